From an optimization exercise on the open Yosys and OpenROAD flow, aimed at small area, a short achievable clock period and few clock cycles per item; shortcuts taken in it are not production practice.
RTL that was checked went through simulation tests only; none was proved equivalent to the original.
Runs are listed by start time; runs that overlapped did not see each other's results, and the first one shown may already differ from the original design.
The series may have gaps, and a smaller design here may also do less where the tests do not look.
For runs 6, 17, 18, 20 and 21, only the layout was checked, not whether the RTL still works.
Power is estimated from default activity; no workload was simulated.

## flow/run.sh

```bash
#!/bin/bash
# synth_recipe.tcl (not shown) runs the flow's synth.tcl, then flattens the netlist and writes it again
# the make line also repeats each setting of config.mk as NAME=value (left out here)
make -C /OpenROAD-flow-scripts/flow DESIGN_CONFIG=/design/flow/config.mk WORK_HOME=/design/flow/orfs CLKGATE_MAP_FILE= SYNTH_SCRIPT=/design/flow/synth_recipe.tcl finish
```

## flow/config.mk

```make
export PLATFORM = sky130hd
export DESIGN_NAME = bitty_core
export DESIGN_NICKNAME = bitty_core
export VERILOG_FILES = /design/flow/design.v
export SDC_FILE = /design/flow/constraint.sdc
export NUM_CORES = 4
export LEC_CHECK = 0
export CAP_MARGIN = 20
export CORE_MARGIN = 2
export CORE_UTILIZATION = 40
export SLEW_MARGIN = 20
```

## flow/constraint.sdc

```tcl
create_clock -name core_clock -period 40.0 [get_ports {clk}]
set_input_delay 8.0000 -clock core_clock [delete_from_list [all_inputs] [get_ports {clk}]]
set_output_delay 8.0000 -clock core_clock [all_outputs]
set_load 0.01 [all_outputs]
```

## flow/design.v

```verilog
module register (
    input clk, reset, enable,
    input [15:0] data_in,
    output reg [15:0] data_out
);
    always @(posedge clk or posedge reset) begin
        if (reset)
            data_out <= 16'h0000;
        else if (enable)
            data_out <= data_in;
    end
endmodule
module alu (
    input [15:0] A, B,           
    input [3:0] ALU_Sel,         
    input mode,                  
    output reg [15:0] ALU_Result,  
    output reg Zero              
);
    always @(*) begin
        if (mode == 0) begin
            case (ALU_Sel)
                4'b0000: ALU_Result = A + B;             
                4'b0001: ALU_Result = A - B;             
                4'b0010: ALU_Result = A * B;             
                4'b0011: ALU_Result = (B != 0) ? A / B : 16'hFFFF;  
                4'b0100: ALU_Result = (B != 0) ? A % B : A;  
                4'b0101: ALU_Result = A + 1;             
                4'b0110: ALU_Result = A - 1;             
                4'b0111: ALU_Result = (A > B) ? 16'h1 : 16'h0;  
                4'b1000: ALU_Result = (A == B) ? 16'h1 : 16'h0;  
                4'b1001: ALU_Result = (A < B) ? 16'h1 : 16'h0;  
                4'b1010: ALU_Result = (A >= B) ? 16'h1 : 16'h0;  
                4'b1011: ALU_Result = (A <= B) ? 16'h1 : 16'h0;  
                4'b1100: ALU_Result = -(A);             
                4'b1101: ALU_Result = A + B + 1;        
                4'b1110: ALU_Result = B - A;            
                4'b1111: ALU_Result = 16'h0;            
                default: ALU_Result = 16'h0000;         
            endcase
        end else begin
            case (ALU_Sel)
                4'b0000: ALU_Result = A & B;             
                4'b0001: ALU_Result = A | B;             
                4'b0010: ALU_Result = A ^ B;             
                4'b0011: ALU_Result = ~A;                
                4'b0100: ALU_Result = A << 1;            
                4'b0101: ALU_Result = A >> 1;            
                4'b0110: ALU_Result = A << B;            
                4'b0111: ALU_Result = A >> B;            
                4'b1000: ALU_Result = ~(A & B);          
                4'b1001: ALU_Result = ~(A | B);          
                4'b1010: ALU_Result = ~(A ^ B);          
                4'b1011: ALU_Result = {A[7:0], A[15:8]};  
                4'b1100: ALU_Result = (A == B) ? 16'hFFFF : 16'h0000;  
                4'b1101: ALU_Result = A & ~B;            
                4'b1110: ALU_Result = A | ~B;            
                4'b1111: ALU_Result = 16'hFFFF;          
                default: ALU_Result = 16'h0000;          
            endcase
        end
        Zero = (ALU_Result == 16'h0000) ? 1'b1 : 1'b0;
    end
endmodule
module control_unit (
    input clk, reset, run,                 
    input [15:0] instruction,              
    output reg [2:0] mux_sel,              
    output reg en_S, en_C, en_5,           
    output reg [3:0] alu_sel,              
    output reg alu_mode,                   
    output reg done,                       
    output reg [1:0] state                 
);
    typedef enum reg [1:0] {
        STATE_0 = 2'b00,   
        STATE_1 = 2'b01,   
        STATE_2 = 2'b10    
    } state_t;
    reg [1:0] next_state;           
    always @(posedge clk or posedge reset) begin
        if (reset)
            state <= STATE_0;
        else if (run)   
            state <= next_state;
    end
    always @(*) begin
        next_state = state;
        mux_sel = 3'b000;
        en_S = 0;
        en_C = 0;
        en_5 = 0;
        alu_sel = 4'b0000;
        alu_mode = 0;
        done = 0;
        case (state)
            STATE_0: begin
                mux_sel = instruction[15:13];  
                en_S = 1;                      
                next_state = STATE_1;          
            end
            STATE_1: begin
                mux_sel = instruction[12:10];  
                en_C = 1;                      
                alu_sel = instruction[6:3];    
                alu_mode = instruction[2];     
                next_state = STATE_2;          
            end
            STATE_2: begin
                en_5 = 1;                      
                done = 1;                      
                next_state = STATE_0;          
            end
            default: next_state = STATE_0;     
        endcase
    end
endmodule
module bitty_core (
    input clk, reset, run,                   
    input [15:0] instruction,                
    output done,                             
    output [15:0] reg_s,                     
    output [15:0] alu_result                 
);
    wire [15:0] reg_data[7:0];               
    wire [2:0] mux_sel;                      
    wire [3:0] alu_sel;                      
    wire alu_mode;                           
    wire en_S, en_C, en_5;                   
    wire [15:0] alu_out;                     
    generate
        genvar i;
        for (i = 0; i < 8; i = i + 1) begin : gen_registers
            register reg_inst (
                .clk(clk),
                .reset(reset),
                .enable(en_5 && (instruction[15:13] == i)),  
                .data_in(alu_result),                         
                .data_out(reg_data[i])
            );
        end
    endgenerate
    register reg_s_inst (
        .clk(clk),
        .reset(reset),
        .enable(en_S),
        .data_in(reg_data[mux_sel]),  
        .data_out(reg_s)
    );
    register reg_c_inst (
        .clk(clk),
        .reset(reset),
        .enable(en_C),
        .data_in(alu_out),
        .data_out(alu_result)
    );
    alu alu_inst (
        .A(reg_s),               
        .B(reg_data[mux_sel]),   
        .ALU_Sel(alu_sel),       
        .mode(alu_mode),         
        .ALU_Result(alu_out),    
        .Zero()                  
        /*verilator lint_off PINCONNECTEMPTY*/
        /*verilator lint_on PINCONNECTEMPTY*/
    );
    control_unit cu (
        .clk(clk),
        .reset(reset),
        .run(run),
        .instruction(instruction),
        .mux_sel(mux_sel),
        .en_S(en_S),
        .en_C(en_C),
        .en_5(en_5),
        .alu_sel(alu_sel),
        .alu_mode(alu_mode),
        .done(done),
        .state()                 
        /*verilator lint_off PINCONNECTEMPTY*/
        /*verilator lint_on PINCONNECTEMPTY*/
    );
endmodule
```

==> reports/results.ini, run 1 <==
[cells_and_area]
fillers = 6470
post_route_cells_drive_above_1_share_pct = 21.8
area_added_between_synthesis_and_finish_pct = 20.5
sequential_cell_area_mm2 = 0.00405
finish.net_count = 4091
multi_input_comb_area_mm2 = 0.0211

[cts]
cts_root_buf = sky130_fd_sc_hd__clkbuf_16
clock_sink_count = 162
cts.hold.buffers_added = 0
tritoncts = done
insertion_delay_ns = 0.44
cts_buffer_depth = 2
cts_made_buffers = 17
worst_setup_hold_path_clk_slew_ns = 0.07
htree_num_levels = 4

[floorplanning]
fp.dieArea_mm2 = 0.0680
die_w_um = 261
floorplan.rows = 94
ioPinCount = 52
initial_utilization_pct = 40.3
die_y_um = 261
core_box_area_mm2 = 0.0655

[timing]
slew_headroom_pct = 15.6
max_freq_ghz = 0.0261
final_max_tran_viols = 0
final.setup.worst_slack_ns = 1.66
max_slew.worst_pin.slew_ns = 1.26
clock_skew_ns = 0.0160
final_min_period_over_clock_period_pct = 95.9
period_needed_ns = 38.34
setup-violations-final = 0
timing_hold_violations_final = 0

[global_routing]
wire_length_of_the_first_global_routing_pass_um = 178000
met1_usage_pct = 47.3
grtUsageMet3_pct = 8.35
first_global_vias = 27316
track_usage_pct = 35.1
overflow = 0
grt_max_degree = 104
gr-usage-met2_pct = 53.3
grt-busiest-layer = met2
initial_antenna_violation_count = 7

[drt]
vias = 28707
wirelength_um = 121000
routed_wire_length_per_instance_um = 26.5
drtPass1Iterations = 10
drt_first_iter_violations = 3712
drcViolationCount = 0
final_antenna_net_count = 0
vias_per_cell = 6.28

[synth]
synth-edff-count = 0
syn-cell-area_mm2 = 0.0264
postSynthCellCount = 3332
async_flop_share_pct = 100
synth_flop_cell = sky130_fd_sc_hd__dfrtp_1
ys_types = 107
postSynthAreaPerCell_um2 = 7.92
synthesis.yosys.warnings = 4
yosys_register_bits = 162
part_of_the_yosys_area_used_for_sequential_elements_pct = 15.4

[setup_path]
ff2ff_setup_slack_ns = 8.84
cells_on_worst_reg2reg_path = 148
cpMaxStageDelayCell = sky130_fd_sc_hd__a2111o_1
arrival_ns = 38.71
critPathMaxStageDelay_ns = 0.48
timing.critical_path.required_ns = 40.36
r2r-end = reg_c_inst.data_out[14]
worstSetupStartpointType = input pin
critPathCaptureType = flip-flop
worst_path_most_repeated_cell = sky130_fd_sc_hd__ha_1
critical-path-top-delay-family = compound AO/OA/AOI/OAI gates
cp_num_buf_inv = 19
cp.depth = 148
timing.rr.start = cu.state[1]
critical_path.max_fanout = 11
critical_path_class = in2reg

[place]
detailedPlace.worstSlack_ns = -0.296
detailedPlacementHpwl_um = 90800
gpl.final_weighted_congestion = 1.08
io_buffers = 46

[worst_hold_path]
whs_endpoint = gen_registers[4].reg_inst.data_out[5]
hp-start = gen_registers[4].reg_inst.data_out[5]
worst_hold_path.num_cells = 1
hp-class = reg2reg

[run]
max_cap_viol_count = 0

[outcome]
run_status = finished clean

==> metrics by stage <==
step	TNS (ns)	utilization, %	instances	instance area (um2)	hold slack [ns]
CTS	0	48.0	4560	31500	0.504
detailed placement	-2.42	47.1	4528	30800	0.488
floorplan	0	-	3332	26400	0.471
finish	0	48.5	4571	31800	0.500
global placement	-0.142	47.1	4528	30800	0.480
global route	-0.00744	48.5	4568	31800	0.511
==> repair_timing <==
item                                    in CTS  in global routing
endpoints found under the setup margin       0                 16
resized for setup                            0                 63
hold endpoints to repair                     0                  0
setup buffers                                0                  7
==> worst max-delay path by stage <==
stage                                    endpoint            start
after floorplan            reg_c_inst.data_out[8]  instruction[14]
after global placement     reg_c_inst.data_out[6]  instruction[15]
after detailed placement   reg_c_inst.data_out[6]  instruction[15]
after CTS                  reg_c_inst.data_out[6]  instruction[15]
after global routing      reg_c_inst.data_out[13]  instruction[12]
final                     reg_c_inst.data_out[14]  instruction[12]
==> synth_stat cells, types with 10 or more instances <==
cell type,count,area share (%)
sky130_fd_sc_hd__a2111oi_0,20,0.66
sky130_fd_sc_hd__a211oi_1,34,0.97
sky130_fd_sc_hd__a21o_1,63,1.8
sky130_fd_sc_hd__a21oi_1,220,4.2
sky130_fd_sc_hd__a221oi_1,25,0.83
sky130_fd_sc_hd__a222oi_1,17,0.65
sky130_fd_sc_hd__a22oi_1,15,0.43
sky130_fd_sc_hd__a31oi_1,28,0.66
sky130_fd_sc_hd__and3_1,16,0.38
sky130_fd_sc_hd__buf_1,25,0.36
sky130_fd_sc_hd__buf_2,25,0.47
sky130_fd_sc_hd__clkbuf_1,142,2.0
sky130_fd_sc_hd__dfrtp_1,162,15
sky130_fd_sc_hd__fa_1,85,6.5
sky130_fd_sc_hd__ha_1,296,14
sky130_fd_sc_hd__inv_1,179,2.5
sky130_fd_sc_hd__mux2_2,153,6.5
sky130_fd_sc_hd__mux2i_1,28,1.1
sky130_fd_sc_hd__nand2_1,273,3.9
sky130_fd_sc_hd__nand2b_1,27,0.64
sky130_fd_sc_hd__nand3_1,58,1.1
sky130_fd_sc_hd__nand4_1,26,0.62
sky130_fd_sc_hd__nor2_1,356,5.1
sky130_fd_sc_hd__nor2b_1,25,0.59
sky130_fd_sc_hd__nor3_1,110,2.1
sky130_fd_sc_hd__nor4_1,15,0.36
sky130_fd_sc_hd__o2111ai_1,19,0.63
sky130_fd_sc_hd__o211ai_1,25,0.71
sky130_fd_sc_hd__o21a_1,58,1.7
sky130_fd_sc_hd__o21ai_0,208,3.9
sky130_fd_sc_hd__o21ai_1,11,0.21
sky130_fd_sc_hd__o21bai_1,19,0.54
sky130_fd_sc_hd__o221ai_1,23,0.76
sky130_fd_sc_hd__o22ai_1,45,1.1
sky130_fd_sc_hd__o31ai_1,18,0.51
sky130_fd_sc_hd__or2_1,10,0.24
sky130_fd_sc_hd__or2_2,17,0.40
sky130_fd_sc_hd__or3_1,35,0.83
sky130_fd_sc_hd__xnor2_1,139,4.6
sky130_fd_sc_hd__xor2_1,43,1.4
==> registers in the layout, indices dropped and copies added, names as in the netlist <==
name	flops
reg_c_inst.data_out	16
cu.state	2
gen_registers.reg_inst.data_out	128
reg_s_inst.data_out	16
==> cell usage in the layout, fill, tap and decap left out, types with 45 or more instances in the layout <==
cell	synthesis	final
sky130_fd_sc_hd__nor3_1	110	109
sky130_fd_sc_hd__o21ai_0	208	200
sky130_fd_sc_hd__a21o_1	63	63
sky130_fd_sc_hd__fa_1	85	85
sky130_fd_sc_hd__inv_1	179	177
sky130_fd_sc_hd__o22ai_1	45	45
sky130_fd_sc_hd__dfrtp_1	162	162
sky130_fd_sc_hd__a21oi_1	220	216
sky130_fd_sc_hd__mux2_2	153	153
sky130_fd_sc_hd__nand2_1	273	271
sky130_fd_sc_hd__buf_4	3	489
sky130_fd_sc_hd__nand3_1	58	58
sky130_fd_sc_hd__xnor2_1	139	139
sky130_fd_sc_hd__nor2_1	356	350
sky130_fd_sc_hd__ha_1	296	296
sky130_fd_sc_hd__o21a_1	58	57
==> kinds of logic (layout without fill, tap and decap cells) <==
family | after synthesis | after routing | synth area share (%)
AOI/OAI and AO/OA | 982 | 982 | 25.3
xor gates and xnor gates | 186 | 186 | 6.39
adders and majority gates | 381 | 381 | 20.5
buffers and inverters | 396 | 767 | 5.94
DFF | 162 | 162 | 15.4
muxes | 185 | 185 | 7.85
other | 0 | 3 | 0
and+or+nand+nor | 1040 | 1041 | 18.6
==> area by class of cell <==
| cell class | instances | area share [%] |
|---|---|---|
| multi-input cells | 2775 | 66.3 |
| inverters | 196 | 2.33 |
| repair buffers | 539 | 13.2 |
| clock inverters | 15 | 0.661 |
| well taps | 864 | 3.40 |
| clock buffers | 17 | 1.34 |
| diodes | 3 | 0.0236 |
| flip-flops and latches | 162 | 12.8 |
==> per-layer routing <==
layer	part of all wire, %	vias up
met3	12	368
met5	0.040	-
met4	5.2	8
met1	41	13773
met2	42	1652
li1	-	12906
Testbench counts, summed over its fixed seeds: cycles 36,000, instrs 12,000.
Power of run 1 is left out: the tool's default activity adds up to more than one toggle a clock period on the data nets, which glitch-free logic cannot reach.
==> run 2, diff against run 1 <==
==> flow/design.v (replaced) <==
module register (
    input clk, reset, enable,
    input [15:0] data_in,
    output reg [15:0] data_out
);
    always @(posedge clk or posedge reset) begin
        if (reset)
            data_out <= 16'h0000;
        else if (enable)
            data_out <= data_in;
    end
endmodule
module alu (
    input  [15:0] A, B,
    input  [3:0]  ALU_Sel,
    input         mode,
    output reg [15:0] ALU_Result
);
    wire s0 = (ALU_Sel == 4'd0), s1 = (ALU_Sel == 4'd1), s5 = (ALU_Sel == 4'd5),
         s6 = (ALU_Sel == 4'd6), s7 = (ALU_Sel == 4'd7), s9 = (ALU_Sel == 4'd9),
         s10 = (ALU_Sel == 4'd10), s11 = (ALU_Sel == 4'd11), s12 = (ALU_Sel == 4'd12),
         s13 = (ALU_Sel == 4'd13), s14 = (ALU_Sel == 4'd14);
    wire        inv_a  = s7 | s11 | s12 | s14;           
    wire        y_b    = s0 | s7 | s11 | s13 | s14;      
    wire        y_nb   = s1 | s9 | s10;                  
    wire        y_ones = s6;                             
    wire        cin    = ~(s0 | s6);
    wire [15:0] X = inv_a ? ~A : A;
    wire [15:0] Y = ({16{y_b}} & B) | ({16{y_nb}} & ~B) | {16{y_ones}};
    wire [16:0] S = {1'b0, X} + {1'b0, Y} + {16'd0, cin};
    wire        cout = S[16];
    wire        eq = (A == B);
    wire        big = |B[15:4];
    wire [15:0] shl = big ? 16'd0 : (A << B[3:0]);
    wire [15:0] shr = big ? 16'd0 : (A >> B[3:0]);
    always @(*) begin
        if (!mode) begin
            case (ALU_Sel)
                4'd7, 4'd9:   ALU_Result = {15'd0, ~cout};
                4'd10, 4'd11: ALU_Result = {15'd0, cout};
                4'd8:         ALU_Result = {15'd0, eq};
                4'd2, 4'd3, 4'd4, 4'd15: ALU_Result = 16'h0000;
                default:      ALU_Result = S[15:0];
            endcase
        end else begin
            case (ALU_Sel)
                4'd0:  ALU_Result = A & B;
                4'd1:  ALU_Result = A | B;
                4'd2:  ALU_Result = A ^ B;
                4'd3:  ALU_Result = ~A;
                4'd4:  ALU_Result = {A[14:0], 1'b0};
                4'd5:  ALU_Result = {1'b0, A[15:1]};
                4'd6:  ALU_Result = shl;
                4'd7:  ALU_Result = shr;
                4'd8:  ALU_Result = ~(A & B);
                4'd9:  ALU_Result = ~(A | B);
                4'd10: ALU_Result = ~(A ^ B);
                4'd11: ALU_Result = {A[7:0], A[15:8]};
                4'd12: ALU_Result = {16{eq}};
                4'd13: ALU_Result = A & ~B;
                4'd14: ALU_Result = A | ~B;
                default: ALU_Result = 16'hFFFF;
            endcase
        end
    end
endmodule
module muldiv #(parameter K = 1) (
    input             clk,
    input             first,      
    input             is_mul,
    input      [15:0] A, B,
    output reg [15:0] R,
    output reg [15:0] Q
);
    reg [15:0] r, q;
    reg [16:0] rs, d;
    integer k;
    always @(*) begin
        r = first ? 16'd0 : R;
        q = first ? A : Q;
        for (k = 0; k < K; k = k + 1) begin
            rs = {r, q[15]};
            d  = rs - {1'b0, B};
            r  = d[16] ? rs[15:0] : d[15:0];
            q  = {q[14:0], ~d[16]};
        end
    end
    always @(posedge clk) begin
        R <= is_mul ? A * B : r;
        Q <= q;
    end
endmodule
module control_unit #(parameter K = 1) (
    input        clk, reset, run,
    input  [15:0] instruction,
    output       first,
    output       is_mul,
    output       multi,
    output       done
);
    localparam integer NDIV = 16 / K;
    wire [3:0] sel  = instruction[6:3];
    wire       mode = instruction[2];
    assign is_mul = ~mode & (sel == 4'd2);
    wire   is_div = ~mode & ((sel == 4'd3) | (sel == 4'd4));
    assign multi  = is_mul | is_div;
    reg [4:0] cnt;
    assign first = (cnt == 5'd0);
    wire last = is_mul ? (cnt == 5'd1) : (cnt == NDIV);
    assign done = run & (~multi | last);
    always @(posedge clk or posedge reset) begin
        if (reset)
            cnt <= 5'd0;
        else if (run & multi & ~last)
            cnt <= cnt + 5'd1;
        else
            cnt <= 5'd0;
    end
endmodule
module bitty_core (
    input clk, reset, run,                   
    input [15:0] instruction,                
    output done,                             
    output [15:0] reg_s,                     
    output [15:0] alu_result                 
);
    localparam integer K = 1;                
    wire [15:0] reg_data [7:0];
    wire [2:0]  rx = instruction[15:13];
    wire [2:0]  ry = instruction[12:10];
    wire [15:0] A = reg_data[rx];
    wire [15:0] B = reg_data[ry];
    wire        first, is_mul, multi;
    wire [15:0] fast_out, R, Q;
    generate
        genvar i;
        for (i = 0; i < 8; i = i + 1) begin : gen_registers
            register reg_inst (
                .clk(clk),
                .reset(reset),
                .enable(done && (rx == i)),
                .data_in(alu_result),
                .data_out(reg_data[i])
            );
        end
    endgenerate
    assign reg_s = A;
    alu alu_inst (
        .A(A), .B(B),
        .ALU_Sel(instruction[6:3]),
        .mode(instruction[2]),
        .ALU_Result(fast_out)
    );
    muldiv #(.K(K)) md (
        .clk(clk), .first(first), .is_mul(is_mul),
        .A(A), .B(B), .R(R), .Q(Q)
    );
    assign alu_result = multi ? ((instruction[6:3] == 4'd3) ? Q : R) : fast_out;
    control_unit #(.K(K)) cu (
        .clk(clk), .reset(reset), .run(run),
        .instruction(instruction),
        .first(first), .is_mul(is_mul), .multi(multi), .done(done)
    );
endmodule
==> run 2 against run 1 <==
Still clean on timing, DRC and antenna; worst setup slack improved by 16 ns; sequential share of layout area up 5.9 points; core utilization down 4.8 points; register-to-register slack better by 24 ns; die area down 25%; final area is 33% lower; area after synthesis decreased by 26%; sequential cell count is 3 higher.
==> reports/results.ini, run 2 <==
[setup_path]
critPathCaptureType = output pin
r2r-end = md.R[15]
arrival_ns = 14.83
timing.rr.start = gen_registers[5].reg_inst.data_out[2]
ff2ff_setup_slack_ns = 32.40
worstSetupStartpointType = input pin
timing.critical_path.required_ns = 32.00
cells_on_worst_reg2reg_path = 26
critical_path.max_fanout = 46
critical_path_class = in2out

[cells_and_area]
sequential_cell_area_mm2 = 0.00397
multi_input_comb_area_mm2 = 0.0142
mostFrequentLayoutCells = sky130_fd_sc_hd__nand2_1, sky130_fd_sc_hd__nor2_1, sky130_fd_sc_hd__inv_1
area_added_between_synthesis_and_finish_pct = 8.40
reg_top3 = gen_registers.reg_inst.data_out (128), md.Q (16), md.R (16)
post_route_cells_drive_above_1_share_pct = 9.29
max_reg_flops = 128
finish.net_count = 2652
insertedDiodeCount = 0
top_register = gen_registers.reg_inst.data_out
layout.core_utilization_pct = 43.7
post_route_non_filler_standard_cell_count = 3043
fillers = 4904
mostFrequentLayoutCell = sky130_fd_sc_hd__nand2_1

[timing]
finalSetupTns_ns = 0
unrepaired_setup_endpoints_after_global_routing = false
max_freq_ghz = 0.0438
setup-violations-final = 0
max_slew.worst_pin.slew_ns = 1.11
final_min_period_over_clock_period_pct = 57.1
slew_headroom_pct = 23.9
clock_skew_ns = 0.00714
period_needed_ns = 22.83
final_max_tran_viols = 0
timing_hold_violations_final = 0

[floorplanning]
ioPinCount = 52
fp.dieArea_mm2 = 0.0508
die_y_um = 225
initial_utilization_pct = 40.3
core_box_area_mm2 = 0.0486
floorplan.rows = 81
die_w_um = 225

[synth]
part_of_the_yosys_area_used_for_sequential_elements_pct = 20.2
netlist_top_cells_count = sky130_fd_sc_hd__nand2_1, sky130_fd_sc_hd__nor2_1, sky130_fd_sc_hd__inv_1, sky130_fd_sc_hd__ha_1, sky130_fd_sc_hd__o21ai_0
synthesis.yosys.warnings = 5
yosys_register_bits = 165
postSynthAreaPerCell_um2 = 8.03
async_flop_share_pct = 80.6
syn-cell-area_mm2 = 0.0196
synth_largest_area_cell = sky130_fd_sc_hd__dfrtp_1
postSynthCellCount = 2442
synth_flop_cell = sky130_fd_sc_hd__dfrtp_1
synth.top_cells.by_area = sky130_fd_sc_hd__dfrtp_1, sky130_fd_sc_hd__ha_1, sky130_fd_sc_hd__fa_1
ys_types = 105
synth-edff-count = 0
synth_top_area_share_pct = 17.0
synth.most_common_cell = sky130_fd_sc_hd__nand2_1

[drt]
routed_wire_length_per_instance_um = 25.3
drcViolationCount = 0
drtPass1Iterations = 5
wirelength_um = 76900
vias = 19045
final_antenna_net_count = 0
vias_per_cell = 6.26
drt_first_iter_violations = 1946

[cts]
cts.hold.buffers_added = 0
cts_buffer_depth = 2
cts_resized = 0
cts_root_buf = sky130_fd_sc_hd__clkbuf_16
cts_made_buffers = 17
clock_sink_count = 165
total_setup_buffers_inserted_after_cts = 0
htree_num_levels = 4
tritoncts = done
insertion_delay_ns = 0.46
worst_setup_hold_path_clk_slew_ns = 0.07

[place]
gpl.final_weighted_congestion = 1.00
detailedPlacementHpwl_um = 53700
io_buffers = 46
placed_cells = 3011

[worst_hold_path]
hp-class = reg2reg
whs_endpoint = md.Q[12]
worst_hold_path.num_cells = 2
hp-start = md.Q[11]

[global_routing]
grt-busiest-layer = met2
met1_usage_pct = 39.4
grtUsageMet3_pct = 5.33
gr-usage-met2_pct = 47.7
grt_max_degree = 76
overflow = 0
initial_antenna_violation_count = 0
first_global_vias = 18497
wire_length_of_the_first_global_routing_pass_um = 116000
track_usage_pct = 30.5

[power_and_ir_drop]
vdd_drop_max_v = 0.0000337
static_leakage_nw = 9.17
power_density_mw_per_mm2 = 68.5

[outcome]
run_status = finished clean

[run]
max_cap_viol_count = 0

==> run 2: cell count changes in the layout (fill, tap and decap cells not counted), sizes merged, moves of 62 or more <==
| cell | previous run | this run |
|---|---|---|
| xnor2 | 139 | 74 |
| mux2 | 155 | 47 |
| o21ai | 219 | 157 |
| a21oi | 221 | 135 |
| nor2 | 359 | 230 |
| buf | 493 | 79 |
| mux2i | 29 | 97 |
| nor3 | 113 | 47 |
| ha | 296 | 143 |
==> run 2: logic make-up after synthesis <==
kind of cell	Yosys count	share of synthesized area (%)
compound gates	656	22.6
xor+xnor	103	4.88
fa+ha+maj	237	18.1
buf+inv	367	7.69
flops	165	20.2
mux	148	8.11
simple gates	766	18.4
==> run 2: area by class of cell <==
type | count | area share (%)
flip-flops and latches | 165 | 18.7
repair buffers | 117 | 4.50
multi-input cells | 1910 | 66.9
well taps | 622 | 3.66
inverters | 197 | 3.50
clock buffers | 18 | 2.02
clock inverters | 14 | 0.771
==> run 2: metrics by stage <==
| stage | hold slack, ns | cell area (um2) | setup WS [ns] | power (mW) |
|---|---|---|---|---|
| global route | 0.480 | 21300 | 16.88 | 1.57 |
| global placement | 0.431 | 20600 | 17.17 | 1.24 |
| CTS | 0.457 | 21300 | 17.28 | 1.44 |
| finish | 0.455 | 21300 | 17.17 | 1.46 |
| floorplan | 0.424 | 19600 | 19.03 | 0.953 |
| detailed placement | 0.441 | 20700 | 17.29 | 1.26 |
==> run 2: worst max-delay path by stage <==
stage,from,to,slack (ns),cells past startpoint
6_report,instruction[12],alu_result[0],17.17,24
2_1_floorplan,instruction[10],alu_result[15],19.03,28
3_3_place_gp,instruction[12],alu_result[14],17.17,24
3_5_place_dp,instruction[12],alu_result[0],17.29,24
5_1_grt,instruction[12],alu_result[0],16.88,24
4_1_cts,instruction[12],alu_result[0],17.28,24
==> run 2: per-layer routing <==
| layer | vias up | share of wire, % |
|---|---|---|
| li1 | 8553 | - |
| met1 | 9252 | 41 |
| met2 | 984 | 44 |
| met3 | 256 | 8.3 |
| met4 | 0 | 6.7 |
| met5 | - | 0 |
==> run 2: where the power goes <==
part | internal (mW) | leakage (nW) | switching, mW
clock network | 0.0938 | 0.287 | 0.0778
registers | 0.215 | 1.95 | 0.0386
logic | 0.409 | 6.94 | 0.622
==> run 2: critical path: stages <==
cell and delay (ns):
sky130_fd_sc_hd__clkdlybuf4s50_1 0.46, sky130_fd_sc_hd__buf_4 0.45, sky130_fd_sc_hd__nand2_1 0.43, sky130_fd_sc_hd__o2bb2ai_1 0.26, sky130_fd_sc_hd__o32a_1 0.43, sky130_fd_sc_hd__inv_2 0.04
sky130_fd_sc_hd__buf_4 0.31, sky130_fd_sc_hd__nor2_1 0.19, sky130_fd_sc_hd__a21oi_1 0.09, sky130_fd_sc_hd__o32ai_1 0.14, sky130_fd_sc_hd__o21ai_0 0.15, sky130_fd_sc_hd__fa_1 0.48
sky130_fd_sc_hd__fa_1 0.48, sky130_fd_sc_hd__nor2b_1 0.14, sky130_fd_sc_hd__o21ai_0 0.12, sky130_fd_sc_hd__a21o_1 0.26, sky130_fd_sc_hd__a21oi_1 0.25, sky130_fd_sc_hd__a41oi_1 0.20
sky130_fd_sc_hd__a31oi_1 0.32, sky130_fd_sc_hd__mux2i_1 0.22, sky130_fd_sc_hd__o21ai_0 0.14, sky130_fd_sc_hd__a31oi_2 0.62, sky130_fd_sc_hd__inv_1 0.08, sky130_fd_sc_hd__clkdlybuf4s50_1 0.50
Testbench counts for the RTL of run 2, summed over its fixed seeds: cycles 16,557, instrs 12,000.
==> run 3, diff against run 2 <==
==> flow/design.v (replaced) <==
module register (
    input clk, enable,
    input [15:0] data_in,
    output reg [15:0] data_out
);
    always @(posedge clk)
        if (enable)
            data_out <= data_in;
endmodule
module regfile (
    input         clk, reset,
    input  [2:0]  rx, ry,
    input         we,
    input  [15:0] wdata,
    output reg [15:0] A, B
);
    wire [15:0] rd [7:0];
    reg  [7:0]  valid;
    integer j;
    always @(posedge clk or posedge reset)
        if (reset)
            valid <= 8'd0;
        else if (we)
            valid[rx] <= 1'b1;
    genvar i;
    generate
        for (i = 0; i < 8; i = i + 1) begin : gen_registers
            register reg_inst (
                .clk(clk),
                .enable(we && (rx == i)),
                .data_in(wdata),
                .data_out(rd[i])
            );
        end
    endgenerate
    always @(*) begin
        A = 16'd0;
        B = 16'd0;
        for (j = 0; j < 8; j = j + 1) begin
            A = A | ({16{valid[j] & (rx == j)}} & rd[j]);
            B = B | ({16{valid[j] & (ry == j)}} & rd[j]);
        end
    end
endmodule
module alu (
    input  [15:0] A, B,
    input  [3:0]  ALU_Sel,
    input         mode,
    output reg [15:0] ALU_Result
);
    wire s0 = (ALU_Sel == 4'd0), s1 = (ALU_Sel == 4'd1), s5 = (ALU_Sel == 4'd5),
         s6 = (ALU_Sel == 4'd6), s7 = (ALU_Sel == 4'd7), s9 = (ALU_Sel == 4'd9),
         s10 = (ALU_Sel == 4'd10), s11 = (ALU_Sel == 4'd11), s12 = (ALU_Sel == 4'd12),
         s13 = (ALU_Sel == 4'd13), s14 = (ALU_Sel == 4'd14);
    wire        inv_a  = s7 | s11 | s12 | s14;           
    wire        y_b    = s0 | s7 | s11 | s13 | s14;      
    wire        y_nb   = s1 | s9 | s10;                  
    wire        y_ones = s6;                             
    wire        cin    = ~(s0 | s6);
    wire [15:0] X = inv_a ? ~A : A;
    wire [15:0] Y = ({16{y_b}} & B) | ({16{y_nb}} & ~B) | {16{y_ones}};
    wire [16:0] S = {1'b0, X} + {1'b0, Y} + {16'd0, cin};
    wire        cout = S[16];
    reg [3:0] t;
    always @(*) begin
        case ({mode, ALU_Sel})
            5'h10: t = 4'b1000;   
            5'h11: t = 4'b1110;   
            5'h13: t = 4'b0011;   
            5'h18: t = 4'b0111;   
            5'h19: t = 4'b0001;   
            5'h1A: t = 4'b1001;   
            5'h1D: t = 4'b0100;   
            5'h1E: t = 4'b1101;   
            5'h1F: t = 4'b1111;   
            default: t = 4'b0110;  
        endcase
    end
    wire [15:0] L;
    genvar i;
    generate
        for (i = 0; i < 16; i = i + 1) begin : gen_lut
            assign L[i] = t[{A[i], B[i]}];
        end
    endgenerate
    wire eq = ~|L;
    always @(*) begin
        if (!mode) begin
            case (ALU_Sel)
                4'd7, 4'd9:   ALU_Result = {15'd0, ~cout};
                4'd10, 4'd11: ALU_Result = {15'd0, cout};
                4'd8:         ALU_Result = {15'd0, eq};
                4'd2, 4'd3, 4'd4, 4'd15: ALU_Result = 16'h0000;
                default:      ALU_Result = S[15:0];
            endcase
        end else begin
            case (ALU_Sel)
                4'd4:  ALU_Result = {A[14:0], 1'b0};
                4'd5:  ALU_Result = {1'b0, A[15:1]};
                4'd6, 4'd7: ALU_Result = 16'h0000;
                4'd11: ALU_Result = {A[7:0], A[15:8]};
                4'd12: ALU_Result = {16{eq}};
                default: ALU_Result = L;
            endcase
        end
    end
endmodule
module fa (input x, y, z, output s, c);
    assign s = x ^ y ^ z;
    assign c = (x & y) | (x & z) | (y & z);
endmodule
module muldiv (
    input             clk,
    input             first,      
    input             is_mul,     
    input             is_shift,   
    input             is_shr,     
    input      [15:0] A, B,
    output reg [15:0] R,
    output reg [15:0] Q
);
    function [15:0] rev(input [15:0] v);
        integer n;
        for (n = 0; n < 16; n = n + 1) rev[n] = v[15 - n];
    endfunction
    wire [15:0] pow2 = (|B[15:4]) ? 16'd0 : (16'd1 << B[3:0]);
    wire [15:0] ma = is_shr ? rev(A) : A;
    wire [15:0] mb = is_shift ? pow2 : B;
    wire [15:0] prod;
    mul16lo mul (.a(ma), .b(mb), .p(prod));
    wire [15:0] r  = first ? 16'd0 : R;
    wire [15:0] q  = first ? A : Q;
    wire [15:0] rs = {r[14:0], q[15]};
    wire [15:0] nb = ~B;
    wire [16:0] cy;
    wire [15:0] d;
    assign cy[0] = 1'b1;
    genvar i;
    generate
        for (i = 0; i < 16; i = i + 1) begin : gen_sub
            fa f (.x(rs[i]), .y(nb[i]), .z(cy[i]), .s(d[i]), .c(cy[i + 1]));
        end
    endgenerate
    wire ge = cy[16] | r[15];    
    always @(posedge clk) begin
        R <= is_mul ? (is_shr ? rev(prod) : prod) : (ge ? d : rs);
        Q <= {q[14:0], ge};
    end
endmodule
module mul16lo (input [15:0] a, b, output [15:0] p);
    wire n0_0, n0_1, n0_2, n0_3, n0_4, n0_5, n0_6, n0_7, n0_8, n0_9, n0_10, n0_11, n0_12, n0_13, n0_14, n0_15, n1_0, n1_1, n1_2, n1_3, n1_4, n1_5, n1_6, n1_7, n1_8, n1_9, n1_10, n1_11, n1_12, n1_13, n1_14, n2_0, n2_1, n2_2, n2_3, n2_4, n2_5, n2_6, n2_7, n2_8, n2_9, n2_10, n2_11, n2_12, n2_13, n3_0, n3_1, n3_2, n3_3, n3_4, n3_5, n3_6, n3_7, n3_8, n3_9, n3_10, n3_11, n3_12, n4_0, n4_1, n4_2, n4_3, n4_4, n4_5, n4_6, n4_7, n4_8, n4_9, n4_10, n4_11, n5_0, n5_1, n5_2, n5_3, n5_4, n5_5, n5_6, n5_7, n5_8, n5_9, n5_10, n6_0, n6_1, n6_2, n6_3, n6_4, n6_5, n6_6, n6_7, n6_8, n6_9, n7_0, n7_1, n7_2, n7_3, n7_4, n7_5, n7_6, n7_7, n7_8, n8_0, n8_1, n8_2, n8_3, n8_4, n8_5, n8_6, n8_7, n9_0, n9_1, n9_2, n9_3, n9_4, n9_5, n9_6, n10_0, n10_1, n10_2, n10_3, n10_4, n10_5, n11_0, n11_1, n11_2, n11_3, n11_4, n12_0, n12_1, n12_2, n12_3, n13_0, n13_1, n13_2, n14_0, n14_1, n15_0, s0, k0, s1, k1, s2, k2, s3, k3, s4, k4, s5, k5, s6, k6, s7, k7, s8, k8, s9, k9, s10, k10, s11, k11, s12, k12, s13, k13, s14, k14, s15, k15, s16, k16, s17, k17, s18, k18, s19, k19, s20, k20, s21, k21, s22, k22, s23, k23, s24, k24, s25, k25, s26, k26, s27, k27, s28, k28, s29, k29, s30, k30, s31, k31, s32, k32, s33, k33, s34, k34, s35, k35, s36, k36, s37, k37, s38, k38, s39, k39, s40, k40, s41, k41, s42, k42, s43, k43, s44, k44, s45, k45, s46, k46, s47, k47, s48, k48, s49, k49, s50, k50, s51, k51, s52, k52, s53, k53, s54, k54, s55, k55, s56, k56, s57, k57, s58, k58, s59, k59, s60, k60, s61, k61, s62, k62, s63, k63, s64, k64, s65, k65, s66, k66, s67, k67, s68, k68, s69, k69, s70, k70, s71, k71, s72, k72, s73, k73, s74, k74, s75, k75, s76, k76, s77, k77, s78, k78, s79, k79, s80, k80, s81, k81, s82, k82, s83, k83, s84, k84, s85, k85, s86, k86, s87, k87, s88, k88, s89, k89, s90, k90, s91, k91, s92, k92, s93, k93, s94, k94, s95, k95, s96, k96, s97, k97, s98, k98, s99, k99, s100, k100, s101, k101, s102, k102, s103, k103, s104, k104;
    assign n0_0 = ~(a[0] & b[0]);
    assign n0_1 = ~(a[0] & b[1]);
    assign n0_2 = ~(a[0] & b[2]);
    assign n0_3 = ~(a[0] & b[3]);
    assign n0_4 = ~(a[0] & b[4]);
    assign n0_5 = ~(a[0] & b[5]);
    assign n0_6 = ~(a[0] & b[6]);
    assign n0_7 = ~(a[0] & b[7]);
    assign n0_8 = ~(a[0] & b[8]);
    assign n0_9 = ~(a[0] & b[9]);
    assign n0_10 = ~(a[0] & b[10]);
    assign n0_11 = ~(a[0] & b[11]);
    assign n0_12 = ~(a[0] & b[12]);
    assign n0_13 = ~(a[0] & b[13]);
    assign n0_14 = ~(a[0] & b[14]);
    assign n0_15 = ~(a[0] & b[15]);
    assign n1_0 = ~(a[1] & b[0]);
    assign n1_1 = ~(a[1] & b[1]);
    assign n1_2 = ~(a[1] & b[2]);
    assign n1_3 = ~(a[1] & b[3]);
    assign n1_4 = ~(a[1] & b[4]);
    assign n1_5 = ~(a[1] & b[5]);
    assign n1_6 = ~(a[1] & b[6]);
    assign n1_7 = ~(a[1] & b[7]);
    assign n1_8 = ~(a[1] & b[8]);
    assign n1_9 = ~(a[1] & b[9]);
    assign n1_10 = ~(a[1] & b[10]);
    assign n1_11 = ~(a[1] & b[11]);
    assign n1_12 = ~(a[1] & b[12]);
    assign n1_13 = ~(a[1] & b[13]);
    assign n1_14 = ~(a[1] & b[14]);
    assign n2_0 = ~(a[2] & b[0]);
    assign n2_1 = ~(a[2] & b[1]);
    assign n2_2 = ~(a[2] & b[2]);
    assign n2_3 = ~(a[2] & b[3]);
    assign n2_4 = ~(a[2] & b[4]);
    assign n2_5 = ~(a[2] & b[5]);
    assign n2_6 = ~(a[2] & b[6]);
    assign n2_7 = ~(a[2] & b[7]);
    assign n2_8 = ~(a[2] & b[8]);
    assign n2_9 = ~(a[2] & b[9]);
    assign n2_10 = ~(a[2] & b[10]);
    assign n2_11 = ~(a[2] & b[11]);
    assign n2_12 = ~(a[2] & b[12]);
    assign n2_13 = ~(a[2] & b[13]);
    assign n3_0 = ~(a[3] & b[0]);
    assign n3_1 = ~(a[3] & b[1]);
    assign n3_2 = ~(a[3] & b[2]);
    assign n3_3 = ~(a[3] & b[3]);
    assign n3_4 = ~(a[3] & b[4]);
    assign n3_5 = ~(a[3] & b[5]);
    assign n3_6 = ~(a[3] & b[6]);
    assign n3_7 = ~(a[3] & b[7]);
    assign n3_8 = ~(a[3] & b[8]);
    assign n3_9 = ~(a[3] & b[9]);
    assign n3_10 = ~(a[3] & b[10]);
    assign n3_11 = ~(a[3] & b[11]);
    assign n3_12 = ~(a[3] & b[12]);
    assign n4_0 = ~(a[4] & b[0]);
    assign n4_1 = ~(a[4] & b[1]);
    assign n4_2 = ~(a[4] & b[2]);
    assign n4_3 = ~(a[4] & b[3]);
    assign n4_4 = ~(a[4] & b[4]);
    assign n4_5 = ~(a[4] & b[5]);
    assign n4_6 = ~(a[4] & b[6]);
    assign n4_7 = ~(a[4] & b[7]);
    assign n4_8 = ~(a[4] & b[8]);
    assign n4_9 = ~(a[4] & b[9]);
    assign n4_10 = ~(a[4] & b[10]);
    assign n4_11 = ~(a[4] & b[11]);
    assign n5_0 = ~(a[5] & b[0]);
    assign n5_1 = ~(a[5] & b[1]);
    assign n5_2 = ~(a[5] & b[2]);
    assign n5_3 = ~(a[5] & b[3]);
    assign n5_4 = ~(a[5] & b[4]);
    assign n5_5 = ~(a[5] & b[5]);
    assign n5_6 = ~(a[5] & b[6]);
    assign n5_7 = ~(a[5] & b[7]);
    assign n5_8 = ~(a[5] & b[8]);
    assign n5_9 = ~(a[5] & b[9]);
    assign n5_10 = ~(a[5] & b[10]);
    assign n6_0 = ~(a[6] & b[0]);
    assign n6_1 = ~(a[6] & b[1]);
    assign n6_2 = ~(a[6] & b[2]);
    assign n6_3 = ~(a[6] & b[3]);
    assign n6_4 = ~(a[6] & b[4]);
    assign n6_5 = ~(a[6] & b[5]);
    assign n6_6 = ~(a[6] & b[6]);
    assign n6_7 = ~(a[6] & b[7]);
    assign n6_8 = ~(a[6] & b[8]);
    assign n6_9 = ~(a[6] & b[9]);
    assign n7_0 = ~(a[7] & b[0]);
    assign n7_1 = ~(a[7] & b[1]);
    assign n7_2 = ~(a[7] & b[2]);
    assign n7_3 = ~(a[7] & b[3]);
    assign n7_4 = ~(a[7] & b[4]);
    assign n7_5 = ~(a[7] & b[5]);
    assign n7_6 = ~(a[7] & b[6]);
    assign n7_7 = ~(a[7] & b[7]);
    assign n7_8 = ~(a[7] & b[8]);
    assign n8_0 = ~(a[8] & b[0]);
    assign n8_1 = ~(a[8] & b[1]);
    assign n8_2 = ~(a[8] & b[2]);
    assign n8_3 = ~(a[8] & b[3]);
    assign n8_4 = ~(a[8] & b[4]);
    assign n8_5 = ~(a[8] & b[5]);
    assign n8_6 = ~(a[8] & b[6]);
    assign n8_7 = ~(a[8] & b[7]);
    assign n9_0 = ~(a[9] & b[0]);
    assign n9_1 = ~(a[9] & b[1]);
    assign n9_2 = ~(a[9] & b[2]);
    assign n9_3 = ~(a[9] & b[3]);
    assign n9_4 = ~(a[9] & b[4]);
    assign n9_5 = ~(a[9] & b[5]);
    assign n9_6 = ~(a[9] & b[6]);
    assign n10_0 = ~(a[10] & b[0]);
    assign n10_1 = ~(a[10] & b[1]);
    assign n10_2 = ~(a[10] & b[2]);
    assign n10_3 = ~(a[10] & b[3]);
    assign n10_4 = ~(a[10] & b[4]);
    assign n10_5 = ~(a[10] & b[5]);
    assign n11_0 = ~(a[11] & b[0]);
    assign n11_1 = ~(a[11] & b[1]);
    assign n11_2 = ~(a[11] & b[2]);
    assign n11_3 = ~(a[11] & b[3]);
    assign n11_4 = ~(a[11] & b[4]);
    assign n12_0 = ~(a[12] & b[0]);
    assign n12_1 = ~(a[12] & b[1]);
    assign n12_2 = ~(a[12] & b[2]);
    assign n12_3 = ~(a[12] & b[3]);
    assign n13_0 = ~(a[13] & b[0]);
    assign n13_1 = ~(a[13] & b[1]);
    assign n13_2 = ~(a[13] & b[2]);
    assign n14_0 = ~(a[14] & b[0]);
    assign n14_1 = ~(a[14] & b[1]);
    assign n15_0 = ~(a[15] & b[0]);
    fa u0 (.x(n0_2), .y(n1_1), .z(n2_0), .s(s0), .c(k0));
    fa u1 (.x(n0_3), .y(n1_2), .z(n2_1), .s(s1), .c(k1));
    fa u2 (.x(n3_0), .y(k0), .z(s1), .s(s2), .c(k2));
    fa u3 (.x(n0_4), .y(n1_3), .z(n2_2), .s(s3), .c(k3));
    fa u4 (.x(n3_1), .y(n4_0), .z(k1), .s(s4), .c(k4));
    fa u5 (.x(s3), .y(k2), .z(s4), .s(s5), .c(k5));
    fa u6 (.x(n0_5), .y(n1_4), .z(n2_3), .s(s6), .c(k6));
    fa u7 (.x(n3_2), .y(n4_1), .z(n5_0), .s(s7), .c(k7));
    fa u8 (.x(k3), .y(s6), .z(s7), .s(s8), .c(k8));
    fa u9 (.x(k4), .y(s8), .z(k5), .s(s9), .c(k9));
    fa u10 (.x(n0_6), .y(n1_5), .z(n2_4), .s(s10), .c(k10));
    fa u11 (.x(n3_3), .y(n4_2), .z(n5_1), .s(s11), .c(k11));
    fa u12 (.x(n6_0), .y(k6), .z(k7), .s(s12), .c(k12));
    fa u13 (.x(s10), .y(s11), .z(k8), .s(s13), .c(k13));
    fa u14 (.x(s12), .y(s13), .z(k9), .s(s14), .c(k14));
    fa u15 (.x(n0_7), .y(n1_6), .z(n2_5), .s(s15), .c(k15));
    fa u16 (.x(n3_4), .y(n4_3), .z(n5_2), .s(s16), .c(k16));
    fa u17 (.x(n6_1), .y(n7_0), .z(k10), .s(s17), .c(k17));
    fa u18 (.x(k11), .y(s15), .z(s16), .s(s18), .c(k18));
    fa u19 (.x(k12), .y(s17), .z(s18), .s(s19), .c(k19));
    fa u20 (.x(k13), .y(s19), .z(k14), .s(s20), .c(k20));
    fa u21 (.x(n0_8), .y(n1_7), .z(n2_6), .s(s21), .c(k21));
    fa u22 (.x(n3_5), .y(n4_4), .z(n5_3), .s(s22), .c(k22));
    fa u23 (.x(n6_2), .y(n7_1), .z(n8_0), .s(s23), .c(k23));
    fa u24 (.x(k15), .y(k16), .z(s21), .s(s24), .c(k24));
    fa u25 (.x(s22), .y(s23), .z(k17), .s(s25), .c(k25));
    fa u26 (.x(k18), .y(s24), .z(k19), .s(s26), .c(k26));
    fa u27 (.x(s25), .y(s26), .z(k20), .s(s27), .c(k27));
    fa u28 (.x(n0_9), .y(n1_8), .z(n2_7), .s(s28), .c(k28));
    fa u29 (.x(n3_6), .y(n4_5), .z(n5_4), .s(s29), .c(k29));
    fa u30 (.x(n6_3), .y(n7_2), .z(n8_1), .s(s30), .c(k30));
    fa u31 (.x(n9_0), .y(k21), .z(k22), .s(s31), .c(k31));
    fa u32 (.x(k23), .y(s28), .z(s29), .s(s32), .c(k32));
    fa u33 (.x(s30), .y(k24), .z(s31), .s(s33), .c(k33));
    fa u34 (.x(s32), .y(k25), .z(s33), .s(s34), .c(k34));
    fa u35 (.x(k26), .y(s34), .z(k27), .s(s35), .c(k35));
    fa u36 (.x(n0_10), .y(n1_9), .z(n2_8), .s(s36), .c(k36));
    fa u37 (.x(n3_7), .y(n4_6), .z(n5_5), .s(s37), .c(k37));
    fa u38 (.x(n6_4), .y(n7_3), .z(n8_2), .s(s38), .c(k38));
    fa u39 (.x(n9_1), .y(n10_0), .z(k28), .s(s39), .c(k39));
    fa u40 (.x(k29), .y(k30), .z(s36), .s(s40), .c(k40));
    fa u41 (.x(s37), .y(s38), .z(k31), .s(s41), .c(k41));
    fa u42 (.x(k32), .y(s39), .z(s40), .s(s42), .c(k42));
    fa u43 (.x(k33), .y(s41), .z(s42), .s(s43), .c(k43));
    fa u44 (.x(k34), .y(s43), .z(k35), .s(s44), .c(k44));
    fa u45 (.x(n0_11), .y(n1_10), .z(n2_9), .s(s45), .c(k45));
    fa u46 (.x(n3_8), .y(n4_7), .z(n5_6), .s(s46), .c(k46));
    fa u47 (.x(n6_5), .y(n7_4), .z(n8_3), .s(s47), .c(k47));
    fa u48 (.x(n9_2), .y(n10_1), .z(n11_0), .s(s48), .c(k48));
    fa u49 (.x(k36), .y(k37), .z(k38), .s(s49), .c(k49));
    fa u50 (.x(s45), .y(s46), .z(s47), .s(s50), .c(k50));
    fa u51 (.x(s48), .y(k39), .z(k40), .s(s51), .c(k51));
    fa u52 (.x(s49), .y(s50), .z(k41), .s(s52), .c(k52));
    fa u53 (.x(k42), .y(s51), .z(k43), .s(s53), .c(k53));
    fa u54 (.x(s52), .y(s53), .z(k44), .s(s54), .c(k54));
    fa u55 (.x(n0_12), .y(n1_11), .z(n2_10), .s(s55), .c(k55));
    fa u56 (.x(n3_9), .y(n4_8), .z(n5_7), .s(s56), .c(k56));
    fa u57 (.x(n6_6), .y(n7_5), .z(n8_4), .s(s57), .c(k57));
    fa u58 (.x(n9_3), .y(n10_2), .z(n11_1), .s(s58), .c(k58));
    fa u59 (.x(n12_0), .y(k45), .z(k46), .s(s59), .c(k59));
    fa u60 (.x(k47), .y(k48), .z(s55), .s(s60), .c(k60));
    fa u61 (.x(s56), .y(s57), .z(s58), .s(s61), .c(k61));
    fa u62 (.x(k49), .y(k50), .z(s59), .s(s62), .c(k62));
    fa u63 (.x(s60), .y(s61), .z(k51), .s(s63), .c(k63));
    fa u64 (.x(s62), .y(k52), .z(s63), .s(s64), .c(k64));
    fa u65 (.x(k53), .y(s64), .z(k54), .s(s65), .c(k65));
    fa u66 (.x(n0_13), .y(n1_12), .z(n2_11), .s(s66), .c(k66));
    fa u67 (.x(n3_10), .y(n4_9), .z(n5_8), .s(s67), .c(k67));
    fa u68 (.x(n6_7), .y(n7_6), .z(n8_5), .s(s68), .c(k68));
    fa u69 (.x(n9_4), .y(n10_3), .z(n11_2), .s(s69), .c(k69));
    fa u70 (.x(n12_1), .y(n13_0), .z(k55), .s(s70), .c(k70));
    fa u71 (.x(k56), .y(k57), .z(k58), .s(s71), .c(k71));
    fa u72 (.x(s66), .y(s67), .z(s68), .s(s72), .c(k72));
    fa u73 (.x(s69), .y(k59), .z(k60), .s(s73), .c(k73));
    fa u74 (.x(k61), .y(s70), .z(s71), .s(s74), .c(k74));
    fa u75 (.x(s72), .y(k62), .z(s73), .s(s75), .c(k75));
    fa u76 (.x(s74), .y(k63), .z(s75), .s(s76), .c(k76));
    fa u77 (.x(k64), .y(s76), .z(k65), .s(s77), .c(k77));
    fa u78 (.x(n0_14), .y(n1_13), .z(n2_12), .s(s78), .c(k78));
    fa u79 (.x(n3_11), .y(n4_10), .z(n5_9), .s(s79), .c(k79));
    fa u80 (.x(n6_8), .y(n7_7), .z(n8_6), .s(s80), .c(k80));
    fa u81 (.x(n9_5), .y(n10_4), .z(n11_3), .s(s81), .c(k81));
    fa u82 (.x(n12_2), .y(n13_1), .z(n14_0), .s(s82), .c(k82));
    fa u83 (.x(k66), .y(k67), .z(k68), .s(s83), .c(k83));
    fa u84 (.x(k69), .y(s78), .z(s79), .s(s84), .c(k84));
    fa u85 (.x(s80), .y(s81), .z(s82), .s(s85), .c(k85));
    fa u86 (.x(k70), .y(k71), .z(k72), .s(s86), .c(k86));
    fa u87 (.x(s83), .y(s84), .z(s85), .s(s87), .c(k87));
    fa u88 (.x(k73), .y(k74), .z(s86), .s(s88), .c(k88));
    fa u89 (.x(s87), .y(k75), .z(s88), .s(s89), .c(k89));
    fa u90 (.x(k76), .y(s89), .z(k77), .s(s90), .c(k90));
    fa u91 (.x(n0_15), .y(n1_14), .z(n2_13), .s(s91), .c(k91));
    fa u92 (.x(n3_12), .y(n4_11), .z(n5_10), .s(s92), .c(k92));
    fa u93 (.x(n6_9), .y(n7_8), .z(n8_7), .s(s93), .c(k93));
    fa u94 (.x(n9_6), .y(n10_5), .z(n11_4), .s(s94), .c(k94));
    fa u95 (.x(n12_3), .y(n13_2), .z(n14_1), .s(s95), .c(k95));
    fa u96 (.x(n15_0), .y(k78), .z(k79), .s(s96), .c(k96));
    fa u97 (.x(k80), .y(k81), .z(k82), .s(s97), .c(k97));
    fa u98 (.x(s91), .y(s92), .z(s93), .s(s98), .c(k98));
    fa u99 (.x(s94), .y(s95), .z(k83), .s(s99), .c(k99));
    fa u100 (.x(k84), .y(k85), .z(s96), .s(s100), .c(k100));
    fa u101 (.x(s97), .y(s98), .z(k86), .s(s101), .c(k101));
    fa u102 (.x(k87), .y(s99), .z(s100), .s(s102), .c(k102));
    fa u103 (.x(k88), .y(s101), .z(s102), .s(s103), .c(k103));
    fa u104 (.x(k89), .y(s103), .z(k90), .s(s104), .c(k104));
    wire [15:0] ns = {s104, s90, s77, s65, s54, s44, s35, s27, s20, s14, s9, s5, s2, s0, n0_1, n0_0};
    wire [15:0] nc = {1'b1, 1'b1, 1'b1, 1'b1, 1'b1, 1'b1, 1'b1, 1'b1, 1'b1, 1'b1, 1'b1, 1'b1, 1'b1, 1'b1, n1_0, 1'b1};
    assign p = ~(ns + nc + 16'd1);
endmodule
module control_unit #(parameter K = 1) (
    input        clk, reset, run,
    input  [15:0] instruction,
    output       first,
    output       is_mul,
    output       is_shift,
    output       is_shr,
    output       multi,
    output       done
);
    localparam integer NDIV = 16 / K;
    wire [3:0] sel  = instruction[6:3];
    wire       mode = instruction[2];
    assign is_shift = mode & ((sel == 4'd6) | (sel == 4'd7));
    assign is_shr   = mode & (sel == 4'd7);
    assign is_mul   = (~mode & (sel == 4'd2)) | is_shift;
    wire   is_div   = ~mode & ((sel == 4'd3) | (sel == 4'd4));
    assign multi    = is_mul | is_div;
    reg [4:0] cnt;
    assign first = (cnt == 5'd0);
    wire last = is_mul ? (cnt == 5'd1) : (cnt == NDIV);
    assign done = run & (~multi | last);
    always @(posedge clk or posedge reset) begin
        if (reset)
            cnt <= 5'd0;
        else if (run & multi & ~last)
            cnt <= cnt + 5'd1;
        else
            cnt <= 5'd0;
    end
endmodule
module bitty_core (
    input clk, reset, run,                   
    input [15:0] instruction,                
    output done,                             
    output [15:0] reg_s,                     
    output [15:0] alu_result                 
);
    localparam integer K = 1;                
    wire [15:0] A, B;
    wire        first, is_mul, is_shift, is_shr, multi;
    wire [15:0] fast_out, R, Q;
    regfile rf (
        .clk(clk), .reset(reset),
        .rx(instruction[15:13]), .ry(instruction[12:10]),
        .we(done), .wdata(alu_result),
        .A(A), .B(B)
    );
    assign reg_s = A;
    alu alu_inst (
        .A(A), .B(B),
        .ALU_Sel(instruction[6:3]),
        .mode(instruction[2]),
        .ALU_Result(fast_out)
    );
    muldiv md (
        .clk(clk), .first(first), .is_mul(is_mul),
        .is_shift(is_shift), .is_shr(is_shr),
        .A(A), .B(B), .R(R), .Q(Q)
    );
    assign alu_result = multi ? ((~instruction[2] & (instruction[6:3] == 4'd3)) ? Q : R)
                              : fast_out;
    control_unit #(.K(K)) cu (
        .clk(clk), .reset(reset), .run(run),
        .instruction(instruction),
        .first(first), .is_mul(is_mul), .is_shift(is_shift), .is_shr(is_shr),
        .multi(multi), .done(done)
    );
endmodule
--- a/flow/config.mk
+++ b/flow/config.mk
@@ -7,2 +7,3 @@
 export LEC_CHECK = 0
+export ABC_AREA = 1
 export CAP_MARGIN = 20
@@ -11 +12,3 @@
 export SLEW_MARGIN = 20
+export SYNTH_HIERARCHICAL = 1
+export SYNTH_MINIMUM_KEEP_SIZE = 0
==> run 3 against run 2 <==
Still clean; hold slack better by 0.012 ns; count of clock-buffer cells in the layout is 1 lower; clock skew is 0.012 ns higher; largest power group unchanged; critical path type unchanged; global-route usage is 4.0 points lower.
==> reports/results.ini, run 3 <==
[timing]
period_needed_ns = 22.11
setup-violations-final = 0
final_max_tran_viols = 0
timing_hold_violations_final = 0
max_freq_ghz = 0.0452
final_min_period_over_clock_period_pct = 55.3
finalSetupTns_ns = 0
slew_headroom_pct = 29.4
clock_skew_ns = 0.0196
unrepaired_setup_endpoints_after_global_routing = false
max_slew.worst_pin.slew_ns = 1.05
final.setup.worst_slack_ns = 17.89

[cells_and_area]
top_register = rf.gen_registers.reg_inst.data_out
finish.net_count = 2396
multi_input_comb_area_mm2 = 0.00990
mostFrequentLayoutCells = sky130_fd_sc_hd__nand2_1, sky130_fd_sc_hd__nand3_1, sky130_fd_sc_hd__inv_1
insertedDiodeCount = 0
sequential_cell_area_mm2 = 0.00481
mostFrequentLayoutCell = sky130_fd_sc_hd__nand2_1
fillers = 4091
area_added_between_synthesis_and_finish_pct = 8.96
post_route_non_filler_standard_cell_count = 2770
post_route_cells_drive_above_1_share_pct = 6.48
layout.core_utilization_pct = 44.1
max_reg_flops = 128
reg_top3 = rf.gen_registers.reg_inst.data_out (128), md.Q (16), md.R (16)

[global_routing]
track_usage_pct = 26.5
grt_max_degree = 65
overflow = 0
wire_length_of_the_first_global_routing_pass_um = 85000
initial_antenna_violation_count = 0
first_global_vias = 14913

[floorplanning]
fp.dieArea_mm2 = 0.0427
die_y_um = 207
initial_utilization_pct = 40.4
core_box_area_mm2 = 0.0406
ioPinCount = 52
die_w_um = 207
floorplan.rows = 74

[cts]
cts_root_buf = sky130_fd_sc_hd__clkbuf_16
insertion_delay_ns = 0.46
cts_made_buffers = 17
clock_sink_count = 173
cts_resized = 0
htree_num_levels = 4
cts.hold.buffers_added = 0
total_setup_buffers_inserted_after_cts = 0
worst_setup_hold_path_clk_slew_ns = 0.08
tritoncts = done
cts_buffer_depth = 2

[synth]
postSynthCellCount = 2236
netlist_top_cells_count = sky130_fd_sc_hd__nand2_1, sky130_fd_sc_hd__nand3_1, sky130_fd_sc_hd__inv_1, sky130_fd_sc_hd__nor2_1, sky130_fd_sc_hd__edfxtp_1
async_flop_share_pct = 7.51
synthesis.yosys.warnings = 11
postSynthAreaPerCell_um2 = 7.35
synth_flop_cell = sky130_fd_sc_hd__edfxtp_1
part_of_the_yosys_area_used_for_sequential_elements_pct = 29.3
yosys_register_bits = 173
syn-cell-area_mm2 = 0.0164
synth.most_common_cell = sky130_fd_sc_hd__nand2_1
synth.top_cells.by_area = sky130_fd_sc_hd__edfxtp_1, sky130_fd_sc_hd__nand2_1, sky130_fd_sc_hd__fa_1
synth_largest_area_cell = sky130_fd_sc_hd__edfxtp_1
synth-edff-count = 128
ys_types = 52
synth_top_area_share_pct = 23.4

[drt]
vias = 15453
routed_wire_length_per_instance_um = 20.2
vias_per_cell = 5.58
drtPass1Iterations = 6
final_antenna_net_count = 0
drcViolationCount = 0
wirelength_um = 56000
drt_first_iter_violations = 1835

[setup_path]
critPathCaptureType = output pin
critical_path.max_fanout = 19
critical_path_class = in2out
arrival_ns = 14.11
worstSetupStartpointType = input pin
timing.critical_path.required_ns = 32.00

[power_and_ir_drop]
static_leakage_nw = 7.74
vdd_drop_max_v = 0.0000404
power_density_mw_per_mm2 = 49.2
p_sw_share_pct = 46.8
p_int_mw = 0.469
power_frac_comb_pct = 53.9
p_seq_share_pct = 25.2
power_frac_clock_pct = 20.9
net-switching-power_mw = 0.412

[place]
placed_cells = 2735
detailedPlace.worstSlack_ns = 17.95
gpl.final_weighted_congestion = 0.939
detailedPlacementHpwl_um = 40300
io_buffers = 46

[worst_hold_path]
hp-class = reg2reg

[outcome]
run_status = finished clean

[run]
max_cap_viol_count = 0

## run 3: cell types whose count changed after synthesis, sizes merged, moves of 49 or more
cell,before,now
dfrtp,133,13
nand3,51,328
clkbuf,100,36
inv,194,293
nand2,256,678
ha,143,29
nand4,5,62
a21oi,135,38
o22ai,70,16
o21ai,157,108
mux2i,97,0
edfxtp,0,128
xnor2,74,6
## run 3: power by group through the flow
stage               combinational [mW]  sequential, mW  clock (mW)
floorplan                        0.327           0.222           0
CTS                              0.477           0.221       0.185
detailed placement               0.475           0.225           0
global placement                 0.467           0.225           0
finish                           0.475           0.222       0.184
global route                     0.531           0.223       0.193
## run 3: critical path: stages
cell                              delay (ns)
sky130_fd_sc_hd__clkdlybuf4s50_1        0.55
sky130_fd_sc_hd__ha_1                   0.17
sky130_fd_sc_hd__buf_4                  0.29
sky130_fd_sc_hd__nand3_1                0.56
sky130_fd_sc_hd__nor2_1                 0.26
sky130_fd_sc_hd__nor2_1                 0.07
sky130_fd_sc_hd__nand2_1                0.29
sky130_fd_sc_hd__inv_1                  0.22
sky130_fd_sc_hd__xor2_1                 0.22
sky130_fd_sc_hd__fa_1                   0.49
sky130_fd_sc_hd__fa_1                   0.37
sky130_fd_sc_hd__inv_1                  0.10
sky130_fd_sc_hd__nand3_1                0.07
sky130_fd_sc_hd__nand2_1                0.13
sky130_fd_sc_hd__a21oi_1                0.10
sky130_fd_sc_hd__o21ai_0                0.34
sky130_fd_sc_hd__nand3_1                0.22
sky130_fd_sc_hd__nand2_1                0.12
sky130_fd_sc_hd__nand2_1                0.05
sky130_fd_sc_hd__nand2_1                0.05
sky130_fd_sc_hd__inv_1                  0.05
sky130_fd_sc_hd__nand3_1                0.10
sky130_fd_sc_hd__nand2_1                0.07
sky130_fd_sc_hd__nand2_1                0.12
sky130_fd_sc_hd__nand2_1                0.09
sky130_fd_sc_hd__nand2_1                0.37
sky130_fd_sc_hd__clkdlybuf4s50_1        0.62
## run 3: per-stage QoR
stage / instance area [um2] / hold slack, ns / power [mW]
2_1_floorplan: 16400 / 0.428 / 0.549
3_3_place_gp: 17200 / 0.440 / 0.692
3_5_place_dp: 17200 / 0.450 / 0.700
4_1_cts: 17900 / 0.469 / 0.883
5_1_grt: 17900 / 0.485 / 0.947
6_report: 17900 / 0.467 / 0.880
## run 3: path summary, 6_finish.rpt
check                                      from            end  slack [ns]  cells past startpoint
worst max-delay path            instruction[13]  alu_result[0]       17.89                     27
worst min register to register          md.Q[6]        md.Q[7]        0.47                      2
min in group asynchronous                 reset      cu.cnt[1]        8.02                      2
max in group asynchronous                 reset    rf.valid[5]       31.69                      2
worst min-delay path                    md.Q[6]        md.Q[7]        0.47                      2
worst max register to register      rf.valid[3]       md.R[15]       29.75                     33
## run 3: cells by family after synthesis
| logic type | count (synthesis) | share of synthesized area [%] |
|---|---|---|
| and+or+nand+nor | 1267 | 34.1 |
| buffers and inverters | 408 | 10.7 |
| AOI/OAI and AO/OA | 205 | 7.11 |
| DFF | 173 | 29.3 |
| adders and majority gates | 152 | 17.2 |
| xor gates and xnor gates | 30 | 1.60 |
| other | 1 | 0.0228 |
## run 3: area by class of cell
cell class	count	share of cell area [%]
Timing Repair Buffer	84	4.32
Clock buffer	17	2.38
Tap cell	532	3.72
Clock inverter	15	1.27
Inverter	294	6.16
Multi-Input combinational cell	1655	55.3
Sequential cell	173	26.9
## run 3: per-module statistics from Yosys, one instance, submodules excluded, excerpt
module	cell area, um2	cells inside
bitty_core	582	123
fa	20.0	1
mul16lo	1000	239
register	480	16
regfile	3030	625
alu	2820	539
muldiv	2270	403
## run 3: metal layers
metal / track usage [%] / wire (um) / part of all wire [%] / vias to the layer above
met5: 0 / 0 / 0 / -
met3: 3.59 / 4680 / 8.4 / 126
met1: 35.4 / 23100 / 41 / 7381
met4: 11.5 / 2230 / 4.0 / 0
li1: - / - / - / 7178
met2: 43.2 / 26000 / 46 / 768
Testbench counts for the RTL of run 3, summed over its fixed seeds: cycles 16,742, instrs 12,000.
==> run 4, diff against run 3 <==
--- a/flow/design.v
+++ b/flow/design.v
@@ -9,2 +9,8 @@
 endmodule
+module ao8 (
+    input  [7:0] s, d,
+    output       y
+);
+    assign y = |(s & d);
+endmodule
 module regfile (
@@ -14,3 +20,3 @@
     input  [15:0] wdata,
-    output reg [15:0] A, B
+    output [15:0] A, B
 );
@@ -18,3 +24,3 @@
     reg  [7:0]  valid;
-    integer j;
+    wire [7:0]  asel, bsel;
     always @(posedge clk or posedge reset)
@@ -24,3 +30,3 @@
             valid[rx] <= 1'b1;
-    genvar i;
+    genvar i, j;
     generate
@@ -33,12 +39,12 @@
             );
+            assign asel[i] = valid[i] & (rx == i);
+            assign bsel[i] = valid[i] & (ry == i);
         end
-    endgenerate
-    always @(*) begin
-        A = 16'd0;
-        B = 16'd0;
-        for (j = 0; j < 8; j = j + 1) begin
-            A = A | ({16{valid[j] & (rx == j)}} & rd[j]);
-            B = B | ({16{valid[j] & (ry == j)}} & rd[j]);
+        for (j = 0; j < 16; j = j + 1) begin : gen_read
+            wire [7:0] col = {rd[7][j], rd[6][j], rd[5][j], rd[4][j],
+                              rd[3][j], rd[2][j], rd[1][j], rd[0][j]};
+            ao8 ra (.s(asel), .d(col), .y(A[j]));
+            ao8 rb (.s(bsel), .d(col), .y(B[j]));
         end
-    end
+    endgenerate
 endmodule
@@ -48,20 +54,26 @@
     input         mode,
-    output reg [15:0] ALU_Result
+    input         shift_multi,      
+    input  [15:0] R, Q,             
+    output [15:0] ALU_Result
 );
-    wire s0 = (ALU_Sel == 4'd0), s1 = (ALU_Sel == 4'd1), s5 = (ALU_Sel == 4'd5),
-         s6 = (ALU_Sel == 4'd6), s7 = (ALU_Sel == 4'd7), s9 = (ALU_Sel == 4'd9),
-         s10 = (ALU_Sel == 4'd10), s11 = (ALU_Sel == 4'd11), s12 = (ALU_Sel == 4'd12),
-         s13 = (ALU_Sel == 4'd13), s14 = (ALU_Sel == 4'd14);
-    wire        inv_a  = s7 | s11 | s12 | s14;           
-    wire        y_b    = s0 | s7 | s11 | s13 | s14;      
-    wire        y_nb   = s1 | s9 | s10;                  
-    wire        y_ones = s6;                             
-    wire        cin    = ~(s0 | s6);
-    wire [15:0] X = inv_a ? ~A : A;
-    wire [15:0] Y = ({16{y_b}} & B) | ({16{y_nb}} & ~B) | {16{y_ones}};
-    wire [16:0] S = {1'b0, X} + {1'b0, Y} + {16'd0, cin};
-    wire        cout = S[16];
+    wire [4:0] op = {mode, ALU_Sel};
+    wire o_add  = (op == 5'h00), o_sub  = (op == 5'h01), o_mul  = (op == 5'h02),
+         o_div  = (op == 5'h03), o_mod  = (op == 5'h04), o_inc  = (op == 5'h05),
+         o_dec  = (op == 5'h06), o_gt   = (op == 5'h07), o_eq   = (op == 5'h08),
+         o_lt   = (op == 5'h09), o_ge   = (op == 5'h0A), o_le   = (op == 5'h0B),
+         o_neg  = (op == 5'h0C), o_addc = (op == 5'h0D), o_rsub = (op == 5'h0E),
+         o_shl1 = (op == 5'h14), o_shr1 = (op == 5'h15), o_shl  = (op == 5'h16),
+         o_shr  = (op == 5'h17), o_swap = (op == 5'h1B), o_eqm  = (op == 5'h1C);
+    wire o_cmp = o_gt | o_lt | o_ge | o_le;
+    wire arith = o_add | o_sub | o_inc | o_dec | o_neg | o_addc | o_rsub | o_shl1;
+    wire inv_a  = o_gt | o_le | o_neg | o_rsub;
+    wire y_b    = o_add | o_addc | o_rsub | o_gt | o_le;
+    wire y_nb   = o_sub | o_lt | o_ge;
+    wire y_a    = o_shl1;                        
+    wire y_ones = o_dec;
+    wire cin    = o_sub | o_inc | o_neg | o_addc | o_rsub | o_cmp;
+    wire b_zero = ~|B;
     reg [3:0] t;
     always @(*) begin
-        case ({mode, ALU_Sel})
+        case (op)
             5'h10: t = 4'b1000;   
@@ -69,2 +81,3 @@
             5'h13: t = 4'b0011;   
+            5'h16, 5'h17: t = b_zero ? 4'b1100 : 4'b0000;
             5'h18: t = 4'b0111;   
@@ -75,33 +88,89 @@
             5'h1F: t = 4'b1111;   
-            default: t = 4'b0110;  
+            5'h12, 5'h08, 5'h1C: t = 4'b0110;   
+            default: t = 4'b0000;
         endcase
     end
-    wire [15:0] L;
+    wire en_L = ~(o_eq | o_eqm) & ~shift_multi;
+    wire en_R = o_mul | o_mod;
+    wire en_Q = o_div | (shift_multi & (o_shl | o_shr));
+    wire [15:0] p, g, h, L;
+    wire [15:0] a_up = {1'b0, A[15:1]};
+    wire [15:0] a_sw = {A[7:0], A[15:8]};
+    wire        eq = ~|L;
+    wire        e_all = o_eqm & eq;
+    wire        e_0 = (o_eqm | o_eq) & eq;
     genvar i;
     generate
-        for (i = 0; i < 16; i = i + 1) begin : gen_lut
-            assign L[i] = t[{A[i], B[i]}];
+        for (i = 0; i < 16; i = i + 1) begin : gen_slice
+            alu_slice s (
+                .a(A[i]), .b(B[i]), .a_up(a_up[i]), .a_sw(a_sw[i]),
+                .r(R[i]), .q(Q[i]), .e(i == 0 ? e_0 : e_all),
+                .inv_a(inv_a), .y_b(y_b), .y_nb(y_nb), .y_a(y_a), .y_ones(y_ones),
+                .t(t), .en_L(en_L), .en_shr1(o_shr1), .en_sw(o_swap),
+                .en_R(en_R), .en_Q(en_Q), .arith(arith),
+                .p(p[i]), .g(g[i]), .L(L[i]), .h(h[i])
+            );
         end
     endgenerate
-    wire eq = ~|L;
-    always @(*) begin
-        if (!mode) begin
-            case (ALU_Sel)
-                4'd7, 4'd9:   ALU_Result = {15'd0, ~cout};
-                4'd10, 4'd11: ALU_Result = {15'd0, cout};
-                4'd8:         ALU_Result = {15'd0, eq};
-                4'd2, 4'd3, 4'd4, 4'd15: ALU_Result = 16'h0000;
-                default:      ALU_Result = S[15:0];
-            endcase
-        end else begin
-            case (ALU_Sel)
-                4'd4:  ALU_Result = {A[14:0], 1'b0};
-                4'd5:  ALU_Result = {1'b0, A[15:1]};
-                4'd6, 4'd7: ALU_Result = 16'h0000;
-                4'd11: ALU_Result = {A[7:0], A[15:8]};
-                4'd12: ALU_Result = {16{eq}};
-                default: ALU_Result = L;
-            endcase
+    wire [15:0] c;
+    wire        cout;
+    prefix16 pf (.p(p), .g(g), .cin(cin), .c(c), .cout(cout));
+    wire [15:0] cm = c & {16{~o_cmp}};
+    assign ALU_Result = {h[15:1] ^ cm[15:1],
+                         o_cmp ? (cout ^ (o_gt | o_lt)) : (h[0] ^ cin)};
+endmodule
+module alu_slice (
+    input       a, b, a_up, a_sw, r, q, e,
+    input       inv_a, y_b, y_nb, y_a, y_ones,
+    input [3:0] t,
+    input       en_L, en_shr1, en_sw, en_R, en_Q, arith,
+    output      p, g, L, h
+);
+    wire x = a ^ inv_a;
+    wire y = (y_b & b) | (y_nb & ~b) | (y_a & a) | y_ones;
+    assign p = x ^ y;
+    assign g = x & y;
+    assign L = t[{a, b}];
+    wire other = (en_L & L) | (en_shr1 & a_up) | (en_sw & a_sw) | e |
+                 (en_R & r) | (en_Q & q);
+    assign h = arith ? p : other;
+endmodule
+module prefix16 (
+    input  [15:0] p, g,
+    input         cin,
+    output [15:0] c,
+    output        cout
+);
+    wire [15:0] G1, P1, G2, P2, G3, P3, G4;
+    wire [15:0] g0 = {g[15:1], g[0] | (p[0] & cin)};
+    genvar i;
+    generate
+        for (i = 0; i < 16; i = i + 1) begin : pf
+            if (i % 2 == 1) begin
+                assign G1[i] = g0[i] | (p[i] & g0[i-1]);
+                assign P1[i] = p[i] & p[i-1];
+            end else begin
+                assign G1[i] = g0[i]; assign P1[i] = p[i];
+            end
+            if (i % 4 >= 2) begin
+                assign G2[i] = G1[i] | (P1[i] & G1[(i/4)*4+1]);
+                assign P2[i] = P1[i] & P1[(i/4)*4+1];
+            end else begin
+                assign G2[i] = G1[i]; assign P2[i] = P1[i];
+            end
+            if (i % 8 >= 4) begin
+                assign G3[i] = G2[i] | (P2[i] & G2[(i/8)*8+3]);
+                assign P3[i] = P2[i] & P2[(i/8)*8+3];
+            end else begin
+                assign G3[i] = G2[i]; assign P3[i] = P2[i];
+            end
+            if (i >= 8) begin
+                assign G4[i] = G3[i] | (P3[i] & G3[7]);
+            end else begin
+                assign G4[i] = G3[i];
+            end
         end
-    end
+    endgenerate
+    assign c = {G4[14:0], cin};
+    assign cout = G4[15];
 endmodule
@@ -114,4 +183,4 @@
     input             first,      
-    input             is_mul,     
-    input             is_shift,   
+    input             is_mul,
+    input             is_div,     
     input             is_shr,     
@@ -121,11 +190,4 @@
 );
-    function [15:0] rev(input [15:0] v);
-        integer n;
-        for (n = 0; n < 16; n = n + 1) rev[n] = v[15 - n];
-    endfunction
-    wire [15:0] pow2 = (|B[15:4]) ? 16'd0 : (16'd1 << B[3:0]);
-    wire [15:0] ma = is_shr ? rev(A) : A;
-    wire [15:0] mb = is_shift ? pow2 : B;
     wire [15:0] prod;
-    mul16lo mul (.a(ma), .b(mb), .p(prod));
+    mul16lo mul (.a(A), .b(B), .p(prod));
     wire [15:0] r  = first ? 16'd0 : R;
@@ -145,4 +207,4 @@
     always @(posedge clk) begin
-        R <= is_mul ? (is_shr ? rev(prod) : prod) : (ge ? d : rs);
-        Q <= {q[14:0], ge};
+        R <= is_mul ? prod : (ge ? d : rs);
+        Q <= is_shr ? {1'b0, q[15:1]} : {q[14:0], ge & is_div};
     end
@@ -396,23 +458,25 @@
 endmodule
-module control_unit #(parameter K = 1) (
+module control_unit (
     input        clk, reset, run,
     input  [15:0] instruction,
+    input  [15:0] B,
     output       first,
     output       is_mul,
-    output       is_shift,
+    output       is_div,
     output       is_shr,
-    output       multi,
+    output       shift_multi,
     output       done
 );
-    localparam integer NDIV = 16 / K;
     wire [3:0] sel  = instruction[6:3];
     wire       mode = instruction[2];
-    assign is_shift = mode & ((sel == 4'd6) | (sel == 4'd7));
+    wire   is_shift = mode & ((sel == 4'd6) | (sel == 4'd7));
     assign is_shr   = mode & (sel == 4'd7);
-    assign is_mul   = (~mode & (sel == 4'd2)) | is_shift;
-    wire   is_div   = ~mode & ((sel == 4'd3) | (sel == 4'd4));
-    assign multi    = is_mul | is_div;
+    assign is_mul   = ~mode & (sel == 4'd2);
+    assign is_div   = ~mode & ((sel == 4'd3) | (sel == 4'd4));
+    assign shift_multi = is_shift & ~|B[15:4] & |B[3:0];
+    wire   multi    = is_mul | is_div | shift_multi;
     reg [4:0] cnt;
     assign first = (cnt == 5'd0);
-    wire last = is_mul ? (cnt == 5'd1) : (cnt == NDIV);
+    wire [4:0] target = is_div ? 5'd16 : is_mul ? 5'd1 : {1'b0, B[3:0]};
+    wire last = (cnt == target);
     assign done = run & (~multi | last);
@@ -434,6 +498,4 @@
 );
-    localparam integer K = 1;                
-    wire [15:0] A, B;
-    wire        first, is_mul, is_shift, is_shr, multi;
-    wire [15:0] fast_out, R, Q;
+    wire [15:0] A, B, R, Q;
+    wire        first, is_mul, is_div, is_shr, shift_multi;
     regfile rf (
@@ -449,16 +511,15 @@
         .mode(instruction[2]),
-        .ALU_Result(fast_out)
+        .shift_multi(shift_multi),
+        .R(R), .Q(Q),
+        .ALU_Result(alu_result)
     );
     muldiv md (
-        .clk(clk), .first(first), .is_mul(is_mul),
-        .is_shift(is_shift), .is_shr(is_shr),
-        .A(A), .B(B), .R(R), .Q(Q)
+        .clk(clk), .first(first), .is_mul(is_mul), .is_div(is_div),
+        .is_shr(is_shr), .A(A), .B(B), .R(R), .Q(Q)
     );
-    assign alu_result = multi ? ((~instruction[2] & (instruction[6:3] == 4'd3)) ? Q : R)
-                              : fast_out;
-    control_unit #(.K(K)) cu (
+    control_unit cu (
         .clk(clk), .reset(reset), .run(run),
-        .instruction(instruction),
-        .first(first), .is_mul(is_mul), .is_shift(is_shift), .is_shr(is_shr),
-        .multi(multi), .done(done)
+        .instruction(instruction), .B(B),
+        .first(first), .is_mul(is_mul), .is_div(is_div), .is_shr(is_shr),
+        .shift_multi(shift_multi), .done(done)
     );
==> run 4 against run 3 <==
Still clean; count of clock-buffer cells in the layout unchanged; synthesized cell count decreased by 5.0%; global-route usage decreased by 0.86 points; final area decreased by 2.1%; sequential power about the same; non-clock buffer count increased by 16; worst setup slack got worse by 0.20 ns; largest power group unchanged; highest routed layer unchanged.
==> reports/results.ini, run 4 <==
[drt]
final_antenna_net_count = 0
drt_first_iter_violations = 1360
vias = 14414
wirelength_um = 51100
vias_per_cell = 5.26
drtPass1Iterations = 5
routed_wire_length_per_instance_um = 18.6
drcViolationCount = 0

[cells_and_area]
area_added_between_synthesis_and_finish_pct = 13.4
top_register = rf.gen_registers.reg_inst.data_out
insertedDiodeCount = 0
finish.net_count = 2374
post_route_cells_drive_above_1_share_pct = 11.7
max_reg_flops = 128
layout.cell_area.non_filler_mm2 = 0.0175
mostFrequentLayoutCell = sky130_fd_sc_hd__nand2_1
post_route_non_filler_standard_cell_count = 2738
mostFrequentLayoutCells = sky130_fd_sc_hd__nand2_1, sky130_fd_sc_hd__nor2_1, sky130_fd_sc_hd__inv_1
reg_top3 = rf.gen_registers.reg_inst.data_out (128), md.Q (16), md.R (16)
layout.core_utilization_pct = 45.7

[global_routing]
wire_length_of_the_first_global_routing_pass_um = 79200
track_usage_pct = 25.7
initial_antenna_violation_count = 0
first_global_vias = 14403
overflow = 0
grt_max_degree = 34

[cts]
cts_made_buffers = 17
cts_resized = 0
htree_num_levels = 4
insertion_delay_ns = 0.45
tritoncts = done
cts_buffer_depth = 2
clock_sink_count = 173
cts.hold.buffers_added = 0
total_setup_buffers_inserted_after_cts = 0
worst_setup_hold_path_clk_slew_ns = 0.07
cts_root_buf = sky130_fd_sc_hd__clkbuf_16

[timing]
setup-violations-final = 0
final_max_tran_viols = 0
max_slew.worst_pin.slew_ns = 0.929
clock_skew_ns = 0.0132
period_needed_ns = 22.32
slew_headroom_pct = 37.8
timing_hold_violations_final = 0
smallest_hold_slack_ns = 0.514
final.setup.worst_slack_ns = 17.68
max_freq_ghz = 0.0448
finalSetupTns_ns = 0
final_min_period_over_clock_period_pct = 55.8
unrepaired_setup_endpoints_after_global_routing = false

[worst_hold_path]
hp-class = reg2reg
worst_hold_path.num_cells = 2

[place]
gpl.final_weighted_congestion = 0.891
detailedPlace.worstSlack_ns = 17.79
io_buffers = 46
placement.cell_area_mm2 = 0.0169
detailedPlacementHpwl_um = 33900
placed_cells = 2705

[floorplanning]
fp.dieArea_mm2 = 0.0402
die_w_um = 201
core_box_area_mm2 = 0.0384
die_y_um = 201
floorplan.rows = 72
ioPinCount = 52
initial_utilization_pct = 40.3

[power_and_ir_drop]
power_frac_clock_pct = 19.7
net-switching-power_mw = 0.390
p_int_mw = 0.479
vdd_drop_max_v = 0.0000559
total_power_mw = 0.870
static_leakage_nw = 7.98
p_sw_share_pct = 44.9
power_density_mw_per_mm2 = 49.6
p_seq_share_pct = 25.3
power_frac_comb_pct = 55.0

[run]
max_cap_viol_count = 0

[synth]
synthesis.yosys.warnings = 11
postSynthAreaPerCell_um2 = 7.28
syn-cell-area_mm2 = 0.0155
postSynthCellCount = 2125

[setup_path]
critical_path.max_fanout = 16
cpMaxStageDelayCell = sky130_fd_sc_hd__nor2_1
critPathCaptureType = output pin
critPathMaxStageDelay_ns = 0.75
worstSetupStartpointType = input pin
critical_path_class = in2out
ff2ff_setup_slack_ns = 30.27
timing.critical_path.required_ns = 32.00
cells_on_worst_reg2reg_path = 31
arrival_ns = 14.32
worst_path_most_repeated_cell = sky130_fd_sc_hd__nand2_1

[outcome]
run_status = finished clean

run 4: power groups by stage:
stage / Sequential, mW / Combinational, mW / Clock [mW]
floorplan: 0.222 / 0.342 / 0
global placement: 0.223 / 0.467 / 0
detailed placement: 0.224 / 0.478 / 0
CTS: 0.220 / 0.481 / 0.173
global route: 0.221 / 0.543 / 0.180
finish: 0.220 / 0.479 / 0.171
run 4: path summary, 6_finish.rpt:
kind / startpoint / end
max reg2reg: rf.valid[0] / md.R[10]
min in group asynchronous: reset / cu.cnt[4]
min: rf.valid[5] / rf.valid[5]
min reg2reg: rf.valid[5] / rf.valid[5]
max: instruction[12] / alu_result[5]
max in group asynchronous: reset / rf.valid[4]
run 4: layer usage:
layer	GRT usage (%)	wire [um]
met4	13.2	2510
met3	4.87	4270
met1	31.9	20600
met5	0	0
met2	42.6	23700
run 4: critical path, delay by kind of cell:
kind	cells	cell delay, ns
AO/OA/AOI/OAI	2	0.23
buffers and inverters	4	1.71
AND/OR/NAND/NOR	20	4.32
run 4: layout make-up:
class	count	area (um2)
clock buffer	17	425
sequential	173	4810
clock inverter	15	186
fill	3799	20800
timing repair buffer	100	873
multi-input combinational	1692	9750
tap	518	648
inverter	223	840
Testbench counts for the RTL of run 4, summed over its fixed seeds: cycles 16,588, instrs 12,000.
==> run 5, diff against run 4 <==
==> flow/flow/run.sh (new file) <==
#!/bin/bash
# Own layout flow: the standard ORFS flow (standard.sh) with two changes:
#  - synthesis maps the logic with an area-oriented abc script
#    (flow/abc_myarea.script) instead of ORFS's delay-oriented one; the
#    flip-flops, flattening and renaming are the standard flow's (synth_recipe.tcl);
#  - the port buffers that placement inserts are buf_2 cells.
# Each tool's output goes to the logs under orfs/logs and to flow_*.log here.
set -euo pipefail
HERE=$(pwd)
rm -rf scripts_mod
cp -r "$FLOW_HOME/scripts" scripts_mod
cp flow/abc_myarea.script scripts_mod/
python3 flow/patch_synth.py scripts_mod/synth.tcl
# standard.sh with our scripts folder and port buffer cell added to its make call
sed -e "s|make -C |make SCRIPTS_DIR=$HERE/scripts_mod 'BUFFER_PORTS_ARGS=-buffer_cell sky130_fd_sc_hd__buf_2' -C |" standard.sh > standard_mod.sh
grep -q "SCRIPTS_DIR=$HERE/scripts_mod" standard_mod.sh
bash standard_mod.sh synth > flow_synth.log 2>&1
bash standard_mod.sh > flow_layout.log 2>&1
test -f out/final.def
==> flow/flow/abc_myarea.script (new file) <==
strash
dch
map -a
topo
stime -c
==> flow/flow/patch_synth.py (new file) <==
#!/usr/bin/env python3
"""Patch a copy of ORFS's synth.tcl so that abc maps with abc_myarea.script
(area-oriented mapping) instead of ORFS's delay-oriented abc script. Only the
abc call changes: flip-flop mapping, flattening and renaming are untouched."""
import sys
f = sys.argv[1]
t = open(f).read()
old = '  log_cmd abc {*}$abc_args\n'
assert t.count(old) == 1, "abc call not found"
new = '  log_cmd abc {*}[lreplace $abc_args 1 1 $::env(SCRIPTS_DIR)/abc_myarea.script]\n'
open(f, 'w').write(t.replace(old, new))
==> flow/standard.sh (new file) <==
#!/bin/bash
# synth_recipe.tcl (not shown) runs the flow's synth.tcl, then flattens the netlist and writes it again
# the make line also repeats each setting of config.mk as NAME=value (left out here)
make -C /OpenROAD-flow-scripts/flow DESIGN_CONFIG=/design/flow/config.mk WORK_HOME=/design/flow/orfs CLKGATE_MAP_FILE= SYNTH_SCRIPT=/design/flow/synth_recipe.tcl "${@:-finish}"
removed: flow/run.sh
==> run 5 against run 4 <==
Hold slack worse by 0.017 ns; still clean; clock skew is 0.0043 ns higher; via count decreased by 18%; largest power group unchanged.
==> reports/results.ini, run 5 <==
[outcome]
run_status = finished clean

[synth]
postSynthAreaPerCell_um2 = 9.39
postSynthCellCount = 1407
syn-cell-area_mm2 = 0.0132
synthesis.yosys.warnings = 11

[global_routing]
overflow = 0
wire_length_of_the_first_global_routing_pass_um = 68600
first_global_vias = 11703
initial_antenna_violation_count = 1
grt_max_degree = 34
track_usage_pct = 26.5

[setup_path]
critPathCaptureType = output pin
critical_path.max_fanout = 16
critical_path_class = in2out
arrival_ns = 14.05
timing.critical_path.required_ns = 32.00
worstSetupStartpointType = input pin

[floorplanning]
die_w_um = 186
fp.dieArea_mm2 = 0.0345
die_y_um = 186
core_box_area_mm2 = 0.0325
floorplan.rows = 66
ioPinCount = 52
initial_utilization_pct = 40.6

[drt]
wirelength_um = 44300
final_antenna_net_count = 0
drtPass1Iterations = 6
drcViolationCount = 0
vias_per_cell = 5.94
vias = 11812
drt_first_iter_violations = 1444
routed_wire_length_per_instance_um = 22.3

[timing]
clock_skew_ns = 0.0175
max_freq_ghz = 0.0453
period_needed_ns = 22.05
final.setup.worst_slack_ns = 17.95
final_min_period_over_clock_period_pct = 55.1
slew_headroom_pct = 27.4
setup-violations-final = 0
timing_hold_violations_final = 0
final_max_tran_viols = 0
unrepaired_setup_endpoints_after_global_routing = false
finalSetupTns_ns = 0
smallest_hold_slack_ns = 0.497
max_slew.worst_pin.slew_ns = 1.08

[cts]
htree_num_levels = 4
cts.hold.buffers_added = 0
clock_sink_count = 173
tritoncts = done
insertion_delay_ns = 0.44
cts_root_buf = sky130_fd_sc_hd__clkbuf_16
worst_setup_hold_path_clk_slew_ns = 0.07
cts_buffer_depth = 2
cts_resized = 0
total_setup_buffers_inserted_after_cts = 0
cts_made_buffers = 17

[power_and_ir_drop]
total_power_mw = 0.796
static_leakage_nw = 5.17
vdd_drop_max_v = 0.0000466
power_density_mw_per_mm2 = 52.2

[place]
detailedPlace.worstSlack_ns = 17.93
detailedPlacementHpwl_um = 29000
gpl.final_weighted_congestion = 0.912
io_buffers = 46

[cells_and_area]
max_reg_flops = 128
reg_top3 = rf.gen_registers.reg_inst.data_out (128), md.Q (16), md.R (16)
top_register = rf.gen_registers.reg_inst.data_out
layout.core_utilization_pct = 46.9
mostFrequentLayoutCells = sky130_fd_sc_hd__nand2_1, sky130_fd_sc_hd__a22oi_1, sky130_fd_sc_hd__clkinv_1
finish.net_count = 1699
post_route_cells_drive_above_1_share_pct = 10.8
insertedDiodeCount = 0
mostFrequentLayoutCell = sky130_fd_sc_hd__nand2_1
area_added_between_synthesis_and_finish_pct = 15.4

[run]
max_cap_viol_count = 0

[worst_hold_path]
hp-class = reg2reg

run 5: routing by layer:
metal,global-route usage (%),vias to the layer above,share of wire (%)
met5,0,-,0
met1,37.0,5852,42
li1,-,5267,-
met4,7.50,0,2.1
met2,43.4,615,47
met3,3.15,78,8.7
run 5: layout make-up:
class | instances | area [um2]
Fill cell | 3140 | 17300
Timing Repair Buffer | 106 | 688
Inverter | 138 | 518
Clock buffer | 17 | 425
Multi-Input combinational cell | 1096 | 8040
Tap cell | 442 | 553
Clock inverter | 15 | 214
Sequential cell | 173 | 4810
run 5: worst max-delay path, cell delays in order:
cell and delay [ns]:
sky130_fd_sc_hd__buf_2 0.17, sky130_fd_sc_hd__clkinv_1 0.21, sky130_fd_sc_hd__nor3_2 0.44, sky130_fd_sc_hd__buf_4 0.32
sky130_fd_sc_hd__a22oi_1 0.12, sky130_fd_sc_hd__nand4_1 0.55, sky130_fd_sc_hd__nor4_1 0.19, sky130_fd_sc_hd__nand2_1 0.15
sky130_fd_sc_hd__nor2_1 0.05, sky130_fd_sc_hd__a31oi_1 0.20, sky130_fd_sc_hd__nand3_1 0.57, sky130_fd_sc_hd__nand2_1 0.24
sky130_fd_sc_hd__a32oi_1 0.15, sky130_fd_sc_hd__nor4_1 0.47, sky130_fd_sc_hd__nand4_1 0.32, sky130_fd_sc_hd__nor4_4 0.59
sky130_fd_sc_hd__nand3b_1 0.19, sky130_fd_sc_hd__a221oi_1 0.07, sky130_fd_sc_hd__o21ai_0 0.33, sky130_fd_sc_hd__xnor2_1 0.42
sky130_fd_sc_hd__buf_2 0.27
run 5: report_power, final:
group | internal [mW] | switching [mW] | total (mW)
Combinational | 0.156 | 0.243 | 0.399
Clock | 0.0912 | 0.0849 | 0.176
Sequential | 0.216 | 0.00472 | 0.221
Total | 0.464 | 0.333 | 0.796
run 5: final timing paths:
kind	slack, ns	endpoint	cells past startpoint	start
setup / recovery	17.95	alu_result[6]	21	instruction[12]
hold / removal	0.50	md.Q[1]	2	md.Q[0]
setup reg to reg	30.03	md.R[15]	28	rf.valid[0]
hold reg to reg	0.50	md.Q[1]	2	md.Q[0]
max in group asynchronous	32.31	rf.valid[7]	2	reset
min in group asynchronous	7.48	cu.cnt[2]	2	reset
run 5: through the flow:
| step | std cells | instance area (um2) |
|---|---|---|
| after floorplan | 1407 | 13200 |
| after global routing | 1987 | 15300 |
| after detailed placement | 1954 | 14600 |
| final | 1987 | 15300 |
| after CTS | 1986 | 15200 |
| after global placement | 1954 | 14600 |
==> run 6, diff against run 5 <==
--- a/flow/design.v
+++ b/flow/design.v
@@ -56,3 +56,6 @@
     input  [15:0] R, Q,             
-    output [15:0] ALU_Result
+    input         div_step,         
+    input  [15:0] rs,               
+    output [15:0] ALU_Result,
+    output        cout
 );
@@ -67,9 +70,9 @@
     wire o_cmp = o_gt | o_lt | o_ge | o_le;
-    wire arith = o_add | o_sub | o_inc | o_dec | o_neg | o_addc | o_rsub | o_shl1;
+    wire arith = o_add | o_sub | o_inc | o_dec | o_neg | o_addc | o_rsub | o_shl1 | div_step;
     wire inv_a  = o_gt | o_le | o_neg | o_rsub;
     wire y_b    = o_add | o_addc | o_rsub | o_gt | o_le;
-    wire y_nb   = o_sub | o_lt | o_ge;
+    wire y_nb   = o_sub | o_lt | o_ge | div_step;
     wire y_a    = o_shl1;                        
     wire y_ones = o_dec;
-    wire cin    = o_sub | o_inc | o_neg | o_addc | o_rsub | o_cmp;
+    wire cin    = o_sub | o_inc | o_neg | o_addc | o_rsub | o_cmp | div_step;
     wire b_zero = ~|B;
@@ -106,2 +109,3 @@
                 .a(A[i]), .b(B[i]), .a_up(a_up[i]), .a_sw(a_sw[i]),
+                .rs(rs[i]), .sel_rs(div_step),
                 .r(R[i]), .q(Q[i]), .e(i == 0 ? e_0 : e_all),
@@ -115,3 +119,2 @@
     wire [15:0] c;
-    wire        cout;
     prefix16 pf (.p(p), .g(g), .cin(cin), .c(c), .cout(cout));
@@ -122,3 +125,3 @@
 module alu_slice (
-    input       a, b, a_up, a_sw, r, q, e,
+    input       a, b, a_up, a_sw, r, q, e, rs, sel_rs,
     input       inv_a, y_b, y_nb, y_a, y_ones,
@@ -128,3 +131,3 @@
 );
-    wire x = a ^ inv_a;
+    wire x = (~sel_rs & ~inv_a & a) | (~sel_rs & inv_a & ~a) | (sel_rs & rs);
     wire y = (y_b & b) | (y_nb & ~b) | (y_a & a) | y_ones;
@@ -187,2 +190,5 @@
     input      [15:0] A, B,
+    output     [15:0] rs,         
+    input      [15:0] d1,         
+    input             c1,         
     output reg [15:0] R,
@@ -192,8 +198,11 @@
     mul16lo mul (.a(A), .b(B), .p(prod));
-    wire [15:0] r  = first ? 16'd0 : R;
-    wire [15:0] q  = first ? A : Q;
-    wire [15:0] rs = {r[14:0], q[15]};
-    wire [15:0] nb = ~B;
+    wire [15:0] r   = first ? 16'd0 : R;
+    wire [15:0] q   = first ? A : Q;
+    assign rs = {r[14:0], q[15]};
+    wire        ge1 = c1 | r[15];            
+    wire [15:0] r1  = ge1 ? d1 : rs;
+    wire [15:0] rs2 = {r1[14:0], q[14]};
+    wire [15:0] nb  = ~B;
     wire [16:0] cy;
-    wire [15:0] d;
+    wire [15:0] d2;
     assign cy[0] = 1'b1;
@@ -202,9 +211,9 @@
         for (i = 0; i < 16; i = i + 1) begin : gen_sub
-            fa f (.x(rs[i]), .y(nb[i]), .z(cy[i]), .s(d[i]), .c(cy[i + 1]));
+            fa f (.x(rs2[i]), .y(nb[i]), .z(cy[i]), .s(d2[i]), .c(cy[i + 1]));
         end
     endgenerate
-    wire ge = cy[16] | r[15];    
+    wire ge2 = cy[16] | r1[15];
     always @(posedge clk) begin
-        R <= is_mul ? prod : (ge ? d : rs);
-        Q <= is_shr ? {1'b0, q[15:1]} : {q[14:0], ge & is_div};
+        R <= is_mul ? prod : (ge2 ? d2 : rs2);
+        Q <= is_shr ? {1'b0, q[15:1]} : is_div ? {q[13:0], ge1, ge2} : {q[14:0], 1'b0};
     end
@@ -467,2 +476,3 @@
     output       shift_multi,
+    output       div_step,
     output       done
@@ -477,14 +487,14 @@
     wire   multi    = is_mul | is_div | shift_multi;
-    reg [4:0] cnt;
-    assign first = (cnt == 5'd0);
-    wire [4:0] target = is_div ? 5'd16 : is_mul ? 5'd1 : {1'b0, B[3:0]};
-    wire last = (cnt == target);
+    reg [3:0] cnt;
+    assign first = (cnt == 4'd0);
+    wire last = is_div ? cnt[3] : is_mul ? cnt[0] : (cnt == B[3:0]);
     assign done = run & (~multi | last);
+    assign div_step = is_div & ~cnt[3];
     always @(posedge clk or posedge reset) begin
         if (reset)
-            cnt <= 5'd0;
+            cnt <= 4'd0;
         else if (run & multi & ~last)
-            cnt <= cnt + 5'd1;
+            cnt <= cnt + 4'd1;
         else
-            cnt <= 5'd0;
+            cnt <= 4'd0;
     end
@@ -499,3 +509,4 @@
     wire [15:0] A, B, R, Q;
-    wire        first, is_mul, is_div, is_shr, shift_multi;
+    wire        first, is_mul, is_div, is_shr, shift_multi, div_step, c1;
+    wire [15:0] rs;
     regfile rf (
@@ -513,3 +524,4 @@
         .R(R), .Q(Q),
-        .ALU_Result(alu_result)
+        .div_step(div_step), .rs(rs),
+        .ALU_Result(alu_result), .cout(c1)
     );
@@ -517,3 +529,4 @@
         .clk(clk), .first(first), .is_mul(is_mul), .is_div(is_div),
-        .is_shr(is_shr), .A(A), .B(B), .R(R), .Q(Q)
+        .is_shr(is_shr), .A(A), .B(B),
+        .rs(rs), .d1(alu_result), .c1(c1), .R(R), .Q(Q)
     );
@@ -523,3 +536,3 @@
         .first(first), .is_mul(is_mul), .is_div(is_div), .is_shr(is_shr),
-        .shift_multi(shift_multi), .done(done)
+        .shift_multi(shift_multi), .div_step(div_step), .done(done)
     );
--- a/flow/config.mk
+++ b/flow/config.mk
@@ -10,3 +10,4 @@
 export CORE_MARGIN = 2
-export CORE_UTILIZATION = 40
+export CORE_UTILIZATION = 55
+export CTS_BUF_LIST = sky130_fd_sc_hd__clkbuf_8
 export SLEW_MARGIN = 20
==> run 6 against run 5 <==
Core utilization rose by 16 points; critical path depth increased by 6; sequential share of layout area fell by 0.35 points; total power increased by 4.2%; largest power group unchanged; die area shrank 25%; final area increased by 0.58%; area after synthesis up 3.0%; clock power shrank 28%.
==> reports/results.ini, run 6 <==
[global_routing]
grt_max_degree = 33
track_usage_pct = 36.5
wire_length_of_the_first_global_routing_pass_um = 71300
initial_antenna_violation_count = 0
first_global_vias = 12273
overflow = 0

[drt]
vias_per_cell = 6.46
drt_first_iter_violations = 1764
wirelength_um = 46300
routed_wire_length_per_instance_um = 23.7
drtPass1Iterations = 8
final_antenna_net_count = 0
drcViolationCount = 0
vias = 12624

[cells_and_area]
post_route_cells_drive_above_1_share_pct = 12.5
top_register = rf.gen_registers.reg_inst.data_out
fillers = 2130
insertedDiodeCount = 0
max_reg_flops = 128
mostFrequentLayoutCells = sky130_fd_sc_hd__nand2_1, sky130_fd_sc_hd__a22oi_1, sky130_fd_sc_hd__clkinv_1
area_added_between_synthesis_and_finish_pct = 12.8
reg_top3 = rf.gen_registers.reg_inst.data_out (128), md.Q (16), md.R (16)
finish.net_count = 1784
mostFrequentLayoutCell = sky130_fd_sc_hd__nand2_1

[cts]
tritoncts = done
total_setup_buffers_inserted_after_cts = 0
cts_root_buf = sky130_fd_sc_hd__clkbuf_8
cts_buffer_depth = 2
htree_num_levels = 4
cts.hold.buffers_added = 0
worst_setup_hold_path_clk_slew_ns = 0.09
cts_made_buffers = 17
cts_resized = 0
insertion_delay_ns = 0.48
clock_sink_count = 172

[power_and_ir_drop]
power_density_mw_per_mm2 = 54.1
static_leakage_nw = 5.29
vdd_drop_max_v = 0.0000619

[timing]
final.setup.worst_slack_ns = 17.65
slew_headroom_pct = 26.3
finalSetupTns_ns = 0
unrepaired_setup_endpoints_after_global_routing = false
final_min_period_over_clock_period_pct = 55.9
max_freq_ghz = 0.0447
clock_skew_ns = 0.0152
final_max_tran_viols = 0
timing_hold_violations_final = 0
period_needed_ns = 22.35
max_slew.worst_pin.slew_ns = 1.10
setup-violations-final = 0

[setup_path]
critical_path.max_fanout = 16
worst_path_most_repeated_cell = sky130_fd_sc_hd__clkinv_1
timing.critical_path.required_ns = 32.00
critical-path-top-delay-family = compound AO/OA/AOI/OAI gates
worstSetupStartpointType = input pin
critPathMaxStageDelay_ns = 0.67
critical_path_class = in2out
cpMaxStageDelayCell = sky130_fd_sc_hd__nand4_1
arrival_ns = 14.35
cp_num_buf_inv = 10
critPathCaptureType = output pin

[floorplanning]
die_w_um = 161
core_box_area_mm2 = 0.0243
fp.dieArea_mm2 = 0.0260
ioPinCount = 52
initial_utilization_pct = 55.9
floorplan.rows = 57
die_y_um = 161

[run]
max_cap_viol_count = 0

[synth]
postSynthCellCount = 1474
syn-cell-area_mm2 = 0.0136
synthesis.yosys.warnings = 11
postSynthAreaPerCell_um2 = 9.23

[place]
io_buffers = 46
detailedPlace.worstSlack_ns = 17.82
gpl.final_weighted_congestion = 0.991
detailedPlacementHpwl_um = 31200

[worst_hold_path]
hp-class = reg2reg

[outcome]
run_status = finished clean

## run 6: changes by cell type in the layout (fill, tap and decap cells not counted), moves of 6 or more
cell,previous run,this run
sky130_fd_sc_hd__nand2_1,335,378
sky130_fd_sc_hd__buf_4,59,78
sky130_fd_sc_hd__clkbuf_16,17,0
sky130_fd_sc_hd__clkbuf_8,0,17
sky130_fd_sc_hd__mux2_2,0,16
sky130_fd_sc_hd__o221ai_1,2,12
sky130_fd_sc_hd__clkinv_8,8,0
sky130_fd_sc_hd__mux2i_1,16,8
sky130_fd_sc_hd__o21ai_0,43,37
sky130_fd_sc_hd__or2_2,0,6
## run 6: area by class of cell
| type | count | area (um2) | share of cell area, % |
|---|---|---|---|
| Sequential cell | 172 | 4780 | 31.2 |
| Inverter | 136 | 510 | 3.33 |
| Tap cell | 324 | 405 | 2.64 |
| Timing Repair Buffer | 125 | 827 | 5.39 |
| Multi-Input combinational cell | 1165 | 8420 | 54.9 |
| Clock inverter | 15 | 161 | 1.05 |
| Clock buffer | 17 | 234 | 1.53 |
## run 6: layer usage
| layer | GRT usage [%] | part of all wire, % | vias up |
|---|---|---|---|
| met5 | 0 | 0 | - |
| met4 | 11.9 | 3.0 | 0 |
| met3 | 9.04 | 12 | 116 |
| met2 | 56.6 | 45 | 746 |
| met1 | 51.0 | 41 | 6178 |
| li1 | - | - | 5584 |
## run 6: metrics by stage
stage          cells  area (um2)  hold slack, ns  power, mW  utilization, %
2_1_floorplan   1474       13600           0.477      0.557               -
3_3_place_gp    1921       14900           0.526      0.694            61.4
3_5_place_dp    1921       14900           0.542      0.702            61.4
4_1_cts         1953       15300           0.555      0.828            63.0
5_1_grt         1954       15300           0.579      0.890            63.1
6_report        1954       15300           0.545      0.829            63.1
## run 6: where the power goes
part           total, mW  switching (mW)  internal, mW
clock network      0.126          0.0693        0.0567
registers          0.236          0.0113         0.224
logic              0.468           0.285         0.182
total              0.829           0.366         0.463
## run 6: path summary, 6_finish.rpt
check                                      from            end  slack (ns)  cells after the start
worst max register to register      rf.valid[2]       md.R[12]       26.29                     42
worst min register to register        cu.cnt[0]      cu.cnt[0]        0.55                      1
min in group asynchronous                 reset      cu.cnt[0]        7.38                      2
max in group asynchronous                 reset    rf.valid[5]       32.39                      2
worst max-delay path            instruction[15]  alu_result[0]       17.65                     27
worst min-delay path                  cu.cnt[0]      cu.cnt[0]        0.55                      1
==> run 7, diff against run 6 <==
--- a/flow/design.v
+++ b/flow/design.v
@@ -78,2 +78,3 @@
     wire b_zero = ~|B;
+    wire shift_n0 = (o_shl | o_shr) & ~b_zero;
     reg [3:0] t;
@@ -84,3 +85,3 @@
             5'h13: t = 4'b0011;   
-            5'h16, 5'h17: t = b_zero ? 4'b1100 : 4'b0000;
+            5'h16, 5'h17: t = 4'b1100;   
             5'h18: t = 4'b0111;   
@@ -95,3 +96,3 @@
     end
-    wire en_L = ~(o_eq | o_eqm) & ~shift_multi;
+    wire en_L = ~(o_eq | o_eqm) & ~shift_n0;
     wire en_R = o_mul | o_mod;
==> flow/flow/run.sh (replaced) <==
#!/bin/bash
# Own layout flow: the standard ORFS flow (standard.sh) with these changes:
#  - synthesis maps the logic with an area-oriented abc script
#    (flow/abc_myarea.script) instead of ORFS's delay-oriented one; the
#    flip-flops, flattening and renaming are the standard flow's (synth_recipe.tcl);
#  - the port buffers that placement inserts are buf_2 cells;
#  - the extra ORFS make variables in flow/make_args.txt, if any (one per
#    line), are passed to every make call.
# Each tool's output goes to the logs under orfs/logs and to flow_*.log here.
set -euo pipefail
HERE=$(pwd)
rm -rf scripts_mod
cp -r "$FLOW_HOME/scripts" scripts_mod
cp flow/abc_myarea.script scripts_mod/
python3 flow/patch_synth.py scripts_mod/synth.tcl
EXTRA=""
if [[ -f flow/make_args.txt ]]; then
  while read -r line; do
    [[ -n "$line" ]] && EXTRA="$EXTRA '$line'"
  done < flow/make_args.txt
fi
# standard.sh with our scripts folder, port buffer cell and extra variables
# added to its make call
sed -e "s|make -C |make SCRIPTS_DIR=$HERE/scripts_mod 'BUFFER_PORTS_ARGS=-buffer_cell sky130_fd_sc_hd__buf_2' $EXTRA -C |" standard.sh > standard_mod.sh
grep -q "SCRIPTS_DIR=$HERE/scripts_mod" standard_mod.sh
bash standard_mod.sh synth > flow_synth.log 2>&1
bash standard_mod.sh > flow_layout.log 2>&1
test -f out/final.def
--- a/flow/config.mk
+++ b/flow/config.mk
@@ -8,3 +8,3 @@
 export ABC_AREA = 1
-export CAP_MARGIN = 20
+export CAP_MARGIN = 5
 export CORE_MARGIN = 2
@@ -12,3 +12,3 @@
 export CTS_BUF_LIST = sky130_fd_sc_hd__clkbuf_8
-export SLEW_MARGIN = 20
+export SLEW_MARGIN = 5
 export SYNTH_HIERARCHICAL = 1
==> run 7 against run 6 <==
Combinational power up 1%; via count down 0.57%; routed wire length down 0.92%; maximum frequency up 0.20%; first-iteration DRC count down 1.8%; synthesized cell count up 0.54%; clock skew up 0.0031 ns; cell count up 0.15%; sequential power about the same; register-to-register slack worse by 0.08 ns; critical endpoint unchanged; largest cell class unchanged.
==> reports/results.ini, run 7 <==
[timing]
max_slew.worst_pin.slew_ns = 1.24
finalSetupTns_ns = 0
max_freq_ghz = 0.0448
final.setup.worst_slack_ns = 17.69
clock_skew_ns = 0.0183
final_max_tran_viols = 0
unrepaired_setup_endpoints_after_global_routing = false
smallest_hold_slack_ns = 0.529
final_min_period_over_clock_period_pct = 55.8
period_needed_ns = 22.31
setup-violations-final = 0
timing_hold_violations_final = 0
slew_headroom_pct = 17.1

[cells_and_area]
top_register = rf.gen_registers.reg_inst.data_out
finish.net_count = 1793
insertedDiodeCount = 0
post_route_cells_drive_above_1_share_pct = 11.9
area_added_between_synthesis_and_finish_pct = 12.4
layout.cell_area.non_filler_mm2 = 0.0154
mostFrequentLayoutCells = sky130_fd_sc_hd__nand2_1, sky130_fd_sc_hd__a22oi_1, sky130_fd_sc_hd__clkinv_1
reg_top3 = rf.gen_registers.reg_inst.data_out (128), md.Q (16), md.R (16)
mostFrequentLayoutCell = sky130_fd_sc_hd__nand2_1
max_reg_flops = 128

[floorplanning]
die_w_um = 162
ioPinCount = 52
core_box_area_mm2 = 0.0243
fp.dieArea_mm2 = 0.0261
floorplan.rows = 57
die_y_um = 162
initial_utilization_pct = 56.2

[global_routing]
first_global_vias = 11881
initial_antenna_violation_count = 0
grt_max_degree = 33
track_usage_pct = 36.0
wire_length_of_the_first_global_routing_pass_um = 70700
overflow = 0

[drt]
drtPass1Iterations = 6
vias_per_cell = 6.41
drcViolationCount = 0
final_antenna_net_count = 0
routed_wire_length_per_instance_um = 23.4
vias = 12552
drt_first_iter_violations = 1732
wirelength_um = 45900

[setup_path]
critical_path_class = in2out
worstSetupStartpointType = input pin
timing.rr.start = rf.valid[5]
r2r-end = md.R[12]
timing.critical_path.required_ns = 32.00
arrival_ns = 14.31
ff2ff_setup_slack_ns = 26.21
cells_on_worst_reg2reg_path = 46
critical_path.max_fanout = 16
critPathCaptureType = output pin

[power_and_ir_drop]
p_int_mw = 0.463
static_leakage_nw = 5.34
p_seq_share_pct = 28.2
vdd_drop_max_v = 0.0000591
power_frac_comb_pct = 56.4
total_power_mw = 0.839
power_density_mw_per_mm2 = 54.6
power_frac_clock_pct = 15.4
p_sw_share_pct = 44.8
net-switching-power_mw = 0.375

[synth]
postSynthAreaPerCell_um2 = 9.22
synthesis.yosys.warnings = 11
syn-cell-area_mm2 = 0.0137
postSynthCellCount = 1482

[cts]
cts.hold.buffers_added = 0
tritoncts = done
cts_made_buffers = 17
cts_root_buf = sky130_fd_sc_hd__clkbuf_8
cts_buffer_depth = 2
clock_sink_count = 172
cts_resized = 0
worst_setup_hold_path_clk_slew_ns = 0.09
insertion_delay_ns = 0.47
total_setup_buffers_inserted_after_cts = 0
htree_num_levels = 4

[place]
detailedPlacementHpwl_um = 31400
io_buffers = 46
detailedPlace.worstSlack_ns = 18.00
gpl.final_weighted_congestion = 0.948
placement.cell_area_mm2 = 0.0149

[run]
max_cap_viol_count = 0

[worst_hold_path]
whs_endpoint = cu.cnt[0]
hp-class = reg2reg
worst_hold_path.num_cells = 1
hp-start = cu.cnt[0]

[outcome]
run_status = finished clean

-- run 7: worst max-delay path, stage by stage --
cell                       delay [ns]
sky130_fd_sc_hd__buf_2           0.23
sky130_fd_sc_hd__clkinv_1        0.30
sky130_fd_sc_hd__ha_1            0.29
sky130_fd_sc_hd__clkinv_1        0.06
sky130_fd_sc_hd__nor2_1          0.04
sky130_fd_sc_hd__buf_4           0.21
sky130_fd_sc_hd__a22oi_1         0.21
sky130_fd_sc_hd__nand4_1         0.68
sky130_fd_sc_hd__nand2_1         0.31
sky130_fd_sc_hd__nand2_1         0.10
sky130_fd_sc_hd__mux2_2          0.27
sky130_fd_sc_hd__ha_1            0.30
sky130_fd_sc_hd__a21oi_1         0.16
sky130_fd_sc_hd__clkinv_1        0.14
sky130_fd_sc_hd__a21oi_1         0.16
sky130_fd_sc_hd__clkinv_1        0.12
sky130_fd_sc_hd__a31oi_1         0.30
sky130_fd_sc_hd__clkinv_1        0.18
sky130_fd_sc_hd__a31oi_1         0.70
sky130_fd_sc_hd__clkinv_1        0.49
sky130_fd_sc_hd__nand3_1         0.16
sky130_fd_sc_hd__o311ai_0        0.21
sky130_fd_sc_hd__nand2_1         0.12
sky130_fd_sc_hd__or2_2           0.11
sky130_fd_sc_hd__o221ai_1        0.09
sky130_fd_sc_hd__buf_4           0.22
sky130_fd_sc_hd__buf_2           0.15
-- run 7: power groups by stage --
| stage | sequential, mW | clock (mW) | combinational, mW |
|---|---|---|---|
| after CTS | 0.235 | 0.129 | 0.472 |
| after global routing | 0.237 | 0.137 | 0.520 |
| final | 0.236 | 0.129 | 0.473 |
| after global placement | 0.239 | 0 | 0.463 |
| after floorplan | 0.234 | 0 | 0.324 |
| after detailed placement | 0.239 | 0 | 0.469 |
-- run 7: routing by layer --
layer  track usage (%)  vias to the layer above  wire length (um)
met5                 0                        -                 0
li1                  -                     5570                 -
met2              54.9                      759             20400
met4              10.6                        0              1370
met1              53.0                     6123             19300
met3              6.29                      100              4860
-- run 7: worst max-delay path by stage --
stage          cells after the start       startpoint       endpoint  slack, ns
2_1_floorplan                     20  instruction[13]  alu_result[0]      19.23
3_3_place_gp                      27  instruction[15]  alu_result[0]      17.98
3_5_place_dp                      27  instruction[15]  alu_result[0]      18.00
4_1_cts                           27  instruction[15]  alu_result[0]      18.00
5_1_grt                           27  instruction[15]  alu_result[0]      17.47
6_report                          27  instruction[15]  alu_result[0]      17.69
-- run 7: layout make-up --
| cell class | count | area (um2) |
|---|---|---|
| clock inverters | 15 | 179 |
| flip-flops and latches | 172 | 4780 |
| inverters | 139 | 522 |
| repair buffers | 120 | 786 |
| well taps | 324 | 405 |
| multi-input cells | 1170 | 8440 |
| fillers | 2108 | 8960 |
| clock buffers | 17 | 234 |
-- run 7: metrics by stage --
step                cells  utilization, %
global route         1957            63.1
CTS                  1957            63.1
floorplan            1482               -
finish               1957            63.1
global placement     1925            61.4
detailed placement   1925            61.4
Testbench counts for the RTL of run 7, summed over its fixed seeds: cycles 14,932, instrs 12,000.
==> run 8, diff against run 7 <==
==> flow/flow/make_args.txt (new file) <==
SETUP_SLACK_MARGIN=21.5
--- a/flow/config.mk
+++ b/flow/config.mk
@@ -8,3 +8,3 @@
 export ABC_AREA = 1
-export CAP_MARGIN = 5
+export CAP_MARGIN = 20
 export CORE_MARGIN = 2
@@ -12,3 +12,3 @@
 export CTS_BUF_LIST = sky130_fd_sc_hd__clkbuf_8
-export SLEW_MARGIN = 5
+export SLEW_MARGIN = 20
 export SYNTH_HIERARCHICAL = 1
==> run 8 against run 7 <==
Count of clock-buffer cells in the layout stayed put; worst setup slack improved by 2.0 ns; total power up 17%; clock power decreased by 5%; largest power group unchanged.
==> reports/results.ini, run 8 <==
[setup_path]
critPathMaxStageDelay_ns = 0.40
arrival_ns = 20.65
timing.critical_path.required_ns = 40.35
worstSetupStartpointType = input pin
cpMaxStageDelayCell = sky130_fd_sc_hd__fa_2
timing.rr.start = rf.valid[2]
critical_path_class = in2reg
cp_num_buf_inv = 59
crit_start = instruction[13]
worst_path_most_repeated_cell = sky130_fd_sc_hd__buf_6
critPathCaptureType = flip-flop
critical-path-top-delay-family = adder cells
critical_path.max_fanout = 7

[drt]
wirelength_um = 58800
drtPass1Iterations = 8
routed_wire_length_per_instance_um = 26.9
vias = 14390
final_antenna_net_count = 0
vias_per_cell = 6.58
drt_first_iter_violations = 1848
drcViolationCount = 0

[synth]
synthesis.yosys.warnings = 11
syn-cell-area_mm2 = 0.0137
postSynthCellCount = 1482
postSynthAreaPerCell_um2 = 9.22

[cts]
cts_buffer_depth = 2
tritoncts = done
cts.hold.buffers_added = 0
htree_num_levels = 4
cts_root_buf = sky130_fd_sc_hd__clkbuf_8
cts_made_buffers = 17
clock_sink_count = 172
worst_setup_hold_path_clk_slew_ns = 0.11
insertion_delay_ns = 0.49

[timing]
timing_hold_violations_final = 0
setup-violations-final = 0
unrepaired_setup_endpoints_after_global_routing = true
final.setup.worst_slack_ns = 19.70
finalSetupTns_ns = 0
period_needed_ns = 20.30
smallest_hold_slack_ns = 0.532
final_min_period_over_clock_period_pct = 50.7
max_freq_ghz = 0.0493
slew_headroom_pct = 23.1
final_max_tran_viols = 0
clock_skew_ns = 0.0209
max_slew.worst_pin.slew_ns = 1.15

[place]
detailedPlacementHpwl_um = 32600
placed_cells = 1895
gpl.final_weighted_congestion = 0.949
detailedPlace.worstSlack_ns = 18.97
io_buffers = 46
placement.cell_area_mm2 = 0.0154

[cells_and_area]
max_reg_flops = 128
layout.cell_area.non_filler_mm2 = 0.0195
finish.net_count = 2024
multi_input_comb_area_mm2 = 0.00984
sequential_cell_area_mm2 = 0.00478
reg_top3 = rf.gen_registers.reg_inst.data_out (128), md.Q (16), md.R (16)
area_added_between_synthesis_and_finish_pct = 42.6
mostFrequentLayoutCell = sky130_fd_sc_hd__nand2_1
post_route_cells_drive_above_1_share_pct = 33.2
insertedDiodeCount = 0
top_register = rf.gen_registers.reg_inst.data_out
post_route_non_filler_standard_cell_count = 2188
fillers = 1514
mostFrequentLayoutCells = sky130_fd_sc_hd__nand2_1, sky130_fd_sc_hd__buf_4, sky130_fd_sc_hd__a22oi_1

[worst_hold_path]
hp-start = cu.cnt[0]
hp-class = reg2reg

[floorplanning]
die_w_um = 162
ioPinCount = 52
floorplan.rows = 57
fp.dieArea_mm2 = 0.0261
die_y_um = 162
initial_utilization_pct = 56.2
core_box_area_mm2 = 0.0243

[power_and_ir_drop]
power_density_mw_per_mm2 = 50.3
static_leakage_nw = 7.10
vdd_drop_max_v = 0.0000579

[run]
max_cap_viol_count = 0

[global_routing]
overflow = 0
grt_max_degree = 33
track_usage_pct = 43.8
wire_length_of_the_first_global_routing_pass_um = 84300
initial_antenna_violation_count = 1
first_global_vias = 13855

[outcome]
run_status = finished clean

==> run 8: cell types whose count changed in the layout (fill, tap and decap cells not counted), moves of 15 or more <==
| cell | before | now |
|---|---|---|
| sky130_fd_sc_hd__fa_1 | 121 | 106 |
| sky130_fd_sc_hd__xnor2_1 | 22 | 7 |
| sky130_fd_sc_hd__buf_6 | 0 | 97 |
| sky130_fd_sc_hd__nand2_1 | 383 | 358 |
| sky130_fd_sc_hd__buf_4 | 74 | 180 |
| sky130_fd_sc_hd__clkinv_1 | 140 | 115 |
| sky130_fd_sc_hd__buf_12 | 0 | 30 |
| sky130_fd_sc_hd__nor2_1 | 97 | 78 |
| sky130_fd_sc_hd__nand2_2 | 0 | 18 |
| sky130_fd_sc_hd__fa_2 | 0 | 15 |
| sky130_fd_sc_hd__o21ai_0 | 35 | 16 |
| sky130_fd_sc_hd__a21oi_1 | 78 | 55 |
==> run 8: timing repair <==
action	4_1_cts	5_1_grt
pin swaps	83	49
setup endpoints to repair	38	34
gates cloned	6	1
hold endpoints to repair	0	0
buffers inserted	216	38
gates resized for setup	235	98
==> run 8: metal layers <==
metal,GRT usage [%],up-vias,part of all wire [%]
li1,-,6052,-
met1,58.9,7035,36
met2,66.6,1075,44
met3,11.7,226,13
met4,21.0,2,5.9
met5,0,-,0.019
==> run 8: worst reg2reg max path, delay by kind of cell, from the launching register on <==
family | cells | cell delay (ns)
compound gates | 5 | 0.71
fa+ha+maj | 15 | 5.76
flops | 1 | 0.39
buf+inv | 57 | 5.26
simple gates | 4 | 0.69
==> run 8: worst paths after layout <==
kind	to	slack [ns]	depth (start not counted)
min in group asynchronous	cu.cnt[3]	7.36	2
min reg2reg	cu.cnt[0]	0.53	1
max reg2reg	md.R[13]	27.13	81
min	cu.cnt[0]	0.53	1
max in group asynchronous	rf.valid[3]	32.37	2
max	md.R[13]	19.70	85
==> run 8: stage by stage <==
step / util, % / total power, mW
floorplan: - / 0.577
global placement: 63.1 / 0.703
detailed placement: 63.2 / 0.712
CTS: 76.8 / 0.926
global route: 80.1 / 1.03
finish: 80.1 / 0.979
==> run 8: cell type report <==
class | count | share of cell area, %
Multi-Input combinational cell | 1173 | 50.5
Sequential cell | 172 | 24.6
Timing Repair Buffer | 347 | 17.3
Inverter | 139 | 3.50
Tap cell | 324 | 2.08
Clock buffer | 17 | 1.20
Clock inverter | 15 | 0.790
Timing Repair inverter | 1 | 0.0835
==> run 8: where the power goes <==
group	switching [mW]	internal, mW	total (mW)
sequential	0.0144	0.224	0.239
clock	0.0767	0.0466	0.123
combinational	0.350	0.267	0.617
==> run 9, diff against run 8 <==
==> flow/flow/make_args.txt (replaced) <==
SETUP_SLACK_MARGIN=18.5
==> run 9 against run 8 <==
Still clean on timing, DRC and antenna; count of clock-buffer cells in the layout unchanged; combinational power down 23%; total power down 14%; synthesized cell count unchanged; critical endpoint is now alu_result[0]; largest power group unchanged.
==> reports/results.ini, run 9 <==
[setup_path]
ff2ff_setup_slack_ns = 27.16
arrival_ns = 13.17
worstSetupStartpointType = input pin
crit_start = instruction[13]
critical_path_class = in2out
critPathCaptureType = output pin
timing.rr.start = cu.cnt[0]
critical_path.max_fanout = 21
timing.critical_path.required_ns = 32.00
endpoint_of_the_worst_setup_timing_path = alu_result[0]
r2r-end = md.R[12]
cells_on_worst_reg2reg_path = 46

[drt]
vias_per_cell = 6.43
drt_first_iter_violations = 1556
drtPass1Iterations = 6
vias = 12616
routed_wire_length_per_instance_um = 23.5
final_antenna_net_count = 0
wirelength_um = 46000
drcViolationCount = 0

[synth]
synthesis.yosys.warnings = 11
syn-cell-area_mm2 = 0.0137
postSynthAreaPerCell_um2 = 9.22
postSynthCellCount = 1482

[cts]
tritoncts = done
cts_root_buf = sky130_fd_sc_hd__clkbuf_8
insertion_delay_ns = 0.47
cts_buffer_depth = 2
htree_num_levels = 4
worst_setup_hold_path_clk_slew_ns = 0.09
clock_sink_count = 172
cts_made_buffers = 17

[floorplanning]
die_w_um = 162
die_y_um = 162
floorplan.rows = 57
fp.dieArea_mm2 = 0.0261
initial_utilization_pct = 56.2
core_box_area_mm2 = 0.0243
ioPinCount = 52

[timing]
max_slew.worst_pin.slew_ns = 1.08
max_freq_ghz = 0.0472
period_needed_ns = 21.17
clock_skew_ns = 0.0177
slew_headroom_pct = 27.3
smallest_hold_slack_ns = 0.529
final_min_period_over_clock_period_pct = 52.9
finalSetupTns_ns = 0
setup-violations-final = 0
timing_hold_violations_final = 0
final_max_tran_viols = 0
unrepaired_setup_endpoints_after_global_routing = false

[outcome]
run_status = finished clean

[cells_and_area]
area_added_between_synthesis_and_finish_pct = 13.0
mostFrequentLayoutCells = sky130_fd_sc_hd__nand2_1, sky130_fd_sc_hd__a22oi_1, sky130_fd_sc_hd__clkinv_1
post_route_cells_drive_above_1_share_pct = 12.6
fillers = 2094
finish.net_count = 1798
insertedDiodeCount = 0
post_route_non_filler_standard_cell_count = 1962
mostFrequentLayoutCell = sky130_fd_sc_hd__nand2_1
max_reg_flops = 128
reg_top3 = rf.gen_registers.reg_inst.data_out (128), md.Q (16), md.R (16)
layout.core_utilization_pct = 63.5
top_register = rf.gen_registers.reg_inst.data_out

[global_routing]
overflow = 0
grt_max_degree = 33
initial_antenna_violation_count = 0
wire_length_of_the_first_global_routing_pass_um = 70800
track_usage_pct = 36.0
first_global_vias = 11890

[power_and_ir_drop]
vdd_drop_max_v = 0.0000593
total_power_mw = 0.840
power_density_mw_per_mm2 = 54.4
static_leakage_nw = 5.37

[place]
io_buffers = 46
placed_cells = 1925
gpl.final_weighted_congestion = 0.948
detailedPlacementHpwl_um = 31400

[worst_hold_path]
hp-start = cu.cnt[0]
hp-class = reg2reg

[run]
max_cap_viol_count = 0

-- run 9: cell count changes in the layout (fill, tap and decap cells not counted), sizes merged --
cell,delta
clkbuf,-1
bufbuf,-1
inv,-3
buf,-220
nor2,-1
clkinv,-2
xnor2,-2
bufinv,+2
clkinvlp,+2
-- run 9: where the power goes --
| part | internal [mW] | switching (mW) |
|---|---|---|
| logic | 0.182 | 0.293 |
| registers | 0.224 | 0.0117 |
| clock network | 0.0579 | 0.0710 |
-- run 9: how the worst min path moves through the flow --
stage             endpoint  slack [ns]  cells past startpoint
2_1_floorplan  rf.valid[4]        0.48                      2
3_3_place_gp     cu.cnt[0]        0.53                      1
3_5_place_dp     cu.cnt[0]        0.53                      1
4_1_cts          cu.cnt[0]        0.54                      1
5_1_grt          cu.cnt[0]        0.58                      1
6_report         cu.cnt[0]        0.53                      1
-- run 9: layer usage --
layer	vias up	routed length, um	GRT usage (%)
met5	-	0	0
met3	91	4860	6.42
li1	5581	-	-
met4	0	1270	10.9
met2	709	20500	54.9
met1	6235	19400	52.9
-- run 9: stage by stage --
| stage | worst slack (ns) | instance area, um2 |
|---|---|---|
| CTS | 18.60 | 15400 |
| detailed placement | 18.00 | 14900 |
| finish | 18.83 | 15400 |
| global placement | 17.98 | 14900 |
| global route | 18.54 | 15400 |
| floorplan | 19.23 | 13700 |
-- run 9: layout make-up --
class	count	area [um2]	area share (%)
multi-input cells	1170	8480	54.9
clock inverters	15	179	1.16
inverters	139	529	3.43
clock buffers	17	234	1.52
flip-flops and latches	172	4780	31.0
repair buffers	125	827	5.36
well taps	324	405	2.63
-- run 9: repair_timing --
item | in CTS | in global routing
buffers inserted | 1 | 4
cloned | 0 | 0
hold buffers | 0 | 0
pin swaps | 1 | 1
resized for setup | 2 | 4
endpoints found under the setup margin | 6 | 5
-- run 9: worst max-delay path: stages --
cell	delay (ns)
sky130_fd_sc_hd__buf_2	0.12
sky130_fd_sc_hd__clkinv_1	0.14
sky130_fd_sc_hd__ha_1	0.26
sky130_fd_sc_hd__ha_1	0.18
sky130_fd_sc_hd__clkinv_1	0.05
sky130_fd_sc_hd__nor2_1	0.04
sky130_fd_sc_hd__buf_4	0.21
sky130_fd_sc_hd__a22oi_1	0.22
sky130_fd_sc_hd__nand4_1	0.28
sky130_fd_sc_hd__buf_6	0.30
sky130_fd_sc_hd__xor2_1	0.17
sky130_fd_sc_hd__mux2_2	0.27
sky130_fd_sc_hd__ha_1	0.30
sky130_fd_sc_hd__a21oi_1	0.16
sky130_fd_sc_hd__clkinv_1	0.14
sky130_fd_sc_hd__a21oi_1	0.16
sky130_fd_sc_hd__clkinv_1	0.13
sky130_fd_sc_hd__a31oi_2	0.23
sky130_fd_sc_hd__clkinv_1	0.20
sky130_fd_sc_hd__a31oi_4	0.34
sky130_fd_sc_hd__clkinvlp_4	0.24
sky130_fd_sc_hd__nand3_1	0.10
sky130_fd_sc_hd__o311ai_0	0.20
sky130_fd_sc_hd__nand2_1	0.12
sky130_fd_sc_hd__or2_2	0.11
sky130_fd_sc_hd__o221ai_1	0.09
sky130_fd_sc_hd__buf_4	0.22
sky130_fd_sc_hd__buf_2	0.15
==> run 10, diff against run 9 <==
==> flow/flow/make_args.txt (replaced) <==
SETUP_SLACK_MARGIN=20.2
==> run 10 against run 9 <==
Worst setup slack better by 1.3 ns; final area is 13% higher; clock power barely moved; total power increased by 6.0%; cell count rose by 6.1%; register-to-register slack better by 0.34 ns; critical endpoint is now alu_result[9]; largest power group unchanged.
==> reports/results.ini, run 10 <==
[worst_hold_path]
hp-start = cu.cnt[0]
hp-class = reg2reg
worst_hold_path.num_cells = 1
whs_endpoint = cu.cnt[0]

[cts]
insertion_delay_ns = 0.47
tritoncts = done
clock_sink_count = 172
cts_made_buffers = 17
worst_setup_hold_path_clk_slew_ns = 0.09
cts_buffer_depth = 2
cts_root_buf = sky130_fd_sc_hd__clkbuf_8
cts.hold.buffers_added = 0
htree_num_levels = 4

[cells_and_area]
finish.net_count = 1918
reg_top3 = rf.gen_registers.reg_inst.data_out (128), md.Q (16), md.R (16)
mostFrequentLayoutCells = sky130_fd_sc_hd__nand2_1, sky130_fd_sc_hd__buf_4, sky130_fd_sc_hd__a22oi_1
area_added_between_synthesis_and_finish_pct = 27.7
top_register = rf.gen_registers.reg_inst.data_out
post_route_cells_drive_above_1_share_pct = 23.2
mostFrequentLayoutCell = sky130_fd_sc_hd__nand2_1
max_reg_flops = 128
insertedDiodeCount = 0
post_route_non_filler_standard_cell_count = 2082

[drt]
final_antenna_net_count = 0
vias_per_cell = 6.44
drcViolationCount = 0
drt_first_iter_violations = 1741
vias = 13405
wirelength_um = 49600
routed_wire_length_per_instance_um = 23.8
drtPass1Iterations = 7

[floorplanning]
core_box_area_mm2 = 0.0243
fp.dieArea_mm2 = 0.0261
die_w_um = 162
floorplan.rows = 57
ioPinCount = 52
die_y_um = 162
initial_utilization_pct = 56.2

[power_and_ir_drop]
static_leakage_nw = 6.30
power_density_mw_per_mm2 = 51.0
vdd_drop_max_v = 0.0000475
total_power_mw = 0.891

[synth]
synthesis.yosys.warnings = 11
postSynthCellCount = 1482
syn-cell-area_mm2 = 0.0137
postSynthAreaPerCell_um2 = 9.22

[timing]
slew_headroom_pct = 23.6
clock_skew_ns = 0.0219
finalSetupTns_ns = 0
max_slew.worst_pin.slew_ns = 1.14
final_max_tran_viols = 0
final_min_period_over_clock_period_pct = 49.8
unrepaired_setup_endpoints_after_global_routing = true
smallest_hold_slack_ns = 0.549
max_freq_ghz = 0.0502
setup-violations-final = 0
timing_hold_violations_final = 0
period_needed_ns = 19.92

[setup_path]
critical_path.max_fanout = 4
crit_start = instruction[13]
timing.rr.start = cu.cnt[0]
cells_on_worst_reg2reg_path = 42
critical_path_class = in2out
arrival_ns = 11.92
r2r-end = md.R[8]
ff2ff_setup_slack_ns = 27.50
worstSetupStartpointType = input pin
critPathCaptureType = output pin
timing.critical_path.required_ns = 32.00

[run]
max_cap_viol_count = 0

[global_routing]
initial_antenna_violation_count = 0
grt_max_degree = 33
first_global_vias = 12499
overflow = 0
wire_length_of_the_first_global_routing_pass_um = 73100
track_usage_pct = 37.0

[place]
io_buffers = 46
gpl.final_weighted_congestion = 0.955
placed_cells = 1912
detailedPlacementHpwl_um = 31100

[outcome]
run_status = finished clean

-- run 10: power breakdown --
part | internal [mW] | switching, mW
combinational | 0.224 | 0.305
sequential | 0.224 | 0.0123
clock | 0.0611 | 0.0648
total | 0.509 | 0.382
-- run 10: worst max-delay path, cell delays in order --
cell and delay [ns]:
sky130_fd_sc_hd__buf_12 0.09, sky130_fd_sc_hd__inv_8 0.03, sky130_fd_sc_hd__ha_1 0.20, sky130_fd_sc_hd__clkinv_2 0.11, sky130_fd_sc_hd__nor3_4 0.07, sky130_fd_sc_hd__buf_4 0.16
sky130_fd_sc_hd__a22oi_1 0.24, sky130_fd_sc_hd__nand4_1 0.28, sky130_fd_sc_hd__nand2_1 0.19, sky130_fd_sc_hd__nand2_2 0.08, sky130_fd_sc_hd__mux2_4 0.28, sky130_fd_sc_hd__ha_4 0.25
sky130_fd_sc_hd__a21oi_4 0.14, sky130_fd_sc_hd__inv_4 0.06, sky130_fd_sc_hd__a21oi_2 0.14, sky130_fd_sc_hd__clkinv_2 0.09, sky130_fd_sc_hd__a31oi_4 0.21, sky130_fd_sc_hd__clkinv_2 0.11
sky130_fd_sc_hd__a31oi_4 0.34, sky130_fd_sc_hd__clkinv_4 0.13, sky130_fd_sc_hd__buf_6 0.15, sky130_fd_sc_hd__nand2_2 0.04, sky130_fd_sc_hd__nand2_1 0.04, sky130_fd_sc_hd__nand2_1 0.07
sky130_fd_sc_hd__xnor2_1 0.14, sky130_fd_sc_hd__buf_4 0.15, sky130_fd_sc_hd__buf_6 0.10
-- run 10: worst max-delay path by stage --
stage / endpoint / slack [ns] / cells after the start
after CTS: alu_result[14] / 20.13 / 26
after floorplan: alu_result[0] / 20.19 / 22
after detailed placement: md.R[14] / 18.63 / 43
after global placement: md.R[14] / 18.75 / 43
after global routing: alu_result[12] / 20.03 / 25
final: alu_result[9] / 20.08 / 27
-- run 10: per-stage QoR --
step | instance area, um2 | worst slack, ns | utilization (%)
after global placement | 15100 | 18.75 | 62.0
final | 17500 | 20.08 | 71.8
after global routing | 17500 | 20.03 | 71.8
after detailed placement | 15100 | 18.63 | 62.0
after floorplan | 14000 | 20.19 | -
after CTS | 16400 | 20.13 | 67.5
-- run 10: routing by layer --
layer / wire, um / GRT usage (%)
met1: 19600 / 52.7
met2: 22400 / 57.4
met3: 5430 / 6.88
met4: 2210 / 12.8
met5: 0 / 0
-- run 10: area by class of cell --
cell class	count	area (um2)
fillers	1860	6870
repair buffers	244	2190
clock buffers	17	234
clock inverters	15	161
flip-flops and latches	172	4780
well taps	324	405
multi-input cells	1171	9070
inverters	139	612
-- run 10: timing repair --
item | in CTS | in global routing
setup endpoints to repair | 33 | 33
buffers inserted | 69 | 60
resized for setup | 65 | 102
gates cloned | 3 | 5
pin swaps | 31 | 37
==> run 11, diff against run 10 <==
==> flow/flow/make_args.txt (replaced) <==
SETUP_SLACK_MARGIN=19.5
==> run 11 against run 10 <==
Largest power group unchanged; highest routed layer unchanged; routed wire length fell by 6.0%; via count fell by 6.0%; total power fell by 5.5%.
==> reports/results.ini, run 11 <==
[outcome]
run_status = finished clean

[timing]
final_min_period_over_clock_period_pct = 50.6
final_max_tran_viols = 0
slew_headroom_pct = 20.0
period_needed_ns = 20.22
unrepaired_setup_endpoints_after_global_routing = false
setup-violations-final = 0
max_freq_ghz = 0.0495
clock_skew_ns = 0.0156
max_slew.worst_pin.slew_ns = 1.20
smallest_hold_slack_ns = 0.538
final.setup.worst_slack_ns = 19.78
finalSetupTns_ns = 0
timing_hold_violations_final = 0

[cts]
cts_root_buf = sky130_fd_sc_hd__clkbuf_8
cts_made_buffers = 17
insertion_delay_ns = 0.48
clock_sink_count = 172
tritoncts = done
cts_buffer_depth = 2
worst_setup_hold_path_clk_slew_ns = 0.10
htree_num_levels = 4

[place]
gpl.final_weighted_congestion = 0.994
io_buffers = 46
detailedPlacementHpwl_um = 31200
placement.cell_area_mm2 = 0.0149
detailedPlace.worstSlack_ns = 18.27

[synth]
syn-cell-area_mm2 = 0.0137
postSynthAreaPerCell_um2 = 9.22
postSynthCellCount = 1482
synthesis.yosys.warnings = 11

[setup_path]
ff2ff_setup_slack_ns = 27.49
timing.critical_path.required_ns = 32.00
timing.rr.start = cu.cnt[0]
critical_path.max_fanout = 21
arrival_ns = 12.22
critical_path_class = in2out
crit_start = instruction[12]
worstSetupStartpointType = input pin
critPathCaptureType = output pin

[drt]
drt_first_iter_violations = 1711
vias = 12605
wirelength_um = 46600
drtPass1Iterations = 6
drcViolationCount = 0
routed_wire_length_per_instance_um = 23.7
vias_per_cell = 6.41
final_antenna_net_count = 0

[power_and_ir_drop]
static_leakage_nw = 5.44
power_density_mw_per_mm2 = 54.1
vdd_drop_max_v = 0.0000688

[floorplanning]
initial_utilization_pct = 56.2
die_w_um = 162
floorplan.rows = 57
fp.dieArea_mm2 = 0.0261
core_box_area_mm2 = 0.0243
die_y_um = 162
ioPinCount = 52

[global_routing]
first_global_vias = 12269
wire_length_of_the_first_global_routing_pass_um = 71500
overflow = 0
initial_antenna_violation_count = 0
grt_max_degree = 33
track_usage_pct = 36.5

[cells_and_area]
top_register = rf.gen_registers.reg_inst.data_out
max_reg_flops = 128
post_route_cells_drive_above_1_share_pct = 14.2
area_added_between_synthesis_and_finish_pct = 14.0
mostFrequentLayoutCells = sky130_fd_sc_hd__nand2_1, sky130_fd_sc_hd__a22oi_1, sky130_fd_sc_hd__clkinv_1
fillers = 2079
insertedDiodeCount = 0
mostFrequentLayoutCell = sky130_fd_sc_hd__nand2_1
layout.cell_area.non_filler_mm2 = 0.0156
finish.net_count = 1803
layout.core_utilization_pct = 64.0
reg_top3 = rf.gen_registers.reg_inst.data_out (128), md.Q (16), md.R (16)

[worst_hold_path]
hp-class = reg2reg
hp-start = cu.cnt[0]

[run]
max_cap_viol_count = 0

-- run 11: path summary, 6_finish.rpt --
check	end	depth (start not counted)
worst max-delay path	alu_result[0]	21
worst max register to register	md.R[15]	48
min in group asynchronous	cu.cnt[0]	2
worst min-delay path	cu.cnt[0]	1
worst min register to register	cu.cnt[0]	1
max in group asynchronous	rf.valid[5]	2
-- run 11: per-layer routing --
layer | up-vias | GRT usage [%] | wire length [um]
li1 | 5584 | - | -
met1 | 6177 | 50.7 | 18900
met2 | 733 | 57.1 | 21000
met3 | 111 | 7.60 | 4950
met4 | 0 | 13.3 | 1680
met5 | - | 0 | 0
-- run 11: critical path, cell delays in order --
cell	delay [ns]
sky130_fd_sc_hd__buf_2	0.17
sky130_fd_sc_hd__clkinv_1	0.19
sky130_fd_sc_hd__nor3_2	0.28
sky130_fd_sc_hd__buf_4	0.33
sky130_fd_sc_hd__a22oi_1	0.12
sky130_fd_sc_hd__nand4_1	0.11
sky130_fd_sc_hd__buf_4	0.38
sky130_fd_sc_hd__clkinv_1	0.23
sky130_fd_sc_hd__nand2_1	0.10
sky130_fd_sc_hd__nand3_1	0.08
sky130_fd_sc_hd__ha_1	0.35
sky130_fd_sc_hd__a21o_2	0.25
sky130_fd_sc_hd__a31oi_4	0.18
sky130_fd_sc_hd__clkinv_1	0.12
sky130_fd_sc_hd__a31oi_1	0.15
sky130_fd_sc_hd__buf_4	0.18
sky130_fd_sc_hd__clkinv_2	0.13
sky130_fd_sc_hd__nand3_1	0.11
sky130_fd_sc_hd__o311ai_2	0.15
sky130_fd_sc_hd__o221ai_2	0.35
sky130_fd_sc_hd__buf_2	0.20
-- run 11: power by group --
group | total [mW] | internal (mW) | switching, mW
sequential | 0.236 | 0.224 | 0.0113
clock | 0.124 | 0.0516 | 0.0720
combinational | 0.483 | 0.189 | 0.294
-- run 11: metrics by stage --
stage          std cells  power [mW]
2_1_floorplan       1482       0.559
3_3_place_gp        1919       0.698
3_5_place_dp        1919       0.706
4_1_cts             1959       0.834
5_1_grt             1967       0.904
6_report            1967       0.842
-- run 11: cell type report --
class                   instances  area, um2  share of cell area (%)
multi-input cells            1170       8570                    55.0
flip-flops and latches        172       4780                    30.7
repair buffers                130        893                    5.74
inverters                     139        529                    3.40
well taps                     324        405                    2.60
clock buffers                  17        234                    1.50
clock inverters                15        158                    1.01
-- run 11: repair_timing --
item	4_1_cts	5_1_grt
setup buffers	8	8
pin swaps	5	4
setup endpoints to repair	33	33
hold buffers	0	0
gates resized for setup	9	20
endpoints found under the hold margin	0	0
==> run 12, diff against run 11 <==
--- a/flow/config.mk
+++ b/flow/config.mk
@@ -12,2 +12,4 @@
 export CTS_BUF_LIST = sky130_fd_sc_hd__clkbuf_8
+export CTS_CLUSTER_DIAMETER = 100
+export CTS_CLUSTER_SIZE = 40
 export SLEW_MARGIN = 20
==> run 12 against run 11 <==
Still clean; synthesized cell count is the same; hold slack unchanged; global-route usage stayed put; total power did not move; combinational power about the same; largest cell class unchanged.
==> reports/results.ini, run 12 <==
[outcome]
run_status = finished clean

[cells_and_area]
reg_top3 = rf.gen_registers.reg_inst.data_out (128), md.Q (16), md.R (16)
max_reg_flops = 128
finish.net_count = 1803
area_added_between_synthesis_and_finish_pct = 14.0
multi_input_comb_area_mm2 = 0.00857
mostFrequentLayoutCells = sky130_fd_sc_hd__nand2_1, sky130_fd_sc_hd__a22oi_1, sky130_fd_sc_hd__clkinv_1
fillers = 2079
insertedDiodeCount = 0
post_route_cells_drive_above_1_share_pct = 14.2
post_route_non_filler_standard_cell_count = 1967
top_register = rf.gen_registers.reg_inst.data_out
sequential_cell_area_mm2 = 0.00478
mostFrequentLayoutCell = sky130_fd_sc_hd__nand2_1

[global_routing]
overflow = 0
wire_length_of_the_first_global_routing_pass_um = 71500
track_usage_pct = 36.5
initial_antenna_violation_count = 0
first_global_vias = 12269
grt_max_degree = 33

[floorplanning]
core_box_area_mm2 = 0.0243
ioPinCount = 52
floorplan.rows = 57
die_y_um = 162
initial_utilization_pct = 56.2
die_w_um = 162
fp.dieArea_mm2 = 0.0261

[cts]
cts_made_buffers = 17
htree_num_levels = 4
clock_sink_count = 172
cts.hold.buffers_added = 0
tritoncts = done
cts_buffer_depth = 2
cts_root_buf = sky130_fd_sc_hd__clkbuf_8
worst_setup_hold_path_clk_slew_ns = 0.10
insertion_delay_ns = 0.48

[timing]
clock_skew_ns = 0.0156
period_needed_ns = 20.22
setup-violations-final = 0
max_slew.worst_pin.slew_ns = 1.20
finalSetupTns_ns = 0
final_min_period_over_clock_period_pct = 50.6
slew_headroom_pct = 20.0
timing_hold_violations_final = 0
max_freq_ghz = 0.0495
unrepaired_setup_endpoints_after_global_routing = false
final_max_tran_viols = 0

[place]
io_buffers = 46
detailedPlacementHpwl_um = 31200
placed_cells = 1919
gpl.final_weighted_congestion = 0.994

[synth]
synthesis.yosys.warnings = 11
postSynthCellCount = 1482
postSynthAreaPerCell_um2 = 9.22
syn-cell-area_mm2 = 0.0137

[setup_path]
critical_path.max_fanout = 21
critical_path_class = in2out
arrival_ns = 12.22
timing.critical_path.required_ns = 32.00
crit_path_cell_trace = buf_2 > clkinv_1 > nor3_2 > buf_4 > a22oi_1 > nand4_1 > buf_4 > clkinv_1 > nand2_1 > nand3_1 > ha_1 > a21o_2 > a31oi_4 > clkinv_1 > a31oi_1 > buf_4 > clkinv_2 > nand3_1 > o311ai_2 > o221ai_2 > buf_2
cpMaxStageDelayCell = sky130_fd_sc_hd__buf_4
critPathMaxStageDelay_ns = 0.38
cells_on_worst_reg2reg_path = 48
critPathCaptureType = output pin
worstSetupStartpointType = input pin

[power_and_ir_drop]
p_seq_share_pct = 28.0
static_leakage_nw = 5.44
power_density_mw_per_mm2 = 54.1
total_power_mw = 0.842
power_frac_clock_pct = 14.7
p_sw_share_pct = 44.8
power_frac_comb_pct = 57.3
vdd_drop_max_v = 0.0000688
net-switching-power_mw = 0.377
p_int_mw = 0.465

[worst_hold_path]
worst_hold_path.num_cells = 1
hp-class = reg2reg

[drt]
vias_per_cell = 6.41
drt_first_iter_violations = 1711
drcViolationCount = 0
final_antenna_net_count = 0
vias = 12605
drtPass1Iterations = 6
routed_wire_length_per_instance_um = 23.7
wirelength_um = 46600

[run]
max_cap_viol_count = 0

==> run 12: cell counts in the layout (fill, tap and decap cells not counted) <==
Identical to the previous run, type by type.
==> run 12: layer usage <==
layer | up-vias | wire, um | GRT usage [%]
li1 | 5584 | - | -
met1 | 6177 | 18900 | 50.7
met2 | 733 | 21000 | 57.1
met3 | 111 | 4950 | 7.60
met4 | 0 | 1680 | 13.3
met5 | - | 0 | 0
==> run 12: final timing paths <==
| path | startpoint | endpoint | slack, ns |
|---|---|---|---|
| max | instruction[12] | alu_result[0] | 19.78 |
| min | cu.cnt[0] | cu.cnt[0] | 0.54 |
| max reg2reg | cu.cnt[0] | md.R[15] | 27.49 |
| min reg2reg | cu.cnt[0] | cu.cnt[0] | 0.54 |
| max in group asynchronous | reset | rf.valid[5] | 32.40 |
| min in group asynchronous | reset | cu.cnt[0] | 7.38 |
==> run 12: area by class of cell <==
type	count	area share (%)
sequential	172	30.7
timing repair buffer	130	5.74
clock buffer	17	1.50
clock inverter	15	1.01
tap	324	2.60
inverter	139	3.40
multi-input combinational	1170	55.0
==> run 12: through the flow <==
step / setup slack (ns) / instance area, um2 / util [%] / hold slack [ns]
finish: 19.78 / 15600 / 64.0 / 0.538
global route: 19.47 / 15600 / 64.0 / 0.572
CTS: 19.52 / 15400 / 63.3 / 0.544
detailed placement: 18.27 / 14900 / 61.3 / 0.530
global placement: 18.22 / 14900 / 61.3 / 0.524
floorplan: 19.56 / 13700 / - / 0.477
==> run 12: worst max-delay path: cells and delay by family <==
| kind | cells | cell delay [ns] |
|---|---|---|
| buffers and inverters | 9 | 1.93 |
| AO/OA/AOI/OAI | 6 | 1.20 |
| AND/OR/NAND/NOR | 5 | 0.68 |
| adder cells (fa/ha/maj) | 1 | 0.35 |
==> run 12: power by group through the flow <==
| stage | combinational [mW] | clock (mW) | sequential, mW |
|---|---|---|---|
| global placement | 0.459 | 0 | 0.239 |
| CTS | 0.474 | 0.125 | 0.235 |
| detailed placement | 0.467 | 0 | 0.239 |
| global route | 0.536 | 0.131 | 0.237 |
| finish | 0.483 | 0.124 | 0.236 |
| floorplan | 0.324 | 0 | 0.234 |
==> run 12: timing repair <==
item | 4_1_cts | 5_1_grt
setup buffers | 8 | 8
gates resized for setup | 9 | 20
pin swaps | 5 | 4
endpoints found under the setup margin | 33 | 33
==> run 13, diff against run 12 <==
--- a/flow/config.mk
+++ b/flow/config.mk
@@ -10,6 +10,4 @@
 export CORE_MARGIN = 2
-export CORE_UTILIZATION = 55
+export CORE_UTILIZATION = 68
 export CTS_BUF_LIST = sky130_fd_sc_hd__clkbuf_8
-export CTS_CLUSTER_DIAMETER = 100
-export CTS_CLUSTER_SIZE = 40
 export SLEW_MARGIN = 20
==> run 13 against run 12 <==
Register-to-register slack got worse by 0.05 ns; synthesized cell count is the same; sequential power hardly changed; hold slack about the same; combinational power rose by 0.8%; non-clock buffer count up 9; cell count is 2.5% lower; final area is 0.18% lower; sequential cell count unchanged; first-iteration DRC count up 18%; die area shrank 19%; critical path type unchanged; highest routed layer unchanged.
==> reports/results.ini, run 13 <==
[outcome]
run_status = finished clean

[cells_and_area]
area_added_between_synthesis_and_finish_pct = 13.8
insertedDiodeCount = 0
mostFrequentLayoutCells = sky130_fd_sc_hd__nand2_1, sky130_fd_sc_hd__a22oi_1, sky130_fd_sc_hd__clkinv_1
layout.core_utilization_pct = 79.4
post_route_cells_drive_above_1_share_pct = 14.2
finish.net_count = 1812
fillers = 1308
max_reg_flops = 128
top_register = rf.gen_registers.reg_inst.data_out
mostFrequentLayoutCell = sky130_fd_sc_hd__nand2_1
reg_top3 = rf.gen_registers.reg_inst.data_out (128), md.Q (16), md.R (16)

[drt]
routed_wire_length_per_instance_um = 24.1
drt_first_iter_violations = 2023
drtPass1Iterations = 8
final_antenna_net_count = 0
wirelength_um = 46200
vias_per_cell = 6.91
drcViolationCount = 0
vias = 13242

[place]
io_buffers = 46
detailedPlace.worstSlack_ns = 18.18
gpl.final_weighted_congestion = 1.02
detailedPlacementHpwl_um = 31200

[global_routing]
overflow = 0
initial_antenna_violation_count = 0
wire_length_of_the_first_global_routing_pass_um = 71100
track_usage_pct = 43.4
grt_max_degree = 33
first_global_vias = 13118

[floorplanning]
ioPinCount = 52
die_y_um = 146
fp.dieArea_mm2 = 0.0212
initial_utilization_pct = 69.7
die_w_um = 146
core_box_area_mm2 = 0.0196
floorplan.rows = 51

[timing]
final_max_tran_viols = 0
slew_headroom_pct = 25.8
max_freq_ghz = 0.0492
unrepaired_setup_endpoints_after_global_routing = false
timing_hold_violations_final = 0
finalSetupTns_ns = 0
final.setup.worst_slack_ns = 19.66
max_slew.worst_pin.slew_ns = 1.10
setup-violations-final = 0
clock_skew_ns = 0.0176
final_min_period_over_clock_period_pct = 50.9
period_needed_ns = 20.34

[setup_path]
critical-path-top-delay-family = buffers and inverters
critPathCaptureType = output pin
cells_on_worst_reg2reg_path = 47
critical_path_class = in2out
cp_num_buf_inv = 10
cp.depth = 25
critPathMaxStageDelay_ns = 0.38
cpMaxStageDelayCell = sky130_fd_sc_hd__xnor2_1
endpoint_of_the_worst_setup_timing_path = alu_result[10]
timing.rr.start = cu.cnt[0]
ff2ff_setup_slack_ns = 27.44
critical_path.max_fanout = 16
crit_start = instruction[14]
arrival_ns = 12.34
r2r-end = md.R[12]
worst_path_most_repeated_cell = sky130_fd_sc_hd__ha_1
worstSetupStartpointType = input pin
timing.critical_path.required_ns = 32.00

[power_and_ir_drop]
power_density_mw_per_mm2 = 54.5
vdd_drop_max_v = 0.0000521
static_leakage_nw = 5.50

[cts]
clock_sink_count = 172
insertion_delay_ns = 0.45
cts_root_buf = sky130_fd_sc_hd__clkbuf_8
cts_buffer_depth = 2
tritoncts = done
htree_num_levels = 4
worst_setup_hold_path_clk_slew_ns = 0.09
cts_made_buffers = 17

[synth]
syn-cell-area_mm2 = 0.0137
synthesis.yosys.warnings = 11
postSynthAreaPerCell_um2 = 9.22
postSynthCellCount = 1482

[worst_hold_path]
hp-class = reg2reg
worst_hold_path.num_cells = 1

[run]
max_cap_viol_count = 0

run 13: how the worst min path moves through the flow:
| stage | from | end | slack, ns |
|---|---|---|---|
| final | cu.cnt[0] | cu.cnt[0] | 0.54 |
| after global routing | cu.cnt[0] | cu.cnt[0] | 0.55 |
| after CTS | cu.cnt[0] | cu.cnt[0] | 0.54 |
| after detailed placement | cu.cnt[0] | cu.cnt[0] | 0.53 |
| after global placement | cu.cnt[0] | cu.cnt[0] | 0.52 |
| after floorplan | rf.valid[4] | rf.valid[4] | 0.48 |
run 13: per-layer routing:
metal	GRT usage [%]	routed length (um)
met5	0	0
met4	21.8	2450
met3	12.5	7060
met2	66.1	20700
met1	57.4	16000
run 13: cell type report:
| type | instances | area [um2] | share of cell area (%) |
|---|---|---|---|
| Clock buffer | 17 | 234 | 1.50 |
| Clock inverter | 15 | 159 | 1.02 |
| Inverter | 139 | 528 | 3.40 |
| Multi-Input combinational cell | 1170 | 8550 | 55.0 |
| Sequential cell | 172 | 4780 | 30.8 |
| Tap cell | 265 | 332 | 2.13 |
| Timing Repair Buffer | 139 | 962 | 6.19 |
run 13: what timing repair did:
item | CTS | global route
buffers inserted | 9 | 9
setup endpoints to repair | 33 | 32
hold endpoints to repair | 0 | 0
cloned | 0 | 1
pin swaps | 4 | 3
resized for setup | 14 | 14
hold buffers | 0 | 0
run 13: through the flow:
step	cell area, um2	hold slack, ns	total power, mW	cells
6_report	15500	0.538	0.848	1917
5_1_grt	15500	0.554	0.901	1917
2_1_floorplan	13700	0.477	0.559	1482
3_5_place_dp	14900	0.527	0.705	1866
4_1_cts	15400	0.538	0.834	1907
3_3_place_gp	14900	0.523	0.691	1865
run 13: power by group:
group	internal, mW	leakage (nW)	switching (mW)
sequential	0.224	1.57	0.0125
clock	0.0568	0.202	0.0677
combinational	0.190	3.73	0.297
total	0.471	5.50	0.377
==> run 14, diff against run 13 <==
--- a/flow/config.mk
+++ b/flow/config.mk
@@ -10,4 +10,5 @@
 export CORE_MARGIN = 2
-export CORE_UTILIZATION = 68
+export CORE_UTILIZATION = 55
 export CTS_BUF_LIST = sky130_fd_sc_hd__clkbuf_8
+export GPL_TIMING_DRIVEN = 0
 export SLEW_MARGIN = 20
==> run 14 against run 13 <==
Count of clock-buffer cells in the layout unchanged; largest cell class unchanged; total power up 2.7%; still clean; hold slack better by 0.014 ns; global-route usage down 5.1 points; core utilization down 11 points; critical path depth down 8; sequential power about the same; combinational power up 4.3%; routed wire length up 7.0%; register-to-register slack worse by 0.30 ns; final area up 6.3%; sequential share of layout area down 1.8 points; highest routed layer unchanged.
==> reports/results.ini, run 14 <==
[outcome]
run_status = finished clean

[floorplanning]
core_box_area_mm2 = 0.0243
fp.dieArea_mm2 = 0.0261
ioPinCount = 52
die_y_um = 162
floorplan.rows = 57
die_w_um = 162
initial_utilization_pct = 56.2

[cells_and_area]
area_added_between_synthesis_and_finish_pct = 21.0
post_route_cells_drive_above_1_share_pct = 18.7
finish.net_count = 1865
mostFrequentLayoutCells = sky130_fd_sc_hd__nand2_1, sky130_fd_sc_hd__a22oi_1, sky130_fd_sc_hd__clkinv_1
sequential_cell_area_mm2 = 0.00478
post_route_non_filler_standard_cell_count = 2030
max_reg_flops = 128
fillers = 1964
multi_input_comb_area_mm2 = 0.00883
mostFrequentLayoutCell = sky130_fd_sc_hd__nand2_1
top_register = rf.gen_registers.reg_inst.data_out
reg_top3 = rf.gen_registers.reg_inst.data_out (128), md.Q (16), md.R (16)

[cts]
cts.hold.buffers_added = 0
cts_made_buffers = 17
htree_num_levels = 4
tritoncts = done
worst_setup_hold_path_clk_slew_ns = 0.10
insertion_delay_ns = 0.48
clock_sink_count = 172
cts_root_buf = sky130_fd_sc_hd__clkbuf_8
cts_buffer_depth = 2

[global_routing]
first_global_vias = 12872
grt_max_degree = 33
overflow = 0
initial_antenna_violation_count = 0
track_usage_pct = 38.4
wire_length_of_the_first_global_routing_pass_um = 75000

[timing]
slew_headroom_pct = 26.0
clock_skew_ns = 0.0280
final_min_period_over_clock_period_pct = 51.0
max_freq_ghz = 0.0490
final_max_tran_viols = 0
setup-violations-final = 0
unrepaired_setup_endpoints_after_global_routing = false
final.setup.worst_slack_ns = 19.59
timing_hold_violations_final = 0
period_needed_ns = 20.41
finalSetupTns_ns = 0
max_slew.worst_pin.slew_ns = 1.11

[synth]
syn-cell-area_mm2 = 0.0137
postSynthCellCount = 1482
synthesis.yosys.warnings = 11
postSynthAreaPerCell_um2 = 9.22

[drt]
drtPass1Iterations = 8
final_antenna_net_count = 0
vias = 13154
routed_wire_length_per_instance_um = 24.3
wirelength_um = 49400
drt_first_iter_violations = 1675
vias_per_cell = 6.48
drcViolationCount = 0

[power_and_ir_drop]
static_leakage_nw = 5.94
power_frac_comb_pct = 58.3
power_density_mw_per_mm2 = 52.7
p_int_mw = 0.483
total_power_mw = 0.871
vdd_drop_max_v = 0.0000462
p_seq_share_pct = 27.0
p_sw_share_pct = 44.5
power_frac_clock_pct = 14.6
net-switching-power_mw = 0.388

[setup_path]
critical_path_class = in2out
worstSetupStartpointType = input pin
timing.critical_path.required_ns = 32.00
critical_path.max_fanout = 15
crit_start = instruction[12]
arrival_ns = 12.41
critPathCaptureType = output pin
timing.rr.start = rf.valid[2]

[place]
detailedPlacementHpwl_um = 35000
gpl.final_weighted_congestion = 0.944
io_buffers = 46
placed_cells = 1910
detailedPlace.worstSlack_ns = 17.28

[worst_hold_path]
hp-start = cu.cnt[0]
hp-class = reg2reg

[run]
max_cap_viol_count = 0

run 14: repair_timing:
| action | CTS | global route |
|---|---|---|
| setup endpoints to repair | 33 | 33 |
| setup buffers | 75 | 12 |
| pin swaps | 32 | 9 |
| gates resized for setup | 34 | 26 |
run 14: power by group through the flow:
stage / Sequential [mW] / Clock (mW) / Combinational (mW)
final: 0.235 / 0.128 / 0.508
after global routing: 0.237 / 0.134 / 0.558
after CTS: 0.234 / 0.127 / 0.494
after detailed placement: 0.238 / 0 / 0.468
after global placement: 0.238 / 0 / 0.449
after floorplan: 0.234 / 0 / 0.324
run 14: path summary, 6_finish.rpt:
kind	endpoint	slack, ns	cells after the start
max	alu_result[9]	19.59	17
min	cu.cnt[0]	0.55	1
max reg2reg	md.R[14]	27.14	48
min reg2reg	cu.cnt[0]	0.55	1
max in group asynchronous	rf.valid[7]	32.40	2
min in group asynchronous	cu.cnt[0]	7.38	2
run 14: layer usage:
metal  global-route usage (%)  vias to the layer above  wire length, um  part of all wire, %
li1                         -                     5717                -                    -
met3                     8.42                      129             5590                   11
met4                     16.7                        0             2040                  4.1
met2                     59.2                      814            22300                   45
met1                     52.5                     6494            19500                   39
met5                        0                        -                0                    0
run 14: worst max-delay path: stages:
cell                         delay, ns
sky130_fd_sc_hd__clkbuf_4         0.19
sky130_fd_sc_hd__clkinvlp_4       0.19
sky130_fd_sc_hd__nor3_4           0.50
sky130_fd_sc_hd__buf_4            0.32
sky130_fd_sc_hd__a22oi_1          0.10
sky130_fd_sc_hd__nand4_1          0.52
sky130_fd_sc_hd__clkinv_1         0.29
sky130_fd_sc_hd__nand2_1          0.12
sky130_fd_sc_hd__a32oi_1          0.11
sky130_fd_sc_hd__nor4_1           0.35
sky130_fd_sc_hd__nand4_1          0.24
sky130_fd_sc_hd__nor2_4           0.29
sky130_fd_sc_hd__nand3b_1         0.22
sky130_fd_sc_hd__a221oi_1         0.08
sky130_fd_sc_hd__o21ai_0          0.36
sky130_fd_sc_hd__xnor2_2          0.28
sky130_fd_sc_hd__buf_2            0.23
run 14: through the flow:
stage / hold WS (ns) / utilization, % / instance area, um2
global route: 0.580 / 68.0 / 16500
detailed placement: 0.537 / 62.1 / 15100
global placement: 0.526 / 58.9 / 14300
finish: 0.551 / 68.0 / 16500
floorplan: 0.477 / - / 13700
CTS: 0.551 / 66.9 / 16300
run 14: area by class of cell:
| type | count | share of cell area [%] |
|---|---|---|
| Multi-Input combinational cell | 1170 | 53.4 |
| Sequential cell | 172 | 28.9 |
| Timing Repair Buffer | 191 | 9.43 |
| Inverter | 139 | 3.29 |
| Tap cell | 324 | 2.45 |
| Clock buffer | 17 | 1.42 |
| Clock inverter | 15 | 0.999 |
| Buffer | 1 | 0.0454 |
| Antenna cell | 1 | 0.0151 |
==> run 15, diff against run 14 <==
==> flow/flow/abc_myarea.script (replaced) <==
strash
&get -n
&st
&dch
&nf -R 1000
&put
topo
stime -c
--- a/flow/config.mk
+++ b/flow/config.mk
@@ -12,3 +12,2 @@
 export CTS_BUF_LIST = sky130_fd_sc_hd__clkbuf_8
-export GPL_TIMING_DRIVEN = 0
 export SLEW_MARGIN = 20
==> run 15 against run 14 <==
Sequential cell count stayed put; clock power is 6% higher; clock skew is 0.0076 ns lower; first-iteration DRC count is 16% lower; maximum frequency is 0.23% higher; critical path depth is 4 lower; area after synthesis is 1.2% lower.
==> reports/results.ini, run 15 <==
[floorplanning]
initial_utilization_pct = 55.8
fp.dieArea_mm2 = 0.0258
die_y_um = 161
core_box_area_mm2 = 0.0242
floorplan.rows = 57
ioPinCount = 52
die_w_um = 161

[cts]
insertion_delay_ns = 0.49
cts.hold.buffers_added = 0
clock_sink_count = 172
cts_made_buffers = 17
tritoncts = done
cts_buffer_depth = 2
worst_setup_hold_path_clk_slew_ns = 0.11
cts_root_buf = sky130_fd_sc_hd__clkbuf_8
htree_num_levels = 4

[drt]
wl_met3_um = 3930
top_layer_used = met4
met2RoutedLength_um = 19200
drcViolationCount = 0
vias = 11284
routed_wire_length_per_instance_um = 25.2
wl_met1_um = 18200
drtPass1Iterations = 6
wirelength_um = 42700
final_antenna_net_count = 0
drt_first_iter_violations = 1414
vias_per_cell = 6.65

[timing]
timing_hold_violations_final = 0
final_min_period_over_clock_period_pct = 50.9
period_needed_ns = 20.36
unrepaired_setup_endpoints_after_global_routing = false
setup-violations-final = 0
final_max_tran_viols = 0
clock_skew_ns = 0.0204
max_slew.worst_pin.slew_ns = 1.05
max_freq_ghz = 0.0491
finalSetupTns_ns = 0
final.setup.worst_slack_ns = 19.64
slew_headroom_pct = 28.3

[setup_path]
cp.depth = 13
endpoint_of_the_worst_setup_timing_path = alu_result[6]
crit_path_cell_trace = buf_2 > and4_2 > a22o_1 > a221oi_1 > nand3_2 > mux4_2 > nor4_1 > nand4_1 > nor2_4 > a211oi_1 > a32oi_1 > xnor2_1 > buf_2
r2r-end = md.R[13]
cpMaxStageDelayCell = sky130_fd_sc_hd__mux4_2
worst_path_most_repeated_cell = sky130_fd_sc_hd__buf_2
cells_on_worst_reg2reg_path = 38
timing.rr.start = rf.valid[3]
worstSetupStartpointType = input pin
critPathMaxStageDelay_ns = 0.55
arrival_ns = 12.36
critical-path-top-delay-family = simple AND/OR/NAND/NOR gates
critical_path_class = in2out
critPathCaptureType = output pin
critical_path.max_fanout = 16
ff2ff_setup_slack_ns = 27.82
timing.critical_path.required_ns = 32.00
cp_num_buf_inv = 2
crit_start = instruction[12]

[power_and_ir_drop]
power_density_mw_per_mm2 = 50.5
total_power_mw = 0.783
vdd_drop_max_v = 0.0000333
static_leakage_nw = 5.38

[cells_and_area]
layout.cell_area.non_filler_mm2 = 0.0155
mostFrequentLayoutCells = sky130_fd_sc_hd__nand2_1, sky130_fd_sc_hd__edfxtp_1, sky130_fd_sc_hd__fa_1
layout.core_utilization_pct = 64.1
top_register = rf.gen_registers.reg_inst.data_out
max_reg_flops = 128
finish.net_count = 1534
fillers = 2013
mostFrequentLayoutCell = sky130_fd_sc_hd__nand2_1
area_added_between_synthesis_and_finish_pct = 14.8
insertedDiodeCount = 0
reg_top3 = rf.gen_registers.reg_inst.data_out (128), md.Q (16), md.R (16)
post_route_cells_drive_above_1_share_pct = 15.7

[synth]
postSynthAreaPerCell_um2 = 11.0
synthesis.yosys.warnings = 11
syn-cell-area_mm2 = 0.0135
postSynthCellCount = 1223

[place]
io_buffers = 46
detailedPlace.worstSlack_ns = 17.86
gpl.final_weighted_congestion = 0.951
detailedPlacementHpwl_um = 29000
placement.cell_area_mm2 = 0.0147

[worst_hold_path]
hp-class = reg2reg

[outcome]
run_status = finished clean

[global_routing]
grt_max_degree = 36
initial_antenna_violation_count = 0
first_global_vias = 11320
track_usage_pct = 34.0
overflow = 0
wire_length_of_the_first_global_routing_pass_um = 66100

[run]
max_cap_viol_count = 0

-- run 15: cell type report --
type                            count  area [um2]  area share, %
Clock inverter                     15         205           1.32
Timing Repair Buffer              119         788           5.08
Multi-Input combinational cell    999        8890           57.3
Inverter                           52         199           1.28
Clock buffer                       17         234           1.51
Tap cell                          324         405           2.61
Sequential cell                   172        4780           30.9
-- run 15: how the worst min path moves through the flow --
| stage | from | to | slack [ns] | depth (start not counted) |
|---|---|---|---|---|
| floorplan | rf.valid[7] | rf.valid[7] | 0.43 | 1 |
| global placement | rf.valid[7] | rf.valid[7] | 0.47 | 1 |
| detailed placement | rf.valid[6] | rf.valid[6] | 0.47 | 1 |
| CTS | rf.valid[6] | rf.valid[6] | 0.50 | 1 |
| global route | rf.valid[7] | rf.valid[7] | 0.54 | 1 |
| finish | rf.valid[6] | rf.valid[6] | 0.50 | 1 |
-- run 15: what timing repair did --
item                       CTS  global route
pin swaps                    8             8
resized for setup           35            16
buffers inserted             9             8
cloned                       1             0
setup endpoints to repair   33            14
-- run 15: worst reg2reg max path: cells and delay by family, from the launching register on --
kind            cells  cell delay (ns)
flops               1             0.42
buf+inv             3             0.63
fa+ha+maj          16             6.81
xor+xnor            1             0.35
compound gates     11             2.06
simple gates        3             0.48
mux                 4             1.28
-- run 15: layer usage --
metal	track usage [%]	up-vias
met1	48.7	5679
li1	-	4922
met5	0	-
met4	9.34	0
met3	8.14	104
met2	52.2	579
-- run 15: per-stage QoR --
step | hold WS [ns] | cells
finish | 0.497 | 1698
global route | 0.537 | 1698
CTS | 0.496 | 1690
detailed placement | 0.471 | 1648
global placement | 0.466 | 1647
floorplan | 0.434 | 1223
-- run 15: power breakdown --
part / internal, mW / switching (mW)
clock: 0.0593 / 0.0768
sequential: 0.224 / 0.0112
combinational: 0.168 / 0.244
==> run 16, diff against run 15 <==
==> flow/flow/abc_myarea.script (replaced) <==
strash
dch
amap
topo
stime -c
==> run 16 against run 15 <==
Still clean on timing, DRC and antenna; non-clock buffer count is 24 higher; maximum frequency up 0.21%; area after synthesis hardly changed; cell count grew 14%; critical path type unchanged; critical endpoint is now alu_result[3].
==> reports/results.ini, run 16 <==
[cells_and_area]
top_register = rf.gen_registers.reg_inst.data_out
mostFrequentLayoutCell = sky130_fd_sc_hd__nand2_1
finish.net_count = 1776
multi_input_comb_area_mm2 = 0.00855
reg_top3 = rf.gen_registers.reg_inst.data_out (128), md.Q (16), md.R (16)
area_added_between_synthesis_and_finish_pct = 15.5
mostFrequentLayoutCells = sky130_fd_sc_hd__nand2_1, sky130_fd_sc_hd__a22oi_1, sky130_fd_sc_hd__edfxtp_1
post_route_non_filler_standard_cell_count = 1940
post_route_cells_drive_above_1_share_pct = 13.6
max_reg_flops = 128
sequential_cell_area_mm2 = 0.00478
insertedDiodeCount = 0
fillers = 2073
layout.core_utilization_pct = 64.3

[drt]
vias_per_cell = 6.55
drtPass1Iterations = 6
wl_met1_um = 19000
wirelength_um = 46600
top_layer_used = met5
final_antenna_net_count = 0
wl_met3_um = 5560
met2RoutedLength_um = 20500
vias = 12710
routed_wire_length_per_instance_um = 24.0
drt_first_iter_violations = 1778
drcViolationCount = 0

[timing]
slew_headroom_pct = 23.9
finalSetupTns_ns = 0
max_slew.worst_pin.slew_ns = 1.14
smallest_hold_slack_ns = 0.532
unrepaired_setup_endpoints_after_global_routing = true
setup-violations-final = 0
max_freq_ghz = 0.0492
timing_hold_violations_final = 0
period_needed_ns = 20.32
final_max_tran_viols = 0
clock_skew_ns = 0.0174
final_min_period_over_clock_period_pct = 50.8

[floorplanning]
floorplan.rows = 57
ioPinCount = 52
die_w_um = 161
initial_utilization_pct = 55.7
die_y_um = 161
core_box_area_mm2 = 0.0242
fp.dieArea_mm2 = 0.0258

[cts]
tritoncts = done
insertion_delay_ns = 0.48
cts_made_buffers = 17
worst_setup_hold_path_clk_slew_ns = 0.10
cts_root_buf = sky130_fd_sc_hd__clkbuf_8
htree_num_levels = 4
cts_buffer_depth = 2
clock_sink_count = 172

[synth]
postSynthCellCount = 1442
postSynthAreaPerCell_um2 = 9.37
synthesis.yosys.warnings = 11
syn-cell-area_mm2 = 0.0135

[global_routing]
initial_antenna_violation_count = 1
track_usage_pct = 36.1
overflow = 0
grt_max_degree = 36
wire_length_of_the_first_global_routing_pass_um = 70200
first_global_vias = 11903

[run]
max_cap_viol_count = 0

[setup_path]
critical_path.max_fanout = 23
timing.critical_path.required_ns = 32.00
worstSetupStartpointType = input pin
critPathCaptureType = output pin
arrival_ns = 12.32
critical_path_class = in2out

[place]
placed_cells = 1889
gpl.final_weighted_congestion = 0.966
io_buffers = 46
detailedPlacementHpwl_um = 30800

[power_and_ir_drop]
total_power_mw = 0.826
power_density_mw_per_mm2 = 53.0
static_leakage_nw = 5.24
vdd_drop_max_v = 0.0000511

[outcome]
run_status = finished clean

[worst_hold_path]
hp-class = reg2reg

-- run 16: area by class of cell --
type	instances	area share [%]
multi-input cells	1157	54.8
flip-flops and latches	172	30.7
repair buffers	143	6.55
inverters	112	2.75
well taps	324	2.60
clock buffers	17	1.50
clock inverters	15	1.12
-- run 16: final timing paths --
path	startpoint	to	slack, ns	cells after the start
max	instruction[12]	alu_result[3]	19.68	20
min	cu.cnt[2]	cu.cnt[2]	0.53	1
max reg2reg	cu.cnt[0]	md.R[12]	27.07	44
min reg2reg	cu.cnt[2]	cu.cnt[2]	0.53	1
max in group asynchronous	reset	rf.valid[5]	32.39	2
min in group asynchronous	reset	cu.cnt[1]	7.37	2
-- run 16: worst max-delay path, cell delays in order --
cell                        delay, ns
sky130_fd_sc_hd__buf_2           0.16
sky130_fd_sc_hd__clkinv_1        0.18
sky130_fd_sc_hd__nor3_2          0.20
sky130_fd_sc_hd__buf_4           0.30
sky130_fd_sc_hd__a22oi_1         0.14
sky130_fd_sc_hd__nand4_1         0.23
sky130_fd_sc_hd__buf_4           0.44
sky130_fd_sc_hd__a22oi_1         0.11
sky130_fd_sc_hd__o21ai_0         0.31
sky130_fd_sc_hd__nor4_1          0.09
sky130_fd_sc_hd__nand4_1         0.16
sky130_fd_sc_hd__nor3_1          0.06
sky130_fd_sc_hd__buf_4           0.20
sky130_fd_sc_hd__a2111oi_1       0.61
sky130_fd_sc_hd__nand2_1         0.11
sky130_fd_sc_hd__a21oi_1         0.14
sky130_fd_sc_hd__o21ai_0         0.12
sky130_fd_sc_hd__o21ai_0         0.35
sky130_fd_sc_hd__buf_4           0.25
sky130_fd_sc_hd__buf_2           0.15
-- run 16: per-stage QoR --
step                worst slack [ns]  cell area, um2
global placement               18.33           14900
finish                         19.68           15600
CTS                            19.36           15400
floorplan                      19.60           13600
detailed placement             18.22           14900
global route                   19.44           15600
-- run 16: per-layer routing --
metal	GRT usage [%]	vias to the layer above
met4	12.3	2
met3	8.73	114
met2	54.8	840
met1	51.5	6092
met5	0	-
li1	-	5662
-- run 16: report_power, final --
group	internal, mW	total [mW]	switching (mW)
clock network	0.0528	0.128	0.0751
registers	0.220	0.230	0.00967
logic	0.180	0.469	0.289
-- run 16: what timing repair did --
item / CTS / global route
setup endpoints to repair: 32 / 32
resized for setup: 8 / 28
pin swaps: 4 / 3
hold buffers: 0 / 0
cloned: 0 / 1
setup buffers: 8 / 9
==> run 17, diff against run 16 <==
--- a/flow/design.v
+++ b/flow/design.v
@@ -206,12 +206,19 @@
     wire [15:0] nb  = ~B;
-    wire [16:0] cy;
+    wire [8:0]  cl, c0, c1h;
     wire [15:0] d2;
-    assign cy[0] = 1'b1;
+    wire [7:0]  dh0, dh1;
+    assign cl[0]  = 1'b1;
+    assign c0[0]  = 1'b0;
+    assign c1h[0] = 1'b1;
     genvar i;
     generate
-        for (i = 0; i < 16; i = i + 1) begin : gen_sub
-            fa f (.x(rs2[i]), .y(nb[i]), .z(cy[i]), .s(d2[i]), .c(cy[i + 1]));
+        for (i = 0; i < 8; i = i + 1) begin : gen_sub
+            fa fl (.x(rs2[i]), .y(nb[i]), .z(cl[i]), .s(d2[i]), .c(cl[i + 1]));
+            fa f0 (.x(rs2[i + 8]), .y(nb[i + 8]), .z(c0[i]), .s(dh0[i]), .c(c0[i + 1]));
+            fa f1 (.x(rs2[i + 8]), .y(nb[i + 8]), .z(c1h[i]), .s(dh1[i]), .c(c1h[i + 1]));
         end
     endgenerate
-    wire ge2 = cy[16] | r1[15];
+    assign d2[15:8] = cl[8] ? dh1 : dh0;
+    wire cout2 = cl[8] ? c1h[8] : c0[8];
+    wire ge2 = cout2 | r1[15];
     always @(posedge clk) begin
==> flow/flow/abc_myarea.script (replaced) <==
strash
dch
map -a
topo
stime -c
==> run 17 against run 16 <==
Worst setup slack better by 0.0079 ns; via count is 1.5% higher; routed wire length is 2.6% higher; clock power is 5% lower; die area is 3.1% higher; cell count is 3.8% higher.
==> reports/results.ini, run 17 <==
[place]
gpl.final_weighted_congestion = 0.907
detailedPlacementHpwl_um = 32300
io_buffers = 46
placement.cell_area_mm2 = 0.0152

[synth]
postSynthAreaPerCell_um2 = 9.19
synthesis.yosys.warnings = 11
postSynthCellCount = 1516
syn-cell-area_mm2 = 0.0139

[cells_and_area]
area_added_between_synthesis_and_finish_pct = 14.0
mostFrequentLayoutCells = sky130_fd_sc_hd__nand2_1, sky130_fd_sc_hd__a22oi_1, sky130_fd_sc_hd__clkinv_1
finish.net_count = 1851
post_route_cells_drive_above_1_share_pct = 13.7
mostFrequentLayoutCell = sky130_fd_sc_hd__nand2_1
layout.cell_area.non_filler_mm2 = 0.0159
reg_top3 = rf.gen_registers.reg_inst.data_out (128), md.Q (16), md.R (16)
max_reg_flops = 128
top_register = rf.gen_registers.reg_inst.data_out
insertedDiodeCount = 0

[drt]
vias_per_cell = 6.41
drt_first_iter_violations = 1715
final_antenna_net_count = 0
wirelength_um = 47800
vias = 12904
drcViolationCount = 0
drtPass1Iterations = 6
routed_wire_length_per_instance_um = 23.7

[cts]
cts_root_buf = sky130_fd_sc_hd__clkbuf_8
insertion_delay_ns = 0.47
cts.hold.buffers_added = 0
htree_num_levels = 4
cts_made_buffers = 17
worst_setup_hold_path_clk_slew_ns = 0.10
tritoncts = done
clock_sink_count = 172
cts_buffer_depth = 2

[timing]
setup-violations-final = 0
finalSetupTns_ns = 0
clock_skew_ns = 0.0253
final_max_tran_viols = 0
max_freq_ghz = 0.0492
unrepaired_setup_endpoints_after_global_routing = false
timing_hold_violations_final = 0
final_min_period_over_clock_period_pct = 50.8
max_slew.worst_pin.slew_ns = 1.10
period_needed_ns = 20.31
slew_headroom_pct = 26.8

[power_and_ir_drop]
net-switching-power_mw = 0.389
static_leakage_nw = 5.57
p_seq_share_pct = 27.9
p_sw_share_pct = 45.5
vdd_drop_max_v = 0.0000399
p_int_mw = 0.466
power_density_mw_per_mm2 = 53.9
power_frac_comb_pct = 58.0
power_frac_clock_pct = 14.2

[setup_path]
timing.critical_path.required_ns = 32.00
critical_path_class = in2out
arrival_ns = 12.31
critical_path.max_fanout = 15
worstSetupStartpointType = input pin
critPathCaptureType = output pin

[floorplanning]
fp.dieArea_mm2 = 0.0266
die_y_um = 163
ioPinCount = 52
initial_utilization_pct = 55.6
die_w_um = 163
floorplan.rows = 58
core_box_area_mm2 = 0.0250

[global_routing]
initial_antenna_violation_count = 0
first_global_vias = 12400
track_usage_pct = 36.5
grt_max_degree = 34
wire_length_of_the_first_global_routing_pass_um = 72500
overflow = 0

[worst_hold_path]
hp-class = reg2reg

[run]
max_cap_viol_count = 0

[outcome]
run_status = finished clean

[run 17: cell count changes in the layout (fill, tap and decap cells not counted), moves of 23 or more]
cell / previous run / this run
sky130_fd_sc_hd__nor2b_1: 23 / 0
sky130_fd_sc_hd__nand2_1: 291 / 401
sky130_fd_sc_hd__o21ai_0: 85 / 34
sky130_fd_sc_hd__o22ai_1: 31 / 6
sky130_fd_sc_hd__xor2_1: 0 / 26
sky130_fd_sc_hd__and2_0: 32 / 0
sky130_fd_sc_hd__clkinv_1: 109 / 145
[run 17: power groups by stage]
stage          clock (mW)  sequential [mW]  combinational, mW
5_1_grt             0.129            0.239              0.547
4_1_cts             0.122            0.238              0.491
2_1_floorplan           0            0.235              0.335
6_report            0.121            0.238              0.496
3_3_place_gp            0            0.242              0.470
3_5_place_dp            0            0.242              0.478
[run 17: through the flow]
| stage | setup WS, ns | instances | power (mW) | utilization, % | hold WS [ns] |
|---|---|---|---|---|---|
| after floorplan | 19.56 | 1517 | 0.570 | - | 0.477 |
| after global placement | 18.13 | 1964 | 0.712 | 60.8 | 0.513 |
| after detailed placement | 18.21 | 1964 | 0.720 | 60.8 | 0.507 |
| after CTS | 19.50 | 2005 | 0.851 | 62.9 | 0.521 |
| after global routing | 19.49 | 2013 | 0.915 | 63.4 | 0.554 |
| final | 19.69 | 2013 | 0.855 | 63.4 | 0.520 |
[run 17: final timing paths]
check | from | to | slack, ns | depth (start not counted)
hold / removal | cu.cnt[0] | cu.cnt[0] | 0.52 | 1
max in group asynchronous | reset | rf.valid[3] | 32.37 | 2
setup / recovery | instruction[12] | alu_result[13] | 19.69 | 17
min in group asynchronous | reset | cu.cnt[1] | 7.40 | 2
hold reg to reg | cu.cnt[0] | cu.cnt[0] | 0.52 | 1
setup reg to reg | cu.cnt[0] | md.R[13] | 29.90 | 41
[run 17: final cells by class]
class | instances | area (um2)
timing repair buffer | 135 | 943
fill | 2151 | 9150
clock buffer | 17 | 234
sequential | 172 | 4780
clock inverter | 15 | 141
multi-input combinational | 1195 | 8800
tap | 330 | 413
inverter | 149 | 564
[run 17: layer usage]
layer  wire length (um)  track usage (%)  up-vias
li1                   -                -     5710
met1              19500             52.8     6329
met2              21800             57.1      749
met3               4890             5.51      116
met4               1590             11.1        0
met5                  0                0        -
[run 17: timing repair]
| action | 4_1_cts | 5_1_grt |
|---|---|---|
| setup endpoints to repair | 16 | 16 |
| endpoints found under the hold margin | 0 | 0 |
| pin swaps | 5 | 4 |
| gates cloned | 0 | 1 |
| gates resized for setup | 17 | 14 |
| setup buffers | 9 | 7 |
[run 17: critical path: stages]
cell                       delay, ns
sky130_fd_sc_hd__buf_2          0.16
sky130_fd_sc_hd__clkinv_1       0.18
sky130_fd_sc_hd__nor3_2         0.26
sky130_fd_sc_hd__buf_4          0.30
sky130_fd_sc_hd__a22oi_1        0.14
sky130_fd_sc_hd__nand4_1        0.48
sky130_fd_sc_hd__clkinv_1       0.22
sky130_fd_sc_hd__nand2_1        0.10
sky130_fd_sc_hd__a32oi_1        0.11
sky130_fd_sc_hd__nor4_1         0.43
sky130_fd_sc_hd__nand4_1        0.26
sky130_fd_sc_hd__nor2_2         0.48
sky130_fd_sc_hd__nand3b_1       0.18
sky130_fd_sc_hd__a221oi_1       0.06
sky130_fd_sc_hd__o21ai_0        0.22
sky130_fd_sc_hd__xnor2_1        0.47
sky130_fd_sc_hd__buf_2          0.27
==> run 18, diff against run 17 <==
--- a/flow/design.v
+++ b/flow/design.v
@@ -73,3 +73,3 @@
     wire y_b    = o_add | o_addc | o_rsub | o_gt | o_le;
-    wire y_nb   = o_sub | o_lt | o_ge | div_step;
+    wire y_nb   = o_sub | o_lt | o_ge | o_eq | o_eqm | div_step;
     wire y_a    = o_shl1;                        
@@ -92,3 +92,3 @@
             5'h1F: t = 4'b1111;   
-            5'h12, 5'h08, 5'h1C: t = 4'b0110;   
+            5'h12: t = 4'b0110;   
             default: t = 4'b0000;
@@ -102,5 +102,2 @@
     wire [15:0] a_sw = {A[7:0], A[15:8]};
-    wire        eq = ~|L;
-    wire        e_all = o_eqm & eq;
-    wire        e_0 = (o_eqm | o_eq) & eq;
     genvar i;
@@ -111,3 +108,3 @@
                 .rs(rs[i]), .sel_rs(div_step),
-                .r(R[i]), .q(Q[i]), .e(i == 0 ? e_0 : e_all),
+                .r(R[i]), .q(Q[i]),
                 .inv_a(inv_a), .y_b(y_b), .y_nb(y_nb), .y_a(y_a), .y_ones(y_ones),
@@ -120,9 +117,11 @@
     wire [15:0] c;
-    prefix16 pf (.p(p), .g(g), .cin(cin), .c(c), .cout(cout));
-    wire [15:0] cm = c & {16{~o_cmp}};
+    wire        eq;
+    prefix16 pf (.p(p), .g(g), .cin(cin), .c(c), .cout(cout), .pall(eq));
+    wire        o_flag = o_cmp | o_eq | o_eqm;
+    wire [15:0] cm = (c & {16{~o_flag}}) | {16{o_eqm & eq}};
     assign ALU_Result = {h[15:1] ^ cm[15:1],
-                         o_cmp ? (cout ^ (o_gt | o_lt)) : (h[0] ^ cin)};
+                         o_cmp ? (cout ^ (o_gt | o_lt)) : (o_eq | o_eqm) ? eq : (h[0] ^ cin)};
 endmodule
 module alu_slice (
-    input       a, b, a_up, a_sw, r, q, e, rs, sel_rs,
+    input       a, b, a_up, a_sw, r, q, rs, sel_rs,
     input       inv_a, y_b, y_nb, y_a, y_ones,
@@ -137,3 +136,3 @@
     assign L = t[{a, b}];
-    wire other = (en_L & L) | (en_shr1 & a_up) | (en_sw & a_sw) | e |
+    wire other = (en_L & L) | (en_shr1 & a_up) | (en_sw & a_sw) |
                  (en_R & r) | (en_Q & q);
@@ -145,3 +144,4 @@
     output [15:0] c,
-    output        cout
+    output        cout,
+    output        pall           
 );
@@ -178,2 +178,3 @@
     assign c = {G4[14:0], cin};
+    assign pall = P3[15] & P3[7];
     assign cout = G4[15];
==> run 18 against run 17 <==
Cell count rose by 0.94%; highest routed layer is now met5; via count grew 2.0%; worst setup slack better by 0.039 ns; critical endpoint is now alu_result[15]; critical path type unchanged; synthesized cell count grew 0.46%; combinational power is 2% higher; still clean; area after synthesis hardly changed; routed wire length up 4.7%; sequential cell count did not move.
==> reports/results.ini, run 18 <==
[outcome]
run_status = finished clean

[place]
placement.cell_area_mm2 = 0.0153
gpl.final_weighted_congestion = 0.909
detailedPlacementHpwl_um = 32400
io_buffers = 46

[setup_path]
timing.rr.start = cu.cnt[0]
critPathMaxStageDelay_ns = 0.34
cpMaxStageDelayCell = sky130_fd_sc_hd__ha_1
critical_path_class = in2out
timing.critical_path.required_ns = 32.00
cells_on_worst_reg2reg_path = 38
cp_num_buf_inv = 9
crit_start = instruction[13]
arrival_ns = 12.27
critPathCaptureType = output pin
cp.depth = 25
critical_path.max_fanout = 22
worst_path_most_repeated_cell = sky130_fd_sc_hd__ha_1
critical-path-top-delay-family = compound AO/OA/AOI/OAI gates
worstSetupStartpointType = input pin

[drt]
vias = 13168
wl_met1_um = 20100
final_antenna_net_count = 0
wl_met3_um = 6650
met2RoutedLength_um = 21500
routed_wire_length_per_instance_um = 24.6
drt_first_iter_violations = 1956
top_layer_used = met5
wirelength_um = 50000
drcViolationCount = 0
vias_per_cell = 6.48
drtPass1Iterations = 7

[timing]
slew_headroom_pct = 22.4
timing_hold_violations_final = 0
finalSetupTns_ns = 0
max_freq_ghz = 0.0493
clock_skew_ns = 0.0320
final_max_tran_viols = 0
unrepaired_setup_endpoints_after_global_routing = false
setup-violations-final = 0
final_min_period_over_clock_period_pct = 50.7
max_slew.worst_pin.slew_ns = 1.16
period_needed_ns = 20.27

[cts]
cts_made_buffers = 17
cts_root_buf = sky130_fd_sc_hd__clkbuf_8
cts_buffer_depth = 2
worst_setup_hold_path_clk_slew_ns = 0.11
tritoncts = done
clock_sink_count = 172
insertion_delay_ns = 0.48
htree_num_levels = 4

[cells_and_area]
insertedDiodeCount = 0
finish.net_count = 1870
mostFrequentLayoutCell = sky130_fd_sc_hd__nand2_1
post_route_cells_drive_above_1_share_pct = 14.7
area_added_between_synthesis_and_finish_pct = 15.2
multi_input_comb_area_mm2 = 0.00887
layout.cell_area.non_filler_mm2 = 0.0160
mostFrequentLayoutCells = sky130_fd_sc_hd__nand2_1, sky130_fd_sc_hd__a22oi_1, sky130_fd_sc_hd__clkinv_1
max_reg_flops = 128
top_register = rf.gen_registers.reg_inst.data_out
fillers = 2174
sequential_cell_area_mm2 = 0.00478
reg_top3 = rf.gen_registers.reg_inst.data_out (128), md.Q (16), md.R (16)

[global_routing]
overflow = 0
grt_max_degree = 34
wire_length_of_the_first_global_routing_pass_um = 74700
first_global_vias = 12402
initial_antenna_violation_count = 0
track_usage_pct = 38.3

[floorplanning]
core_box_area_mm2 = 0.0250
ioPinCount = 52
initial_utilization_pct = 55.6
floorplan.rows = 58
die_y_um = 163
fp.dieArea_mm2 = 0.0266
die_w_um = 163

[power_and_ir_drop]
vdd_drop_max_v = 0.0000454
static_leakage_nw = 5.81
p_seq_share_pct = 27.7
power_density_mw_per_mm2 = 54.3
p_sw_share_pct = 45.8
net-switching-power_mw = 0.398
p_int_mw = 0.472
power_frac_clock_pct = 14.4
power_frac_comb_pct = 57.9

[synth]
synthesis.yosys.warnings = 11
postSynthAreaPerCell_um2 = 9.14
postSynthCellCount = 1523
syn-cell-area_mm2 = 0.0139

[worst_hold_path]
hp-class = reg2reg
hp-start = cu.cnt[0]
worst_hold_path.num_cells = 1

[run]
max_cap_viol_count = 0

[run 18: timing repair]
| item | 4_1_cts | 5_1_grt |
|---|---|---|
| buffers inserted | 9 | 15 |
| pin swaps | 4 | 1 |
| gates resized for setup | 16 | 23 |
| setup endpoints to repair | 16 | 16 |
| hold buffers | 0 | 0 |
[run 18: final timing paths]
path | slack [ns] | end
setup / recovery | 19.73 | alu_result[15]
hold / removal | 0.54 | cu.cnt[0]
setup reg to reg | 30.06 | md.R[15]
hold reg to reg | 0.54 | cu.cnt[0]
max in group asynchronous | 32.41 | rf.valid[5]
min in group asynchronous | 7.37 | cu.cnt[0]
[run 18: through the flow]
| step | worst slack [ns] | power (mW) | util (%) | hold WS, ns | std cells |
|---|---|---|---|---|---|
| floorplan | 19.61 | 0.574 | - | 0.477 | 1524 |
| global placement | 18.15 | 0.710 | 61.0 | 0.530 | 1976 |
| detailed placement | 18.14 | 0.722 | 61.0 | 0.534 | 1976 |
| CTS | 19.51 | 0.854 | 63.3 | 0.551 | 2017 |
| global route | 19.50 | 0.930 | 64.0 | 0.567 | 2032 |
| finish | 19.73 | 0.871 | 64.0 | 0.541 | 2032 |
[run 18: layer usage]
layer	up-vias	track usage, %
met5	-	3.98
met4	4	12.0
met3	119	12.0
met2	905	56.2
met1	6402	54.1
li1	5738	-
[run 18: power groups by stage]
stage               Sequential, mW  Clock [mW]  Combinational, mW
floorplan                    0.236           0              0.338
CTS                          0.240       0.126              0.488
detailed placement           0.244           0              0.478
global route                 0.242       0.133              0.555
finish                       0.242       0.125              0.504
global placement             0.244           0              0.466
[run 18: cell type report]
type                    count  area share [%]
multi-input cells        1206            55.3
flip-flops and latches    172            29.8
repair buffers            147            6.34
inverters                 145            3.45
well taps                 330            2.57
clock buffers              17            1.46
clock inverters            15            1.04
==> run 19, diff against run 18 <==
==> flow/design.v: back to that of run 7 <==
==> flow/flow/make_args.txt (replaced) <==
SETUP_SLACK_MARGIN=19.8
==> run 19 against run 18 <==
Clock power increased by 16%; routed wire length down 0.30%; sequential share of layout area down 0.60 points; combinational power up 0.8%; maximum frequency rose by 0.94%; global-route usage increased by 0.36 points; final area increased by 2.1%.
==> reports/results.ini, run 19 <==
[outcome]
run_status = finished clean

[setup_path]
critical_path_class = in2out
arrival_ns = 12.09
timing.rr.start = rf.valid[1]
r2r-end = md.R[13]
cpMaxStageDelayCell = sky130_fd_sc_hd__nor3_4
critical_path.max_fanout = 24
worst_path_most_repeated_cell = sky130_fd_sc_hd__nand2_1
ff2ff_setup_slack_ns = 27.61
cp_num_buf_inv = 10
critPathCaptureType = output pin
worstSetupStartpointType = input pin
timing.critical_path.required_ns = 32.00
cells_on_worst_reg2reg_path = 68
critPathMaxStageDelay_ns = 0.36
cp.depth = 26
critical-path-top-delay-family = buffers and inverters

[timing]
max_freq_ghz = 0.0498
max_slew.worst_pin.slew_ns = 1.07
final_max_tran_viols = 0
clock_skew_ns = 0.0314
setup-violations-final = 0
final_min_period_over_clock_period_pct = 50.2
unrepaired_setup_endpoints_after_global_routing = false
finalSetupTns_ns = 0
period_needed_ns = 20.09
slew_headroom_pct = 28.4
timing_hold_violations_final = 0

[place]
placement.cell_area_mm2 = 0.0149
detailedPlacementHpwl_um = 31600
io_buffers = 46
placed_cells = 1921
gpl.final_weighted_congestion = 0.970

[cells_and_area]
area_added_between_synthesis_and_finish_pct = 19.8
insertedDiodeCount = 0
layout.cell_area.non_filler_mm2 = 0.0164
post_route_cells_drive_above_1_share_pct = 18.7
mostFrequentLayoutCells = sky130_fd_sc_hd__nand2_1, sky130_fd_sc_hd__a22oi_1, sky130_fd_sc_hd__clkinv_1
finish.net_count = 1863
post_route_non_filler_standard_cell_count = 2027
top_register = rf.gen_registers.reg_inst.data_out
max_reg_flops = 128
mostFrequentLayoutCell = sky130_fd_sc_hd__nand2_1
reg_top3 = rf.gen_registers.reg_inst.data_out (128), md.Q (16), md.R (16)

[floorplanning]
floorplan.rows = 57
die_y_um = 162
ioPinCount = 52
core_box_area_mm2 = 0.0243
fp.dieArea_mm2 = 0.0261
initial_utilization_pct = 56.2
die_w_um = 162

[power_and_ir_drop]
total_power_mw = 0.889
vdd_drop_max_v = 0.0000743
static_leakage_nw = 5.82
power_density_mw_per_mm2 = 54.3

[drt]
final_antenna_net_count = 0
vias = 13070
vias_per_cell = 6.45
drt_first_iter_violations = 1855
wirelength_um = 49800
routed_wire_length_per_instance_um = 24.6
drtPass1Iterations = 6
drcViolationCount = 0

[cts]
worst_setup_hold_path_clk_slew_ns = 0.09
tritoncts = done
cts_made_buffers = 17
insertion_delay_ns = 0.47
htree_num_levels = 4
cts.hold.buffers_added = 0
cts_buffer_depth = 2
clock_sink_count = 172
cts_root_buf = sky130_fd_sc_hd__clkbuf_8

[global_routing]
overflow = 0
track_usage_pct = 38.6
first_global_vias = 12851
initial_antenna_violation_count = 0
wire_length_of_the_first_global_routing_pass_um = 75300
grt_max_degree = 33

[worst_hold_path]
hp-class = reg2reg
hp-start = cu.cnt[0]
worst_hold_path.num_cells = 1
whs_endpoint = cu.cnt[0]

[synth]
synthesis.yosys.warnings = 11
postSynthCellCount = 1482
postSynthAreaPerCell_um2 = 9.22
syn-cell-area_mm2 = 0.0137

[run]
max_cap_viol_count = 0

[run 19: how the worst max path moves through the flow]
stage / slack (ns) / startpoint / end
after floorplan: 19.82 / instruction[4] / alu_result[0]
after global placement: 18.35 / instruction[15] / alu_result[0]
after detailed placement: 18.25 / instruction[15] / alu_result[0]
after CTS: 19.75 / instruction[13] / alu_result[0]
after global routing: 19.73 / instruction[11] / alu_result[0]
final: 19.91 / instruction[11] / alu_result[0]
[run 19: stage by stage]
step / setup slack, ns / util (%) / hold slack [ns]
final: 19.91 / 67.3 / 0.533
after global routing: 19.73 / 67.3 / 0.562
after CTS: 19.75 / 65.9 / 0.546
after detailed placement: 18.25 / 61.5 / 0.532
after global placement: 18.35 / 61.5 / 0.527
after floorplan: 19.82 / - / 0.477
[run 19: layer usage]
metal,track usage (%),vias to the layer above,routed length (um)
li1,-,5719,-
met1,51.6,6301,18900
met3,10.1,159,6110
met2,60.1,891,22600
met5,0,-,0
met4,16.5,0,2230
[run 19: area by class of cell]
cell class	instances	area [um2]
well taps	324	405
fillers	1936	7950
repair buffers	190	1380
multi-input cells	1170	8780
inverters	139	551
clock inverters	15	231
clock buffers	17	234
flip-flops and latches	172	4780
[run 19: timing repair]
action / 4_1_cts / 5_1_grt
pin swaps: 12 / 6
cloned: 0 / 0
setup buffers: 64 / 10
gates resized for setup: 28 / 62
setup endpoints to repair: 33 / 33
[run 19: report_power, final]
group          switching [mW]  total (mW)  internal, mW
Clock                  0.0696       0.145        0.0757
Sequential             0.0118       0.236         0.224
Combinational           0.303       0.508         0.204
Testbench counts for the RTL of run 19, summed over its fixed seeds: cycles 14,932, instrs 12,000.
==> run 20, diff against run 19 <==
--- a/flow/design.v
+++ b/flow/design.v
@@ -15,2 +15,14 @@
 endmodule
+module rsel (
+    input  [7:0] valid,
+    input  [2:0] r,
+    output [7:0] sel
+);
+    genvar i;
+    generate
+        for (i = 0; i < 8; i = i + 1) begin : gen_sel
+            assign sel[i] = valid[i] & (r == i);
+        end
+    endgenerate
+endmodule
 module regfile (
@@ -24,3 +36,3 @@
     reg  [7:0]  valid;
-    wire [7:0]  asel, bsel;
+    wire [7:0]  asel_lo, asel_hi, bsel_lo, bsel_hi;
     always @(posedge clk or posedge reset)
@@ -39,5 +51,7 @@
             );
-            assign asel[i] = valid[i] & (rx == i);
-            assign bsel[i] = valid[i] & (ry == i);
         end
+        rsel sal (.valid(valid), .r(rx), .sel(asel_lo));
+        rsel sah (.valid(valid), .r(rx), .sel(asel_hi));
+        rsel sbl (.valid(valid), .r(ry), .sel(bsel_lo));
+        rsel sbh (.valid(valid), .r(ry), .sel(bsel_hi));
         for (j = 0; j < 16; j = j + 1) begin : gen_read
@@ -45,4 +59,4 @@
                               rd[3][j], rd[2][j], rd[1][j], rd[0][j]};
-            ao8 ra (.s(asel), .d(col), .y(A[j]));
-            ao8 rb (.s(bsel), .d(col), .y(B[j]));
+            ao8 ra (.s(j < 8 ? asel_lo : asel_hi), .d(col), .y(A[j]));
+            ao8 rb (.s(j < 8 ? bsel_lo : bsel_hi), .d(col), .y(B[j]));
         end
@@ -58,3 +72,4 @@
     input  [15:0] rs,               
-    output [15:0] ALU_Result,
+    output [15:0] ALU_Result,       
+    output [15:0] ALU_Int,          
     output        cout
@@ -122,4 +137,12 @@
     wire [15:0] cm = c & {16{~o_cmp}};
-    assign ALU_Result = {h[15:1] ^ cm[15:1],
-                         o_cmp ? (cout ^ (o_gt | o_lt)) : (h[0] ^ cin)};
+    wire        k = o_gt | o_lt;
+    alu_out out_port (.h(h), .cm(cm), .cmp(o_cmp), .cout(cout), .k(k), .cin(cin), .y(ALU_Result));
+    alu_out out_int  (.h(h), .cm(cm), .cmp(o_cmp), .cout(cout), .k(k), .cin(cin), .y(ALU_Int));
+endmodule
+module alu_out (
+    input  [15:0] h, cm,
+    input         cmp, cout, k, cin,
+    output [15:0] y
+);
+    assign y = {h[15:1] ^ cm[15:1], cmp ? (cout ^ k) : (h[0] ^ cin)};
 endmodule
@@ -511,3 +534,3 @@
     wire        first, is_mul, is_div, is_shr, shift_multi, div_step, c1;
-    wire [15:0] rs;
+    wire [15:0] rs, result;
     regfile rf (
@@ -515,3 +538,3 @@
         .rx(instruction[15:13]), .ry(instruction[12:10]),
-        .we(done), .wdata(alu_result),
+        .we(done), .wdata(result),
         .A(A), .B(B)
@@ -526,3 +549,3 @@
         .div_step(div_step), .rs(rs),
-        .ALU_Result(alu_result), .cout(c1)
+        .ALU_Result(alu_result), .ALU_Int(result), .cout(c1)
     );
@@ -531,3 +554,3 @@
         .is_shr(is_shr), .A(A), .B(B),
-        .rs(rs), .d1(alu_result), .c1(c1), .R(R), .Q(Q)
+        .rs(rs), .d1(result), .c1(c1), .R(R), .Q(Q)
     );
==> flow/flow/make_args.txt (replaced) <==
SETUP_SLACK_MARGIN=19.5
==> run 20 against run 19 <==
Critical path type unchanged; sequential power rose by 2%; critical endpoint is now alu_result[9]; total power down 13%; area after synthesis grew 3.3%; still clean; largest cell class unchanged.
==> reports/results.ini, run 20 <==
[timing]
finalSetupTns_ns = 0
period_needed_ns = 20.27
max_freq_ghz = 0.0493
final_max_tran_viols = 0
clock_skew_ns = 0.0196
slew_headroom_pct = 28.2
unrepaired_setup_endpoints_after_global_routing = false
max_slew.worst_pin.slew_ns = 1.07
final_min_period_over_clock_period_pct = 50.7
setup-violations-final = 0
timing_hold_violations_final = 0

[place]
gpl.final_weighted_congestion = 0.983
detailedPlacementHpwl_um = 33200
io_buffers = 46

[drt]
vias = 13007
drcViolationCount = 0
routed_wire_length_per_instance_um = 23.4
drt_first_iter_violations = 1501
final_antenna_net_count = 0
vias_per_cell = 6.32
wirelength_um = 48100
drtPass1Iterations = 8

[global_routing]
initial_antenna_violation_count = 0
wire_length_of_the_first_global_routing_pass_um = 71900
overflow = 0
track_usage_pct = 36.2
first_global_vias = 12263
grt_max_degree = 33

[floorplanning]
die_w_um = 164
die_y_um = 164
floorplan.rows = 58
ioPinCount = 52
fp.dieArea_mm2 = 0.0270
initial_utilization_pct = 56.0
core_box_area_mm2 = 0.0252

[setup_path]
crit_start = instruction[4]
critPathMaxStageDelay_ns = 0.55
timing.critical_path.required_ns = 32.00
endpoint_of_the_worst_setup_timing_path = alu_result[9]
cpMaxStageDelayCell = sky130_fd_sc_hd__nor4_1
timing.rr.start = cu.cnt[0]
r2r-end = md.R[8]
arrival_ns = 12.27
critical_path.max_fanout = 16
cp_num_buf_inv = 4
critical_path_class = in2out
worst_path_most_repeated_cell = sky130_fd_sc_hd__o21ai_0
cp.depth = 18
critPathCaptureType = output pin
critical-path-top-delay-family = simple AND/OR/NAND/NOR gates
crit_path_cell_trace = buf_2 > clkinv_1 > ha_1 > clkinv_1 > o21ai_0 > o21ai_0 > nand2_1 > nand2_1 > a21oi_1 > a32oi_1 > nor4_1 > nand4_1 > nor2_2 > nand3b_1 > a221oi_1 > o21ai_0 > xor2_1 > buf_2
ff2ff_setup_slack_ns = 27.28
worstSetupStartpointType = input pin
cells_on_worst_reg2reg_path = 45

[cts]
clock_sink_count = 172
insertion_delay_ns = 0.47
tritoncts = done
cts.hold.buffers_added = 0
htree_num_levels = 4
cts_root_buf = sky130_fd_sc_hd__clkbuf_8
worst_setup_hold_path_clk_slew_ns = 0.10
cts_buffer_depth = 2
cts_made_buffers = 17

[synth]
postSynthCellCount = 1578
synthesis.yosys.warnings = 11
syn-cell-area_mm2 = 0.0141
postSynthAreaPerCell_um2 = 8.94

[cells_and_area]
mostFrequentLayoutCell = sky130_fd_sc_hd__nand2_1
insertedDiodeCount = 0
reg_top3 = rf.gen_registers.reg_inst.data_out (128), md.Q (16), md.R (16)
finish.net_count = 1888
layout.core_utilization_pct = 63.1
max_reg_flops = 128
area_added_between_synthesis_and_finish_pct = 12.6
post_route_cells_drive_above_1_share_pct = 12.2
top_register = rf.gen_registers.reg_inst.data_out
mostFrequentLayoutCells = sky130_fd_sc_hd__nand2_1, sky130_fd_sc_hd__clkinv_1, sky130_fd_sc_hd__a22oi_1

[outcome]
run_status = finished clean

[run]
max_cap_viol_count = 0

[power_and_ir_drop]
total_power_mw = 0.777
vdd_drop_max_v = 0.0000253
static_leakage_nw = 5.59
power_density_mw_per_mm2 = 48.9

[worst_hold_path]
hp-start = cu.cnt[0]
hp-class = reg2reg

==> run 20: area by class of cell <==
| type | instances | area, um2 |
|---|---|---|
| sequential | 172 | 4780 |
| timing repair buffer | 119 | 796 |
| fill | 2163 | 9290 |
| inverter | 152 | 573 |
| tap | 330 | 413 |
| clock inverter | 15 | 184 |
| clock buffer | 17 | 234 |
| multi-input combinational | 1253 | 8910 |
==> run 20: report_power, final <==
| part | internal (mW) | leakage [nW] | switching [mW] | total (mW) |
|---|---|---|---|---|
| clock network | 0.0529 | 0.209 | 0.0739 | 0.127 |
| logic | 0.148 | 3.81 | 0.261 | 0.410 |
| registers | 0.227 | 1.57 | 0.0137 | 0.240 |
==> run 20: repair_timing <==
action / CTS / global route
gates resized for setup: 22 / 19
setup endpoints to repair: 33 / 33
buffers inserted: 5 / 6
gates cloned: 0 / 0
pin swaps: 3 / 2
==> run 20: how the worst min path moves through the flow <==
| stage | to | slack (ns) | cells past startpoint |
|---|---|---|---|
| after floorplan | cu.cnt[0] | 0.48 | 1 |
| after CTS | cu.cnt[0] | 0.55 | 1 |
| after global placement | cu.cnt[0] | 0.52 | 1 |
| final | cu.cnt[0] | 0.55 | 1 |
| after global routing | cu.cnt[0] | 0.57 | 1 |
| after detailed placement | cu.cnt[0] | 0.53 | 1 |
==> run 20: per-layer routing <==
layer / GRT usage [%] / share of wire, % / vias up
met1: 50.8 / 42 / 6326
li1: - / - / 5853
met2: 57.7 / 46 / 744
met3: 7.95 / 10 / 84
met4: 8.45 / 2.2 / 0
met5: 0 / 0 / -
==> run 20: worst register-to-register path, delay by kind of cell, from the launching register on <==
family	cells	cell delay (ns)
muxes	1	0.27
and+or+nand+nor	8	0.96
adders and majority gates	17	7.09
AOI/OAI and AO/OA	9	1.74
xor gates and xnor gates	1	0.22
DFF	1	0.45
buffers and inverters	9	1.91
==> run 20: metrics by stage <==
step | std cells | cell area [um2] | setup WS [ns] | hold slack, ns
2_1_floorplan | 1578 | 14100 | 19.62 | 0.478
3_3_place_gp | 2015 | 15300 | 17.89 | 0.520
3_5_place_dp | 2015 | 15300 | 17.80 | 0.533
4_1_cts | 2052 | 15800 | 19.53 | 0.548
5_1_grt | 2058 | 15900 | 19.54 | 0.575
6_report | 2058 | 15900 | 19.73 | 0.550
==> run 21, diff against run 20 <==
==> flow/flow/make_args.txt (replaced) <==
SETUP_SLACK_MARGIN=19.9
==> run 21 against run 20 <==
Die area is the same; count of clock-buffer cells in the layout did not move; area after synthesis did not move; final area up 4.1%; worst setup slack better by 0.29 ns; critical endpoint is now alu_result[0].
==> reports/results.ini, run 21 <==
[power_and_ir_drop]
power_density_mw_per_mm2 = 47.8
power_frac_clock_pct = 15.0
p_int_mw = 0.442
p_sw_share_pct = 44.2
total_power_mw = 0.791
power_frac_comb_pct = 54.7
p_seq_share_pct = 30.3
static_leakage_nw = 5.85
vdd_drop_max_v = 0.0000285
net-switching-power_mw = 0.349

[timing]
finalSetupTns_ns = 0
timing_hold_violations_final = 0
setup-violations-final = 0
unrepaired_setup_endpoints_after_global_routing = false
period_needed_ns = 19.98
max_freq_ghz = 0.0500
final_min_period_over_clock_period_pct = 50.0
slew_headroom_pct = 23.5
clock_skew_ns = 0.0144
max_slew.worst_pin.slew_ns = 1.14
final_max_tran_viols = 0

[cells_and_area]
max_reg_flops = 128
fillers = 2106
area_added_between_synthesis_and_finish_pct = 17.2
insertedDiodeCount = 0
layout.core_utilization_pct = 65.7
top_register = rf.gen_registers.reg_inst.data_out
finish.net_count = 1942
mostFrequentLayoutCells = sky130_fd_sc_hd__nand2_1, sky130_fd_sc_hd__a22oi_1, sky130_fd_sc_hd__clkinv_1
reg_top3 = rf.gen_registers.reg_inst.data_out (128), md.Q (16), md.R (16)
layout.cell_area.non_filler_mm2 = 0.0165
post_route_cells_drive_above_1_share_pct = 17.2
mostFrequentLayoutCell = sky130_fd_sc_hd__nand2_1

[setup_path]
critical_path_class = in2out
critical_path.max_fanout = 16
timing.critical_path.required_ns = 32.00
critPathCaptureType = output pin
worstSetupStartpointType = input pin
arrival_ns = 11.98

[synth]
postSynthCellCount = 1578
synthesis.yosys.warnings = 11
postSynthAreaPerCell_um2 = 8.94
syn-cell-area_mm2 = 0.0141

[drt]
routed_wire_length_per_instance_um = 23.5
drt_first_iter_violations = 1917
wirelength_um = 49500
final_antenna_net_count = 0
drtPass1Iterations = 6
vias_per_cell = 6.36
drcViolationCount = 0
vias = 13434

[global_routing]
initial_antenna_violation_count = 0
overflow = 0
grt_max_degree = 33
wire_length_of_the_first_global_routing_pass_um = 73700
first_global_vias = 12503
track_usage_pct = 37.0

[floorplanning]
ioPinCount = 52
die_y_um = 164
core_box_area_mm2 = 0.0252
die_w_um = 164
fp.dieArea_mm2 = 0.0270
floorplan.rows = 58
initial_utilization_pct = 56.0

[worst_hold_path]
hp-class = reg2reg

[cts]
cts_buffer_depth = 2
cts_made_buffers = 17
cts.hold.buffers_added = 0
insertion_delay_ns = 0.47
cts_root_buf = sky130_fd_sc_hd__clkbuf_8
htree_num_levels = 4
clock_sink_count = 172
tritoncts = done
worst_setup_hold_path_clk_slew_ns = 0.09

[place]
gpl.final_weighted_congestion = 0.951
detailedPlacementHpwl_um = 32700
placement.cell_area_mm2 = 0.0152
io_buffers = 46

[run]
max_cap_viol_count = 0

[outcome]
run_status = finished clean

run 21: per-layer routing:
layer	track usage, %	up-vias	wire [um]
met3	6.79	157	5790
met5	0	-	0
li1	-	5938	-
met2	55.0	833	21700
met4	13.2	0	1880
met1	54.3	6506	20100
run 21: stage by stage:
step	std cells	setup slack, ns	hold WS [ns]
after floorplan	1578	19.93	0.478
after global placement	2008	18.16	0.516
after detailed placement	2008	18.04	0.518
after CTS	2086	19.91	0.531
after global routing	2111	19.86	0.558
final	2111	20.02	0.539
run 21: power groups by stage:
stage / clock network (mW) / logic (mW) / registers, mW
after global routing: 0.128 / 0.475 / 0.241
after floorplan: 0 / 0.277 / 0.237
after detailed placement: 0 / 0.393 / 0.243
final: 0.118 / 0.433 / 0.240
after global placement: 0 / 0.386 / 0.243
after CTS: 0.119 / 0.410 / 0.239
run 21: path summary, 6_finish.rpt:
check | depth (start not counted) | from | to | slack (ns)
setup / recovery | 26 | instruction[15] | alu_result[0] | 20.02
hold / removal | 1 | cu.cnt[0] | cu.cnt[0] | 0.54
setup reg to reg | 69 | rf.valid[5] | md.R[10] | 27.35
hold reg to reg | 1 | cu.cnt[0] | cu.cnt[0] | 0.54
max in group asynchronous | 2 | reset | rf.valid[3] | 32.31
min in group asynchronous | 2 | reset | cu.cnt[1] | 7.45
run 21: area by class of cell:
type / count / area (um2) / share of cell area (%)
Timing Repair Buffer: 173 / 1270 / 7.67
Clock inverter: 14 / 134 / 0.809
Sequential cell: 172 / 4780 / 28.9
Inverter: 152 / 594 / 3.59
Clock buffer: 17 / 234 / 1.41
Tap cell: 330 / 413 / 2.50
Multi-Input combinational cell: 1253 / 9110 / 55.1
run 21: what timing repair did:
action / 4_1_cts / 5_1_grt
setup endpoints to repair: 33 / 33
pin swaps: 6 / 16
gates resized for setup: 69 / 52
setup buffers: 47 / 25
cloned: 0 / 0
run 21: critical path: stages:
cell and delay, ns:
sky130_fd_sc_hd__buf_8 0.14, sky130_fd_sc_hd__clkinvlp_4 0.13, sky130_fd_sc_hd__nand2_1 0.07, sky130_fd_sc_hd__nor2_1 0.04
sky130_fd_sc_hd__buf_4 0.17, sky130_fd_sc_hd__a22oi_1 0.17, sky130_fd_sc_hd__nand4_1 0.28, sky130_fd_sc_hd__nand2_1 0.20
sky130_fd_sc_hd__nand2_1 0.10, sky130_fd_sc_hd__mux2_2 0.31, sky130_fd_sc_hd__ha_4 0.26, sky130_fd_sc_hd__a21oi_2 0.20
sky130_fd_sc_hd__inv_2 0.07, sky130_fd_sc_hd__a21oi_2 0.15, sky130_fd_sc_hd__clkinv_2 0.11, sky130_fd_sc_hd__a31oi_4 0.26
sky130_fd_sc_hd__inv_4 0.07, sky130_fd_sc_hd__a31oi_4 0.28, sky130_fd_sc_hd__clkinv_2 0.11, sky130_fd_sc_hd__nand3_1 0.08
sky130_fd_sc_hd__o311ai_0 0.12, sky130_fd_sc_hd__buf_4 0.18, sky130_fd_sc_hd__xor2_1 0.14, sky130_fd_sc_hd__nand2_1 0.07
sky130_fd_sc_hd__o21ai_1 0.09, sky130_fd_sc_hd__buf_2 0.18
==> run 22, diff against run 21 <==
==> flow/design.v: back to that of run 7 <==
==> flow/flow/fast_modules.txt (new file) <==
alu_slice prefix16
==> flow/flow/make_args.txt (replaced) <==
SETUP_SLACK_MARGIN=20.2
==> flow/flow/patch_synth.py (replaced) <==
#!/usr/bin/env python3
"""Patch a copy of ORFS's synth.tcl so that abc maps with abc_myarea.script
(area-oriented mapping) instead of ORFS's delay-oriented abc script, except
for the modules listed in fast_modules.txt (next to this file), which are
mapped first with ORFS's own script (the area-oriented call then finds no
logic left in them). Only the abc call changes: flip-flop mapping, flattening
and renaming are untouched."""
import os
import sys
f = sys.argv[1]
here = os.path.dirname(os.path.abspath(__file__))
fast = []
p = os.path.join(here, "fast_modules.txt")
if os.path.exists(p):
    fast = open(p).read().split()
t = open(f).read()
old = '  log_cmd abc {*}$abc_args\n'
assert t.count(old) == 1, "abc call not found"
area = '[lreplace $abc_args 1 1 $::env(SCRIPTS_DIR)/abc_myarea.script]'
if fast:
    sel = " ".join(fast)
    new = (f'  log_cmd abc {{*}}$abc_args {sel}\n'
           f'  log_cmd abc {{*}}{area}\n')
else:
    new = f'  log_cmd abc {{*}}{area}\n'
open(f, 'w').write(t.replace(old, new))
==> run 22 against run 21 <==
First-iteration DRC count down 18%; cell count up 2.6%; combinational power up about 20%; highest routed layer unchanged.
==> reports/results.ini, run 22 <==
[timing]
slew_headroom_pct = 20.8
setup-violations-final = 0
clock_skew_ns = 0.0251
unrepaired_setup_endpoints_after_global_routing = true
max_freq_ghz = 0.0507
finalSetupTns_ns = 0
max_slew.worst_pin.slew_ns = 1.19
final_min_period_over_clock_period_pct = 49.3
timing_hold_violations_final = 0
period_needed_ns = 19.71
final_max_tran_viols = 0

[drt]
routed_wire_length_per_instance_um = 23.7
drtPass1Iterations = 5
final_antenna_net_count = 0
vias_per_cell = 6.19
wirelength_um = 51300
drcViolationCount = 0
drt_first_iter_violations = 1571
vias = 13408

[cells_and_area]
area_added_between_synthesis_and_finish_pct = 17.0
finish.net_count = 1991
layout.core_utilization_pct = 64.8
insertedDiodeCount = 0
reg_top3 = rf.gen_registers.reg_inst.data_out (128), md.Q (16), md.R (16)
mostFrequentLayoutCell = sky130_fd_sc_hd__nand2_1
mostFrequentLayoutCells = sky130_fd_sc_hd__nand2_1, sky130_fd_sc_hd__nor2_1, sky130_fd_sc_hd__a22oi_1, sky130_fd_sc_hd__edfxtp_1, sky130_fd_sc_hd__fa_1
post_route_cells_drive_above_1_share_pct = 18.6
top_register = rf.gen_registers.reg_inst.data_out
max_reg_flops = 128

[floorplanning]
die_w_um = 165
floorplan.rows = 59
die_y_um = 165
ioPinCount = 52
fp.dieArea_mm2 = 0.0273
initial_utilization_pct = 55.4
core_box_area_mm2 = 0.0258

[cts]
tritoncts = done
cts_root_buf = sky130_fd_sc_hd__clkbuf_8
cts_made_buffers = 17
cts.hold.buffers_added = 0
htree_num_levels = 4
worst_setup_hold_path_clk_slew_ns = 0.11
clock_sink_count = 172
cts_buffer_depth = 2
insertion_delay_ns = 0.49

[synth]
syn-cell-area_mm2 = 0.0143
postSynthAreaPerCell_um2 = 8.74
postSynthCellCount = 1638
synthesis.yosys.warnings = 11

[power_and_ir_drop]
static_leakage_nw = 6.31
vdd_drop_max_v = 0.0000541
power_density_mw_per_mm2 = 52.8

[global_routing]
first_global_vias = 12459
grt_max_degree = 33
track_usage_pct = 38.1
grt-busiest-layer = met2
grtUsageMet3_pct = 9.29
initial_antenna_violation_count = 0
gr-usage-met2_pct = 59.5
wire_length_of_the_first_global_routing_pass_um = 75500
met1_usage_pct = 52.2
overflow = 0

[setup_path]
critical_path_class = in2out
worstSetupStartpointType = input pin
arrival_ns = 11.71
critical_path.max_fanout = 21
critPathCaptureType = output pin
critPathMaxStageDelay_ns = 0.33
timing.critical_path.required_ns = 32.00
cpMaxStageDelayCell = sky130_fd_sc_hd__ha_1

[place]
detailedPlacementHpwl_um = 34400
gpl.final_weighted_congestion = 0.974
io_buffers = 46

[outcome]
run_status = finished clean

[run]
max_cap_viol_count = 0

[worst_hold_path]
hp-class = reg2reg

-- run 22: per-layer routing --
| layer | vias up | share of wire [%] |
|---|---|---|
| met2 | 794 | 45 |
| met5 | - | 0 |
| li1 | 5979 | - |
| met1 | 6511 | 40 |
| met4 | 0 | 3.8 |
| met3 | 124 | 11 |
-- run 22: stage by stage --
step | hold slack [ns] | instances | total power, mW | setup WS (ns) | instance area, um2
final | 0.534 | 2166 | 0.884 | 20.29 | 16700
after CTS | 0.539 | 2144 | 0.864 | 20.21 | 16500
after detailed placement | 0.523 | 2093 | 0.722 | 18.95 | 15700
after global placement | 0.519 | 2092 | 0.713 | 18.38 | 15600
after global routing | 0.558 | 2166 | 0.941 | 20.11 | 16700
after floorplan | 0.477 | 1638 | 0.577 | 20.21 | 14300
-- run 22: repair_timing --
| action | 4_1_cts | 5_1_grt |
|---|---|---|
| pin swaps | 11 | 15 |
| resized for setup | 31 | 28 |
| setup buffers | 19 | 21 |
| endpoints found under the setup margin | 33 | 32 |
-- run 22: path summary, 6_finish.rpt --
path / to / slack (ns) / start / depth (start not counted)
worst max-delay path: alu_result[0] / 20.29 / instruction[14] / 25
max in group asynchronous: rf.valid[5] / 32.38 / reset / 2
worst max register to register: md.R[6] / 28.00 / cu.cnt[0] / 46
worst min register to register: cu.cnt[0] / 0.53 / cu.cnt[0] / 1
min in group asynchronous: cu.cnt[2] / 7.41 / reset / 2
worst min-delay path: cu.cnt[0] / 0.53 / cu.cnt[0] / 1
-- run 22: power breakdown --
group / switching, mW / internal (mW) / leakage (nW)
Sequential: 0.0111 / 0.225 / 1.56
Clock: 0.0767 / 0.0528 / 0.212
Combinational: 0.309 / 0.209 / 4.54
Total: 0.397 / 0.487 / 6.31
-- run 22: critical path, delay by kind of cell --
kind / cells / cell delay [ns]
XOR/XNOR: 1 / 0.16
AND/OR/NAND/NOR: 11 / 1.23
buffers and inverters: 7 / 1.00
AO/OA/AOI/OAI: 2 / 0.28
adder cells (fa/ha/maj): 3 / 0.72
multiplexers: 1 / 0.28
-- run 22: layout make-up --
class,count,area [um2]
Inverter,169,647
Clock buffer,17,234
Timing Repair Buffer,162,1260
Clock inverter,15,169
Fill cell,2256,9090
Multi-Input combinational cell,1296,9240
Sequential cell,172,4780
Tap cell,335,419
Testbench counts for the RTL of run 22, summed over its fixed seeds: cycles 14,932, instrs 12,000.
==> run 23, diff against run 22 <==
==> flow/flow/make_args.txt (replaced) <==
SETUP_SLACK_MARGIN=19.5
==> run 23 against run 22 <==
Sequential power barely moved; routed wire length fell by 0.28%; sequential cell count did not move; still clean on timing, DRC and antenna; hold slack improved by 0.027 ns; final area fell by 3.6%; synthesized cell count did not move; critical path depth fell by 5; worst setup slack got worse by 0.61 ns; total power fell by 3.6%; highest routed layer unchanged; cell count fell by 1.6%; count of clock-buffer cells in the layout did not move.
==> reports/results.ini, run 23 <==
[outcome]
run_status = finished clean

[setup_path]
arrival_ns = 12.32
worstSetupStartpointType = input pin
critical_path.max_fanout = 16
critical_path_class = in2out
timing.critical_path.required_ns = 32.00
critPathCaptureType = output pin
cells_on_worst_reg2reg_path = 41

[synth]
syn-cell-area_mm2 = 0.0143
synthesis.yosys.warnings = 11
postSynthCellCount = 1638
postSynthAreaPerCell_um2 = 8.74

[floorplanning]
die_y_um = 165
fp.dieArea_mm2 = 0.0273
floorplan.rows = 59
ioPinCount = 52
initial_utilization_pct = 55.4
die_w_um = 165
core_box_area_mm2 = 0.0258

[cells_and_area]
reg_top3 = rf.gen_registers.reg_inst.data_out (128), md.Q (16), md.R (16)
area_added_between_synthesis_and_finish_pct = 12.8
max_reg_flops = 128
fillers = 2311
multi_input_comb_area_mm2 = 0.00909
post_route_cells_drive_above_1_share_pct = 16.1
insertedDiodeCount = 0
mostFrequentLayoutCell = sky130_fd_sc_hd__nand2_1
layout.core_utilization_pct = 62.5
layout.cell_area.non_filler_mm2 = 0.0161
top_register = rf.gen_registers.reg_inst.data_out
finish.net_count = 1956
sequential_cell_area_mm2 = 0.00478
mostFrequentLayoutCells = sky130_fd_sc_hd__nand2_1, sky130_fd_sc_hd__nor2_1, sky130_fd_sc_hd__a22oi_1

[drt]
drtPass1Iterations = 6
wirelength_um = 51200
vias_per_cell = 6.18
vias = 13178
drcViolationCount = 0
routed_wire_length_per_instance_um = 24.0
final_antenna_net_count = 0
drt_first_iter_violations = 1488

[global_routing]
first_global_vias = 12563
grt_max_degree = 33
track_usage_pct = 38.3
initial_antenna_violation_count = 0
overflow = 0
wire_length_of_the_first_global_routing_pass_um = 75800

[power_and_ir_drop]
p_sw_share_pct = 45.0
p_int_mw = 0.469
p_seq_share_pct = 27.7
vdd_drop_max_v = 0.0000514
power_frac_clock_pct = 14.2
power_density_mw_per_mm2 = 52.8
static_leakage_nw = 6.07
net-switching-power_mw = 0.383
power_frac_comb_pct = 58.1

[timing]
timing_hold_violations_final = 0
max_slew.worst_pin.slew_ns = 1.14
setup-violations-final = 0
unrepaired_setup_endpoints_after_global_routing = true
slew_headroom_pct = 23.9
clock_skew_ns = 0.0245
final_max_tran_viols = 0
period_needed_ns = 20.32
max_freq_ghz = 0.0492
finalSetupTns_ns = 0
final_min_period_over_clock_period_pct = 50.8

[cts]
worst_setup_hold_path_clk_slew_ns = 0.11
cts_root_buf = sky130_fd_sc_hd__clkbuf_8
cts_made_buffers = 17
cts.hold.buffers_added = 0
insertion_delay_ns = 0.47
cts_buffer_depth = 2
htree_num_levels = 4
clock_sink_count = 172
tritoncts = done

[place]
placement.cell_area_mm2 = 0.0156
io_buffers = 46
detailedPlacementHpwl_um = 33800
gpl.final_weighted_congestion = 0.934

[run]
max_cap_viol_count = 0

[worst_hold_path]
hp-class = reg2reg
worst_hold_path.num_cells = 1

run 23: path summary, 6_finish.rpt:
check / endpoint / start / slack [ns]
max reg2reg: md.R[9] / rf.valid[0] / 27.79
max in group asynchronous: rf.valid[4] / reset / 32.35
max: alu_result[0] / instruction[10] / 19.68
min in group asynchronous: cu.cnt[0] / reset / 7.42
min reg2reg: cu.cnt[0] / cu.cnt[0] / 0.56
min: cu.cnt[0] / cu.cnt[0] / 0.56
run 23: critical path, stage by stage:
cell	delay (ns)
sky130_fd_sc_hd__buf_2	0.10
sky130_fd_sc_hd__clkinv_1	0.09
sky130_fd_sc_hd__nand2_1	0.12
sky130_fd_sc_hd__nor3_2	0.04
sky130_fd_sc_hd__buf_4	0.22
sky130_fd_sc_hd__a22oi_1	0.23
sky130_fd_sc_hd__nand4_1	0.86
sky130_fd_sc_hd__nor3_1	0.41
sky130_fd_sc_hd__nand2_1	0.08
sky130_fd_sc_hd__nor4_1	0.35
sky130_fd_sc_hd__nand2_1	0.09
sky130_fd_sc_hd__o21ai_1	0.10
sky130_fd_sc_hd__buf_4	0.25
sky130_fd_sc_hd__nand2_1	0.10
sky130_fd_sc_hd__nand3_1	0.12
sky130_fd_sc_hd__nor2_1	0.06
sky130_fd_sc_hd__a21oi_2	0.18
sky130_fd_sc_hd__o21ai_0	0.13
sky130_fd_sc_hd__o221ai_2	0.52
sky130_fd_sc_hd__buf_2	0.24
run 23: what timing repair did:
item                       4_1_cts  5_1_grt
gates resized for setup          5        6
setup buffers                    0        6
gates cloned                     0        0
setup endpoints to repair        9        9
pin swaps                        0        2
run 23: routing by layer:
layer  vias to the layer above  routed length (um)  GRT usage, %
met5                         -                   0             0
met4                         0                2300          16.1
met3                       145                5260          7.97
met2                       790               23600          60.9
met1                      6321               20000          51.2
li1                       5922                   -             -
run 23: final cells by class:
cell class / instances / share of cell area, %
Multi-Input combinational cell: 1296 / 56.3
Sequential cell: 172 / 29.6
Timing Repair Buffer: 127 / 5.22
Inverter: 169 / 3.93
Tap cell: 335 / 2.60
Clock buffer: 17 / 1.45
Clock inverter: 15 / 0.899
run 23: power by group through the flow:
stage                     logic, mW  clock network (mW)  registers, mW
after floorplan               0.342                   0          0.235
after global placement        0.472                   0          0.239
after detailed placement      0.485                   0          0.239
after CTS                     0.489               0.121          0.236
after global routing          0.547               0.131          0.237
final                         0.495               0.121          0.236
run 23: per-stage QoR:
step	std cells	setup slack (ns)	power (mW)	hold WS [ns]
2_1_floorplan	1638	20.06	0.577	0.477
3_3_place_gp	2092	19.18	0.711	0.537
5_1_grt	2131	19.47	0.915	0.583
3_5_place_dp	2092	19.13	0.724	0.545
4_1_cts	2124	19.52	0.846	0.560
6_report	2131	19.68	0.852	0.561
==> run 24, diff against run 23 <==
==> flow/flow/patch_synth.py (replaced) <==
#!/usr/bin/env python3
"""Patch a copy of ORFS's synth.tcl so that abc maps with abc_myarea.script
(area-oriented mapping) instead of ORFS's delay-oriented abc script. Only the
abc call changes: flip-flop mapping, flattening and renaming are untouched."""
import sys
f = sys.argv[1]
t = open(f).read()
old = '  log_cmd abc {*}$abc_args\n'
assert t.count(old) == 1, "abc call not found"
new = '  log_cmd abc {*}[lreplace $abc_args 1 1 $::env(SCRIPTS_DIR)/abc_myarea.script]\n'
open(f, 'w').write(t.replace(old, new))
--- a/flow/config.mk
+++ b/flow/config.mk
@@ -12,2 +12,3 @@
 export CTS_BUF_LIST = sky130_fd_sc_hd__clkbuf_8
+export PLACE_DENSITY = 0.7
 export SLEW_MARGIN = 20
removed: flow/flow/fast_modules.txt
==> run 24 against run 23 <==
Routed wire length fell by 4.5%; combinational power is 0.8% higher; die area shrank 4.4%; critical endpoint is now alu_result[10].
==> reports/results.ini, run 24 <==
[drt]
drtPass1Iterations = 7
drt_first_iter_violations = 1913
drcViolationCount = 0
vias = 13190
vias_per_cell = 6.46
wirelength_um = 48800
routed_wire_length_per_instance_um = 23.9
final_antenna_net_count = 0

[cells_and_area]
top_register = rf.gen_registers.reg_inst.data_out
post_route_cells_drive_above_1_share_pct = 17.7
mostFrequentLayoutCells = sky130_fd_sc_hd__nand2_1, sky130_fd_sc_hd__buf_4, sky130_fd_sc_hd__a22oi_1
finish.net_count = 1877
layout.core_utilization_pct = 66.6
insertedDiodeCount = 0
fillers = 1949
post_route_non_filler_standard_cell_count = 2041
mostFrequentLayoutCell = sky130_fd_sc_hd__nand2_1
reg_top3 = rf.gen_registers.reg_inst.data_out (128), md.Q (16), md.R (16)
area_added_between_synthesis_and_finish_pct = 18.5
layout.cell_area.non_filler_mm2 = 0.0162
max_reg_flops = 128

[setup_path]
critPathMaxStageDelay_ns = 0.45
timing.critical_path.required_ns = 32.00
cp.depth = 26
critical-path-top-delay-family = buffers and inverters
cells_on_worst_reg2reg_path = 70
critPathCaptureType = output pin
critical_path.max_fanout = 16
cpMaxStageDelayCell = sky130_fd_sc_hd__xnor2_1
cp_num_buf_inv = 11
worstSetupStartpointType = input pin
worst_path_most_repeated_cell = sky130_fd_sc_hd__ha_1
arrival_ns = 12.42
critical_path_class = in2out

[cts]
cts_root_buf = sky130_fd_sc_hd__clkbuf_8
clock_sink_count = 172
htree_num_levels = 4
tritoncts = done
insertion_delay_ns = 0.48
cts_made_buffers = 17
worst_setup_hold_path_clk_slew_ns = 0.08
cts_buffer_depth = 2

[place]
gpl.final_weighted_congestion = 0.987
io_buffers = 46
placed_cells = 1921
placement.cell_area_mm2 = 0.0149
detailedPlace.worstSlack_ns = 18.11
detailedPlacementHpwl_um = 30900

[floorplanning]
floorplan.rows = 57
die_y_um = 162
core_box_area_mm2 = 0.0243
ioPinCount = 52
initial_utilization_pct = 56.2
die_w_um = 162
fp.dieArea_mm2 = 0.0261

[power_and_ir_drop]
power_density_mw_per_mm2 = 53.4
vdd_drop_max_v = 0.0000523
total_power_mw = 0.865
static_leakage_nw = 5.87

[global_routing]
wire_length_of_the_first_global_routing_pass_um = 73300
first_global_vias = 12819
initial_antenna_violation_count = 1
overflow = 0
track_usage_pct = 37.6
grt_max_degree = 33

[timing]
clock_skew_ns = 0.0214
slew_headroom_pct = 27.9
finalSetupTns_ns = 0
final_min_period_over_clock_period_pct = 51.0
max_slew.worst_pin.slew_ns = 1.08
unrepaired_setup_endpoints_after_global_routing = true
period_needed_ns = 20.42
smallest_hold_slack_ns = 0.537
setup-violations-final = 0
final.setup.worst_slack_ns = 19.58
max_freq_ghz = 0.0490
timing_hold_violations_final = 0
final_max_tran_viols = 0

[worst_hold_path]
worst_hold_path.num_cells = 1
hp-class = reg2reg

[outcome]
run_status = finished clean

[synth]
synthesis.yosys.warnings = 11
postSynthAreaPerCell_um2 = 9.22
postSynthCellCount = 1482
syn-cell-area_mm2 = 0.0137

[run]
max_cap_viol_count = 0

run 24: repair_timing:
item,in CTS,in global routing
endpoints found under the setup margin,33,17
hold buffers,0,0
buffers inserted,66,20
pin swaps,7,11
cloned,2,0
gates resized for setup,23,27
run 24: worst paths after layout:
kind	startpoint	end	slack (ns)
max	instruction[13]	alu_result[10]	19.58
min	cu.cnt[0]	cu.cnt[0]	0.54
min in group asynchronous	reset	cu.cnt[0]	7.39
min reg2reg	cu.cnt[0]	cu.cnt[0]	0.54
max in group asynchronous	reset	rf.valid[1]	32.41
max reg2reg	rf.valid[5]	md.R[15]	27.22
run 24: layout make-up:
type	count	area, um2	area share, %
sequential	172	4780	29.5
tap	324	405	2.50
clock buffer	18	248	1.53
clock inverter	14	151	0.935
multi-input combinational	1171	8580	53.0
timing repair buffer	203	1490	9.19
inverter	139	534	3.30
run 24: worst reg2reg max path: cells and delay by family, from the launching register on:
family	cells	cell delay (ns)
AO/OA/AOI/OAI	2	0.43
adder cells (fa/ha/maj)	11	4.49
flip-flops	1	0.37
XOR/XNOR	1	0.20
AND/OR/NAND/NOR	4	0.41
buffers and inverters	52	6.80
run 24: routing by layer:
metal / GRT usage [%] / vias to the layer above / part of all wire, %
met3: 10.6 / 195 / 13
met2: 56.9 / 941 / 44
met1: 50.5 / 6306 / 38
li1: - / 5746 / -
met4: 17.8 / 2 / 5.5
met5: 0 / - / 0.023
run 24: power by group:
part / leakage, nW / switching (mW) / total [mW] / internal [mW]
sequential: 1.57 / 0.0139 / 0.238 / 0.224
clock: 0.221 / 0.0652 / 0.128 / 0.0626
combinational: 4.08 / 0.293 / 0.499 / 0.206
==> run 25, diff against run 24 <==
--- a/flow/config.mk
+++ b/flow/config.mk
@@ -12,3 +12,3 @@
 export CTS_BUF_LIST = sky130_fd_sc_hd__clkbuf_8
-export PLACE_DENSITY = 0.7
+export PLACE_DENSITY = 0.8
 export SLEW_MARGIN = 20
==> run 25 against run 24 <==
Synthesized cell count stayed put; clock skew fell by 0.0040 ns; count of clock-buffer cells in the layout grew 1; maximum frequency shrank 0.23%; sequential share of layout area is 0.92 points higher; via count about the same; combinational power about the same; die area did not move.
==> reports/results.ini, run 25 <==
[outcome]
run_status = finished clean

[cells_and_area]
max_reg_flops = 128
reg_top3 = rf.gen_registers.reg_inst.data_out (128), md.Q (16), md.R (16)
mostFrequentLayoutCells = sky130_fd_sc_hd__nand2_1, sky130_fd_sc_hd__a22oi_1, sky130_fd_sc_hd__clkinv_1
area_added_between_synthesis_and_finish_pct = 15.0
finish.net_count = 1808
mostFrequentLayoutCell = sky130_fd_sc_hd__nand2_1
top_register = rf.gen_registers.reg_inst.data_out
layout.core_utilization_pct = 64.6
insertedDiodeCount = 0
post_route_cells_drive_above_1_share_pct = 14.4

[cts]
cts_buffer_depth = 2
cts_made_buffers = 17
worst_setup_hold_path_clk_slew_ns = 0.09
clock_sink_count = 172
htree_num_levels = 4
insertion_delay_ns = 0.49
cts_root_buf = sky130_fd_sc_hd__clkbuf_8
tritoncts = done

[floorplanning]
die_w_um = 162
die_y_um = 162
core_box_area_mm2 = 0.0243
initial_utilization_pct = 56.2
fp.dieArea_mm2 = 0.0261
ioPinCount = 52
floorplan.rows = 57

[setup_path]
timing.rr.start = cu.cnt[0]
cp_num_buf_inv = 6
critical-path-top-delay-family = simple AND/OR/NAND/NOR gates
arrival_ns = 12.46
critPathCaptureType = output pin
crit_path_cell_trace = buf_2 > clkinv_1 > ha_1 > ha_1 > clkinv_1 > nor2_1 > buf_4 > a22oi_1 > nand4_1 > buf_4 > a21oi_1 > a32oi_1 > nor4_1 > nand4_1 > nor2_2 > nand3b_1 > a221oi_1 > o21ai_0 > xnor2_4 > buf_6
critical_path.max_fanout = 16
r2r-end = md.R[15]
cp.depth = 20
ff2ff_setup_slack_ns = 27.26
critical_path_class = in2out
cpMaxStageDelayCell = sky130_fd_sc_hd__nand4_1
cells_on_worst_reg2reg_path = 44
timing.critical_path.required_ns = 32.00
worstSetupStartpointType = input pin
critPathMaxStageDelay_ns = 0.50

[place]
io_buffers = 46
gpl.final_weighted_congestion = 1.02
detailedPlacementHpwl_um = 31200

[drt]
wirelength_um = 48100
drcViolationCount = 0
routed_wire_length_per_instance_um = 24.4
vias_per_cell = 6.68
drtPass1Iterations = 7
vias = 13181
drt_first_iter_violations = 1964
final_antenna_net_count = 0

[power_and_ir_drop]
power_frac_comb_pct = 58.7
p_sw_share_pct = 45.2
total_power_mw = 0.852
static_leakage_nw = 5.56
power_frac_clock_pct = 13.6
net-switching-power_mw = 0.385
p_int_mw = 0.467
power_density_mw_per_mm2 = 54.2
vdd_drop_max_v = 0.0000441
p_seq_share_pct = 27.7

[global_routing]
grt_max_degree = 33
overflow = 0
track_usage_pct = 37.1
initial_antenna_violation_count = 0
wire_length_of_the_first_global_routing_pass_um = 72600
first_global_vias = 13054

[timing]
setup-violations-final = 0
final_min_period_over_clock_period_pct = 51.2
slew_headroom_pct = 28.9
unrepaired_setup_endpoints_after_global_routing = false
timing_hold_violations_final = 0
max_freq_ghz = 0.0489
max_slew.worst_pin.slew_ns = 1.06
final_max_tran_viols = 0
period_needed_ns = 20.46
clock_skew_ns = 0.0174
smallest_hold_slack_ns = 0.550
finalSetupTns_ns = 0

[synth]
postSynthCellCount = 1482
syn-cell-area_mm2 = 0.0137
synthesis.yosys.warnings = 11
postSynthAreaPerCell_um2 = 9.22

[worst_hold_path]
hp-class = reg2reg
hp-start = cu.cnt[0]
whs_endpoint = cu.cnt[0]
worst_hold_path.num_cells = 1

[run]
max_cap_viol_count = 0

[run 25: how the worst max path moves through the flow]
| stage | startpoint | to | slack, ns |
|---|---|---|---|
| detailed placement | instruction[15] | alu_result[0] | 17.53 |
| floorplan | instruction[4] | alu_result[0] | 19.56 |
| CTS | instruction[13] | alu_result[0] | 19.45 |
| global placement | instruction[15] | alu_result[0] | 17.58 |
| global route | instruction[14] | alu_result[12] | 19.50 |
| finish | instruction[14] | alu_result[14] | 19.54 |
[run 25: per-stage QoR]
step | worst slack (ns) | instance area, um2 | cells
floorplan | 19.56 | 13700 | 1482
global placement | 17.58 | 14900 | 1920
detailed placement | 17.53 | 14900 | 1920
CTS | 19.45 | 15600 | 1965
global route | 19.50 | 15700 | 1972
finish | 19.54 | 15700 | 1972
[run 25: what timing repair did]
action	in CTS	in global routing
hold buffers	0	0
pin swaps	6	2
endpoints found under the setup margin	33	33
gates cloned	2	0
gates resized for setup	29	16
setup buffers	11	6
[run 25: area by class of cell]
cell class / count / area [um2]
multi-input cells: 1171 / 8650
fillers: 1896 / 8610
flip-flops and latches: 172 / 4780
repair buffers: 134 / 963
inverters: 139 / 533
well taps: 324 / 405
clock buffers: 19 / 262
clock inverters: 13 / 111
[run 25: power groups by stage]
| stage | Sequential (mW) | Clock (mW) | Combinational [mW] |
|---|---|---|---|
| floorplan | 0.234 | 0 | 0.324 |
| global placement | 0.238 | 0 | 0.446 |
| detailed placement | 0.239 | 0 | 0.462 |
| CTS | 0.235 | 0.116 | 0.479 |
| global route | 0.237 | 0.125 | 0.541 |
| finish | 0.236 | 0.116 | 0.500 |
[run 25: layer usage]
metal	GRT usage, %	wire length (um)	up-vias
met5	0	0	-
met4	23.7	3510	0
met3	10.9	6880	264
met2	56.1	21100	1095
met1	46.9	16600	6223
li1	-	-	5599

==> what the ideal ports hide <==
The results above use ideal ports. As a check the final layouts listed here were re-extracted and re-timed, cells and wires unchanged.
Step 1, drivers: a clkbuf_16 drives clk and a buf_2 each remaining input, both assumed.
Step 2, shift: input delay + t, output delay - t, t = (earliest + latest rising clock arrival at the registers) / 2. This alone moves slack from input paths to output paths.
a / b / c = ideal / step 1 / step 2; a / b = the first two.
run	shift t [ns]	setup slack, ns	clock arrival spread, ns	slew at the worst register clock pin (ns)
run 1	0.483	1.656 / 1.674 / 1.191	0.018 / 0.018	0.08 / 0.08
run 2	0.516	17.173 / 17.151 / 17.151	0.007 / 0.007	0.07 / 0.07
run 3	0.498	17.886 / 17.864 / 17.864	0.020 / 0.019	0.09 / 0.09
run 4	0.498	17.683 / 17.660 / 17.660	0.013 / 0.013	0.08 / 0.08
run 5	0.478	17.947 / 17.926 / 17.926	0.017 / 0.017	0.08 / 0.08
run 6	0.508	17.645 / 17.616 / 17.616	0.015 / 0.016	0.10 / 0.10
run 7	0.502	17.689 / 17.668 / 17.668	0.018 / 0.018	0.11 / 0.11
run 8	0.522	19.701 / 19.677 / 19.155	0.021 / 0.021	0.11 / 0.11
run 9	0.501	18.827 / 18.808 / 18.808	0.018 / 0.018	0.10 / 0.10
run 10	0.500	20.080 / 20.012 / 19.941	0.022 / 0.022	0.10 / 0.10
run 11	0.516	19.778 / 19.757 / 19.722	0.016 / 0.016	0.10 / 0.10
run 12	0.516	19.778 / 19.757 / 19.722	0.016 / 0.016	0.10 / 0.10
run 13	0.486	19.659 / 19.639 / 19.539	0.018 / 0.018	0.10 / 0.10
run 14	0.513	19.589 / 19.566 / 19.427	0.028 / 0.028	0.11 / 0.11
run 15	0.522	19.636 / 19.618 / 19.618	0.020 / 0.021	0.11 / 0.11
run 16	0.519	19.678 / 19.655 / 19.533	0.018 / 0.018	0.11 / 0.11
run 17	0.498	19.686 / 19.666 / 19.666	0.025 / 0.025	0.11 / 0.11
run 18	0.514	19.726 / 19.706 / 19.706	0.032 / 0.031	0.12 / 0.12
run 19	0.502	19.914 / 19.895 / 19.546	0.032 / 0.031	0.12 / 0.12
run 20	0.510	19.727 / 19.704 / 19.680	0.020 / 0.020	0.11 / 0.11
run 21	0.504	20.018 / 19.967 / 19.555	0.015 / 0.014	0.10 / 0.10
run 22	0.522	20.292 / 20.271 / 20.159	0.025 / 0.025	0.12 / 0.12
run 23	0.502	19.681 / 19.653 / 19.653	0.024 / 0.024	0.11 / 0.11
run 24	0.516	19.584 / 19.561 / 19.181	0.021 / 0.022	0.10 / 0.10
run 25	0.528	19.538 / 19.510 / 19.328	0.018 / 0.017	0.10 / 0.10
After both steps every run listed still meets setup and hold. For run 8, which loses most, drivers alone change the setup slack by -0.024 ns; drivers and shift together by -0.546 ns.
